What follows belongs to an exercise in optimizing a design on an open flow for small area; a production flow would make more cautious choices.
Where RTL was checked, it was by simulation tests only, not by an equivalence proof against the original.
Order is by start time. A run may have started before the one above it ended, and the first run may already hold edits.
The series may have gaps, and a smaller design here may also do less where the tests do not look.
No functional check of the RTL was part of runs 2, 3 and 5 to 10. The clock port is modelled as an ideal driver; clocking choices that lean on that would not hold on a real chip.

**config.mk**
```make
export PLATFORM = sky130hd
export DESIGN_NAME = build
export DESIGN_NICKNAME = build
export VERILOG_FILES = /design/flow/design.v
export SDC_FILE = /design/flow/constraint.sdc
export NUM_CORES = 4
export LEC_CHECK = 0
export CAP_MARGIN = 20
export CORE_MARGIN = 2
export CORE_UTILIZATION = 45
export PLACE_DENSITY = 0.6
export SLEW_MARGIN = 20
```
**constraint.sdc**
```tcl
create_clock -name core_clock -period 12.0 [get_ports {clk}]
set_input_delay 2.4000 -clock core_clock [delete_from_list [all_inputs] [get_ports {clk}]]
set_output_delay 2.4000 -clock core_clock [all_outputs]
set_load 0.01 [all_outputs]
```
**design.v**
```verilog
module line_buff(rst,clk,sin,sout,x1,x2,x3);
  parameter bitsize = 8,length=480;
  input rst, clk;
  input [bitsize-1:0] sin;
  output [bitsize-1:0] sout;
  output [bitsize-1:0] x1,x2,x3;
  genvar k,i;
  generate
    for(k=0;k<length;k=k+1)
    begin : buff
      reg [bitsize-1:0] b;
    end
  endgenerate
  generate
    for(i=0;i<length-1;i=i+1)
    begin
    always @(posedge clk)
      begin
        buff[i+1].b <= rst?'b0:buff[i].b;
      end
    end
  endgenerate
  always @(posedge clk)
      begin
        buff[0].b <= rst?'b0:sin;
      end
  assign sout = buff[length-1].b;
  assign x1 = buff[0].b;
  assign x2 = buff[1].b;
  assign x3 = buff[2].b;
endmodule
module kernel(x1,y1,z1,x2,y2,z2,x3,y3,z3,sum);
  parameter bitsize = 8;
  input [bitsize-1:0] x1,y1,z1,x2,y2,z2,x3,y3,z3;
  output wire [bitsize:0] sum;
  wire signed [bitsize:0] Sum;
  assign Sum = x1+x2+x2+x3-z1-z2-z2-z3;
  assign sum = Sum[bitsize] ? -Sum : Sum;
endmodule
module CORDIC_VEC(clk,x_in,y_in,r);
  parameter bitsize = 16;
  input [bitsize-1:0] x_in,y_in;
  input clk;
  reg [bitsize-1:0] theta_out;
  output [bitsize-1:0] r;
  wire [2*bitsize-1:0] rbuff;
  genvar k;
  generate
    for(k = 0; k < bitsize; k = k + 1)
    begin : w
      wire [bitsize-1:0] m,n,p,deltheta;
    end
  endgenerate
  genvar i;
  generate
    for(i = 0; i<bitsize;i=i+1)
    begin : PIPES 
      if(i==0)
        PIP_BLOC #(.bitsize(bitsize),.i(i))BLOC(.clk(clk),.theta_in(16'h0000),.x_in(x_in),.y_in(y_in),.theta_out(w[i].p),.x_out(w[i].m),.y_out(w[i].n),.deltheta(w[i].deltheta));
      else if(i==15)
        PIP_BLOC #(.bitsize(bitsize),.i(i))BLOC(.clk(clk),.theta_in(w[i-1].p),.x_in(w[i-1].m),.y_in(w[i-1].n),.theta_out(w[i].p),.x_out(w[i].m),.y_out(w[i].n),.deltheta(w[i].deltheta));
      else  
      PIP_BLOC #(.bitsize(bitsize),.i(i))BLOC(.clk(clk),.theta_in(w[i-1].p),.x_in(w[i-1].m),.y_in(w[i-1].n),.theta_out(w[i].p),.x_out(w[i].m),.y_out(w[i].n),.deltheta(w[i].deltheta));
    end
  endgenerate
    always @ (posedge clk)
    begin
      theta_out <= w[15].p;
    end
    assign w[0].deltheta = 16'b0011001001000100;
    assign w[1].deltheta = 16'b0001110110101100;
    assign w[2].deltheta = 16'b0000111110101110;
    assign w[3].deltheta = 16'b0000011111110101;
    assign w[4].deltheta = 16'b0000001111111111;
    assign w[5].deltheta = 16'b0000001000000000;
    assign w[6].deltheta = 16'b0000000100000000;
    assign w[7].deltheta = 16'b0000000010000000;
    assign w[8].deltheta = 16'b0000000001000000;
    assign w[9].deltheta = 16'b0000000000100000;
    assign w[10].deltheta = 16'b0000000000010000;
    assign w[11].deltheta = 16'b0000000000001000;
    assign w[12].deltheta = 16'b0000000000000100;
    assign w[13].deltheta = 16'b0000000000000010;
    assign w[14].deltheta = 16'b0000000000000001;
    assign w[15].deltheta = 16'b0000000000000000;
    assign r = rbuff[2*bitsize-3:2*bitsize-18];
    assign rbuff = (w[15].m*16'h26dd);
endmodule
module PIP_BLOC(clk,theta_in,x_in,y_in,theta_out,x_out,y_out,deltheta);
  parameter i = 0;
  parameter bitsize = 16;
  input clk;
  input [bitsize-1:0] theta_in,x_in,y_in,deltheta;
  output reg [bitsize-1:0] theta_out,x_out,y_out;
  reg [bitsize-1:0] theta,x,y;
  wire [bitsize-1:0] x_shift,y_shift;
  assign y_sign = y[bitsize-1];
  shifter #(.i(i),.bitsize(bitsize)) s1(x,x_shift);
  shifter #(.i(i),.bitsize(bitsize)) s2(y,y_shift);
  always @ (posedge clk)
  begin
    x <= x_in;
    y <= y_in;
    theta <= theta_in;
  end
  always @ (*)
  begin
    if(~y_sign)
      x_out <= x + y_shift;
    else
      x_out <= x - y_shift;
  end
  always @ (*)
  begin
    if(~y_sign)
      y_out <= y - x_shift;
    else
      y_out <= y + x_shift;
  end
  always @ (*)
  begin
    if(~y_sign)
      theta_out <= theta + deltheta;
    else
      theta_out <= theta - deltheta;
  end
endmodule
module shifter(In,Out);
  parameter i=0;
  parameter bitsize=8;
  input [bitsize-1:0] In;
  output reg [bitsize-1:0] Out;
  integer k;
  always@(*)
  begin
    for(k=0;k<bitsize;k=k+1)
    begin
      if(k+i>bitsize-1)
        Out[k] = In[bitsize-1];
      else
        Out[k] = In[k+i];
    end
  end
endmodule
module build(rst,clk,sin,sout);
  parameter bitsize = 8, length=256;
  input rst,clk;
  input [bitsize-1:0] sin;
  output [bitsize-1:0] sout;
  wire [bitsize-1:0] w1,w2,w3,x1,x2,x3,y1,y2,y3,z1,z2,z3;
  wire [bitsize:0] sumx,sumy;
  wire [15:0] Sumx,Sumy,Sout;
  line_buff #(.bitsize(bitsize),.length(length)) l1(.rst(rst),.clk(clk),.sin(sin),.sout(w1),.x1(x1),.x2(x2),.x3(x3));
  line_buff #(.bitsize(bitsize),.length(length)) l2(.rst(rst),.clk(clk),.sin(w1),.sout(w2),.x1(y1),.x2(y2),.x3(y3));
  line_buff #(.bitsize(bitsize),.length(length)) l3(.rst(rst),.clk(clk),.sin(w2),.sout(w3),.x1(z1),.x2(z2),.x3(z3));
  kernel #(.bitsize(bitsize)) kx(x1,y1,z1,x2,y2,z2,x3,y3,z3,sumx);
  kernel #(.bitsize(bitsize)) ky(x1,x2,x3,y1,y2,y3,z1,z2,z3,sumy);
  assign Sumx={sumx[bitsize],1'b0,sumx[bitsize-1:0],6'd0};
  assign Sumy={sumy[bitsize],1'b0,sumy[bitsize-1:0],6'd0};
  CORDIC_VEC #(.bitsize(16)) grad(clk,Sumx,Sumy,Sout);
  assign sout = Sout[13:6];
  endmodule
```
**run.sh**
```bash
#!/bin/bash
# synth_recipe.tcl (not shown) runs the flow's synth.tcl, then flattens the netlist and writes it again
# the make line also repeats each setting of config.mk as NAME=value (left out here)
make -C /OpenROAD-flow-scripts/flow DESIGN_CONFIG=/design/flow/config.mk WORK_HOME=/design/flow/orfs CLKGATE_MAP_FILE= SYNTH_SCRIPT=/design/flow/synth_recipe.tcl finish
```
==> notes.md, run 1 <==
Setup violations remaining at the end of the flow were counted as 0. From synthesis to final layout, the design area changed by 12.9%. The count of pins over their slew limit is 0, and the buffer depth of the longest clock path is 4.

The run gives 138 mm as the HPWL after detailed placement. The critical path contains buffers and inverters numbering 7 combined. The run gives 0.149 mm² as the netlist area before placement.

The kind of start point of the critical path was a flip-flop. For the clock buffer count from CTS, the log shows 438. The path type of the worst min-delay path is reg2reg. The wire length of the first global-routing pass was 393 mm. In the final timing run, aggregate negative setup slack is 0 ns. The net count of the finished layout is 14000. The sort of element at the end of the critical path is a primary output.

The worst pin sits at a relative slew slack of 20.9%. Final critical-path share of the clock period: 95.2%. In this run the standard cell core region covers 0.330 mm².

The synthesized design spends more area on one cell type than any other, namely sky130_fd_sc_hd__dfxtp_1. Entering global routing, the biggest net connects 275 pins. For this run, the leading register cell type out of synthesis is sky130_fd_sc_hd__dfxtp_1. The logs give 9.60 ns for the data required time at the worst endpoint and 79400 for the total vias in the final route. The startpoint identified for the worst hold timing path is l1.buff[24].b[0]. The maximum level of the CTS H-tree is 5, and the post-synthesis share of cell area spent on xor and xnor gates is 3.11%. Summing the areas of all compound-gate instances in the mapped netlist gives 4.09% of the synthesized area.

The tools report the total detailed-routing wirelength as 230 mm. Across every metal layer, demand over resource in global routing totals 13.7%. TritonCTS built the clock tree.

The via count normalized by instance count came out at 4.44. Among cell families on the critical path, the largest total delay comes from adder cells. Tracing the worst setup path back leads to its startpoint at grad.PIPES[15].genblk1.genblk1.BLOC.y[15]. The clock reaches the later pin of the worst-skew pair after 0.93 ns. The synthesized netlist devotes 20.8% of its cell area to simple gates. For this configuration, the core starts out at a cell density of 45.1%.

I/O pin count: 18. The cell with the most instances on the worst path was sky130_fd_sc_hd__inv_1. In this run the worst path has a maximum fanout of 5. The x dimension of the die was 579 µm. Of the post-synthesis cell area, the dominant cell type holds 61.5%.

The most common cell after layout, fill and taps aside is sky130_fd_sc_hd__dfxtp_1. Yosys printed 50 warnings. The number of port buffers was 17; the share of cells above drive strength 1 was 6.22%.

The tools report the launch point of the worst reg-to-reg path as l1.buff[0].b[1]. Hold violation total from the final report: 0. Dividing the synthesized area by the synthesized cell count gives 11.3 µm². The combinational family with the most area after synthesis is simple AND/OR/NAND/NOR gates.

After clock tree synthesis, the clock-pin slew on the worst setup and hold paths is 0.06 ns. Total routed wire length on the met1 layer: 116 mm. Highest routing layer actually used: met4. The number of nets in the synthesized netlist is 14000. The overall overflow remaining after global route was 0. The largest individual stage delay along the critical path comes from the cell sky130_fd_sc_hd__o311ai_0. In this run, synthesis produced a sequential element count of 4571. The slew at the pin closest to its max-slew limit came out at 1.18 ns. Setup repair after global routing left no endpoint under its margin.

Summing the areas of all fa, ha and maj instances in the mapped netlist gives 7.66% of the synthesized area. The number of placement rows came out at 211. Measured along the y axis, the die boundary spans 579 µm. The die covers 0.335 mm². Counting every sink on the clock net gives 4571. In this run, the number of DRC markers left after iteration 0 of detailed routing was 3446.

For the instance count of the mapped netlist, the log shows 13200. In the post-synthesis netlist, the biggest area contributors are sky130_fd_sc_hd__dfxtp_1, sky130_fd_sc_hd__nor2b_1, sky130_fd_sc_hd__ha_1. For the number of global-route vias before repair, the log shows 79800. The wire length per cell is 12.8 µm, and the highest cell delay on the worst timing path is 0.60 ns.

The share of synthesized flip-flops with an asynchronous set or reset works out to 0%. After filler insertion, the fill cell instance count of the layout stands at 28900. In the synthesized netlist, mux cells make up 0.306% of the area. The clock arrives with 0.0696 ns of skew. The run gives 7.93 mm as the met3 wire length. Worst setup path category: reg2out.

The tools report the clock root buffer as sky130_fd_sc_hd__clkbuf_16. The number of optimization iterations in the first detailed-route pass was 5. The run finished with no timing, DRC or antenna violations. Detailed routing placed a total of 99.9 mm of wire on met2.

The number of different library cells used by synthesis comes to 70. The reported max-cap violation count came out at 0. The remaining routing DRC violations was 0; the post-route minimum period was 11.43 ns.

In the layout the commonest cells are sky130_fd_sc_hd__dfxtp_1, sky130_fd_sc_hd__nor2b_1, sky130_fd_sc_hd__ha_1. Routability-driven placement finished with a final weighted congestion of 0.825. The number of flops mapped to enable cells by yosys was 0.

Fmax: 87.5 MHz. The post-synthesis sequential area ratio is 61.5%, and the residual antenna-violating net count after detailed routing is 0. For the number of antenna violations at the first check in global routing, the log shows 1. The arrival time at the worst endpoint is 9.03 ns.
stage by stage:
| stage | instances | area [µm²] | util, % | setup slack (ns) | hold slack [ns] |
|---|---|---|---|---|---|
| finish | 17900 | 168000 | 51.0 | 0.574 | 0.401 |
| global route | 17900 | 168000 | 51.0 | 0.0494 | 0.417 |
| CTS | 17900 | 168000 | 50.9 | 0.102 | 0.397 |
| detailed placement | 17100 | 153000 | 46.4 | 0.825 | 0.420 |
| global placement | 17100 | 153000 | 46.4 | 0.598 | 0.415 |
| floorplan | 13200 | 149000 | - | 2.52 | 0.414 |
path summary, 6_finish.rpt:
kind                            slack (ns)                               to  cells past startpoint
worst max register to register        7.13  grad.PIPES[0].genblk1.BLOC.y[7]                     14
worst max-delay path                  0.57                          sout[7]                     28
worst min-delay path                  0.40                 l1.buff[25].b[0]                      1
worst min register to register        0.40                 l1.buff[25].b[0]                      1
flip-flops by register name, indices dropped and copies added, names as in the netlist:
register                           flops
l1.buff.b                           2048
l2.buff.b                           2048
grad.PIPES.genblk1.genblk1.BLOC.x    224
grad.PIPES.genblk1.genblk1.BLOC.y    209
l3.buff.b                             24
grad.PIPES.genblk1.BLOC.x              9
grad.PIPES.genblk1.BLOC.y              9
cell usage after synthesis, drive strengths merged (8+ instances only):
cell type,count
nor4,25
inv,514
and3,23
or2,40
xor2,122
xnor2,406
o22a,9
dfxtp,4571
nor4b,13
a31o,22
o41ai,14
and2,31
o21ai,241
a21boi,10
nor2,457
a2bb2oi,8
a21oi,288
a31oi,31
nor3,191
or4,10
o31a,15
buf,11
mux2i,23
a211oi,16
mux2,20
clkbuf,486
o211ai,26
fa,176
nor2b,4121
o21bai,64
a21o,56
o22ai,11
o31ai,25
nand3,27
nor3b,10
or3,41
ha,630
o21a,76
a211o,9
nand2b,24
nand2,206
metal layers:
metal	track usage [%]	up-vias
met2	21.5	807
met3	2.50	454
met5	0	-
met1	19.0	36700
met4	4.12	0
li1	-	41500
worst register-to-register path, delay by kind of cell (launching register included):
| family | cells | cell delay, ns |
|---|---|---|
| fa+ha+maj | 5 | 2.31 |
| buf+inv | 2 | 0.16 |
| flops | 1 | 0.37 |
| compound gates | 5 | 0.86 |
| xor+xnor | 1 | 0.65 |
| mux | 1 | 0.42 |
cell families (layout without fill, tap and decap cells):
logic type / after synthesis / in the layout
flip-flops: 4571 / 4571
adder cells (fa/ha/maj): 806 / 806
buffers and inverters: 1011 / 1368
multiplexers: 43 / 43
other: 0 / 2
AO/OA/AOI/OAI: 969 / 969
XOR/XNOR: 528 / 528
AND/OR/NAND/NOR: 5243 / 5243
layout make-up:
type	instances	area [µm²]	area share (%)
diodes	2	5.00	0.00298
repair buffers	58	716	0.426
inverters	514	1930	1.15
clock buffers	655	13000	7.73
clock inverters	140	1760	1.05
flip-flops and latches	4571	91500	54.5
multi-input cells	7589	53700	31.9
well taps	4366	5460	3.25
repair inverters	1	7.51	0.00447
repair_timing:
action / in CTS / in global routing
gates resized for setup: 7 / 9
buffers inserted: 1 / 4
pin swaps: 0 / 3
hold buffers: 0 / 0
endpoints found under the setup margin: 4 / 6
cloned: 0 / 1
Power of run 1 is not shown: default switching activity piles up to over one toggle a cycle in this logic, so the estimate is an artifact.
==> run 2, diff against run 1 <==
==> design.v (replaced) <==
module line_buff(clk, rst, sin, x1, x2, x3, y1, y3, z1, z2, z3);
  input clk, rst;
  input [7:0] sin;
  output [7:0] x1, x2, x3, y1, y3, z1, z2, z3;
  localparam N = 515;
  reg [8*N-1:0] sr;
  reg [9:0] age;
  always @(posedge clk) begin
    sr <= {sr[8*(N-1)-1:0], sin};
    if (rst)
      age <= 10'd0;
    else if (age != 10'd515)
      age <= age + 10'd1;
  end
  wire v0   = (age != 10'd0);
  wire v1   = (age >  10'd1);
  wire v2   = (age >  10'd2);
  wire v256 = (age >  10'd256);
  wire v258 = (age >  10'd258);
  wire v512 = (age >  10'd512);
  wire v513 = (age >  10'd513);
  wire v514 = (age >  10'd514);
  assign x1 = sr[8*0   +: 8] & {8{v0}};
  assign x2 = sr[8*1   +: 8] & {8{v1}};
  assign x3 = sr[8*2   +: 8] & {8{v2}};
  assign y1 = sr[8*256 +: 8] & {8{v256}};
  assign y3 = sr[8*258 +: 8] & {8{v258}};
  assign z1 = sr[8*512 +: 8] & {8{v512}};
  assign z2 = sr[8*513 +: 8] & {8{v513}};
  assign z3 = sr[8*514 +: 8] & {8{v514}};
endmodule
module kernel(x1, x2, x3, y1, y3, z1, z2, z3, ax, ay);
  input [7:0] x1, x2, x3, y1, y3, z1, z2, z3;
  output [8:0] ax, ay;
  wire [8:0] gx = x1 + {x2, 1'b0} + x3 - z1 - {z2, 1'b0} - z3;
  wire [8:0] gy = x1 + {y1, 1'b0} + z1 - x3 - {y3, 1'b0} - z3;
  assign ax = gx[8] ? -gx : gx;
  assign ay = gy[8] ? -gy : gy;
endmodule
module rca(a, b, ci, s);
  parameter W = 16;
  input [W-1:0] a, b;
  input ci;
  output [W-1:0] s;
  wire [W:0] c;
  assign c[0] = ci;
  genvar j;
  generate
    for (j = 0; j < W; j = j + 1) begin : b_
      assign s[j] = a[j] ^ b[j] ^ c[j];
      assign c[j+1] = (a[j] & b[j]) | (a[j] & c[j]) | (b[j] & c[j]);
    end
  endgenerate
endmodule
module cstage(x, y, xo, yo);
  parameter I = 0;
  input [15:0] x, y;
  output [15:0] xo, yo;
  wire [15:0] xsh = $signed(x) >>> I;
  wire [15:0] ysh = $signed(y) >>> I;
  wire n = y[15];
  rca #(16) ax_(.a(x), .b(ysh ^ {16{n}}), .ci(n), .s(xo));
  rca #(16) ay_(.a(y), .b(xsh ^ {16{~n}}), .ci(~n), .s(yo));
endmodule
module cordic_mag(clk, ax, ay, mag);
  input clk;
  input [8:0] ax, ay;
  output reg [7:0] mag;
  wire [15:0] x0 = {ax[8], 1'b0, ax[7:0], 6'b0};
  wire [15:0] y0 = {ay[8], 1'b0, ay[7:0], 6'b0};
  wire [15:0] x1, y1, x2, y2;
  cstage #(0) s0(.x(x0), .y(y0), .xo(x1), .yo(y1));
  cstage #(1) s1(.x(x1), .y(y1), .xo(x2), .yo(y2));
  genvar k;
  generate
    for (k = 0; k <= 12; k = k + 1) begin : it
      reg [15:0] xr, yr;
      if (k == 0) begin : f
        always @(posedge clk) begin
          xr <= x2;
          yr <= y2;
        end
      end else begin : s
        wire [15:0] xn, yn;
        cstage #(k + 1) s(.x(it[k-1].xr), .y(it[k-1].yr), .xo(xn), .yo(yn));
        always @(posedge clk) begin
          xr <= xn;
          yr <= yn;
        end
      end
    end
  endgenerate
  wire [15:0] x15, y15;
  cstage #(14) s14(.x(it[12].xr), .y(it[12].yr), .xo(x15), .yo(y15));
  reg [15:0] x15r;
  reg n15r;
  always @(posedge clk) begin
    x15r <= x15;
    n15r <= y15[15];
  end
  wire [15:0] x16 = x15r + {15'b0, n15r};
  wire [27:0] p = x16 * 28'h26DD;
  always @(posedge clk)
    mag <= p[27:20];
endmodule
module build(rst, clk, sin, sout);
  parameter bitsize = 8, length = 256;
  input rst, clk;
  input [bitsize-1:0] sin;
  output [bitsize-1:0] sout;
  wire [7:0] x1, x2, x3, y1, y3, z1, z2, z3;
  wire [8:0] ax, ay;
  reg [8:0] axr, ayr;
  line_buff lb(.clk(clk), .rst(rst), .sin(sin), .x1(x1), .x2(x2), .x3(x3),
               .y1(y1), .y3(y3), .z1(z1), .z2(z2), .z3(z3));
  kernel k(.x1(x1), .x2(x2), .x3(x3), .y1(y1), .y3(y3), .z1(z1), .z2(z2),
           .z3(z3), .ax(ax), .ay(ay));
  always @(posedge clk) begin
    axr <= ax;
    ayr <= ay;
  end
  cordic_mag c(.clk(clk), .ax(axr), .ay(ayr), .mag(sout));
endmodule
==> run 2 against run 1 <==
Via count decreased by 49%. Register-to-register slack lost 3.6 ns. Synthesized cell count down 50%.
==> notes.md, run 2 <==
The flow ran to the end and the layout has no timing, DRC or antenna violations. The post-CTS setup-driven buffer insertion count came out at 0 (-1). The tools report the pin count of the biggest net entering global routing as 28 (-90%). The wire length per cell was 11.8 µm (-8.4%).

STA classifies the critical path startpoint as a flip-flop. TritonCTS built the clock tree. The via count normalized by instance count is 3.85 (-13%), and the post-synthesis sequential area ratio is 83.1% (+22 points). The number of antenna violations at the first check in global routing was 1 (unchanged). The number of flip-flops in the largest register is 4120, and the number of flops mapped to enable cells by yosys is 0 (unchanged). The setup violation total in the final timing report came out at 0 (unchanged). The largest area contributor in the synthesized netlist was sky130_fd_sc_hd__dfxtp_1. The wire length of the first global-routing pass was 215 mm (-45%). The remaining routing DRC violations is 0 (unchanged), and the number of distinct library cells after synthesis is 46 (-34%). The post-route minimum period works out to 8.44 ns (-2.99 ns).

By area the synthesized netlist is led by sky130_fd_sc_hd__dfxtp_1, sky130_fd_sc_hd__fa_1, sky130_fd_sc_hd__ha_1. Number of fill cells in the layout: 19300 (-33%). The clock transition at the register clock pins on the worst setup and hold paths after CTS is 0.06 ns (about the same). The most instantiated flip-flop cell in the synthesis netlist is sky130_fd_sc_hd__dfxtp_1. The share of synthesized flip-flops with an asynchronous set or reset works out to 0% (unchanged). The tools report the fmax as 118 MHz (+35%). The layout overhead on the synthesized area came out at 16.7%. The cell at the slowest stage of the critical path is sky130_fd_sc_hd__dfxtp_1. The maximum fanout along the worst path came out at 18 (+13). In the layout the commonest cells are sky130_fd_sc_hd__dfxtp_1, sky130_fd_sc_hd__inv_1, sky130_fd_sc_hd__clkbuf_16.

The I/O pin count was 18 (unchanged); the number of optimization iterations in the first detailed-route pass was 4 (-1). The cell with the most instances on the worst path was sky130_fd_sc_hd__fa_1. The TritonCTS sink count came out at 4573 (+0.044%). The path class of the tightest hold or removal check is reg2reg. The tools report the overall overflow remaining after global route as 0 (unchanged). The run gives 417 (-4.8%) as the clock buffer count from CTS. The source-to-sink clock delay at the later pin of the worst-skew pair was 0.92 ns (about the same).

The worst-case register-to-register setup slack is 3.56 ns (-3.57 ns), and the share of cells above drive strength 1 is 9.64% (+3.4 points). The number of global-route vias before repair was 43400 (-46%); the starting density of the core was 45.3% (+0.11 points). In the final layout, the registers with the most flip-flops are lb.sr (4120), c.it.xr (200), c.it.yr (200). X dimension of the die: 499 µm (-14%).

Post-cts repair resize count: 0 (-7). The hold violation total from the final report is 0 (unchanged), and the count of pins over their slew limit is 0 (unchanged). The capturing instance or port of the critical path is c.it[0].yr[15]. Residual antenna-violating net count after detailed routing: 0 (unchanged).

The category of cells accounting for the largest share of critical-path delay was adder cells. The logs give 5 (unchanged) for the maximum level of the CTS H-tree and 1428 (-59%) for the iteration-0 DRC count of the detailed router. The logs give 181 (-14%) for the number of placement rows and 10500 (-41%) for the non-filler instance count after layout.

The capture instance of the worst register-to-register path is c.it[0].yr[15]. The core area came out at 0.243 mm² (-26%). The data required time at the worst endpoint is 12.78 ns (+3.18 ns). The post-synthesis average cell area is 16.7 µm² (+48%). The y dimension of the die was 499 µm (-14%).

Yosys instantiated no cell more often than sky130_fd_sc_hd__dfxtp_1. The highest cell delay on the worst timing path came out at 0.89 ns (+0.29 ns). Worst setup path category: reg2reg. The number of port buffers works out to 17 (unchanged).

The post-synthesis register bit count was 4573 (+0.044%). Setup repair after global routing left no endpoint under its margin. The worst reg2reg path depth was 23 (+9). The final critical-path share of the clock period is 70.3% (-25 points).

Ranked by flip-flop count, first place goes to lb.sr. The total negative slack came out at 0 ns (unchanged). The run gives 3 (-94%) as the count of synthesis-stage warnings from yosys. Total vias in the final route: 40500 (-49%). Buffer depth of the longest clock path: 4 (unchanged). The tools report the number of nets produced by synthesis as 7265 (-48%). The worst setup path is captured at a flip-flop. The launch point of the critical path is ayr[8]. The number of cells in the design after placement came out at 9795 (-43%).

The most common cell after layout, fill and taps aside was sky130_fd_sc_hd__dfxtp_1. The worst hold path stage count works out to 0 (-1). The tools report the clock root buffer as sky130_fd_sc_hd__clkbuf_16.

Ranked by instance count, the synthesized netlist is headed by sky130_fd_sc_hd__dfxtp_1, sky130_fd_sc_hd__inv_1, sky130_fd_sc_hd__fa_1. The signal on the critical path passes through xor2_1, fa_1, inv_1, fa_1, fa_1, fa_1, fa_1, fa_1, fa_1, ha_1, xnor2_2, buf_4, xnor2_1, fa_1, fa_1, fa_1, fa_1, fa_1, fa_1, fa_1, fa_1, fa_1, xor2_1. The worst slew slack as a fraction of its limit was 33.3% (+12 points). The slew at the pin closest to its max-slew limit came out at 0.997 ns (-0.181 ns). The logs give 69.8 mm (-50%) for the HPWL after detailed placement and 0.249 mm² (-26%) for the area enclosed by the die boundary. The net count reported at finish is 7688 (-45%), and the total detailed-routing wirelength is 124 mm (-46%). The netlist area before placement came out at 0.110 mm² (-26%).

Fraction of post-synthesis cell area in the top cell type by area: 83.1% (+22 points). The arrival time at the worst endpoint came out at 9.22 ns (+0.19 ns). In this run the critical register-to-register path is launched from ayr[8]. The instance count of the mapped netlist was 6589 (-50%).

The logs give 0.0508 ns (-0.0188 ns) for the clock tree skew after final layout and 0 (unchanged) for the reported max-cap violation count. The logic depth of the worst setup path including buffers works out to 23 (-18%). The last weighted congestion value of the routability-driven placer is 0.788 (-4.5%). The tools report the count of hold buffers inserted by post-cts repair as 0 (unchanged). The aggregate global-route resource usage was 10.3% (-3.3 points); the combined buffer and inverter count along the critical path was 2 (-5).
run 2: per-layer routing:
metal,global-route usage [%],wire (µm),vias to the layer above
li1,-,-,20800
met1,14.9,64400,18800
met2,14.8,50300,528
met3,2.41,4960,363
met4,4.62,4330,0
met5,0,0,-
run 2: how the worst min path moves through the flow:
stage                 from     endpoint  slack (ns)
3_5_place_dp   lb.sr[1124]  lb.sr[1132]        0.31
3_3_place_gp   lb.sr[2110]  lb.sr[2118]        0.31
6_report       lb.sr[2901]  lb.sr[2909]        0.29
4_1_cts        lb.sr[2901]  lb.sr[2909]        0.29
5_1_grt        lb.sr[3411]  lb.sr[3419]        0.29
2_1_floorplan   lb.sr[992]  lb.sr[1000]        0.31
run 2: kinds of logic after synthesis:
group / count (synthesis) / synth area share (%)
simple gates: 197 / 0.846
flops: 4573 / 83.1
compound gates: 93 / 0.521
fa+ha+maj: 666 / 10.4
mux: 13 / 0.136
xor+xnor: 317 / 2.56
buf+inv: 730 / 2.49
run 2: layout make-up:
cell class                 count  area, µm²  area share [%]
sequential                  4573      91500            71.2
multi-input combinational   1286      15900            12.4
clock buffer                 578      12000            9.32
tap                         3202       4010            3.12
inverter                     702       2640            2.05
clock inverter               161       2210            1.72
timing repair buffer          32        283           0.220
antenna                        1       2.50         0.00195
run 2: stage by stage:
step | hold slack [ns] | instance area, µm² | util [%] | worst slack, ns
final | 0.289 | 129000 | 52.8 | 3.56
after global routing | 0.294 | 129000 | 52.8 | 3.18
after CTS | 0.291 | 129000 | 52.8 | 3.51
after detailed placement | 0.312 | 114000 | 47.0 | 3.55
after global placement | 0.310 | 114000 | 47.0 | 3.47
after floorplan | 0.310 | 110000 | - | 3.08
Power of run 2 is left out for the same reason.
==> run 3, diff against run 2 <==
--- a/config.mk
+++ b/config.mk
@@ -9,4 +9,6 @@
 export CORE_MARGIN = 2
 export CORE_UTILIZATION = 45
+export CTS_CLUSTER_DIAMETER = 150
+export CTS_CLUSTER_SIZE = 30
 export PLACE_DENSITY = 0.6
 export SLEW_MARGIN = 20
==> run 3 against run 2 <==
Critical endpoint unchanged. Highest routed layer unchanged. Maximum frequency down 0.11%. Area after synthesis unchanged. Flip-flop and latch count unchanged. Largest cell class unchanged. Non-clock buffer count unchanged.
==> notes.md, run 3 <==
Fmax: 118 MHz (-0.11%). The combined buffer and inverter count along the critical path works out to 2 (unchanged). TritonCTS built the clock tree.

Cell with the most instances on the worst path: sky130_fd_sc_hd__fa_1. The number of optimization iterations in the first detailed-route pass is 4 (unchanged), and the data required time at the worst endpoint is 12.71 ns (-0.07 ns). The tools report the aggregate global-route resource usage as 9.77% (-0.54 points). The clock tree skew after final layout is 0.0421 ns (-0.00866 ns). The arrival time at the worst endpoint was 9.16 ns (-0.06 ns); the final critical-path share of the clock period was 70.4% (+0.080 points). In this run the clock root is driven by a sky130_fd_sc_hd__clkbuf_16.

The setup violation total in the final timing report is 0 (unchanged), and the clock transition at the register clock pins on the worst setup and hold paths after CTS is 0.11 ns (+0.05 ns). Path type of the worst min-delay path: reg2reg. The register cell area after layout is 0.0915 mm² (unchanged), and the number of global-route vias before repair is 40400 (-6.8%). The hold violation total from the final report came out at 0 (unchanged).

For this design, the slowest cell found on the critical path is sky130_fd_sc_hd__dfxtp_1. The run gives 0 (unchanged) as the post-cts repair resize count. The tools report the last weighted congestion value of the routability-driven placer as 0.788 (unchanged). The overall overflow remaining after global route is 0 (unchanged), and the number of nets produced by synthesis is 7265 (unchanged). I/O pin count: 18 (unchanged). Count of synthesis-stage warnings from yosys: 3 (unchanged). The number of fill cells in the layout came out at 20200 (+4.5%).

Setup repair after global routing left no endpoint under its margin. Among all cell types in the netlist, the one instantiated most often is sky130_fd_sc_hd__dfxtp_1. Iteration-0 DRC count of the detailed router: 1571 (+10%). The net count reported at finish was 7442 (-3.2%). The library cell used most frequently in the layout, excluding fill and tap cells, is sky130_fd_sc_hd__dfxtp_1. STA classifies the critical path startpoint as a flip-flop. The cell family contributing the most delay on the critical path is adder cells. The share of synthesized flip-flops with an asynchronous set or reset is 0% (unchanged). The number of placement rows is 181 (unchanged). For the netlist area before placement, the log shows 0.110 mm² (unchanged). The reported max-cap violation count is 0 (unchanged), and the post-synthesis average cell area is 16.7 µm² (unchanged). The worst setup path is captured at a flip-flop.

The number of distinct library cells after synthesis is 46 (unchanged). The run finished with no timing, DRC or antenna violations. Number of flops mapped to enable cells by yosys: 0 (unchanged). The post-route minimum period was 8.45 ns (+0.00961 ns); the total detailed-routing wirelength was 117 mm (-5.6%). The tools report the worst slew slack as a fraction of its limit as 32.5% (-0.80 points).

The worst reg2reg path depth was 23 (unchanged); the core area was 0.243 mm² (unchanged). The maximum fanout along the worst path is 18 (unchanged). The number of flip-flops in the largest register works out to 4120 (unchanged). The logic depth of the worst setup path including buffers came out at 23 (unchanged).

The via count normalized by instance count works out to 3.86 (+0.40%). Highest cell delay on the worst timing path: 0.91 ns (+0.02 ns). Ranked by instance count, the synthesized netlist is headed by sky130_fd_sc_hd__dfxtp_1, sky130_fd_sc_hd__inv_1, sky130_fd_sc_hd__fa_1. Y dimension of the die: 499 µm (unchanged).

The area enclosed by the die boundary was 0.249 mm² (unchanged). The source-to-sink clock delay at the later pin of the worst-skew pair was 0.86 ns (-0.06 ns). The remaining routing DRC violations is 0 (unchanged), and the pin count of the biggest net entering global routing is 31 (+11%). The x dimension of the die works out to 499 µm (unchanged). The logs give 0 (unchanged) for the post-CTS setup-driven buffer insertion count and 0.0159 mm² (unchanged) for the multi-input combinational cell area. The run gives 0 (unchanged) as the residual antenna-violating net count after detailed routing. The post-synthesis sequential area ratio is 83.1% (unchanged). The register with the most flip-flops in the final layout is lb.sr. The clock buffer count from CTS is 171 (-59%). The share of cells above drive strength 1 is 3.35% (-6.3 points), and the slew at the pin closest to its max-slew limit is 1.01 ns (+0.0153 ns). The largest total area in the synthesized netlist belongs to sky130_fd_sc_hd__dfxtp_1. The run gives 4573 (unchanged) as the TritonCTS sink count. The fraction of post-synthesis cell area in the top cell type by area came out at 83.1% (unchanged).

The signal on the critical path passes through xor2_1, fa_1, inv_1, fa_1, fa_1, fa_1, fa_1, fa_1, fa_1, ha_1, xnor2_2, buf_4, xnor2_1, fa_1, fa_1, fa_1, fa_1, fa_1, fa_1, fa_1, fa_1, fa_1, xor2_1. In the final layout, the registers with the most flip-flops are lb.sr (4120), c.it.xr (200), c.it.yr (200). The tools report the count of hold buffers inserted by post-cts repair as 0 (unchanged).

For the count of pins over their slew limit, the log shows 0 (unchanged). The critical path in this run is classified as reg2reg. In the layout the commonest cells are sky130_fd_sc_hd__dfxtp_1, sky130_fd_sc_hd__inv_1, sky130_fd_sc_hd__fa_1. Post-synthesis register bit count: 4573 (unchanged). Total negative slack: 0 ns (unchanged).

The wire length per cell works out to 11.7 µm (-0.40%). The logs give 203 mm (-5.7%) for the wire length of the first global-routing pass and 6589 (unchanged) for the instance count of the mapped netlist. The number of port buffers is 17 (unchanged).

HPWL after detailed placement: 69.8 mm (unchanged). The most instantiated flip-flop cell in the synthesis netlist is sky130_fd_sc_hd__dfxtp_1. Compared with the post-synthesis result, the final layout area differs by 8.04%. For the buffer depth of the longest clock path, the log shows 3 (-1). Worst hold path stage count: 0 (unchanged). The run gives 4 (-1) as the maximum level of the CTS H-tree. Number of antenna violations at the first check in global routing: 1 (unchanged). Total vias in the final route: 38600 (-4.8%).

Starting density of the core: 45.3% (unchanged). After synthesis, the cell types taking the most area are sky130_fd_sc_hd__dfxtp_1, sky130_fd_sc_hd__fa_1, sky130_fd_sc_hd__ha_1.
==> run 3: cell counts after synthesis <==
No cell type changed its count.
==> run 3: layout make-up <==
| cell class | instances | share of cell area (%) |
|---|---|---|
| sequential | 4573 | 76.9 |
| clock inverter | 16 | 0.275 |
| multi-input combinational | 1286 | 13.4 |
| tap | 3202 | 3.37 |
| timing repair buffer | 32 | 0.238 |
| clock buffer | 172 | 3.62 |
| antenna | 3 | 0.00631 |
| inverter | 702 | 2.21 |
==> run 3: layer usage <==
| layer | vias to the layer above | part of all wire (%) | routed length [µm] | GRT usage, % |
|---|---|---|---|---|
| li1 | 20000 | - | - | - |
| met1 | 18100 | 54 | 63400 | 14.7 |
| met2 | 263 | 40 | 47100 | 14.1 |
| met3 | 204 | 2.9 | 3450 | 1.82 |
| met4 | 0 | 2.7 | 3200 | 3.46 |
| met5 | - | 0 | 0 | 0 |
==> run 3: worst paths after layout <==
path / start / to / slack (ns)
min: lb.sr[3115] / lb.sr[3123] / 0.30
max: ayr[8] / c.it[0].yr[15] / 3.55
max reg2reg: ayr[8] / c.it[0].yr[15] / 3.55
min reg2reg: lb.sr[3115] / lb.sr[3123] / 0.30
==> run 3: kinds of logic (layout without fill, tap and decap cells) <==
| family | count (synthesis) | count (layout) | share of synthesized area, % |
|---|---|---|---|
| flip-flops | 4573 | 4573 | 83.1 |
| multiplexers | 13 | 13 | 0.136 |
| XOR/XNOR | 317 | 317 | 2.56 |
| AO/OA/AOI/OAI | 93 | 93 | 0.521 |
| adder cells (fa/ha/maj) | 666 | 666 | 10.4 |
| other | 0 | 3 | 0 |
| buffers and inverters | 730 | 922 | 2.49 |
| AND/OR/NAND/NOR | 197 | 197 | 0.846 |
==> run 3: per-stage QoR <==
stage | worst slack [ns] | instances | utilization, % | area [µm²] | hold WS (ns)
after global routing | 3.18 | 9984 | 48.9 | 119000 | 0.312
after global placement | 3.47 | 9795 | 47.0 | 114000 | 0.310
after CTS | 3.51 | 9983 | 48.9 | 119000 | 0.307
after detailed placement | 3.55 | 9795 | 47.0 | 114000 | 0.312
final | 3.55 | 9986 | 48.9 | 119000 | 0.305
after floorplan | 3.08 | 6589 | - | 110000 | 0.310
Power of run 3 is left out for the same reason.
==> run 4, diff against run 3 <==
--- a/design.v
+++ b/design.v
@@ -57,6 +57,12 @@
   input [15:0] x, y;
   output [15:0] xo, yo;
-  wire [15:0] xsh = $signed(x) >>> I;
-  wire [15:0] ysh = $signed(y) >>> I;
+  wire [15:0] xsh, ysh;
+  genvar j;
+  generate
+    for (j = 0; j < 16; j = j + 1) begin : sh
+      assign xsh[j] = x[(j + I > 15) ? 15 : j + I];
+      assign ysh[j] = y[(j + I > 15) ? 15 : j + I];
+    end
+  endgenerate
   wire n = y[15];
   rca #(16) ax_(.a(x), .b(ysh ^ {16{n}}), .ci(n), .s(xo));
==> run 4 against run 3 <==
Hold slack got worse by 0.00066 ns. Final area rose by 0.23%. Register-to-register slack improved by 0.03 ns. First-iteration DRC count fell by 4.3%. Utilization rose by 0.11 points. Worst setup slack improved by 0.034 ns. Area after synthesis rose by 0.15%. Die area rose by 0.15%. Largest cell class unchanged. Non-clock buffer count rose by 1. Synthesized cell count rose by 0.41%. Final cell count rose by 0.25%.
==> notes.md, run 4 <==
The tools report the wire length of the first global-routing pass as 205 mm (+0.85%). For the area enclosed by the die boundary, the log shows 0.249 mm² (+0.15%). The logs give 3 (unchanged) for the buffer depth of the longest clock path and 4573 (unchanged) for the TritonCTS sink count. The tools report the number of global-route vias before repair as 40700 (+0.78%).

TritonCTS built the clock tree. The run gives 0 (unchanged) as the post-CTS setup-driven buffer insertion count. The x dimension of the die was 499 µm (about the same).

The root buffer cell chosen for the clock tree is sky130_fd_sc_hd__clkbuf_16. The count of hold buffers inserted by post-cts repair was 0 (unchanged). Ranked by flip-flop count, first place goes to lb.sr. For the number of placement rows, the log shows 181 (unchanged). The top cell types in the final layout, fill and taps aside, are sky130_fd_sc_hd__dfxtp_1, sky130_fd_sc_hd__inv_1, sky130_fd_sc_hd__fa_1. The post-synthesis register bit count came out at 4573 (unchanged).

The count of pins over their slew limit is 0 (unchanged). The run finished with no timing, DRC or antenna violations. For the data required time at the worst endpoint, the log shows 12.74 ns (+0.03 ns). The post-cts repair resize count came out at 0 (unchanged).

The tools report the remaining routing DRC violations as 0 (unchanged). The largest registers in the layout are lb.sr (4120), c.it.xr (200), c.it.yr (200). The most common cell after layout, fill and taps aside is sky130_fd_sc_hd__dfxtp_1. The post-synthesis average cell area works out to 16.7 µm² (-0.26%). STA classifies the critical path endpoint as a flip-flop. The logs give 9.16 ns (about the same) for the arrival time at the worst endpoint and 0.768 (-2.5%) for the last weighted congestion value of the routability-driven placer. The layout overhead on the synthesized area is 8.12% (about the same), and the post-route minimum period is 8.42 ns (-0.0342 ns). The number of cells in the design after placement came out at 9817 (+0.22%). The worst setup path category was reg2reg. The wire length per cell came out at 11.8 µm (+0.50%). The slew at the pin closest to its max-slew limit is 1.00 ns (-0.00950 ns). The fraction of post-synthesis cell area in the top cell type by area is 83.0% (-0.12 points). The count of synthesis-stage warnings from yosys is 3 (unchanged). Setup repair after global routing left no endpoint under its margin. Clock transition at the register clock pins on the worst setup and hold paths after CTS: 0.11 ns (about the same). Y dimension of the die: 499 µm (about the same).

The maximum fanout along the worst path came out at 18 (unchanged). The logs give 83.0% (-0.12 points) for the post-synthesis sequential area ratio and 172 (+0.58%) for the clock buffer count from CTS. Area of all placed cells without fillers: 0.119 mm² (+0.23%).

The overall overflow remaining after global route was 0 (unchanged). The clock tree skew after final layout is 0.0411 ns (-0.000996 ns), and the setup violation total in the final timing report is 0 (unchanged). The tools report the number of antenna violations at the first check in global routing as 1 (unchanged). The number of nets produced by synthesis was 7292 (+0.37%); the number of port buffers was 17 (unchanged). Maximum level of the CTS H-tree: 4 (unchanged). The via count normalized by instance count works out to 3.88 (+0.41%). Core area: 0.243 mm² (unchanged). The tools report the number of distinct library cells after synthesis as 54 (+17%).

The pin count of the biggest net entering global routing came out at 31 (unchanged). The most instantiated flip-flop cell in the synthesis netlist was sky130_fd_sc_hd__dfxtp_1. The source-to-sink clock delay at the later pin of the worst-skew pair was 0.87 ns (about the same); the number of optimization iterations in the first detailed-route pass was 4 (unchanged). The run gives 32.9% (+0.41 points) as the worst slew slack as a fraction of its limit. The non-filler instance count after layout was 10000 (+0.25%); the instance count of the mapped netlist was 6616 (+0.41%). The number of flops mapped to enable cells by yosys is 0 (unchanged). The share of cells above drive strength 1 came out at 3.39% (+0.046 points).

The reported max-cap violation count came out at 0 (unchanged). STA classifies the critical path startpoint as a flip-flop. The residual antenna-violating net count after detailed routing was 0 (unchanged). The largest area contributor in the synthesized netlist is sky130_fd_sc_hd__dfxtp_1. The netlist area before placement is 0.110 mm² (+0.15%), and the iteration-0 DRC count of the detailed router is 1503 (-4.3%). Final critical-path share of the clock period: 70.1% (-0.28 points). The commonest cells after synthesis are sky130_fd_sc_hd__dfxtp_1, sky130_fd_sc_hd__inv_1, sky130_fd_sc_hd__fa_1. The run gives 0.115 mm² (+0.12%) as the instance area after placement. The starting density of the core is 45.3% (+0.066 points). sky130_fd_sc_hd__dfxtp_1 is the most common cell in the netlist. The share of synthesized flip-flops with an asynchronous set or reset was 0% (unchanged). The total detailed-routing wirelength was 118 mm (+0.75%); the net count reported at finish was 7465 (+0.31%). The hold violation total from the final report came out at 0 (unchanged).

The path type of the worst min-delay path is reg2reg. Sorting the synthesized cells by area gives the leading types as sky130_fd_sc_hd__dfxtp_1, sky130_fd_sc_hd__fa_1, sky130_fd_sc_hd__ha_1. The total negative slack was 0 ns (unchanged). The total vias in the final route came out at 38800 (+0.66%).

The logs give 119 MHz (+0.41%) for the fmax and 9.83% (+0.060 points) for the aggregate global-route resource usage. I/O pin count: 18 (unchanged). Final core area utilization: 49.0% (+0.11 points). The HPWL after detailed placement is 69.5 mm (-0.34%), and the number of flip-flops in the largest register is 4120 (unchanged).
[run 4: cell types whose count changed after synthesis, sizes merged, moves of 4 or more]
cell    change
xor2        +4
a211oi      +6
clkbuf      +9
o21ai       +5
and3        +7
o21bai      +6
xnor2       -6
[run 4: worst max-delay path, stage by stage, from the launching register on]
cell and delay, ns:
sky130_fd_sc_hd__dfxtp_1 0.89, sky130_fd_sc_hd__xor2_1 0.25, sky130_fd_sc_hd__fa_1 0.20, sky130_fd_sc_hd__inv_1 0.05, sky130_fd_sc_hd__fa_1 0.37, sky130_fd_sc_hd__fa_1 0.39
sky130_fd_sc_hd__fa_1 0.39, sky130_fd_sc_hd__fa_1 0.40, sky130_fd_sc_hd__fa_1 0.40, sky130_fd_sc_hd__fa_1 0.39, sky130_fd_sc_hd__ha_1 0.26, sky130_fd_sc_hd__xnor2_2 0.12
sky130_fd_sc_hd__buf_4 0.28, sky130_fd_sc_hd__xnor2_1 0.13, sky130_fd_sc_hd__fa_1 0.43, sky130_fd_sc_hd__fa_1 0.40, sky130_fd_sc_hd__fa_1 0.39, sky130_fd_sc_hd__fa_1 0.39
sky130_fd_sc_hd__fa_1 0.40, sky130_fd_sc_hd__fa_1 0.40, sky130_fd_sc_hd__fa_1 0.39, sky130_fd_sc_hd__fa_1 0.41, sky130_fd_sc_hd__fa_1 0.39, sky130_fd_sc_hd__xor2_1 0.17
[run 4: cell type report]
class	instances	area, µm²
clock buffer	173	4330
clock inverter	18	418
inverter	701	2630
sequential	4573	91500
antenna	3	7.51
timing repair buffer	33	290
fill	20200	124000
multi-input combinational	1308	16100
tap	3202	4010
[run 4: cells by family after synthesis]
group                    count (synthesis)  share of synthesized area [%]
XOR/XNOR                               314                           2.51
multiplexers                            16                          0.163
flip-flops                            4573                           83.0
buffers and inverters                  735                           2.51
AO/OA/AOI/OAI                          108                          0.615
AND/OR/NAND/NOR                        204                          0.893
adder cells (fa/ha/maj)                666                           10.3
[run 4: final timing paths]
kind	start	end	cells after the start	slack, ns
hold / removal	lb.sr[2193]	lb.sr[2201]	0	0.30
setup reg to reg	ayr[8]	c.it[0].yr[15]	23	3.58
hold reg to reg	lb.sr[2193]	lb.sr[2201]	0	0.30
setup / recovery	ayr[8]	c.it[0].yr[15]	23	3.58
[run 4: metal layers]
layer  vias up  wire length (µm)  share of wire, %  track usage, %
met5         -                 0                 0               0
met4         0              3300               2.8            3.39
met3       218              3810               3.2            2.04
met2       288             47300                40            14.1
met1     18300             63600                54            14.7
li1      20000                 -                 -               -
[run 4: metrics by stage]
| step | setup WS, ns | hold slack (ns) |
|---|---|---|
| 2_1_floorplan | 3.05 | 0.310 |
| 3_3_place_gp | 3.48 | 0.310 |
| 3_5_place_dp | 3.57 | 0.312 |
| 4_1_cts | 3.54 | 0.303 |
| 5_1_grt | 3.14 | 0.313 |
| 6_report | 3.58 | 0.304 |
Power of run 4 is left out for the same reason.
==> run 5, diff against run 4 <==
--- a/design.v
+++ b/design.v
@@ -53,19 +53,28 @@
   endgenerate
 endmodule
-module cstage(x, y, xo, yo);
+module cstage(x, t, n, xo, to, no);
   parameter I = 0;
-  input [15:0] x, y;
-  output [15:0] xo, yo;
-  wire [15:0] xsh, ysh;
+  input [15:0] x;
+  input [14:0] t;
+  input n;
+  output [15:0] xo;
+  output [14:0] to;
+  output no;
+  wire [15:0] tsh, xsh, d;
   genvar j;
   generate
     for (j = 0; j < 16; j = j + 1) begin : sh
       assign xsh[j] = x[(j + I > 15) ? 15 : j + I];
-      assign ysh[j] = y[(j + I > 15) ? 15 : j + I];
+      if (j + I > 14) begin : z
+        assign tsh[j] = 1'b0;
+      end else begin : v
+        assign tsh[j] = t[j + I];
+      end
     end
   endgenerate
-  wire n = y[15];
-  rca #(16) ax_(.a(x), .b(ysh ^ {16{n}}), .ci(n), .s(xo));
-  rca #(16) ay_(.a(y), .b(xsh ^ {16{~n}}), .ci(~n), .s(yo));
+  rca #(16) ax_(.a(x), .b(tsh), .ci(n), .s(xo));
+  rca #(16) ay_(.a({1'b0, t}), .b(~xsh), .ci(1'b1), .s(d));
+  assign to = d[14:0] ^ {15{d[15]}};
+  assign no = n ^ d[15];
 endmodule
 module cordic_mag(clk, ax, ay, mag);
@@ -74,39 +83,94 @@
   output reg [7:0] mag;
   wire [15:0] x0 = {ax[8], 1'b0, ax[7:0], 6'b0};
-  wire [15:0] y0 = {ay[8], 1'b0, ay[7:0], 6'b0};
-  wire [15:0] x1, y1, x2, y2;
-  cstage #(0) s0(.x(x0), .y(y0), .xo(x1), .yo(y1));
-  cstage #(1) s1(.x(x1), .y(y1), .xo(x2), .yo(y2));
+  wire [14:0] t0 = ay[8] ? 15'h7FFF : {1'b0, ay[7:0], 6'b0};
+  wire [15:0] x1, x2;
+  wire [14:0] t1, t2;
+  wire n1, n2;
+  cstage #(0) s0(.x(x0), .t(t0), .n(ay[8]), .xo(x1), .to(t1), .no(n1));
+  cstage #(1) s1(.x(x1), .t(t1), .n(n1), .xo(x2), .to(t2), .no(n2));
   genvar k;
   generate
     for (k = 0; k <= 12; k = k + 1) begin : it
-      reg [15:0] xr, yr;
+      reg [15:0] xr;
+      reg [14:0] tr;
+      reg nr;
       if (k == 0) begin : f
         always @(posedge clk) begin
           xr <= x2;
-          yr <= y2;
+          tr <= t2;
+          nr <= n2;
         end
       end else begin : s
-        wire [15:0] xn, yn;
-        cstage #(k + 1) s(.x(it[k-1].xr), .y(it[k-1].yr), .xo(xn), .yo(yn));
+        wire [15:0] xn;
+        wire [14:0] tn;
+        wire nn;
+        cstage #(k + 1) s(.x(it[k-1].xr), .t(it[k-1].tr), .n(it[k-1].nr),
+                          .xo(xn), .to(tn), .no(nn));
         always @(posedge clk) begin
           xr <= xn;
-          yr <= yn;
+          tr <= tn;
+          nr <= nn;
         end
       end
     end
   endgenerate
-  wire [15:0] x15, y15;
-  cstage #(14) s14(.x(it[12].xr), .y(it[12].yr), .xo(x15), .yo(y15));
+  wire [15:0] x15;
+  wire [14:0] t15;
+  wire n15;
+  cstage #(14) s14(.x(it[12].xr), .t(it[12].tr), .n(it[12].nr),
+                   .xo(x15), .to(t15), .no(n15));
   reg [15:0] x15r;
   reg n15r;
   always @(posedge clk) begin
     x15r <= x15;
-    n15r <= y15[15];
+    n15r <= n15;
   end
-  wire [15:0] x16 = x15r + {15'b0, n15r};
-  wire [27:0] p = x16 * 28'h26DD;
+  wire [7:0] m;
+  gain_mul g(.x(x15r), .n(n15r), .mag(m));
   always @(posedge clk)
-    mag <= p[27:20];
+    mag <= m;
+endmodule
+module gain_mul(x, n, mag);
+  input [15:0] x;
+  input n;
+  output [7:0] mag;
+  wire [15:0] nx = ~x;
+  wire [27:0] r0 = {x[14:0], 13'b0};
+  wire [27:0] r1 = {1'b0, x, 11'b0};
+  wire [27:0] r2 = {4'b0, nx, 8'b0};
+  wire [27:0] r3 = {7'b0, nx, 5'b0};
+  wire [27:0] r4 = {11'b0, nx, 1'b0};
+  wire [27:0] r5 = {12'b0, nx};
+  wire [27:0] r6 = n ? 28'hEDD2800 : 28'hEDD0123;
+  wire [27:0] r7 = 28'd0;
+  wire [27:0] s1, c1, s2, c2, s3, c3, s4, c4, s5, c5, s6, c6;
+  csa28 a1(r0, r1, r2, s1, c1);
+  csa28 a2(r3, r4, r5, s2, c2);
+  csa28 a3(s1, c1, s2, s3, c3);
+  csa28 a4(c2, r6, r7, s4, c4);
+  csa28 a5(s3, c3, s4, s5, c5);
+  csa28 a6(s5, c5, c4, s6, c6);
+  wire [19:0] g = s6[19:0] & c6[19:0];
+  wire [19:0] p = s6[19:0] | c6[19:0];
+  wire [5:0] cb;
+  assign cb[0] = 1'b0;
+  genvar k;
+  generate
+    for (k = 0; k < 5; k = k + 1) begin : blk
+      wire [3:0] gg = g[4*k +: 4];
+      wire [3:0] pp = p[4*k +: 4];
+      wire bg = gg[3] | (pp[3] & gg[2]) | (pp[3] & pp[2] & gg[1]) |
+                (pp[3] & pp[2] & pp[1] & gg[0]);
+      wire bp = &pp;
+      assign cb[k+1] = bg | (bp & cb[k]);
+    end
+  endgenerate
+  rca #(8) hi(.a(s6[27:20]), .b(c6[27:20]), .ci(cb[5]), .s(mag));
+endmodule
+module csa28(a, b, c, s, cy);
+  input [27:0] a, b, c;
+  output [27:0] s, cy;
+  assign s = a ^ b ^ c;
+  assign cy = {(a[26:0] & b[26:0]) | (a[26:0] & c[26:0]) | (b[26:0] & c[26:0]), 1'b0};
 endmodule
 module build(rst, clk, sin, sout);
--- a/config.mk
+++ b/config.mk
@@ -6,4 +6,5 @@
 export NUM_CORES = 4
 export LEC_CHECK = 0
+export ABC_AREA = 1
 export CAP_MARGIN = 20
 export CORE_MARGIN = 2
==> run 5 against run 4 <==
Worst setup slack got worse by 0.43 ns. Wire length shrank 2.8%. Final cell count is 3.1% lower. Largest cell class unchanged. Clock skew grew 0.0065 ns.
==> notes.md, run 5 <==
Number of port buffers: 17 (unchanged). For the number of cells in the design after placement, the log shows 9514 (-3.1%). The worst-case register-to-register setup slack was 3.15 ns (-0.43 ns). The total detailed-routing wirelength is 115 mm (-2.8%).

The clock tree skew after final layout was 0.0476 ns (+0.00646 ns); the highest cell delay on the worst timing path was 0.57 ns (-0.32 ns). The share of cells above drive strength 1 is 3.61% (+0.21 points). Kind of start point of the critical path: a flip-flop. Sort of element at the end of the critical path: a flip-flop. The number of placement rows was 180 (-0.55%); the via count normalized by instance count was 3.84 (-0.88%).

The slew at the pin closest to its max-slew limit was 0.614 ns (-0.389 ns). For the core area, the log shows 0.240 mm² (-1.4%). The path class of the tightest hold or removal check is reg2reg.

The worst reg2reg path depth came out at 29 (+26%). X dimension of the die: 495 µm (-0.87%). The clock root buffer is sky130_fd_sc_hd__clkbuf_16. Remaining routing DRC violations: 0 (unchanged). The commonest cells after synthesis are sky130_fd_sc_hd__dfxtp_1, sky130_fd_sc_hd__inv_1, sky130_fd_sc_hd__fa_1. The number of optimization iterations in the first detailed-route pass came out at 5 (+1). The tools report the post-CTS setup-driven buffer insertion count as 0 (unchanged). The run gives 0 (unchanged) as the overall overflow remaining after global route. The count of synthesis-stage warnings from yosys was 3 (unchanged). The tools report the buffer depth of the longest clock path as 3 (unchanged). The most flop-heavy register is lb.sr. Cell with the most instances on the worst path: sky130_fd_sc_hd__fa_1. The TritonCTS sink count was 4577 (+0.087%). The worst hold path begins at lb.sr[3176].

The worst hold path stage count was 0 (unchanged). The tools report the instance area after placement as 0.113 mm² (-1.7%). Among all flip-flop cells after synthesis, the most frequent one is sky130_fd_sc_hd__dfxtp_1.

The number of flip-flops in the largest register came out at 4120 (unchanged). The flow ran to the end and the layout has no timing, DRC or antenna violations. The run gives 0 (unchanged) as the residual antenna-violating net count after detailed routing.

sky130_fd_sc_hd__dfxtp_1 takes more of the synthesized area than any other cell. Total negative slack: 0 ns (unchanged). The run gives 0 (unchanged) as the count of hold buffers inserted by post-cts repair. The tools report the hold violation total from the final report as 0 (unchanged).

The logs give 0 (unchanged) for the count of pins over their slew limit and 39700 (-2.4%) for the number of global-route vias before repair. TritonCTS built the clock tree. Netlist area before placement: 0.108 mm² (-1.7%). The most common cell in the synthesized netlist is sky130_fd_sc_hd__dfxtp_1. Maximum fanout along the worst path: 11 (-7). The clock transition at the register clock pins on the worst setup and hold paths after CTS was 0.12 ns (about the same). The source-to-sink clock delay at the later pin of the worst-skew pair came out at 0.84 ns (-0.03 ns). The maximum level of the CTS H-tree came out at 4 (unchanged). The post-cts repair resize count was 0 (unchanged).

The tools report the sink of the worst hold path as lb.sr[3184]. The setup violation total in the final timing report was 0 (unchanged); the post-route minimum period was 8.85 ns (+0.433 ns). The tools report the capture instance of the worst register-to-register path as c.it[0].tr[6]. The worst setup path category is reg2reg. The pin count of the biggest net entering global routing came out at 31 (unchanged). The layout overhead on the synthesized area was 8.04% (about the same); the last weighted congestion value of the routability-driven placer was 0.757 (-1.4%). The launch point of the worst reg-to-reg path was ayr[8].

The fraction of post-synthesis cell area in the top cell type by area came out at 84.5% (+1.5 points). In the layout the commonest cells are sky130_fd_sc_hd__dfxtp_1, sky130_fd_sc_hd__inv_1, sky130_fd_sc_hd__fa_1. The run gives 6949 (-4.7%) as the number of nets produced by synthesis.

The library cell used most frequently in the layout, excluding fill and tap cells, is sky130_fd_sc_hd__dfxtp_1. For the area enclosed by the die boundary, the log shows 0.245 mm² (-1.7%). The number of distinct library cells after synthesis is 42 (-22%), and the I/O pin count is 18 (unchanged). The share of synthesized flip-flops with an asynchronous set or reset came out at 0% (unchanged).

By area the synthesized netlist is led by sky130_fd_sc_hd__dfxtp_1, sky130_fd_sc_hd__fa_1, sky130_fd_sc_hd__ha_1. The tools report the reported max-cap violation count as 0 (unchanged). On the critical path, the stage with the largest delay is an instance of sky130_fd_sc_hd__dfxtp_1.

Number of flops mapped to enable cells by yosys: 0 (unchanged). The arrival time at the worst endpoint is 9.60 ns (+0.44 ns). The wire length per cell is 11.8 µm (+0.34%), and the worst slew slack as a fraction of its limit is 59.0% (+26 points). The clock buffer count from CTS was 170 (-1.2%); the iteration-0 DRC count of the detailed router was 1469 (-2.3%). Area of all placed cells without fillers: 0.117 mm² (-1.8%).

The post-synthesis register bit count works out to 4577 (+0.087%). The starting density of the core is 45.2% (-0.16 points). The logs give 7135 (-4.4%) for the net count reported at finish and 12.75 ns (about the same) for the data required time at the worst endpoint. For the number of antenna violations at the first check in global routing, the log shows 2 (+1). The post-synthesis average cell area is 17.2 µm² (+2.9%). Worst setup slack before clock tree synthesis: 3.09 ns (-0.475 ns).

Setup repair after global routing left no endpoint under its margin. The y dimension of the die works out to 495 µm (-0.87%). The final worst-path setup slack is 3.15 ns (-0.433 ns), and the aggregate global-route resource usage is 9.81% (-0.026 points). The fmax is 113 MHz (-4.9%), and the non-filler instance count after layout is 9702 (-3.1%). The final critical-path share of the clock period came out at 73.7% (+3.6 points).

The tools report the HPWL after detailed placement as 67.5 mm (-2.9%). The largest registers in the layout are lb.sr (4120), c.it.xr (202), c.it.tr (191). The run gives 84.5% (+1.5 points) as the post-synthesis sequential area ratio. Total vias in the final route: 37300 (-3.9%). The wire length of the first global-routing pass is 200 mm (-2.4%), and the instance count of the mapped netlist is 6315 (-4.5%).
==> run 5: logic make-up (layout without fill, tap and decap cells) <==
kind of cell | Yosys count | count (layout) | synth area share [%]
DFF | 4577 | 4577 | 84.5
adders and majority gates | 624 | 624 | 10.0
buffers and inverters | 497 | 698 | 1.74
and+or+nand+nor | 304 | 304 | 1.33
xor gates and xnor gates | 257 | 257 | 2.12
AOI/OAI and AO/OA | 54 | 54 | 0.292
other | 2 | 3 | 0.00693
==> run 5: how the worst max path moves through the flow <==
stage                 from            end  slack (ns)  cells past startpoint
finish              ayr[8]  c.it[0].tr[6]        3.15                     29
global route        ayr[8]  c.it[0].tr[6]        2.55                     29
CTS                 ayr[8]  c.it[0].tr[6]        3.04                     29
detailed placement  ayr[8]  c.it[0].tr[6]        3.09                     29
global placement    ayr[8]  c.it[0].tr[5]        3.14                     29
floorplan           ayr[8]  c.it[0].tr[5]        3.63                     30
==> run 5: final cells by class <==
class | count | area, µm²
clock inverters | 15 | 288
flip-flops and latches | 4577 | 91600
diodes | 1 | 2.50
multi-input cells | 1241 | 14900
well taps | 3185 | 3990
clock buffers | 172 | 4260
inverters | 481 | 1810
fillers | 20200 | 123000
repair buffers | 30 | 268
==> run 5: critical path, delay by kind of cell (launching register included) <==
kind | cells | cell delay, ns
adders and majority gates | 18 | 6.34
buffers and inverters | 4 | 0.28
and+or+nand+nor | 2 | 0.19
xor gates and xnor gates | 4 | 1.23
DFF | 1 | 0.57
AOI/OAI and AO/OA | 1 | 0.16
==> run 5: metrics by stage <==
stage	hold WS [ns]	util, %
floorplan	0.310	-
global placement	0.310	46.9
detailed placement	0.312	46.9
CTS	0.301	48.8
global route	0.307	48.8
finish	0.303	48.8
==> run 5: routing by layer <==
metal  GRT usage [%]  vias up  wire, µm
met4            3.43        0      2950
met2            14.1      298     45900
met1            14.7    17500     62300
li1                -    19300         -
met3            1.95      206      3530
met5               0        -         0
Power of run 5 is not shown: the default activity estimate is doubtful for this run.
==> run 6, diff against run 5 <==
--- a/config.mk
+++ b/config.mk
@@ -6,5 +6,4 @@
 export NUM_CORES = 4
 export LEC_CHECK = 0
-export ABC_AREA = 1
 export CAP_MARGIN = 20
 export CORE_MARGIN = 2
==> run 6 against run 5 <==
Worst setup slack got worse by 0.36 ns. Die area fell by 0.55%. Maximum frequency fell by 3.9%. Hold slack got worse by 0.00094 ns. Via count fell by 2.5%. Critical path depth rose by 1. Count of clock-buffer cells in the layout fell by 1. Utilization rose by 0.20 points. Sequential share of layout area rose by 0.33 points. Critical path type unchanged. Critical endpoint unchanged.
==> notes.md, run 6 <==
The flow ran to the end and the layout has no timing, DRC or antenna violations. The share of synthesized flip-flops with an asynchronous set or reset was 0% (unchanged); the post-route minimum period was 9.21 ns (+0.359 ns). In this run the critical register-to-register path is captured at c.it[0].tr[6]. The data required time at the worst endpoint was 12.73 ns (-0.02 ns); the overall overflow remaining after global route was 0 (unchanged). The via count normalized by instance count was 3.82 (-0.46%). By startpoint and endpoint, the worst setup path is classified as reg2reg.

The clock buffer count from CTS was 171 (+0.59%); the wire length per cell was 12.0 µm (+1.2%). The tools report the TritonCTS sink count as 4577 (unchanged). The instance count of the mapped netlist was 6135 (-2.9%); the layout overhead on the synthesized area was 8.19%. Pin count of the biggest net entering global routing: 31 (unchanged). Counting instances in the post-synthesis netlist gives the leading cell types as sky130_fd_sc_hd__dfxtp_1, sky130_fd_sc_hd__fa_1, sky130_fd_sc_hd__inv_1. The run gives 0 ns (unchanged) as the total negative slack. The number of global-route vias before repair is 38200 (-3.9%), and the count of synthesis-stage warnings from yosys is 3 (unchanged). The run gives 6952 (-2.6%) as the net count reported at finish. The post-cts repair resize count is 0 (unchanged).

The largest registers in the layout are lb.sr (4120), c.it.xr (202), c.it.tr (191). Clock tree skew after final layout: 0.0412 ns (-0.00636 ns). In this run the most critical hold path is launched from lb.sr[1258]. In this run the clock root is driven by a sky130_fd_sc_hd__clkbuf_16. The run gives 1 (-1) as the number of antenna violations at the first check in global routing. The tightest min-delay check is of the reg2reg type. The run gives 0 (unchanged) as the setup violation total in the final timing report.

The number of flip-flops in the largest register was 4120 (unchanged). Setup repair after global routing left no endpoint under its margin. Number of optimization iterations in the first detailed-route pass: 4 (-1). For the hold violation total from the final report, the log shows 0 (unchanged). The post-synthesis sequential area ratio was 85.0% (+0.48 points). The run gives 0 (unchanged) as the count of hold buffers inserted by post-cts repair. The worst hold path stage count is 0 (unchanged). The category of cells accounting for the largest share of critical-path delay is adder cells. The tools report the I/O pin count as 18 (unchanged).

The run gives 109 MHz (-3.9%) as the fmax. The clock transition at the register clock pins on the worst setup and hold paths after CTS came out at 0.10 ns (-0.02 ns). The area enclosed by the die boundary is 0.244 mm² (-0.55%). TritonCTS built the clock tree.

The tools report the final worst-path setup slack as 2.79 ns (-0.359 ns). The number of nets produced by synthesis is 6769 (-2.6%). The count of pins over their slew limit came out at 0 (unchanged). Highest cell delay on the worst timing path: 0.60 ns (+0.03 ns).

The final core area utilization came out at 49.0% (+0.20 points). The cell with the most instances on the worst path is sky130_fd_sc_hd__fa_1. The worst-case register-to-register setup slack is 2.79 ns (-0.36 ns). Maximum fanout along the worst path: 12 (+1). The leading cell type by number of instances after synthesis is sky130_fd_sc_hd__dfxtp_1. The sort of element at the end of the critical path was a flip-flop. The number of flops mapped to enable cells by yosys is 0 (unchanged), and the worst reg2reg path depth is 30 (+3.4%). The total detailed-routing wirelength is 114 mm (-0.89%), and the post-CTS setup-driven buffer insertion count is 0 (unchanged). The post-synthesis register bit count is 4577 (unchanged), and the netlist area before placement is 0.108 mm² (-0.56%). The top cell types in the final layout, fill and taps aside, are sky130_fd_sc_hd__dfxtp_1, sky130_fd_sc_hd__fa_1, sky130_fd_sc_hd__inv_1. In the synthesized netlist the dominant register cell turns out to be sky130_fd_sc_hd__dfxtp_1.

The slew at the pin closest to its max-slew limit was 0.983 ns (+0.369 ns); the remaining routing DRC violations was 0 (unchanged). The run gives 179 (-0.56%) as the number of placement rows. Share of cells above drive strength 1: 3.44% (-0.16 points). The number of port buffers works out to 17 (unchanged).

For the starting density of the core, the log shows 45.3% (+0.13 points). The most flop-heavy register is lb.sr. The post-synthesis average cell area works out to 17.6 µm² (+2.4%). For hold timing, the worst endpoint is lb.sr[1266]. The largest total area in the synthesized netlist belongs to sky130_fd_sc_hd__dfxtp_1. The combined buffer and inverter count along the critical path was 4 (unchanged). The arrival time at the worst endpoint is 9.94 ns (+0.34 ns).

STA classifies the critical path startpoint as a flip-flop. The fraction of post-synthesis cell area in the top cell type by area is 85.0% (+0.48 points). The reported max-cap violation count was 0 (unchanged); the y dimension of the die was 493 µm (-0.28%). The wire length of the first global-routing pass is 195 mm (-2.4%), and the core area is 0.238 mm² (-0.84%). The worst slew slack as a fraction of its limit came out at 34.0% (-25 points).

The run gives 9.63% (-0.18 points) as the aggregate global-route resource usage. For the maximum level of the CTS H-tree, the log shows 4 (unchanged). The x dimension of the die is 493 µm (-0.28%). The tools report the last weighted congestion value of the routability-driven placer as 0.737 (-2.7%).

Residual antenna-violating net count after detailed routing: 0 (unchanged). The tools report the buffer depth of the longest clock path as 3 (unchanged). The slowest stage of the critical path is the sky130_fd_sc_hd__xor2_2 cell. The total vias in the final route came out at 36300 (-2.5%). The logs give 66.1 mm (-2.0%) for the HPWL after detailed placement and 1443 (-1.8%) for the iteration-0 DRC count of the detailed router. The source-to-sink clock delay at the later pin of the worst-skew pair is 0.85 ns (about the same). The library cell used most frequently in the layout, excluding fill and tap cells, is sky130_fd_sc_hd__dfxtp_1. The worst setup slack before clock tree synthesis is 2.66 ns (-0.429 ns). The worst register-to-register path begins at ayr[8].

The tools report the number of distinct library cells after synthesis as 50 (+19%). The final critical-path share of the clock period was 76.7% (+3.0 points). In the post-synthesis netlist, the biggest area contributors are sky130_fd_sc_hd__dfxtp_1, sky130_fd_sc_hd__fa_1, sky130_fd_sc_hd__ha_1.
run 6: cells by family (layout without fill, tap and decap cells):
logic type,Yosys count,after routing,synth area share (%)
flops,4577,4577,85.0
fa+ha+maj,631,631,10.1
buf+inv,417,616,1.46
xor+xnor,273,273,2.24
simple gates,177,177,0.827
compound gates,54,54,0.323
mux,4,4,0.0395
other cells,2,3,0.00697
run 6: worst register-to-register path: cells and delay by family, from the launching register on:
family                     cells  cell delay, ns
DFF                            1            0.59
and+or+nand+nor                2            0.24
buffers and inverters          4            0.39
adders and majority gates     18            6.41
AOI/OAI and AO/OA              1            0.06
xor gates and xnor gates       5            1.41
run 6: worst max-delay path by stage:
stage,from,end,slack [ns],cells past startpoint
finish,ayr[8],c.it[0].tr[6],2.79,30
global route,ayr[8],c.it[0].tr[6],2.18,30
CTS,ayr[8],c.it[0].tr[6],2.66,30
detailed placement,ayr[8],c.it[0].tr[6],2.66,30
global placement,ayr[8],c.it[0].tr[6],2.68,30
floorplan,ayr[8],c.it[0].tr[6],3.03,30
run 6: layout make-up:
class / count / area, µm²
timing repair buffer: 30 / 268
inverter: 397 / 1490
clock inverter: 18 / 402
tap: 3167 / 3960
multi-input combinational: 1141 / 14600
fill: 19600 / 121000
clock buffer: 171 / 4280
sequential: 4577 / 91600
antenna: 1 / 2.50
run 6: metal layers:
layer  GRT usage, %  part of all wire (%)  up-vias
li1               -                     -    18800
met1           14.3                    54    17100
met2           13.9                    41      243
met3           2.06                   3.1      184
met4           3.22                   2.6        0
met5              0                     0        -
run 6: through the flow:
step	hold WS (ns)	area (µm²)	std cells
floorplan	0.310	108000	6135
global placement	0.310	112000	9312
detailed placement	0.312	112000	9312
CTS	0.292	117000	9501
global route	0.303	117000	9502
finish	0.302	117000	9502
Power of run 6 is not shown: the default activity estimate is doubtful for this run.
==> run 7, diff against run 6 <==
--- a/design.v
+++ b/design.v
@@ -33,8 +33,43 @@
   input [7:0] x1, x2, x3, y1, y3, z1, z2, z3;
   output [8:0] ax, ay;
-  wire [8:0] gx = x1 + {x2, 1'b0} + x3 - z1 - {z2, 1'b0} - z3;
-  wire [8:0] gy = x1 + {y1, 1'b0} + z1 - x3 - {y3, 1'b0} - z3;
-  assign ax = gx[8] ? -gx : gx;
-  assign ay = gy[8] ? -gy : gy;
+  wire [8:0] gx, gy;
+  sum6 sx(.a({1'b0, x1}), .b({x2, 1'b1}), .c({1'b0, x3}),
+          .d({1'b0, ~z1}), .e({~z2, 1'b1}), .f({1'b0, ~z3}), .s(gx));
+  sum6 sy(.a({1'b0, x1}), .b({y1, 1'b1}), .c({1'b0, z1}),
+          .d({1'b0, ~x3}), .e({~y3, 1'b1}), .f({1'b0, ~z3}), .s(gy));
+  absv abx(.g(gx), .a(ax));
+  absv aby(.g(gy), .a(ay));
+endmodule
+module sum6(a, b, c, d, e, f, s);
+  input [8:0] a, b, c, d, e, f;
+  output [8:0] s;
+  wire [8:0] s1, c1, s2, c2, s3, c3, s4, c4;
+  csa9 k1(a, b, c, s1, c1);
+  csa9 k2(d, e, f, s2, c2);
+  csa9 k3(s1, c1, s2, s3, c3);
+  csa9 k4(s3, c3, c2, s4, c4);
+  rca #(9) r(.a(s4), .b({c4[8:1], 1'b1}), .ci(1'b1), .s(s));
+endmodule
+module csa9(a, b, c, s, cy);
+  input [8:0] a, b, c;
+  output [8:0] s, cy;
+  assign s = a ^ b ^ c;
+  assign cy = {(a[7:0] & b[7:0]) | (a[7:0] & c[7:0]) | (b[7:0] & c[7:0]), 1'b0};
+endmodule
+module absv(g, a);
+  input [8:0] g;
+  output [8:0] a;
+  wire [8:0] c;
+  assign c[0] = g[8];
+  genvar j;
+  generate
+    for (j = 0; j < 9; j = j + 1) begin : b_
+      wire v = g[j] ^ g[8];
+      assign a[j] = v ^ c[j];
+      if (j < 8) begin : n
+        assign c[j+1] = v & c[j];
+      end
+    end
+  endgenerate
 endmodule
 module rca(a, b, ci, s);
==> run 7 against run 6 <==
Still clean on timing, DRC and antenna. Sequential share of layout area up 0.059 points. Register-to-register slack worse by 0.07 ns. Count of clock-buffer cells in the layout up 1. Maximum frequency down 0.80%.
==> notes.md, run 7 <==
The cell with the most instances on the worst path was sky130_fd_sc_hd__fa_1. The last weighted congestion value of the routability-driven placer is 0.736 (about the same). The leading cell type by number of instances after synthesis is sky130_fd_sc_hd__dfxtp_1.

The I/O pin count is 18 (unchanged), and the share of cells above drive strength 1 is 3.52% (+0.081 points). The wire length per cell works out to 11.9 µm (-0.76%). The most congested layer reported by global routing was met1. For the setup violation total in the final timing report, the log shows 0 (unchanged).

The fraction of post-synthesis cell area in the top cell type by area is 85.1% (about the same). The flow ran to the end and the layout has no timing, DRC or antenna violations. The via count normalized by instance count was 3.81 (-0.39%). The y dimension of the die is 493 µm (about the same), and the register cell area after layout is 0.0916 mm² (unchanged). The post-synthesis register bit count is 4577 (unchanged), and the number of optimization iterations in the first detailed-route pass is 4 (unchanged). The netlist area before placement was 0.108 mm² (about the same).

The non-filler instance count after layout was 9470 (-0.34%). The highest cell delay on the worst timing path works out to 0.60 ns (about the same). The number of port buffers is 17 (unchanged). The met2 track utilization from global routing was 14.0% (+0.076 points). The final critical-path share of the clock period came out at 77.4% (+0.62 points). The number of flops mapped to enable cells by yosys was 0 (unchanged); the post-CTS setup-driven buffer insertion count was 0 (unchanged).

The largest individual stage delay along the critical path comes from the cell sky130_fd_sc_hd__dfxtp_1. The run gives 9.66% (+0.027 points) as the aggregate global-route resource usage. The hold violation total from the final report came out at 0 (unchanged). The tools report the wire length of the first global-routing pass as 195 mm (-0.11%).

The number of nets produced by synthesis came out at 6743 (-0.38%). The number of flip-flops in the largest register was 4120 (unchanged). The count of synthesis-stage warnings from yosys is 3 (unchanged), and the number of antenna violations at the first check in global routing is 3 (+2).

For the iteration-0 DRC count of the detailed router, the log shows 1377 (-4.6%). For the instance area after placement, the log shows 0.112 mm² (about the same). The number of fill cells in the layout is 19700 (+0.76%). Sorting the synthesized cells by area gives the leading types as sky130_fd_sc_hd__dfxtp_1, sky130_fd_sc_hd__fa_1, sky130_fd_sc_hd__ha_1. The post-synthesis sequential area ratio came out at 85.1% (about the same). sky130_fd_sc_hd__dfxtp_1 takes more of the synthesized area than any other cell. The worst slew slack as a fraction of its limit was 54.3% (+20 points); the count of hold buffers inserted by post-cts repair was 0 (unchanged). The met1 track utilization from global routing is 14.3% (about the same). The total negative slack came out at 0 ns (unchanged).

The tools report the data required time at the worst endpoint as 12.71 ns (-0.02 ns). The met3 track demand over resource in global routing is 1.93% (-0.12 points). The logs give 0.238 mm² (unchanged) for the core area and 53 (+6.0%) for the number of distinct library cells after synthesis. Path type of the worst min-delay path: reg2reg. The number of cells in the design after placement was 9282 (-0.32%).

By count the netlist is led by sky130_fd_sc_hd__dfxtp_1, sky130_fd_sc_hd__inv_1, sky130_fd_sc_hd__fa_1. The run gives 170 (-0.58%) as the clock buffer count from CTS. The tools report the overall overflow remaining after global route as 0 (unchanged). The reported max-cap violation count was 0 (unchanged); the residual antenna-violating net count after detailed routing was 0 (unchanged).

Leaving out fill and tap cells, the most frequent cells in the layout are sky130_fd_sc_hd__dfxtp_1, sky130_fd_sc_hd__inv_1, sky130_fd_sc_hd__fa_1. The TritonCTS sink count came out at 4577 (unchanged). The number of global-route vias before repair is 38400 (+0.50%), and the instance count of the mapped netlist is 6101 (-0.55%). For the HPWL after detailed placement, the log shows 65.6 mm (-0.78%). The share of synthesized flip-flops with an asynchronous set or reset is 0% (unchanged), and the buffer depth of the longest clock path is 3 (unchanged). The clock transition at the register clock pins on the worst setup and hold paths after CTS works out to 0.11 ns (about the same).

The area of all placed cells without fillers was 0.117 mm² (about the same). Post-cts repair resize count: 0 (unchanged). The worst setup path is launched from a flip-flop. The logs give 6929 (-0.33%) for the net count reported at finish and 0.0144 mm² (-1.6%) for the multi-input combinational cell area. The post-route minimum period is 9.28 ns (+0.0739 ns), and the worst-case register-to-register setup slack is 2.72 ns (-0.07 ns). The clock root buffer is sky130_fd_sc_hd__clkbuf_16.

The slew at the pin closest to its max-slew limit works out to 0.685 ns (-0.298 ns). The total vias in the final route was 36100 (-0.72%); the number of placement rows was 179 (unchanged). The run gives 0 (unchanged) as the count of pins over their slew limit. STA classifies the critical path endpoint as a flip-flop.

The maximum fanout along the worst path came out at 12 (unchanged). More flip-flops sit in one register than any other, and that register is lb.sr. The starting density of the core was 45.3% (about the same). The x dimension of the die is 493 µm (about the same). The setup path with the least slack is of type reg2reg. For the remaining routing DRC violations, the log shows 0 (unchanged). The post-synthesis average cell area was 17.7 µm² (+0.47%). The largest registers in the layout are lb.sr (4120), c.it.xr (202), c.it.tr (191).

The area enclosed by the die boundary is 0.243 mm² (about the same). For the total detailed-routing wirelength, the log shows 112 mm (-1.1%). The tools report the fmax as 108 MHz (-0.80%).

The run gives 4 (unchanged) as the maximum level of the CTS H-tree. Setup repair after global routing left no endpoint under its margin. Among all flip-flop cells after synthesis, the most frequent one is sky130_fd_sc_hd__dfxtp_1.

The clock tree skew after final layout was 0.0633 ns (+0.0221 ns). Leaving out fill and tap cells, the most frequent cell in the layout is sky130_fd_sc_hd__dfxtp_1. The arrival time at the worst endpoint is 9.99 ns (+0.05 ns). TritonCTS built the clock tree.

The layout overhead on the synthesized area works out to 8.20% (about the same). The logs give 0.88 ns (+0.03 ns) for the source-to-sink clock delay at the later pin of the worst-skew pair and 31 (unchanged) for the pin count of the biggest net entering global routing.
-- run 7: cell count changes in the layout (fill, tap and decap cells not counted), sizes merged, moves of 9 or more --
cell and change:
and2 +9, fa +10, a21oi -13, nor2 -9, inv +35, nor2b -18
-- run 7: area by class of cell --
cell class                      count  area share [%]
Antenna cell                        1         0.00215
Sequential cell                  4577            78.6
Multi-Input combinational cell   1072            12.3
Clock inverter                     15           0.337
Tap cell                         3167            3.40
Timing Repair Buffer               31           0.236
Inverter                          435            1.40
Clock buffer                      172            3.67
-- run 7: kinds of logic (layout without fill, tap and decap cells) --
logic type / count (synthesis) / after routing / synth area share, %
AND/OR/NAND/NOR: 140 / 140 / 0.675
AO/OA/AOI/OAI: 26 / 26 / 0.170
XOR/XNOR: 269 / 269 / 2.24
buffers and inverters: 452 / 653 / 1.59
flip-flops: 4577 / 4577 / 85.1
adder cells (fa/ha/maj): 634 / 634 / 10.3
multiplexers: 1 / 1 / 0.00929
other: 2 / 3 / 0.00697
-- run 7: path summary, 6_finish.rpt --
check             start             to  depth (start not counted)
max              ayr[8]  c.it[0].tr[6]                         29
min reg2reg  lb.sr[219]     lb.sr[227]                          0
min          lb.sr[219]     lb.sr[227]                          0
max reg2reg      ayr[8]  c.it[0].tr[6]                         29
-- run 7: worst max-delay path: cells and delay by family (launching register included) --
kind,cells,cell delay [ns]
DFF,1,0.60
and+or+nand+nor,2,0.25
AOI/OAI and AO/OA,1,0.07
xor gates and xnor gates,5,1.72
buffers and inverters,3,0.18
adders and majority gates,18,6.32
-- run 7: per-layer routing --
layer | routed length [µm] | part of all wire [%] | up-vias
met5 | 0 | 0 | -
met4 | 3200 | 2.8 | 0
met3 | 3630 | 3.2 | 215
met2 | 45100 | 40 | 255
met1 | 60500 | 54 | 17000
li1 | - | - | 18600
-- run 7: through the flow --
| stage | util [%] | worst slack (ns) | hold slack (ns) |
|---|---|---|---|
| 2_1_floorplan | - | 3.30 | 0.310 |
| 3_3_place_gp | 47.0 | 2.65 | 0.310 |
| 3_5_place_dp | 47.0 | 2.69 | 0.312 |
| 4_1_cts | 49.0 | 2.64 | 0.296 |
| 5_1_grt | 49.0 | 2.23 | 0.310 |
| 6_report | 49.0 | 2.72 | 0.301 |
Power of run 7 is not shown: the default activity estimate is doubtful for this run.
==> run 8, diff against run 7 <==
--- a/config.mk
+++ b/config.mk
@@ -8,7 +8,7 @@
 export CAP_MARGIN = 20
 export CORE_MARGIN = 2
-export CORE_UTILIZATION = 45
+export CORE_UTILIZATION = 65
 export CTS_CLUSTER_DIAMETER = 150
 export CTS_CLUSTER_SIZE = 30
-export PLACE_DENSITY = 0.6
+export PLACE_DENSITY = 0.75
 export SLEW_MARGIN = 20
==> run 8 against run 7 <==
Still clean on timing, DRC and antenna. Register-to-register slack about the same. Via count rose by 0.60%. Wire length rose by 8.7%. Highest routed layer unchanged.
==> notes.md, run 8 <==
STA classifies the critical path startpoint as a flip-flop. The maximum fanout along the worst path was 12 (unchanged); the area enclosed by the die boundary was 0.169 mm² (-31%). The y dimension of the die came out at 411 µm (-17%). The HPWL after detailed placement was 67.3 mm (+2.6%). In the post-synthesis netlist, the cell with the most instances is sky130_fd_sc_hd__dfxtp_1.

The post-synthesis sequential area ratio is 85.1% (unchanged), and the total vias in the final route is 36300 (+0.60%). The layout overhead on the synthesized area is 6.97%, and the post-synthesis average cell area is 17.7 µm² (unchanged). The logs give 108 MHz (about the same) for the fmax and 53 (unchanged) for the number of distinct library cells after synthesis.

The run gives 0 (unchanged) as the count of hold buffers inserted by post-cts repair. The arrival time at the worst endpoint is 10.02 ns (+0.03 ns). The I/O pin count came out at 18 (unchanged). Worst slew slack as a fraction of its limit: 38.3% (-16 points). The logs give 6927 (-0.029%) for the net count reported at finish and 4577 (unchanged) for the TritonCTS sink count. For the number of nets produced by synthesis, the log shows 6743 (unchanged).

For the instance count of the mapped netlist, the log shows 6101 (unchanged). The tools report the residual antenna-violating net count after detailed routing as 0 (unchanged). The fraction of post-synthesis cell area in the top cell type by area was 85.1% (unchanged). The total negative slack is 0 ns (unchanged). For the pin count of the biggest net entering global routing, the log shows 31 (unchanged). The tools report the maximum level of the CTS H-tree as 4 (unchanged).

The number of port buffers works out to 17 (unchanged). The slew at the pin closest to its max-slew limit was 0.921 ns (+0.236 ns); the instance area after placement was 0.111 mm² (-1.1%). The wire length per cell was 14.4 µm (+21%); the number of flops mapped to enable cells by yosys was 0 (unchanged).

The post-synthesis register bit count is 4577 (unchanged), and the overall overflow remaining after global route is 0 (unchanged). Ranked by instance count, the synthesized netlist is headed by sky130_fd_sc_hd__dfxtp_1, sky130_fd_sc_hd__inv_1, sky130_fd_sc_hd__fa_1. The path type of the worst min-delay path was reg2reg. Starting density of the core: 65.4% (+20 points). The critical path is of the reg2reg type.

The tools report the number of placement rows as 149 (-17%). The synthesized design spends more area on one cell type than any other, namely sky130_fd_sc_hd__dfxtp_1. The tools report the core area as 0.165 mm² (-31%). The logs give 0.802 (+8.9%) for the last weighted congestion value of the routability-driven placer and 0.108 mm² (unchanged) for the netlist area before placement. The most flop-heavy register is lb.sr. For the aggregate global-route resource usage, the log shows 15.2% (+5.6 points).

The run gives 40100 (+4.3%) as the number of global-route vias before repair. The number of optimization iterations in the first detailed-route pass was 4 (unchanged). Count of pins over their slew limit: 0 (unchanged).

Setup repair after global routing left no endpoint under its margin. The post-route minimum period was 9.29 ns (+0.00618 ns). The number of flip-flops in the largest register came out at 4120 (unchanged). The run gives 0 (unchanged) as the remaining routing DRC violations.

The tools report the wire length of the first global-routing pass as 206 mm (+5.9%). The worst setup path is captured at a flip-flop. Most instantiated flip-flop cell in the synthesis netlist: sky130_fd_sc_hd__dfxtp_1. The via count normalized by instance count came out at 4.28 (+12%). The area of all placed cells without fillers was 0.115 mm² (-1.1%); the buffer depth of the longest clock path was 3 (unchanged).

The run gives 0.0210 ns (-0.0423 ns) as the clock tree skew after final layout. After synthesis, the cell types taking the most area are sky130_fd_sc_hd__dfxtp_1, sky130_fd_sc_hd__fa_1, sky130_fd_sc_hd__ha_1. The logs give 170 (unchanged) for the clock buffer count from CTS and 0 (unchanged) for the hold violation total from the final report.

The top cell types in the final layout, fill and taps aside, are sky130_fd_sc_hd__dfxtp_1, sky130_fd_sc_hd__inv_1, sky130_fd_sc_hd__fa_1. The run gives 0 (unchanged) as the post-CTS setup-driven buffer insertion count. The root buffer cell chosen for the clock tree is sky130_fd_sc_hd__clkbuf_16.

The share of cells above drive strength 1 was 3.49% (-0.030 points); the post-cts repair resize count was 0 (unchanged). Leaving out fill and tap cells, the most frequent cell in the layout is sky130_fd_sc_hd__dfxtp_1. The count of synthesis-stage warnings from yosys was 3 (unchanged); the x dimension of the die was 411 µm (-17%).

The highest cell delay on the worst timing path came out at 0.60 ns (about the same). The tools report the total detailed-routing wirelength as 122 mm (+8.7%). In the final layout, the registers with the most flip-flops are lb.sr (4120), c.it.xr (202), c.it.tr (191).

The share of synthesized flip-flops with an asynchronous set or reset is 0% (unchanged), and the iteration-0 DRC count of the detailed router is 1539 (+12%). For the number of antenna violations at the first check in global routing, the log shows 0 (-3). In this design, the critical path's most frequently occurring cell is sky130_fd_sc_hd__fa_1.

The reported max-cap violation count came out at 0 (unchanged). The source-to-sink clock delay at the later pin of the worst-skew pair is 0.84 ns (-0.04 ns). TritonCTS built the clock tree. The setup violation total in the final timing report was 0 (unchanged).

The clock transition at the register clock pins on the worst setup and hold paths after CTS works out to 0.12 ns (about the same). For this design, the slowest cell found on the critical path is sky130_fd_sc_hd__dfxtp_1. The flow ran to the end and the layout has no timing, DRC or antenna violations. Final critical-path share of the clock period: 77.4% (about the same).

The data required time at the worst endpoint is 12.73 ns (+0.02 ns).
run 8: worst max-delay path: cells and delay by family (launching register included):
kind	cells	cell delay, ns
flops	1	0.60
buf+inv	3	0.18
compound gates	1	0.06
fa+ha+maj	18	6.40
simple gates	2	0.22
xor+xnor	5	1.69
run 8: worst paths after layout:
check                                  from            end  slack [ns]  cells past startpoint
worst max-delay path                 ayr[8]  c.it[0].tr[6]        2.71                     29
worst min-delay path            lb.sr[3187]    lb.sr[3195]        0.32                      0
worst max register to register       ayr[8]  c.it[0].tr[6]        2.71                     29
worst min register to register  lb.sr[3187]    lb.sr[3195]        0.32                      0
run 8: through the flow:
step / hold slack [ns] / setup WS, ns / utilization [%] / std cells
5_1_grt: 0.317 / 2.07 / 69.9 / 8488
3_5_place_dp: 0.312 / 2.60 / 67.1 / 8302
4_1_cts: 0.313 / 2.60 / 69.9 / 8488
2_1_floorplan: 0.310 / 3.30 / - / 6101
6_report: 0.316 / 2.71 / 69.9 / 8489
3_3_place_gp: 0.310 / 2.66 / 67.1 / 8302
run 8: cell families after synthesis:
kind of cell,Yosys count,share of synthesized area [%]
flip-flops,4577,85.1
XOR/XNOR,269,2.24
adder cells (fa/ha/maj),634,10.3
buffers and inverters,452,1.59
multiplexers,1,0.00929
AO/OA/AOI/OAI,26,0.170
other,2,0.00697
AND/OR/NAND/NOR,140,0.675
run 8: area by class of cell:
cell class | instances | area, µm²
multi-input combinational | 1072 | 14400
inverter | 435 | 1630
fill | 10400 | 49600
clock buffer | 172 | 4300
sequential | 4577 | 91600
tap | 2189 | 2740
timing repair buffer | 29 | 260
clock inverter | 14 | 290
antenna | 1 | 2.50
run 8: per-layer routing:
layer | part of all wire [%] | up-vias | global-route usage [%]
li1 | - | 18600 | -
met1 | 49 | 17200 | 21.2
met2 | 46 | 264 | 24.8
met3 | 2.5 | 204 | 2.46
met4 | 2.3 | 0 | 4.77
met5 | 0 | - | 0
Power of run 8 is not shown: the default activity estimate is doubtful for this run.
==> run 9, diff against run 8 <==
--- a/config.mk
+++ b/config.mk
@@ -8,7 +8,7 @@
 export CAP_MARGIN = 20
 export CORE_MARGIN = 2
-export CORE_UTILIZATION = 65
-export CTS_CLUSTER_DIAMETER = 150
-export CTS_CLUSTER_SIZE = 30
-export PLACE_DENSITY = 0.75
+export CORE_UTILIZATION = 45
+export CTS_CLUSTER_DIAMETER = 100
+export CTS_CLUSTER_SIZE = 35
+export PLACE_DENSITY = 0.6
 export SLEW_MARGIN = 20
==> run 9 against run 8 <==
Final area is 1.2% higher. Global-route usage is 5.7 points lower. Non-clock buffer count is 2 higher. Critical path depth stayed put. Critical path type unchanged.
==> notes.md, run 9 <==
The largest registers in the layout are lb.sr (4120), c.it.xr (202), c.it.tr (191). The post-synthesis average cell area came out at 17.7 µm² (unchanged). The tools report the count of pins over their slew limit as 0 (unchanged).

The met3 wire length is 3.47 mm (+14%), and the via count normalized by instance count is 3.79 (-11%). The tools report the TritonCTS sink count as 4577 (unchanged). The tree is rooted in a sky130_fd_sc_hd__clkbuf_16.

The fmax is 108 MHz (+0.62%). Cell at the slowest stage of the critical path: sky130_fd_sc_hd__dfxtp_1. The run gives 157 (-7.6%) as the clock buffer count from CTS.

The starting density of the core was 45.3% (-20 points). The instance count of the mapped netlist was 6101 (unchanged). Slew at the pin closest to its max-slew limit: 0.685 ns (-0.236 ns). The number of global-route vias before repair is 38200 (-4.6%). The final critical-path share of the clock period came out at 76.9% (-0.48 points). The flow ran to the end and the layout has no timing, DRC or antenna violations. The number of antenna violations at the first check in global routing is 3 (+3). Residual antenna-violating net count after detailed routing: 0 (unchanged). The aggregate global-route resource usage is 9.55% (-5.7 points), and the arrival time at the worst endpoint is 9.93 ns (-0.09 ns). The maximum level of the CTS H-tree was 4 (unchanged).

Ranked by instance count, the synthesized netlist is headed by sky130_fd_sc_hd__dfxtp_1, sky130_fd_sc_hd__inv_1, sky130_fd_sc_hd__fa_1. The count of hold buffers inserted by post-cts repair came out at 0 (unchanged). The y dimension of the die is 493 µm (+20%), and the fraction of post-synthesis cell area in the top cell type by area is 85.1% (unchanged). The synthesized design spends more area on one cell type than any other, namely sky130_fd_sc_hd__dfxtp_1.

STA classifies the critical path endpoint as a flip-flop. The number of port buffers is 17 (unchanged). The post-synthesis register bit count is 4577 (unchanged), and the reported max-cap violation count is 0 (unchanged).

By instance count, the leading cell after synthesis is sky130_fd_sc_hd__dfxtp_1. The clock transition at the register clock pins on the worst setup and hold paths after CTS works out to 0.12 ns (about the same). Setup repair after global routing left no endpoint under its margin.

The remaining routing DRC violations was 0 (unchanged). The number of flip-flops in the largest register is 4120 (unchanged), and the HPWL after detailed placement is 65.6 mm (-2.5%). Cell with the most instances on the worst path: sky130_fd_sc_hd__fa_1. The most flop-heavy register was lb.sr.

For the number of optimization iterations in the first detailed-route pass, the log shows 4 (unchanged). The maximum fanout along the worst path is 12 (unchanged), and the final hold slack is 0.309 ns (-0.00686 ns). The overall overflow remaining after global route is 0 (unchanged), and the share of cells above drive strength 1 is 3.66% (+0.17 points). The netlist area before placement is 0.108 mm² (unchanged), and the I/O pin count is 18 (unchanged). For the post-synthesis sequential area ratio, the log shows 85.1% (unchanged). The worst hold path belongs to the class reg2reg.

The wire length of the first global-routing pass is 193 mm (-6.4%), and the length of routed met2 wiring is 44.9 mm (-21%). The tools report the post-cts repair resize count as 0 (unchanged). The source-to-sink clock delay at the later pin of the worst-skew pair is 0.86 ns (+0.02 ns).

The wire length per cell is 11.8 µm (-18%), and the worst slew slack as a fraction of its limit is 54.3% (+16 points). TritonCTS built the clock tree. The detailed router used layers up to and including met4. The worst setup slack before clock tree synthesis is 2.69 ns (+0.0902 ns), and the number of nets produced by synthesis is 6743 (unchanged).

Total detailed-routing wirelength: 112 mm (-8.3%). By startpoint and endpoint, the worst setup path is classified as reg2reg. Layout overhead on the synthesized area: 8.23%. Count of synthesis-stage warnings from yosys: 3 (unchanged). The logs give 0.0624 ns (+0.0414 ns) for the clock tree skew after final layout and 35900 (-0.96%) for the total vias in the final route. X dimension of the die: 493 µm (+20%). The number of placement rows was 179 (+20%); the post-CTS setup-driven buffer insertion count was 0 (unchanged). The area enclosed by the die boundary was 0.243 mm² (+44%); the number of distinct library cells after synthesis was 53 (unchanged). In the synthesized netlist the dominant register cell turns out to be sky130_fd_sc_hd__dfxtp_1. The last weighted congestion value of the routability-driven placer was 0.736 (-8.2%); the final worst-path setup slack was 2.77 ns (+0.0576 ns). The logs give 1469 (-4.5%) for the iteration-0 DRC count of the detailed router and 60.8 mm (+2.0%) for the total routed wire length on the met1 layer. The tools report the kind of start point of the critical path as a flip-flop.

The net count reported at finish was 6916 (-0.16%); the total negative slack was 0 ns (unchanged). The data required time at the worst endpoint came out at 12.70 ns (-0.03 ns). The core area was 0.238 mm² (+44%); the pin count of the biggest net entering global routing was 36 (+16%). Yosys attributes the largest share of cell area to sky130_fd_sc_hd__dfxtp_1, sky130_fd_sc_hd__fa_1, sky130_fd_sc_hd__ha_1. The hold violation total from the final report was 0 (unchanged); the setup violation total in the final timing report was 0 (unchanged).

The tools report the buffer depth of the longest clock path as 3 (unchanged). The most common cell after layout, fill and taps aside is sky130_fd_sc_hd__dfxtp_1. In the layout the commonest cells are sky130_fd_sc_hd__dfxtp_1, sky130_fd_sc_hd__inv_1, sky130_fd_sc_hd__fa_1. The post-route minimum period is 9.23 ns (-0.0576 ns). The highest cell delay on the worst timing path is 0.59 ns (about the same), and the number of flops mapped to enable cells by yosys is 0 (unchanged). Share of synthesized flip-flops with an asynchronous set or reset: 0% (unchanged).
==> run 9: cell counts after synthesis <==
Identical to the previous run, type by type.
==> run 9: layout make-up <==
cell class	count	area [µm²]
diodes	1	2.50
flip-flops and latches	4577	91600
well taps	3167	3960
repair buffers	31	275
fillers	19700	121000
multi-input cells	1072	14400
inverters	435	1630
clock inverters	37	766
clock buffers	158	3940
==> run 9: cells by family (layout without fill, tap and decap cells) <==
group           after synthesis  count (layout)  share of synthesized area [%]
flops                      4577            4577                           85.1
other cells                   2               3                        0.00697
xor+xnor                    269             269                           2.24
compound gates               26              26                          0.170
fa+ha+maj                   634             634                           10.3
mux                           1               1                        0.00929
buf+inv                     452             661                           1.59
simple gates                140             140                          0.675
==> run 9: critical path: cells and delay by family, from the launching register on <==
kind / cells / cell delay [ns]
AOI/OAI and AO/OA: 1 / 0.07
xor gates and xnor gates: 5 / 1.71
DFF: 1 / 0.59
adders and majority gates: 18 / 6.31
and+or+nand+nor: 2 / 0.24
buffers and inverters: 3 / 0.18
==> run 9: path summary, 6_finish.rpt <==
check        cells after the start         from  slack [ns]       endpoint
max reg2reg                     29       ayr[8]        2.77  c.it[0].tr[6]
max                             29       ayr[8]        2.77  c.it[0].tr[6]
min reg2reg                      0  lb.sr[1128]        0.31    lb.sr[1136]
min                              0  lb.sr[1128]        0.31    lb.sr[1136]
==> run 9: stage by stage <==
| step | instances | cell area (µm²) | util [%] |
|---|---|---|---|
| 2_1_floorplan | 6101 | 108000 | - |
| 3_3_place_gp | 9282 | 112000 | 47.0 |
| 3_5_place_dp | 9282 | 112000 | 47.0 |
| 4_1_cts | 9477 | 117000 | 49.0 |
| 5_1_grt | 9478 | 117000 | 49.0 |
| 6_report | 9478 | 117000 | 49.0 |
==> run 9: routing by layer <==
metal | vias up | global-route usage (%)
li1 | 18600 | -
met1 | 16900 | 14.2
met2 | 257 | 13.9
met3 | 194 | 1.88
met4 | 0 | 3.30
met5 | - | 0
Power of run 9 is not shown: the default activity estimate is doubtful for this run.
==> run 10, diff against run 9 <==
--- a/design.v
+++ b/design.v
@@ -170,20 +170,19 @@
   input n;
   output [7:0] mag;
-  wire [15:0] nx = ~x;
+  wire [27:0] q0 = {4'b0, x, 8'b0};
+  wire [27:0] q1 = {7'b0, x, 5'b0};
+  wire [27:0] q2 = {11'b0, x, 1'b0};
+  wire [27:0] q3 = {12'b0, x};
+  wire [27:0] ms1, mc1, ms, mc;
+  csa28 m1(q0, q1, q2, ms1, mc1);
+  csa28 m2(ms1, mc1, q3, ms, mc);
   wire [27:0] r0 = {x[14:0], 13'b0};
   wire [27:0] r1 = {1'b0, x, 11'b0};
-  wire [27:0] r2 = {4'b0, nx, 8'b0};
-  wire [27:0] r3 = {7'b0, nx, 5'b0};
-  wire [27:0] r4 = {11'b0, nx, 1'b0};
-  wire [27:0] r5 = {12'b0, nx};
-  wire [27:0] r6 = n ? 28'hEDD2800 : 28'hEDD0123;
-  wire [27:0] r7 = 28'd0;
-  wire [27:0] s1, c1, s2, c2, s3, c3, s4, c4, s5, c5, s6, c6;
+  wire [27:0] r2 = n ? 28'h00026DF : 28'h0000002;
+  wire [27:0] s1, c1, s2, c2, s3, c3;
   csa28 a1(r0, r1, r2, s1, c1);
-  csa28 a2(r3, r4, r5, s2, c2);
-  csa28 a3(s1, c1, s2, s3, c3);
-  csa28 a4(c2, r6, r7, s4, c4);
-  csa28 a5(s3, c3, s4, s5, c5);
-  csa28 a6(s5, c5, c4, s6, c6);
+  csa28 a2(s1, c1, ~ms, s2, c2);
+  csa28 a3(s2, c2, ~mc, s3, c3);
+  wire [27:0] s6 = s3, c6 = c3;
   wire [19:0] g = s6[19:0] & c6[19:0];
   wire [19:0] p = s6[19:0] | c6[19:0];
==> flow/run.sh (new file) <==
#!/bin/bash
# Standard layout, with clock tree synthesis run without dummy loads.
set -e
cp standard.sh standard_sh.txt
export CTS_ARGS="-sink_clustering_enable -repair_clock_nets -sink_clustering_size 30 -sink_clustering_max_diameter 150 -dont_use_dummy_load"
bash standard.sh > standard.log 2>&1
==> standard.sh (new file) <==
#!/bin/bash
# synth_recipe.tcl (not shown) runs the flow's synth.tcl, then flattens the netlist and writes it again
# the make line also repeats each setting of config.mk as NAME=value (left out here)
make -C /OpenROAD-flow-scripts/flow DESIGN_CONFIG=/design/flow/config.mk WORK_HOME=/design/flow/orfs CLKGATE_MAP_FILE= SYNTH_SCRIPT=/design/flow/synth_recipe.tcl "${@:-finish}"
--- a/config.mk
+++ b/config.mk
@@ -9,6 +9,6 @@
 export CORE_MARGIN = 2
 export CORE_UTILIZATION = 45
-export CTS_CLUSTER_DIAMETER = 100
-export CTS_CLUSTER_SIZE = 35
+export CTS_CLUSTER_DIAMETER = 150
+export CTS_CLUSTER_SIZE = 30
 export PLACE_DENSITY = 0.6
 export SLEW_MARGIN = 20
removed: run.sh
==> run 10 against run 9 <==
Area after synthesis is essentially flat. Die area is essentially flat. Wire length decreased by 1.7%. Critical path depth did not move. Synthesized cell count shrank 0.48%. First-iteration DRC count fell by 8.8%. Final area is 0.42% lower. Final cell count down 0.59%. Global-route usage is 0.18 points lower.
==> notes.md, run 10 <==
The run finished with no timing, DRC or antenna violations. The most flop-heavy register is lb.sr. The category of cells accounting for the largest share of critical-path delay is adder cells. By area the synthesized netlist is led by sky130_fd_sc_hd__dfxtp_1, sky130_fd_sc_hd__fa_1, sky130_fd_sc_hd__ha_1. The number of flops mapped to enable cells by yosys is 0 (unchanged), and the overall overflow remaining after global route is 0 (unchanged). The kind of start point of the critical path was a flip-flop.

The post-cts repair resize count came out at 0 (unchanged). The tools report the I/O pin count as 18 (unchanged). Layout overhead on the synthesized area: 7.80%. The library cell used most frequently in the layout, excluding fill and tap cells, is sky130_fd_sc_hd__dfxtp_1. The clock root buffer was sky130_fd_sc_hd__clkbuf_16. For the arrival time at the worst endpoint, the log shows 9.98 ns (+0.05 ns). Hold violation total from the final report: 0 (unchanged).

Setup repair after global routing left no endpoint under its margin. The fraction of post-synthesis cell area in the top cell type by area is 85.1% (about the same). The tools report the remaining routing DRC violations as 0 (unchanged).

Count of hold buffers inserted by post-cts repair: 0 (unchanged). The share of cells above drive strength 1 is 3.34% (-0.32 points). The clock buffer count from CTS came out at 170 (+8.3%). The path class of the tightest hold or removal check is reg2reg. STA classifies the critical path endpoint as a flip-flop. The maximum fanout along the worst path is 12 (unchanged). The clock transition at the register clock pins on the worst setup and hold paths after CTS is 0.11 ns (about the same), and the post-route minimum period is 9.26 ns (+0.0307 ns). The number of placement rows was 179 (unchanged); the net count reported at finish was 6894 (-0.32%).

The number of port buffers was 17 (unchanged); the share of synthesized flip-flops with an asynchronous set or reset was 0% (unchanged). The logs give 63.1 mm (-3.9%) for the HPWL after detailed placement and 1340 (-8.8%) for the iteration-0 DRC count of the detailed router. The TritonCTS sink count was 4577 (unchanged); the post-synthesis average cell area was 17.7 µm² (+0.45%). sky130_fd_sc_hd__dfxtp_1 takes more of the synthesized area than any other cell. For the total vias in the final route, the log shows 36000 (+0.14%). The source-to-sink clock delay at the later pin of the worst-skew pair was 0.83 ns (-0.03 ns). The number of flip-flops in the largest register was 4120 (unchanged); the via count normalized by instance count was 3.82 (+0.73%).

TritonCTS built the clock tree. For the core area, the log shows 0.238 mm² (about the same). The total negative slack is 0 ns (unchanged).

The reported max-cap violation count was 0 (unchanged); the number of distinct library cells after synthesis was 51 (-3.8%). The maximum level of the CTS H-tree came out at 4 (unchanged). The count of pins over their slew limit is 0 (unchanged).

In the layout the commonest cells are sky130_fd_sc_hd__dfxtp_1, sky130_fd_sc_hd__fa_1, sky130_fd_sc_hd__inv_1. The worst setup path category is reg2reg. For the netlist area before placement, the log shows 0.108 mm² (about the same). The starting density of the core is 45.3% (about the same), and the fmax is 108 MHz (-0.33%). The most used flip-flop cell after synthesis is sky130_fd_sc_hd__dfxtp_1. The tools report the last weighted congestion value of the routability-driven placer as 0.742 (+0.81%).

The slew at the pin closest to its max-slew limit came out at 0.891 ns (+0.206 ns). The post-CTS setup-driven buffer insertion count came out at 0 (unchanged). The tools report the aggregate global-route resource usage as 9.37% (-0.18 points). On the critical path, the stage with the largest delay is an instance of sky130_fd_sc_hd__xor2_2. The total detailed-routing wirelength is 110 mm (-1.7%), and the number of global-route vias before repair is 37900 (-0.86%). The wire length of the first global-routing pass was 191 mm (-1.2%).

The largest registers in the layout are lb.sr (4120), c.it.xr (202), c.it.tr (191). In the post-synthesis netlist, the cell with the most instances is sky130_fd_sc_hd__dfxtp_1. The instance count of the mapped netlist is 6072 (-0.48%).

For the data required time at the worst endpoint, the log shows 12.72 ns (+0.02 ns). The y dimension of the die came out at 493 µm (about the same). The pin count of the biggest net entering global routing was 31 (-14%). The combined buffer and inverter count along the critical path is 3 (unchanged). For the number of fill cells in the layout, the log shows 19800 (+0.30%).

The setup violation total in the final timing report is 0 (unchanged). For the count of synthesis-stage warnings from yosys, the log shows 3 (unchanged). The post-synthesis register bit count came out at 4577 (unchanged). The highest cell delay on the worst timing path came out at 0.62 ns (+0.03 ns). The worst slew slack as a fraction of its limit came out at 40.5% (-14 points). The commonest cells after synthesis are sky130_fd_sc_hd__dfxtp_1, sky130_fd_sc_hd__fa_1, sky130_fd_sc_hd__inv_1.

The clock tree skew after final layout is 0.0534 ns (-0.00898 ns), and the number of antenna violations at the first check in global routing is 2 (-1). The number of optimization iterations in the first detailed-route pass is 4 (unchanged), and the final critical-path share of the clock period is 77.2% (+0.26 points). The number of nets produced by synthesis was 6710 (-0.49%); the wire length per cell was 11.7 µm (-1.1%). Post-synthesis sequential area ratio: 85.1% (about the same).

The most numerous cell type found on the critical path is sky130_fd_sc_hd__fa_1. The buffer depth of the longest clock path came out at 3 (unchanged). The area enclosed by the die boundary was 0.243 mm² (about the same); the residual antenna-violating net count after detailed routing was 0 (unchanged). The x dimension of the die was 493 µm (about the same).
==> run 10: cell types whose count changed after synthesis, sizes merged, moves of 3 or more <==
cell    change
nor2b       -3
buf         -4
clkbuf      +4
nand3       +5
fa          +3
maj3        +5
ha          -7
nand2       +3
inv        -32
==> run 10: area by class of cell <==
| class | instances | area, µm² | share of cell area, % |
|---|---|---|---|
| flip-flops and latches | 4577 | 91600 | 78.9 |
| multi-input cells | 1075 | 14500 | 12.5 |
| clock buffers | 170 | 4250 | 3.66 |
| well taps | 3167 | 3960 | 3.41 |
| inverters | 403 | 1510 | 1.30 |
| repair buffers | 29 | 260 | 0.224 |
| diodes | 1 | 2.50 | 0.00216 |
==> run 10: through the flow <==
stage	instances	hold slack, ns	utilization (%)	area, µm²	setup WS, ns
2_1_floorplan	6072	0.310	-	108000	3.30
3_3_place_gp	9251	0.310	47.0	112000	2.61
3_5_place_dp	9251	0.312	47.0	112000	2.64
4_1_cts	9421	0.298	48.8	116000	2.66
5_1_grt	9422	0.295	48.8	116000	2.16
6_report	9422	0.292	48.8	116000	2.74
==> run 10: worst paths after layout <==
path | end | slack, ns | from | depth (start not counted)
worst max-delay path | c.it[0].tr[6] | 2.74 | ayr[8] | 29
worst min-delay path | lb.sr[143] | 0.29 | lb.sr[135] | 0
worst max register to register | c.it[0].tr[6] | 2.74 | ayr[8] | 29
worst min register to register | lb.sr[143] | 0.29 | lb.sr[135] | 0
==> run 10: worst reg2reg max path: cells and delay by family, from the launching register on <==
family          cells  cell delay, ns
fa+ha+maj          18            6.37
buf+inv             3            0.19
simple gates        2            0.23
flops               1            0.59
compound gates      1            0.06
xor+xnor            5            1.75
==> run 10: logic make-up (layout without fill, tap and decap cells) <==
kind of cell,after synthesis,after routing,synth area share [%]
AO/OA/AOI/OAI,28,28,0.188
other,2,3,0.00697
flip-flops,4577,4577,85.1
adder cells (fa/ha/maj),635,635,10.3
buffers and inverters,420,602,1.47
XOR/XNOR,269,269,2.30
AND/OR/NAND/NOR,141,141,0.681
==> run 10: metal layers <==
metal	routed length, µm	vias to the layer above	GRT usage (%)
met2	43800	244	13.3
met1	59900	17100	14.2
met4	2850	0	3.12
li1	-	18500	-
met3	3650	182	2.02
met5	0	-	0
Power of run 10 is not shown: the default activity estimate is doubtful for this run.
==> run 11, diff against run 10 <==
--- a/design.v
+++ b/design.v
@@ -90,4 +90,5 @@
 module cstage(x, t, n, xo, to, no);
   parameter I = 0;
+  parameter Z = 0;
   input [15:0] x;
   input [14:0] t;
@@ -96,20 +97,67 @@
   output [14:0] to;
   output no;
-  wire [15:0] tsh, xsh, d;
+  wire [15:0] xz, tsh, xsh, d;
+  wire [14:0] tz;
   genvar j;
   generate
     for (j = 0; j < 16; j = j + 1) begin : sh
-      assign xsh[j] = x[(j + I > 15) ? 15 : j + I];
+      if (j < Z) begin : k
+        assign xz[j] = 1'b0;
+      end else begin : v
+        assign xz[j] = x[j];
+      end
+      if (j < 15) begin : tb
+        if (j < Z) begin : k
+          assign tz[j] = n;
+        end else begin : v
+          assign tz[j] = t[j];
+        end
+      end
+    end
+    for (j = 0; j < 16; j = j + 1) begin : sr
+      assign xsh[j] = xz[(j + I > 15) ? 15 : j + I];
       if (j + I > 14) begin : z
         assign tsh[j] = 1'b0;
       end else begin : v
-        assign tsh[j] = t[j + I];
-      end
-    end
-  endgenerate
-  rca #(16) ax_(.a(x), .b(tsh), .ci(n), .s(xo));
-  rca #(16) ay_(.a({1'b0, t}), .b(~xsh), .ci(1'b1), .s(d));
+        assign tsh[j] = tz[j + I];
+      end
+    end
+  endgenerate
+  rca #(16) ax_(.a(xz), .b(tsh), .ci(n), .s(xo));
+  rca #(16) ay_(.a({1'b0, tz}), .b(~xsh), .ci(1'b1), .s(d));
   assign to = d[14:0] ^ {15{d[15]}};
   assign no = n ^ d[15];
+endmodule
+module cstate(clk, x, t, n, xq, tq, nq);
+  parameter I = 2;
+  localparam Z = (I < 2) ? 6 : (I == 2) ? 5 : (I == 3) ? 3 : 0;
+  input clk;
+  input [15:0] x;
+  input [14:0] t;
+  input n;
+  output [15:0] xq;
+  output [14:0] tq;
+  output reg nq;
+  reg [15:Z] xr;
+  reg [14:Z] tr;
+  always @(posedge clk) begin
+    xr <= x[15:Z];
+    tr <= t[14:Z];
+    nq <= n;
+  end
+  genvar j;
+  generate
+    for (j = 0; j < 16; j = j + 1) begin : b
+      if (j < Z) begin : k
+        assign xq[j] = 1'b0;
+        assign tq[j] = nq;
+      end else begin : v
+        assign xq[j] = xr[j];
+        if (j < 15) begin : t_
+          assign tq[j] = tr[j];
+        end
+      end
+    end
+  endgenerate
 endmodule
 module cordic_mag(clk, ax, ay, mag);
@@ -122,51 +170,48 @@
   wire [14:0] t1, t2;
   wire n1, n2;
-  cstage #(0) s0(.x(x0), .t(t0), .n(ay[8]), .xo(x1), .to(t1), .no(n1));
-  cstage #(1) s1(.x(x1), .t(t1), .n(n1), .xo(x2), .to(t2), .no(n2));
+  cstage #(.I(0), .Z(6)) s0(.x(x0), .t(t0), .n(ay[8]), .xo(x1), .to(t1), .no(n1));
+  cstage #(.I(1), .Z(6)) s1(.x(x1), .t(t1), .n(n1), .xo(x2), .to(t2), .no(n2));
   genvar k;
   generate
-    for (k = 0; k <= 12; k = k + 1) begin : it
-      reg [15:0] xr;
-      reg [14:0] tr;
-      reg nr;
+    for (k = 0; k <= 11; k = k + 1) begin : it
+      wire [15:0] xq;
+      wire [14:0] tq;
+      wire nq;
       if (k == 0) begin : f
-        always @(posedge clk) begin
-          xr <= x2;
-          tr <= t2;
-          nr <= n2;
-        end
+        cstate #(.I(2)) r(.clk(clk), .x(x2), .t(t2), .n(n2), .xq(xq), .tq(tq), .nq(nq));
       end else begin : s
         wire [15:0] xn;
         wire [14:0] tn;
         wire nn;
-        cstage #(k + 1) s(.x(it[k-1].xr), .t(it[k-1].tr), .n(it[k-1].nr),
-                          .xo(xn), .to(tn), .no(nn));
-        always @(posedge clk) begin
-          xr <= xn;
-          tr <= tn;
-          nr <= nn;
-        end
-      end
-    end
-  endgenerate
-  wire [15:0] x15;
-  wire [14:0] t15;
-  wire n15;
-  cstage #(14) s14(.x(it[12].xr), .t(it[12].tr), .n(it[12].nr),
-                   .xo(x15), .to(t15), .no(n15));
-  reg [15:0] x15r;
-  reg n15r;
-  always @(posedge clk) begin
-    x15r <= x15;
-    n15r <= n15;
+        cstage #(.I(k + 1), .Z((k == 1) ? 5 : (k == 2) ? 3 : 0))
+          s(.x(it[k-1].xq), .t(it[k-1].tq), .n(it[k-1].nq), .xo(xn), .to(tn), .no(nn));
+        cstate #(.I(k + 2)) r(.clk(clk), .x(xn), .t(tn), .n(nn), .xq(xq), .tq(tq), .nq(nq));
+      end
+    end
+  endgenerate
+  wire [15:0] x14;
+  wire [14:0] t14, t15;
+  wire n14, n15;
+  wire [15:0] x15_unused;
+  cstage #(.I(13)) s13(.x(it[11].xq), .t(it[11].tq), .n(it[11].nq),
+                       .xo(x14), .to(t14), .no(n14));
+  cstage #(.I(14)) s14(.x(x14), .t(t14), .n(n14), .xo(x15_unused), .to(t15), .no(n15));
+  reg [15:0] x14r;
+  reg [1:0] sr;
+  always @(posedge clk) begin
+    x14r <= x14;
+    sr <= {1'b0, t14[14]} + {1'b0, n14} + {1'b0, n15};
   end
   wire [7:0] m;
-  gain_mul g(.x(x15r), .n(n15r), .mag(m));
-  always @(posedge clk)
-    mag <= m;
-endmodule
-module gain_mul(x, n, mag);
+  reg [7:0] mr;
+  gain_mul g(.x(x14r), .s(sr), .mag(m));
+  always @(posedge clk) begin
+    mr <= m;
+    mag <= mr;
+  end
+endmodule
+module gain_mul(x, s, mag);
   input [15:0] x;
-  input n;
+  input [1:0] s;
   output [7:0] mag;
   wire [27:0] q0 = {4'b0, x, 8'b0};
@@ -179,5 +224,6 @@
   wire [27:0] r0 = {x[14:0], 13'b0};
   wire [27:0] r1 = {1'b0, x, 11'b0};
-  wire [27:0] r2 = n ? 28'h00026DF : 28'h0000002;
+  wire [27:0] r2 = (s == 2'd0) ? 28'd2 : (s == 2'd1) ? 28'd9951 :
+                   (s == 2'd2) ? 28'd19900 : 28'd29849;
   wire [27:0] s1, c1, s2, c2, s3, c3;
   csa28 a1(r0, r1, r2, s1, c1);
==> run 11 against run 10 <==
Non-clock buffer count is the same. Utilization increased by 0.10 points. Worst setup slack got worse by 0.12 ns. First-iteration DRC count up 2.6%. Via count is 0.32% lower. Die area is 0.74% lower. Highest routed layer unchanged. Final cell count fell by 0.47%. Clock skew rose by 0.0058 ns. Flip-flop and latch count decreased by 27.
==> notes.md, run 11 <==
The buffer depth of the longest clock path was 3 (unchanged); the number of nets produced by synthesis was 6670 (-0.60%). The fraction of post-synthesis cell area in the top cell type by area was 85.2% (+0.14 points); the data required time at the worst endpoint was 12.67 ns (-0.05 ns). The run gives 178 (-0.56%) as the number of placement rows. The number of antenna violations at the first check in global routing was 3 (+1); the x dimension of the die was 491 µm (-0.37%).

The wire length per cell was 11.9 µm (+1.3%). The run gives 10.06 ns (+0.08 ns) as the arrival time at the worst endpoint. The pin count of the biggest net entering global routing was 31 (unchanged). The run gives 0 (unchanged) as the count of pins over their slew limit.

The met3 wire length is 3.58 mm (-1.9%). The clock transition at the register clock pins on the worst setup and hold paths after CTS is 0.12 ns (about the same). The starting density of the core is 45.4% (+0.085 points), and the share of synthesized flip-flops with an asynchronous set or reset is 0% (unchanged). The hold violation total from the final report is 0 (unchanged).

The post-cts repair resize count was 0 (unchanged); the TritonCTS sink count was 4550 (-0.59%). The number of global-route vias before repair is 38200 (+0.75%). For the instance count of the mapped netlist, the log shows 6044 (-0.46%). The reported max-cap violation count was 0 (unchanged); the residual antenna-violating net count after detailed routing was 0 (unchanged). The run gives 0 ns (unchanged) as the total negative slack. The run gives 35900 (-0.32%) as the total vias in the final route. Clock tree synthesis selected as its root buffer the cell sky130_fd_sc_hd__clkbuf_16.

In the layout the commonest cells are sky130_fd_sc_hd__dfxtp_1, sky130_fd_sc_hd__inv_1, sky130_fd_sc_hd__fa_1. In the post-synthesis netlist, the cell with the most instances is sky130_fd_sc_hd__dfxtp_1. The aggregate global-route resource usage is 9.48% (+0.11 points), and the netlist area before placement is 0.107 mm² (-0.75%). In the final layout, the registers with the most flip-flops are lb.sr (4120), c.it.s.r.xr (173), c.it.s.r.tr (162). More flip-flops sit in one register than any other, and that register is lb.sr. The y dimension of the die was 491 µm (-0.37%). The tools report the worst slew slack as a fraction of its limit as 50.1% (+9.6 points). The core area is 0.236 mm² (-0.93%), and the net count reported at finish is 6855 (-0.57%).

The wire length of the first global-routing pass was 191 mm (+0.25%). TritonCTS built the clock tree. Ranked by total cell area, the synthesized netlist is headed by sky130_fd_sc_hd__dfxtp_1, sky130_fd_sc_hd__fa_1, sky130_fd_sc_hd__ha_1. The HPWL after detailed placement was 64.3 mm (+2.0%).

The logs give 44.3 mm (+1.2%) for the length of routed met2 wiring and 60.2 mm (+0.45%) for the total routed wire length on the met1 layer. The logs give 4 (unchanged) for the maximum level of the CTS H-tree and 0.0592 ns (+0.00579 ns) for the clock tree skew after final layout. The setup violation total in the final timing report is 0 (unchanged). The library cell used most frequently in the layout, excluding fill and tap cells, is sky130_fd_sc_hd__dfxtp_1.

The number of flops mapped to enable cells by yosys was 0 (unchanged). The logs give 169 (-0.59%) for the clock buffer count from CTS and 107 MHz (-1.3%) for the fmax. STA classifies the critical path startpoint as a flip-flop. Share of cells above drive strength 1: 3.24% (-0.098 points). The final critical-path share of the clock period is 78.2% (+1.0 points), and the last weighted congestion value of the routability-driven placer is 0.738 (-0.65%). The count of synthesis-stage warnings from yosys is 15 (+12). The post-synthesis average cell area was 17.7 µm² (-0.29%). STA classifies the critical path endpoint as a flip-flop. By startpoint and endpoint, the worst setup path is classified as reg2reg. The multi-input combinational cell area was 0.0142 mm² (-2.2%). Overall overflow remaining after global route: 0 (unchanged). The maximum fanout along the worst path came out at 11 (-1). The tools report the number of distinct library cells after synthesis as 44 (-14%). Layout overhead on the synthesized area: 7.83% (about the same).

The number of port buffers came out at 17 (unchanged). The run finished with no timing, DRC or antenna violations. The I/O pin count is 18 (unchanged), and the post-CTS setup-driven buffer insertion count is 0 (unchanged).

The slew at the pin closest to its max-slew limit works out to 0.747 ns (-0.144 ns). The area enclosed by the die boundary was 0.241 mm² (-0.74%). For the register cell area after layout, the log shows 0.0911 mm² (-0.59%).

The number of optimization iterations in the first detailed-route pass was 4 (unchanged); the number of flip-flops in the largest register was 4120 (unchanged). The post-route minimum period is 9.38 ns (+0.121 ns), and the count of hold buffers inserted by post-cts repair is 0 (unchanged). The via count normalized by instance count works out to 3.83 (+0.15%). The total detailed-routing wirelength is 111 mm (+0.84%).

By count the netlist is led by sky130_fd_sc_hd__dfxtp_1, sky130_fd_sc_hd__inv_1, sky130_fd_sc_hd__fa_1. Iteration-0 DRC count of the detailed router: 1375 (+2.6%). In the synthesized netlist the dominant register cell turns out to be sky130_fd_sc_hd__dfxtp_1. The remaining routing DRC violations was 0 (unchanged); the number of fill cells in the layout was 19700 (-0.36%). The post-synthesis register bit count works out to 4550 (-0.59%). The post-synthesis sequential area ratio is 85.2% (+0.14 points). The biggest area contributor in the post-synthesis netlist is sky130_fd_sc_hd__dfxtp_1.

The source-to-sink clock delay at the later pin of the worst-skew pair is 0.84 ns (about the same). Setup repair after global routing left no endpoint under its margin. Path type of the worst min-delay path: reg2reg.

The detailed router used layers up to and including met4.
-- run 11: cell count changes after synthesis, moves of 4 or more --
cell and change:
sky130_fd_sc_hd__dfxtp_1 -27, sky130_fd_sc_hd__maj3_1 -6, sky130_fd_sc_hd__buf_2 -9, sky130_fd_sc_hd__clkbuf_1 +6, sky130_fd_sc_hd__nor2_1 +5, sky130_fd_sc_hd__xnor2_1 -12
sky130_fd_sc_hd__inv_1 +19, sky130_fd_sc_hd__or2_2 +4, sky130_fd_sc_hd__ha_1 -15
-- run 11: critical path: stages (launching register included) --
cell                      delay [ns]
sky130_fd_sc_hd__dfxtp_1        0.54
sky130_fd_sc_hd__or2_2          0.19
sky130_fd_sc_hd__inv_1          0.06
sky130_fd_sc_hd__ha_1           0.19
sky130_fd_sc_hd__fa_1           0.39
sky130_fd_sc_hd__fa_1           0.39
sky130_fd_sc_hd__fa_1           0.39
sky130_fd_sc_hd__fa_1           0.40
sky130_fd_sc_hd__fa_1           0.39
sky130_fd_sc_hd__fa_1           0.41
sky130_fd_sc_hd__fa_1           0.40
sky130_fd_sc_hd__ha_1           0.22
sky130_fd_sc_hd__xor2_1         0.14
sky130_fd_sc_hd__buf_4          0.19
sky130_fd_sc_hd__xnor2_1        0.31
sky130_fd_sc_hd__ha_1           0.21
sky130_fd_sc_hd__inv_1          0.05
sky130_fd_sc_hd__fa_1           0.38
sky130_fd_sc_hd__fa_1           0.41
sky130_fd_sc_hd__fa_1           0.40
sky130_fd_sc_hd__fa_1           0.39
sky130_fd_sc_hd__fa_1           0.39
sky130_fd_sc_hd__fa_1           0.40
sky130_fd_sc_hd__fa_1           0.40
sky130_fd_sc_hd__fa_1           0.43
sky130_fd_sc_hd__fa_1           0.43
sky130_fd_sc_hd__xor2_2         0.56
sky130_fd_sc_hd__xnor2_1        0.15
-- run 11: layout make-up --
type	count	share of cell area (%)
antenna	1	0.00217
inverter	422	1.37
tap	3150	3.42
sequential	4550	79.0
timing repair buffer	29	0.226
clock buffer	169	3.67
multi-input combinational	1057	12.3
-- run 11: stage by stage --
stage | hold slack [ns] | utilization, % | worst slack [ns] | cells | cell area [µm²]
6_report | 0.281 | 48.9 | 2.62 | 9378 | 115000
5_1_grt | 0.293 | 48.9 | 2.09 | 9378 | 115000
4_1_cts | 0.282 | 48.9 | 2.52 | 9377 | 115000
3_5_place_dp | 0.312 | 47.1 | 2.59 | 9208 | 111000
3_3_place_gp | 0.310 | 47.1 | 2.64 | 9208 | 111000
2_1_floorplan | 0.310 | - | 2.82 | 6044 | 107000
-- run 11: path summary, 6_finish.rpt --
path,from,to,slack [ns],cells past startpoint
min reg2reg,lb.sr[2982],lb.sr[2990],0.28,0
min,lb.sr[2982],lb.sr[2990],0.28,0
max reg2reg,ayr[8],c.it[0].f.r.nq,2.62,27
max,ayr[8],c.it[0].f.r.nq,2.62,27
-- run 11: logic make-up (layout without fill, tap and decap cells) --
group	count (synthesis)	in the layout	share of synthesized area (%)
flip-flops	4550	4550	85.2
XOR/XNOR	250	250	2.12
other	0	1	0
AND/OR/NAND/NOR	146	146	0.678
buffers and inverters	437	620	1.54
AO/OA/AOI/OAI	41	41	0.250
multiplexers	3	3	0.0304
adder cells (fa/ha/maj)	617	617	10.2
-- run 11: metal layers --
| layer | global-route usage [%] | vias to the layer above |
|---|---|---|
| met3 | 2.04 | 205 |
| li1 | - | 18400 |
| met1 | 14.0 | 17000 |
| met4 | 3.16 | 0 |
| met2 | 13.8 | 235 |
| met5 | 0 | - |
Power of run 11 is not shown: the default activity estimate is doubtful for this run.
==> run 12, diff against run 11 <==
==> flow/run.sh (replaced) <==
#!/bin/bash
# Standard layout, with clock tree synthesis run without dummy loads.
set -e
cp standard.sh standard_sh.txt
export CTS_ARGS="-sink_clustering_enable -repair_clock_nets -sink_clustering_size 35 -sink_clustering_max_diameter 80 -dont_use_dummy_load"
bash standard.sh > standard.log 2>&1
--- a/config.mk
+++ b/config.mk
@@ -9,6 +9,6 @@
 export CORE_MARGIN = 2
 export CORE_UTILIZATION = 45
-export CTS_CLUSTER_DIAMETER = 150
-export CTS_CLUSTER_SIZE = 30
+export CTS_CLUSTER_DIAMETER = 80
+export CTS_CLUSTER_SIZE = 35
 export PLACE_DENSITY = 0.6
 export SLEW_MARGIN = 20
==> run 12 against run 11 <==
Still clean on timing, DRC and antenna. First-iteration DRC count grew 4.3%. Utilization is 0.053 points lower. Synthesized cell count unchanged. Sequential share of layout area up 0.086 points. Via count hardly changed. Critical path depth stayed put. Final area shrank 0.11%. Final cell count is essentially flat. Worst setup slack got worse by 0.0098 ns. Register-to-register slack about the same. Largest cell class unchanged.
==> notes.md, run 12 <==
STA classifies the critical path endpoint as a flip-flop. Number of cells in the design after placement: 9208 (unchanged). Among all flip-flop cells after synthesis, the most frequent one is sky130_fd_sc_hd__dfxtp_1.

Among all stages on the critical path, the largest delay is contributed by sky130_fd_sc_hd__xor2_2. The wire length of the first global-routing pass was 190 mm (-0.35%). The x dimension of the die was 491 µm (unchanged). The tools report the maximum level of the CTS H-tree as 4 (unchanged). The number of port buffers is 17 (unchanged). The category of cells accounting for the largest share of critical-path delay is adder cells. The most numerous cell type found on the critical path is sky130_fd_sc_hd__fa_1. The run gives 12.64 ns (-0.03 ns) as the data required time at the worst endpoint.

Worst slew slack as a fraction of its limit: 50.2% (+0.060 points). Number of optimization iterations in the first detailed-route pass: 4 (unchanged). The flow ran to the end and the layout has no timing, DRC or antenna violations. The non-filler instance count after layout is 9373 (-0.053%).

The path type of the worst min-delay path was reg2reg. Clock transition at the register clock pins on the worst setup and hold paths after CTS: 0.11 ns (about the same). The y dimension of the die was 491 µm (unchanged); the number of fill cells in the layout was 19700 (+0.061%).

TritonCTS built the clock tree. The largest registers in the layout are lb.sr (4120), c.it.s.r.xr (173), c.it.s.r.tr (162). The residual antenna-violating net count after detailed routing is 0 (unchanged).

Clock tree synthesis selected as its root buffer the cell sky130_fd_sc_hd__clkbuf_16. In the layout the commonest cells are sky130_fd_sc_hd__dfxtp_1, sky130_fd_sc_hd__inv_1, sky130_fd_sc_hd__fa_1. The last weighted congestion value of the routability-driven placer is 0.738 (unchanged), and the post-synthesis register bit count is 4550 (unchanged). The multi-input combinational cell area was 0.0142 mm² (unchanged).

The count of hold buffers inserted by post-cts repair came out at 0 (unchanged). The share of cells above drive strength 1 works out to 3.17% (-0.078 points). The wire length per cell was 11.8 µm (-0.21%); the buffer depth of the longest clock path was 3 (unchanged).

For the total vias in the final route, the log shows 35800 (-0.095%). After synthesis, the cell types taking the most area are sky130_fd_sc_hd__dfxtp_1, sky130_fd_sc_hd__fa_1, sky130_fd_sc_hd__ha_1. For the remaining routing DRC violations, the log shows 0 (unchanged).

The tools report the total detailed-routing wirelength as 111 mm (-0.26%). The most common cell after layout, fill and taps aside was sky130_fd_sc_hd__dfxtp_1. The met2 track utilization from global routing came out at 13.7% (-0.14 points). The logs give 3 (unchanged) for the number of antenna violations at the first check in global routing and 0 (unchanged) for the setup violation total in the final timing report. The met1 track utilization from global routing came out at 14.0% (about the same).

The clock buffer count from CTS is 164 (-3.0%), and the layout overhead on the synthesized area is 7.71%. The fraction of post-synthesis cell area in the top cell type by area is 85.2% (unchanged). The slew at the pin closest to its max-slew limit works out to 0.746 ns (-0.000906 ns). The instance count of the mapped netlist is 6044 (unchanged), and the final core area utilization is 48.9% (-0.053 points). The starting density of the core is 45.4% (unchanged), and the number of flip-flops in the largest register is 4120 (unchanged).

The post-synthesis average cell area works out to 17.7 µm² (unchanged). The number of nets produced by synthesis was 6670 (unchanged). The worst-case register-to-register setup slack came out at 2.61 ns (about the same).

Count of synthesis-stage warnings from yosys: 15 (unchanged). The reported max-cap violation count was 0 (unchanged). The number of flops mapped to enable cells by yosys is 0 (unchanged), and the number of global-route vias before repair is 37900 (-0.63%).

The tools report the area enclosed by the die boundary as 0.241 mm² (unchanged). The largest total area in the synthesized netlist belongs to sky130_fd_sc_hd__dfxtp_1. The count of pins over their slew limit came out at 0 (unchanged). The source-to-sink clock delay at the later pin of the worst-skew pair is 0.83 ns (about the same).

The run gives 106 MHz (-0.10%) as the fmax. The area of all placed cells without fillers is 0.115 mm² (-0.11%). The tools report the hold violation total from the final report as 0 (unchanged). The total negative slack is 0 ns (unchanged). Yosys instantiated no cell more often than sky130_fd_sc_hd__dfxtp_1. The instance area after placement came out at 0.111 mm² (unchanged). The worst setup path is of the reg2reg kind. The arrival time at the worst endpoint came out at 10.03 ns (-0.03 ns). The pin count of the biggest net entering global routing came out at 36 (+16%). The post-synthesis sequential area ratio is 85.2% (unchanged). The combined buffer and inverter count along the critical path was 3 (unchanged); the post-route minimum period was 9.39 ns (+0.00982 ns). For the overall overflow remaining after global route, the log shows 0 (unchanged). The highest cell delay on the worst timing path was 0.56 ns (about the same); the I/O pin count was 18 (unchanged). The most flop-heavy register was lb.sr. The logs give 1434 (+4.3%) for the iteration-0 DRC count of the detailed router and 1.94% (-0.098 points) for the met3 track demand over resource in global routing. Core area: 0.236 mm² (unchanged). Most congested layer reported by global routing: met1. For the netlist area before placement, the log shows 0.107 mm² (unchanged). The register cell area after layout is 0.0911 mm² (unchanged).

Counting instances in the post-synthesis netlist gives the leading cell types as sky130_fd_sc_hd__dfxtp_1, sky130_fd_sc_hd__inv_1, sky130_fd_sc_hd__fa_1. The final critical-path share of the clock period came out at 78.3% (+0.082 points). The HPWL after detailed placement was 64.3 mm (unchanged). The tools report the kind of start point of the critical path as a flip-flop. The net count reported at finish is 6850 (-0.073%). The tools report the aggregate global-route resource usage as 9.46% (-0.027 points). Setup repair after global routing left no endpoint under its margin. The number of placement rows was 178 (unchanged). The number of distinct library cells after synthesis was 44 (unchanged). The clock tree skew after final layout was 0.0791 ns (+0.0200 ns). The via count normalized by instance count was 3.82 (about the same); the post-CTS setup-driven buffer insertion count was 0 (unchanged). The share of synthesized flip-flops with an asynchronous set or reset was 0% (unchanged); the post-cts repair resize count was 0 (unchanged). The maximum fanout along the worst path was 11 (unchanged); the TritonCTS sink count was 4550 (unchanged).
-- run 12: worst paths after layout --
path	startpoint	to	cells past startpoint
min	lb.sr[3841]	lb.sr[3849]	0
min reg2reg	lb.sr[3841]	lb.sr[3849]	0
max	ayr[8]	c.it[0].f.r.nq	27
max reg2reg	ayr[8]	c.it[0].f.r.nq	27
-- run 12: layer usage --
layer	vias up	wire, µm
li1	18400	-
met1	17000	60000
met2	227	44100
met3	193	3680
met4	0	3130
met5	-	0
-- run 12: kinds of logic (layout without fill, tap and decap cells) --
group,count (synthesis),after routing,share of synthesized area (%)
other cells,0,1,0
mux,3,3,0.0304
compound gates,41,41,0.250
flops,4550,4550,85.2
fa+ha+maj,617,617,10.2
xor+xnor,250,250,2.12
buf+inv,437,615,1.54
simple gates,146,146,0.678
-- run 12: final cells by class --
type                       count  share of cell area, %
sequential                  4550                   79.1
multi-input combinational   1057                   12.3
clock buffer                 164                   3.56
tap                         3150                   3.42
inverter                     422                   1.38
timing repair buffer          29                  0.226
antenna                        1                0.00217
-- run 12: worst register-to-register path, delay by kind of cell, from the launching register on --
family | cells | cell delay, ns
adders and majority gates | 19 | 7.04
DFF | 1 | 0.52
xor gates and xnor gates | 4 | 1.16
and+or+nand+nor | 1 | 0.20
buffers and inverters | 3 | 0.30
-- run 12: metrics by stage --
stage	setup WS [ns]	hold WS, ns
finish	2.61	0.283
global route	2.09	0.287
CTS	2.51	0.280
detailed placement	2.59	0.312
global placement	2.64	0.310
floorplan	2.82	0.310
Power of run 12 is not shown: the default activity estimate is doubtful for this run.
==> run 13, diff against run 12 <==
==> flow/run.sh (replaced) <==
#!/bin/bash
# Standard layout, with clock tree synthesis run without dummy loads.
set -e
export CTS_ARGS="-sink_clustering_enable -repair_clock_nets -sink_clustering_size 35 -sink_clustering_max_diameter 80 -dont_use_dummy_load"
bash standard.sh > standard.log 2>&1
==> run 13 against run 12 <==
Die area is the same. Final cell count is the same. Final area is the same. Worst setup slack is the same. Flip-flop and latch count is the same. Global-route usage is the same. Hold slack is the same. Critical path depth is the same. Synthesized cell count is the same. First-iteration DRC count is the same. Area after synthesis is the same. Utilization is the same.
==> notes.md, run 13 <==
The post-synthesis average cell area is 17.7 µm² (unchanged). The tools report the number of distinct library cells after synthesis as 44 (unchanged). The met2 track utilization from global routing is 13.7% (unchanged). The critical path starts at ayr[8]. The logs give 0 (unchanged) for the overall overflow remaining after global route and 6044 (unchanged) for the instance count of the mapped netlist. Layout overhead on the synthesized area: 7.71% (unchanged). The source-to-sink clock delay at the later pin of the worst-skew pair is 0.83 ns (about the same). In the synthesized netlist, the cells that appear most often are sky130_fd_sc_hd__dfxtp_1, sky130_fd_sc_hd__inv_1, sky130_fd_sc_hd__fa_1. The x dimension of the die works out to 491 µm (unchanged). The logs give 0 (unchanged) for the remaining routing DRC violations and 12.64 ns (about the same) for the data required time at the worst endpoint.

The library cells used most frequently in the layout, excluding fill and tap cells, are sky130_fd_sc_hd__dfxtp_1, sky130_fd_sc_hd__inv_1, sky130_fd_sc_hd__fa_1. TritonCTS built the clock tree. The worst reg2reg path depth came out at 27 (unchanged). The maximum level of the CTS H-tree was 4 (unchanged). The share of cells above drive strength 1 is 3.17% (unchanged), and the reported max-cap violation count is 0 (unchanged). Final critical-path share of the clock period: 78.3% (unchanged). The post-CTS setup-driven buffer insertion count was 0 (unchanged); the count of hold buffers inserted by post-cts repair was 0 (unchanged). The number of port buffers works out to 17 (unchanged). For the count of pins over their slew limit, the log shows 0 (unchanged).

The logs give 36 (unchanged) for the pin count of the biggest net entering global routing and 6850 (unchanged) for the net count reported at finish. Path type of the worst min-delay path: reg2reg. sky130_fd_sc_hd__dfxtp_1 takes more of the synthesized area than any other cell. The fmax is 106 MHz (unchanged). The register with the most flip-flops in the final layout is lb.sr. The tools report the area of all placed cells without fillers as 0.115 mm² (unchanged). The tools report the launch point of the worst reg-to-reg path as ayr[8]. The aggregate global-route resource usage was 9.46% (unchanged).

The clock transition at the register clock pins on the worst setup and hold paths after CTS was 0.11 ns (about the same). The y dimension of the die is 491 µm (unchanged), and the worst-case register-to-register setup slack is 2.61 ns (about the same). The clock root buffer was sky130_fd_sc_hd__clkbuf_16.

Via count normalized by instance count: 3.82 (unchanged). met1 is the most crowded layer. The run gives 4550 (unchanged) as the TritonCTS sink count. The worst setup path is launched from a flip-flop.

The number of flip-flops in the largest register was 4120 (unchanged). The number of flops mapped to enable cells by yosys was 0 (unchanged). The final core area utilization is 48.9% (unchanged). For the met1 track utilization from global routing, the log shows 14.0% (unchanged).

The logs give 0.111 mm² (unchanged) for the instance area after placement and 4 (unchanged) for the number of optimization iterations in the first detailed-route pass. The last weighted congestion value of the routability-driven placer came out at 0.738 (unchanged). Among all flip-flop cells after synthesis, the most frequent one is sky130_fd_sc_hd__dfxtp_1. The critical path is of the reg2reg type. The run gives 0.283 ns (unchanged) as the final hold slack. The starting density of the core was 45.4% (unchanged). The sort of element at the end of the critical path is a flip-flop. Clock buffer count from CTS: 164 (unchanged).

The flow ran to the end and the layout has no timing, DRC or antenna violations. The HPWL after detailed placement was 64.3 mm (unchanged). The buffer depth of the longest clock path is 3 (unchanged), and the slew at the pin closest to its max-slew limit is 0.746 ns (unchanged). The number of global-route vias before repair was 37900 (unchanged); the post-route minimum period was 9.39 ns (unchanged). The setup violation total in the final timing report was 0 (unchanged); the area enclosed by the die boundary was 0.241 mm² (unchanged). The maximum fanout along the worst path is 11 (unchanged), and the number of nets produced by synthesis is 6670 (unchanged). The residual antenna-violating net count after detailed routing is 0 (unchanged). The clock tree skew after final layout is 0.0791 ns (unchanged). The total detailed-routing wirelength was 111 mm (unchanged); the I/O pin count was 18 (unchanged). The fraction of post-synthesis cell area in the top cell type by area works out to 85.2% (unchanged). Arrival time at the worst endpoint: 10.03 ns (about the same). The core area is 0.236 mm² (unchanged), and the iteration-0 DRC count of the detailed router is 1434 (unchanged).

The share of synthesized flip-flops with an asynchronous set or reset was 0% (unchanged); the hold violation total from the final report was 0 (unchanged). Wire length per cell: 11.8 µm (unchanged). Leading cell type by number of instances after synthesis: sky130_fd_sc_hd__dfxtp_1. The total vias in the final route is 35800 (unchanged), and the post-synthesis sequential area ratio is 85.2% (unchanged).

The worst slew slack as a fraction of its limit was 50.2% (unchanged); the post-synthesis register bit count was 4550 (unchanged). Setup repair after global routing left no endpoint under its margin. The logs give 0.107 mm² (unchanged) for the netlist area before placement and 0 ns (unchanged) for the total negative slack. Leaving out fill and tap cells, the most frequent cell in the layout is sky130_fd_sc_hd__dfxtp_1. Sorting the synthesized cells by area gives the leading types as sky130_fd_sc_hd__dfxtp_1, sky130_fd_sc_hd__fa_1, sky130_fd_sc_hd__ha_1. The tools report the number of antenna violations at the first check in global routing as 3 (unchanged). Capture instance of the worst register-to-register path: c.it[0].f.r.nq. For the met3 track demand over resource in global routing, the log shows 1.94% (unchanged).

Capturing instance or port of the critical path: c.it[0].f.r.nq. The largest registers in the layout are lb.sr (4120), c.it.s.r.xr (173), c.it.s.r.tr (162). The logs give 190 mm (unchanged) for the wire length of the first global-routing pass and 0 (unchanged) for the post-cts repair resize count. The number of placement rows is 178 (unchanged), and the count of synthesis-stage warnings from yosys is 15 (unchanged).
## run 13: worst min path at each step
stage,from,end,slack (ns),cells past startpoint
floorplan,c.mr[0],c.mag[0],0.31,0
global placement,lb.sr[708],lb.sr[716],0.31,0
detailed placement,lb.sr[1145],lb.sr[1153],0.31,0
CTS,lb.sr[267],lb.sr[275],0.28,0
global route,lb.sr[3841],lb.sr[3849],0.29,0
finish,lb.sr[3841],lb.sr[3849],0.28,0
## run 13: worst max-delay path, stage by stage, from the launching register on
cell	delay, ns
sky130_fd_sc_hd__dfxtp_1	0.52
sky130_fd_sc_hd__or2_2	0.19
sky130_fd_sc_hd__inv_1	0.06
sky130_fd_sc_hd__ha_1	0.19
sky130_fd_sc_hd__fa_1	0.39
sky130_fd_sc_hd__fa_1	0.39
sky130_fd_sc_hd__fa_1	0.39
sky130_fd_sc_hd__fa_1	0.40
sky130_fd_sc_hd__fa_1	0.39
sky130_fd_sc_hd__fa_1	0.41
sky130_fd_sc_hd__fa_1	0.40
sky130_fd_sc_hd__ha_1	0.22
sky130_fd_sc_hd__xor2_1	0.14
sky130_fd_sc_hd__buf_4	0.19
sky130_fd_sc_hd__xnor2_1	0.31
sky130_fd_sc_hd__ha_1	0.22
sky130_fd_sc_hd__inv_1	0.05
sky130_fd_sc_hd__fa_1	0.39
sky130_fd_sc_hd__fa_1	0.41
sky130_fd_sc_hd__fa_1	0.40
sky130_fd_sc_hd__fa_1	0.39
sky130_fd_sc_hd__fa_1	0.39
sky130_fd_sc_hd__fa_1	0.40
sky130_fd_sc_hd__fa_1	0.40
sky130_fd_sc_hd__fa_1	0.43
sky130_fd_sc_hd__fa_1	0.43
sky130_fd_sc_hd__xor2_2	0.56
sky130_fd_sc_hd__xnor2_1	0.15
## run 13: kinds of logic (layout without fill, tap and decap cells)
family / Yosys count / after routing / share of synthesized area (%)
compound gates: 41 / 41 / 0.250
xor+xnor: 250 / 250 / 2.12
other cells: 0 / 1 / 0
mux: 3 / 3 / 0.0304
fa+ha+maj: 617 / 617 / 10.2
flops: 4550 / 4550 / 85.2
simple gates: 146 / 146 / 0.678
buf+inv: 437 / 615 / 1.54
## run 13: per-layer routing
layer / wire [µm] / share of wire (%) / up-vias
met5: 0 / 0 / -
met4: 3130 / 2.8 / 0
met3: 3680 / 3.3 / 193
met2: 44100 / 40 / 227
met1: 60000 / 54 / 17000
li1: - / - / 18400
## run 13: layout make-up
type	instances	area [µm²]
diodes	1	2.50
well taps	3150	3940
clock buffers	164	4100
flip-flops and latches	4550	91100
multi-input cells	1057	14200
fillers	19700	120000
inverters	422	1580
repair buffers	29	260
## run 13: per-stage QoR
stage	setup slack, ns	std cells
2_1_floorplan	2.82	6044
3_3_place_gp	2.64	9208
3_5_place_dp	2.59	9208
4_1_cts	2.51	9372
5_1_grt	2.09	9373
6_report	2.61	9373
Power of run 13 is not shown: the default activity estimate is doubtful for this run.
==> run 14, diff against run 13 <==
==> flow/run.sh (replaced) <==
#!/bin/bash
# Standard layout, with clock tree synthesis run without dummy loads and the
# ports buffered with the smallest buffer.
set -e
export CTS_ARGS="-sink_clustering_enable -repair_clock_nets -sink_clustering_size 35 -sink_clustering_max_diameter 80 -dont_use_dummy_load"
export BUFFER_PORTS_ARGS="-buffer_cell sky130_fd_sc_hd__buf_1"
bash standard.sh > standard.log 2>&1
==> run 14 against run 13 <==
Critical path type unchanged. Via count down 0.20%. Worst setup slack better by 0.049 ns. Area after synthesis unchanged.
==> notes.md, run 14 <==
The pin count of the biggest net entering global routing was 36 (unchanged). Fmax: 107 MHz (+0.52%). The tools report the worst setup slack before clock tree synthesis as 2.60 ns (+0.0179 ns). The cell with the most instances on the worst path was sky130_fd_sc_hd__fa_1. The y dimension of the die is 491 µm (unchanged). The reported max-cap violation count came out at 0 (unchanged).

Ranked by instance count, the synthesized netlist is headed by sky130_fd_sc_hd__dfxtp_1, sky130_fd_sc_hd__inv_1, sky130_fd_sc_hd__fa_1. The overall overflow remaining after global route was 0 (unchanged). The run gives 0.107 mm² (unchanged) as the netlist area before placement. The final critical-path share of the clock period was 77.9% (-0.40 points); the clock transition at the register clock pins on the worst setup and hold paths after CTS was 0.11 ns (about the same). By area the synthesized netlist is led by sky130_fd_sc_hd__dfxtp_1, sky130_fd_sc_hd__fa_1, sky130_fd_sc_hd__ha_1. Setup repair after global routing left no endpoint under its margin. The starting density of the core is 45.4% (unchanged), and the total detailed-routing wirelength is 110 mm (-1.1%). The last weighted congestion value of the routability-driven placer was 0.742 (+0.53%).

The count of hold buffers inserted by post-cts repair is 0 (unchanged), and the net count reported at finish is 6851 (+0.015%). Sort of element at the end of the critical path: a flip-flop. The remaining routing DRC violations was 0 (unchanged); the layout overhead on the synthesized area was 7.64% (about the same). The number of flip-flops in the largest register is 4120 (unchanged), and the instance count of the mapped netlist is 6044 (unchanged). The run gives 63.0 mm (-2.0%) as the HPWL after detailed placement. The worst setup path category is reg2reg. Final core area utilization: 48.8% (about the same). Register cell area after layout: 0.0911 mm² (unchanged). The iteration-0 DRC count of the detailed router was 1352 (-5.7%); the residual antenna-violating net count after detailed routing was 0 (unchanged). The tools report the maximum level of the CTS H-tree as 4 (unchanged).

The final worst-path setup slack was 2.66 ns (+0.0486 ns). The number of flops mapped to enable cells by yosys is 0 (unchanged), and the clock tree skew after final layout is 0.0803 ns (+0.00112 ns). The fraction of post-synthesis cell area in the top cell type by area works out to 85.2% (unchanged). The cell at the slowest stage of the critical path is sky130_fd_sc_hd__xor2_2. The via count normalized by instance count was 3.82 (-0.22%).

The largest registers in the layout are lb.sr (4120), c.it.s.r.xr (173), c.it.s.r.tr (162). The source-to-sink clock delay at the later pin of the worst-skew pair is 0.83 ns (about the same). The run gives 0 (unchanged) as the post-cts repair resize count. The flow ran to the end and the layout has no timing, DRC or antenna violations. The tree is rooted in a sky130_fd_sc_hd__clkbuf_16. The run gives 4550 (unchanged) as the TritonCTS sink count. The x dimension of the die was 491 µm (unchanged); the I/O pin count was 18 (unchanged).

The tools report the data required time at the worst endpoint as 12.66 ns (+0.02 ns). The arrival time at the worst endpoint is 10.01 ns (-0.02 ns). The most common cell after layout, fill and taps aside is sky130_fd_sc_hd__dfxtp_1. TritonCTS built the clock tree.

The number of global-route vias before repair is 37500 (-1.1%). Number of antenna violations at the first check in global routing: 1 (-2). The run gives 47.5% (-2.6 points) as the worst slew slack as a fraction of its limit. The share of synthesized flip-flops with an asynchronous set or reset is 0% (unchanged), and the number of placement rows is 178 (unchanged).

The run gives 85.2% (unchanged) as the post-synthesis sequential area ratio. The leading cell type by number of instances after synthesis is sky130_fd_sc_hd__dfxtp_1. The post-synthesis average cell area is 17.7 µm² (unchanged), and the area enclosed by the die boundary is 0.241 mm² (unchanged).

The most instantiated flip-flop cell in the synthesis netlist was sky130_fd_sc_hd__dfxtp_1. For the setup violation total in the final timing report, the log shows 0 (unchanged). The share of cells above drive strength 1 is 3.18% (+0.016 points). The tools report the buffer depth of the longest clock path as 3 (unchanged). The synthesized design spends more area on one cell type than any other, namely sky130_fd_sc_hd__dfxtp_1.

The tools report the wire length of the first global-routing pass as 188 mm (-1.2%). The total negative slack came out at 0 ns (unchanged). The wire length per cell is 11.7 µm (-1.1%), and the slew at the pin closest to its max-slew limit is 0.786 ns (+0.0396 ns). The post-route minimum period came out at 9.34 ns (-0.0486 ns).

The core area is 0.236 mm² (unchanged). The logs give 0 (unchanged) for the count of pins over their slew limit and 6670 (unchanged) for the number of nets produced by synthesis. The aggregate global-route resource usage came out at 9.30% (-0.16 points). The number of port buffers was 17 (unchanged); the multi-input combinational cell area was 0.0142 mm² (unchanged). Post-CTS setup-driven buffer insertion count: 0 (unchanged). The logs give 4 (unchanged) for the number of optimization iterations in the first detailed-route pass and 35800 (-0.20%) for the total vias in the final route. The run gives 15 (unchanged) as the count of synthesis-stage warnings from yosys. In the layout the commonest cells are sky130_fd_sc_hd__dfxtp_1, sky130_fd_sc_hd__inv_1, sky130_fd_sc_hd__fa_1.

The clock buffer count from CTS is 165 (+0.61%), and the highest cell delay on the worst timing path is 0.56 ns (about the same). The maximum fanout along the worst path is 11 (unchanged). The tightest min-delay check is of the reg2reg type. The number of distinct library cells after synthesis was 44 (unchanged).

The logs give 19700 (-0.32%) for the number of fill cells in the layout and 0 (unchanged) for the hold violation total from the final report. The post-synthesis register bit count came out at 4550 (unchanged). The kind of start point of the critical path is a flip-flop. The most flop-heavy register was lb.sr.
run 14: cell counts after synthesis:
No cell type changed its count.
run 14: cell families after synthesis:
kind of cell	share of synthesized area, %
multiplexers	0.0304
XOR/XNOR	2.12
adder cells (fa/ha/maj)	10.2
flip-flops	85.2
AO/OA/AOI/OAI	0.250
buffers and inverters	1.54
AND/OR/NAND/NOR	0.678
run 14: layer usage:
metal | global-route usage, % | vias to the layer above | part of all wire (%)
li1 | - | 18400 | -
met2 | 13.4 | 245 | 40
met3 | 1.96 | 211 | 3.2
met5 | 0 | - | 0
met4 | 3.20 | 0 | 2.8
met1 | 13.9 | 16900 | 54
run 14: final cells by class:
cell class              instances  share of cell area [%]
inverters                     422                    1.38
diodes                          2                 0.00435
well taps                    3150                    3.43
repair buffers                 29                   0.134
flip-flops and latches       4550                    79.2
multi-input cells            1057                    12.3
clock buffers                 165                    3.59
run 14: final timing paths:
path,from,endpoint,slack (ns),cells past startpoint
worst min register to register,lb.sr[492],lb.sr[500],0.25,0
worst max register to register,ayr[8],c.it[0].f.r.nq,2.66,27
worst min-delay path,lb.sr[492],lb.sr[500],0.25,0
worst max-delay path,ayr[8],c.it[0].f.r.nq,2.66,27
run 14: critical path, delay by kind of cell (launching register included):
family / cells / cell delay [ns]
XOR/XNOR: 4 / 1.17
adder cells (fa/ha/maj): 19 / 6.98
AND/OR/NAND/NOR: 1 / 0.19
buffers and inverters: 3 / 0.30
flip-flops: 1 / 0.54
run 14: per-stage QoR:
stage / instances / area [µm²] / hold WS (ns)
CTS: 9373 / 115000 / 0.246
detailed placement: 9208 / 111000 / 0.312
global route: 9374 / 115000 / 0.243
global placement: 9208 / 111000 / 0.310
finish: 9375 / 115000 / 0.247
floorplan: 6044 / 107000 / 0.310
Power of run 14 is not shown: the default activity estimate is doubtful for this run.
==> run 15, diff against run 14 <==
--- a/design.v
+++ b/design.v
@@ -97,35 +97,66 @@
   output [14:0] to;
   output no;
-  wire [15:0] xz, tsh, xsh, d;
-  wire [14:0] tz;
+  wire [15:0] d;
+  wire cx, cy;
+  cslice #(.I(I), .L(0), .H(16), .Z(Z)) s(.x(x), .t(t), .n(n), .cxi(n), .cyi(1'b1),
+                                          .xo(xo), .d(d), .cxo(cx), .cyo(cy));
+  assign to = d[14:0] ^ {15{d[15]}};
+  assign no = n ^ d[15];
+endmodule
+module cslice(x, t, n, cxi, cyi, xo, d, cxo, cyo);
+  parameter I = 0;
+  parameter L = 0;
+  parameter H = 16;
+  parameter Z = 0;
+  input [15:0] x;
+  input [14:0] t;
+  input n;
+  input cxi, cyi;
+  output [15:0] xo, d;
+  output cxo, cyo;
+  wire [15:0] xz, tz;
+  wire [16:0] cx, cy;
   genvar j;
   generate
-    for (j = 0; j < 16; j = j + 1) begin : sh
+    for (j = 0; j < 16; j = j + 1) begin : b
       if (j < Z) begin : k
         assign xz[j] = 1'b0;
+        assign tz[j] = n;
       end else begin : v
         assign xz[j] = x[j];
-      end
-      if (j < 15) begin : tb
-        if (j < Z) begin : k
-          assign tz[j] = n;
-        end else begin : v
+        if (j < 15) begin : t_
           assign tz[j] = t[j];
+        end else begin : t15
+          assign tz[j] = 1'b0;
         end
       end
     end
-    for (j = 0; j < 16; j = j + 1) begin : sr
-      assign xsh[j] = xz[(j + I > 15) ? 15 : j + I];
-      if (j + I > 14) begin : z
-        assign tsh[j] = 1'b0;
+    for (j = 0; j <= 16; j = j + 1) begin : c
+      if (j < L || j > H) begin : u
+        assign cx[j] = 1'b0;
+        assign cy[j] = 1'b0;
+      end else if (j == L) begin : i
+        assign cx[j] = cxi;
+        assign cy[j] = cyi;
+      end
+    end
+    for (j = 0; j < 16; j = j + 1) begin : a
+      if (j < L || j >= H) begin : u
+        assign xo[j] = 1'b0;
+        assign d[j] = 1'b0;
       end else begin : v
-        assign tsh[j] = tz[j + I];
+        wire xa = xz[j];
+        wire xb = (j + I > 14) ? 1'b0 : tz[(j + I > 14) ? 14 : j + I];
+        wire ya = tz[j];
+        wire yb = ~xz[(j + I > 15) ? 15 : j + I];
+        assign xo[j] = xa ^ xb ^ cx[j];
+        assign cx[j+1] = (xa & xb) | (xa & cx[j]) | (xb & cx[j]);
+        assign d[j] = ya ^ yb ^ cy[j];
+        assign cy[j+1] = (ya & yb) | (ya & cy[j]) | (yb & cy[j]);
       end
     end
   endgenerate
-  rca #(16) ax_(.a(xz), .b(tsh), .ci(n), .s(xo));
-  rca #(16) ay_(.a({1'b0, tz}), .b(~xsh), .ci(1'b1), .s(d));
-  assign to = d[14:0] ^ {15{d[15]}};
-  assign no = n ^ d[15];
+  assign cxo = cx[H];
+  assign cyo = cy[H];
 endmodule
 module cstate(clk, x, t, n, xq, tq, nq);
@@ -164,5 +195,5 @@
   input clk;
   input [8:0] ax, ay;
-  output reg [7:0] mag;
+  output [7:0] mag;
   wire [15:0] x0 = {ax[8], 1'b0, ax[7:0], 6'b0};
   wire [14:0] t0 = ay[8] ? 15'h7FFF : {1'b0, ay[7:0], 6'b0};
@@ -172,42 +203,206 @@
   cstage #(.I(0), .Z(6)) s0(.x(x0), .t(t0), .n(ay[8]), .xo(x1), .to(t1), .no(n1));
   cstage #(.I(1), .Z(6)) s1(.x(x1), .t(t1), .n(n1), .xo(x2), .to(t2), .no(n2));
-  genvar k;
-  generate
-    for (k = 0; k <= 11; k = k + 1) begin : it
-      wire [15:0] xq;
-      wire [14:0] tq;
-      wire nq;
-      if (k == 0) begin : f
-        cstate #(.I(2)) r(.clk(clk), .x(x2), .t(t2), .n(n2), .xq(xq), .tq(tq), .nq(nq));
-      end else begin : s
-        wire [15:0] xn;
-        wire [14:0] tn;
-        wire nn;
-        cstage #(.I(k + 1), .Z((k == 1) ? 5 : (k == 2) ? 3 : 0))
-          s(.x(it[k-1].xq), .t(it[k-1].tq), .n(it[k-1].nq), .xo(xn), .to(tn), .no(nn));
-        cstate #(.I(k + 2)) r(.clk(clk), .x(xn), .t(tn), .n(nn), .xq(xq), .tq(tq), .nq(nq));
-      end
-    end
-  endgenerate
-  wire [15:0] x14;
-  wire [14:0] t14, t15;
-  wire n14, n15;
-  wire [15:0] x15_unused;
-  cstage #(.I(13)) s13(.x(it[11].xq), .t(it[11].tq), .n(it[11].nq),
-                       .xo(x14), .to(t14), .no(n14));
-  cstage #(.I(14)) s14(.x(x14), .t(t14), .n(n14), .xo(x15_unused), .to(t15), .no(n15));
-  reg [15:0] x14r;
-  reg [1:0] sr;
+  wire [15:0] x_2;
+  wire [14:0] t_2;
+  wire n_2;
+  cstate #(.I(2)) r2(.clk(clk), .x(x2), .t(t2), .n(n2), .xq(x_2), .tq(t_2), .nq(n_2));
+  wire [15:0] x_3;
+  wire [14:0] t_3;
+  wire n_3;
+  cstage #(.I(2), .Z(5)) s2(.x(x_2), .t(t_2), .n(n_2), .xo(x_3), .to(t_3), .no(n_3));
+  wire [15:0] xl_3, dl_3;
+  wire cxl_3, cyl_3;
+  cslice #(.I(3), .L(0), .H(6), .Z(3)) lo3(.x(x_3), .t(t_3), .n(n_3), .cxi(n_3), .cyi(1'b1),
+    .xo(xl_3), .d(dl_3), .cxo(cxl_3), .cyo(cyl_3));
+  reg [5:0] rxl_3, rdl_3;
+  reg rcx_3, rcy_3, rn_3;
+  reg [15:6] rx_3;
+  reg [14:6] rt_3;
   always @(posedge clk) begin
-    x14r <= x14;
-    sr <= {1'b0, t14[14]} + {1'b0, n14} + {1'b0, n15};
+    rxl_3 <= xl_3[5:0];
+    rdl_3 <= dl_3[5:0];
+    rcx_3 <= cxl_3;
+    rcy_3 <= cyl_3;
+    rn_3 <= n_3;
+    rx_3 <= x_3[15:6];
+    rt_3 <= t_3[14:6];
   end
-  wire [7:0] m;
-  reg [7:0] mr;
-  gain_mul g(.x(x14r), .s(sr), .mag(m));
+  wire [15:0] xh_3, dh_3;
+  wire cxh_3, cyh_3;
+  cslice #(.I(3), .L(6), .H(16), .Z(0)) hi3(.x({rx_3, 6'b0}), .t({rt_3, 6'b0}), .n(rn_3), .cxi(rcx_3), .cyi(rcy_3),
+    .xo(xh_3), .d(dh_3), .cxo(cxh_3), .cyo(cyh_3));
+  wire [15:0] d_3 = {dh_3[15:6], rdl_3};
+  wire [15:0] x_4 = {xh_3[15:6], rxl_3};
+  wire [14:0] t_4 = d_3[14:0] ^ {15{d_3[15]}};
+  wire n_4 = rn_3 ^ d_3[15];
+  wire [15:0] xl_4, dl_4;
+  wire cxl_4, cyl_4;
+  cslice #(.I(4), .L(0), .H(12), .Z(0)) lo4(.x(x_4), .t(t_4), .n(n_4), .cxi(n_4), .cyi(1'b1),
+    .xo(xl_4), .d(dl_4), .cxo(cxl_4), .cyo(cyl_4));
+  reg [11:0] rxl_4, rdl_4;
+  reg rcx_4, rcy_4, rn_4;
+  reg [15:12] rx_4;
+  reg [14:12] rt_4;
+  always @(posedge clk) begin
+    rxl_4 <= xl_4[11:0];
+    rdl_4 <= dl_4[11:0];
+    rcx_4 <= cxl_4;
+    rcy_4 <= cyl_4;
+    rn_4 <= n_4;
+    rx_4 <= x_4[15:12];
+    rt_4 <= t_4[14:12];
+  end
+  wire [15:0] xh_4, dh_4;
+  wire cxh_4, cyh_4;
+  cslice #(.I(4), .L(12), .H(16), .Z(0)) hi4(.x({rx_4, 12'b0}), .t({rt_4, 12'b0}), .n(rn_4), .cxi(rcx_4), .cyi(rcy_4),
+    .xo(xh_4), .d(dh_4), .cxo(cxh_4), .cyo(cyh_4));
+  wire [15:0] d_4 = {dh_4[15:12], rdl_4};
+  wire [15:0] x_5 = {xh_4[15:12], rxl_4};
+  wire [14:0] t_5 = d_4[14:0] ^ {15{d_4[15]}};
+  wire n_5 = rn_4 ^ d_4[15];
+  wire [15:0] x_6;
+  wire [14:0] t_6;
+  wire n_6;
+  cstage #(.I(5), .Z(0)) s5(.x(x_5), .t(t_5), .n(n_5), .xo(x_6), .to(t_6), .no(n_6));
+  wire [15:0] xq_6;
+  wire [14:0] tq_6;
+  wire nq_6;
+  cstate #(.I(6)) r6(.clk(clk), .x(x_6), .t(t_6), .n(n_6), .xq(xq_6), .tq(tq_6), .nq(nq_6));
+  wire [15:0] x_7;
+  wire [14:0] t_7;
+  wire n_7;
+  cstage #(.I(6), .Z(0)) s6(.x(xq_6), .t(tq_6), .n(nq_6), .xo(x_7), .to(t_7), .no(n_7));
+  wire [15:0] xl_7, dl_7;
+  wire cxl_7, cyl_7;
+  cslice #(.I(7), .L(0), .H(6), .Z(0)) lo7(.x(x_7), .t(t_7), .n(n_7), .cxi(n_7), .cyi(1'b1),
+    .xo(xl_7), .d(dl_7), .cxo(cxl_7), .cyo(cyl_7));
+  reg [5:0] rxl_7, rdl_7;
+  reg rcx_7, rcy_7, rn_7;
+  reg [15:6] rx_7;
+  reg [14:6] rt_7;
+  always @(posedge clk) begin
+    rxl_7 <= xl_7[5:0];
+    rdl_7 <= dl_7[5:0];
+    rcx_7 <= cxl_7;
+    rcy_7 <= cyl_7;
+    rn_7 <= n_7;
+    rx_7 <= x_7[15:6];
+    rt_7 <= t_7[14:6];
+  end
+  wire [15:0] xh_7, dh_7;
+  wire cxh_7, cyh_7;
+  cslice #(.I(7), .L(6), .H(16), .Z(0)) hi7(.x({rx_7, 6'b0}), .t({rt_7, 6'b0}), .n(rn_7), .cxi(rcx_7), .cyi(rcy_7),
+    .xo(xh_7), .d(dh_7), .cxo(cxh_7), .cyo(cyh_7));
+  wire [15:0] d_7 = {dh_7[15:6], rdl_7};
+  wire [15:0] x_8 = {xh_7[15:6], rxl_7};
+  wire [14:0] t_8 = d_7[14:0] ^ {15{d_7[15]}};
+  wire n_8 = rn_7 ^ d_7[15];
+  wire [15:0] xl_8, dl_8;
+  wire cxl_8, cyl_8;
+  cslice #(.I(8), .L(0), .H(12), .Z(0)) lo8(.x(x_8), .t(t_8), .n(n_8), .cxi(n_8), .cyi(1'b1),
+    .xo(xl_8), .d(dl_8), .cxo(cxl_8), .cyo(cyl_8));
+  reg [11:0] rxl_8, rdl_8;
+  reg rcx_8, rcy_8, rn_8;
+  reg [15:12] rx_8;
+  reg [14:12] rt_8;
   always @(posedge clk) begin
-    mr <= m;
-    mag <= mr;
+    rxl_8 <= xl_8[11:0];
+    rdl_8 <= dl_8[11:0];
+    rcx_8 <= cxl_8;
+    rcy_8 <= cyl_8;
+    rn_8 <= n_8;
+    rx_8 <= x_8[15:12];
+    rt_8 <= t_8[14:12];
   end
+  wire [15:0] xh_8, dh_8;
+  wire cxh_8, cyh_8;
+  cslice #(.I(8), .L(12), .H(16), .Z(0)) hi8(.x({rx_8, 12'b0}), .t({rt_8, 12'b0}), .n(rn_8), .cxi(rcx_8), .cyi(rcy_8),
+    .xo(xh_8), .d(dh_8), .cxo(cxh_8), .cyo(cyh_8));
+  wire [15:0] d_8 = {dh_8[15:12], rdl_8};
+  wire [15:0] x_9 = {xh_8[15:12], rxl_8};
+  wire [14:0] t_9 = d_8[14:0] ^ {15{d_8[15]}};
+  wire n_9 = rn_8 ^ d_8[15];
+  wire [15:0] x_10;
+  wire [14:0] t_10;
+  wire n_10;
+  cstage #(.I(9), .Z(0)) s9(.x(x_9), .t(t_9), .n(n_9), .xo(x_10), .to(t_10), .no(n_10));
+  wire [15:0] xq_10;
+  wire [14:0] tq_10;
+  wire nq_10;
+  cstate #(.I(10)) r10(.clk(clk), .x(x_10), .t(t_10), .n(n_10), .xq(xq_10), .tq(tq_10), .nq(nq_10));
+  wire [15:0] x_11;
+  wire [14:0] t_11;
+  wire n_11;
+  cstage #(.I(10), .Z(0)) s10(.x(xq_10), .t(tq_10), .n(nq_10), .xo(x_11), .to(t_11), .no(n_11));
+  wire [15:0] xl_11, dl_11;
+  wire cxl_11, cyl_11;
+  cslice #(.I(11), .L(0), .H(7), .Z(0)) lo11(.x(x_11), .t(t_11), .n(n_11), .cxi(n_11), .cyi(1'b1),
+    .xo(xl_11), .d(dl_11), .cxo(cxl_11), .cyo(cyl_11));
+  reg [6:0] rxl_11, rdl_11;
+  reg rcx_11, rcy_11, rn_11;
+  reg [15:7] rx_11;
+  reg [14:7] rt_11;
+  always @(posedge clk) begin
+    rxl_11 <= xl_11[6:0];
+    rdl_11 <= dl_11[6:0];
+    rcx_11 <= cxl_11;
+    rcy_11 <= cyl_11;
+    rn_11 <= n_11;
+    rx_11 <= x_11[15:7];
+    rt_11 <= t_11[14:7];
+  end
+  wire [15:0] xh_11, dh_11;
+  wire cxh_11, cyh_11;
+  cslice #(.I(11), .L(7), .H(16), .Z(0)) hi11(.x({rx_11, 7'b0}), .t({rt_11, 7'b0}), .n(rn_11), .cxi(rcx_11), .cyi(rcy_11),
+    .xo(xh_11), .d(dh_11), .cxo(cxh_11), .cyo(cyh_11));
+  wire [15:0] d_11 = {dh_11[15:7], rdl_11};
+  wire [15:0] x_12 = {xh_11[15:7], rxl_11};
+  wire [14:0] t_12 = d_11[14:0] ^ {15{d_11[15]}};
+  wire n_12 = rn_11 ^ d_11[15];
+  wire [15:0] xl_12, dl_12;
+  wire cxl_12, cyl_12;
+  cslice #(.I(12), .L(0), .H(13), .Z(0)) lo12(.x(x_12), .t(t_12), .n(n_12), .cxi(n_12), .cyi(1'b1),
+    .xo(xl_12), .d(dl_12), .cxo(cxl_12), .cyo(cyl_12));
+  reg [12:0] rxl_12, rdl_12;
+  reg rcx_12, rcy_12, rn_12;
+  reg [15:13] rx_12;
+  reg [14:13] rt_12;
+  always @(posedge clk) begin
+    rxl_12 <= xl_12[12:0];
+    rdl_12 <= dl_12[12:0];
+    rcx_12 <= cxl_12;
+    rcy_12 <= cyl_12;
+    rn_12 <= n_12;
+    rx_12 <= x_12[15:13];
+    rt_12 <= t_12[14:13];
+  end
+  wire [15:0] xh_12, dh_12;
+  wire cxh_12, cyh_12;
+  cslice #(.I(12), .L(13), .H(16), .Z(0)) hi12(.x({rx_12, 13'b0}), .t({rt_12, 13'b0}), .n(rn_12), .cxi(rcx_12), .cyi(rcy_12),
+    .xo(xh_12), .d(dh_12), .cxo(cxh_12), .cyo(cyh_12));
+  wire [15:0] d_12 = {dh_12[15:13], rdl_12};
+  wire [15:0] x_13 = {xh_12[15:13], rxl_12};
+  wire [14:0] t_13 = d_12[14:0] ^ {15{d_12[15]}};
+  wire n_13 = rn_12 ^ d_12[15];
+  wire [15:0] x_14;
+  wire [14:0] t_14;
+  wire n_14;
+  cstage #(.I(13), .Z(0)) s13(.x(x_13), .t(t_13), .n(n_13), .xo(x_14), .to(t_14), .no(n_14));
+  reg [15:0] x14r;
+  reg t14r, n14r, z14r;
+  always @(posedge clk) begin
+    x14r <= x_14;
+    t14r <= t_14[14];
+    n14r <= n_14;
+    z14r <= (t_14 == 15'd0);
+  end
+  wire n15 = n14r ^ (z14r & (x14r[15:14] == 2'b01));
+  wire [1:0] s = {1'b0, t14r} + {1'b0, n14r} + {1'b0, n15};
+  wire [7:0] m;
+  gain_mul g(.x(x14r), .s(s), .mag(m));
+  reg [8*5-1:0] md;
+  always @(posedge clk)
+    md <= {md[8*4-1:0], m};
+  assign mag = md[8*5-1 -: 8];
 endmodule
 module gain_mul(x, s, mag);
==> run 15 against run 14 <==
Synthesized cell count grew 0.74%. Area after synthesis shrank 0.58%. Flip-flop and latch count shrank 53. Hold slack lost 0.026 ns. Final cell count grew 0.43%. Via count is essentially flat. Maximum frequency shrank 11%. Critical endpoint is now c.rdl_11[6]. Highest routed layer unchanged.
==> notes.md, run 15 <==
The number of placement rows is 178 (unchanged), and the final critical-path share of the clock period is 87.2% (+9.4 points). The total detailed-routing wirelength is 111 mm (+1.3%). The buffer depth of the longest clock path came out at 3 (unchanged). The fmax is 95.5 MHz (-11%).

The category of cells accounting for the largest share of critical-path delay is adder cells. For the total vias in the final route, the log shows 35800 (-0.034%). Leading cell type by number of instances after synthesis: sky130_fd_sc_hd__dfxtp_1. The tools report the setup violation total in the final timing report as 0 (unchanged). The layout overhead on the synthesized area is 7.61% (about the same). The tree is rooted in a sky130_fd_sc_hd__clkbuf_16. Final hold slack: 0.221 ns (-0.0256 ns).

Most flop-heavy register: lb.sr. The post-synthesis register bit count is 4497 (-1.2%), and the starting density of the core is 45.2% (-0.14 points). The worst setup path is of the reg2reg kind. Launch point of the critical path: c.r10.xr[10]. The share of cells above drive strength 1 works out to 3.32% (+0.14 points). The post-route minimum period is 10.47 ns (+1.13 ns). For the last weighted congestion value of the routability-driven placer, the log shows 0.750 (+1.1%). The number of fill cells in the layout was 19500 (-0.86%); the clock tree skew after final layout was 0.106 ns (+0.0256 ns).

STA classifies the critical path endpoint as a flip-flop. For the clock buffer count from CTS, the log shows 163 (-1.2%). Following the worst setup path forward leads to its endpoint at c.rdl_11[6]. The highest cell delay on the worst timing path works out to 0.51 ns (-0.05 ns).

The tools report the number of optimization iterations in the first detailed-route pass as 4 (unchanged). The arrival time at the worst endpoint is 11.16 ns (+1.15 ns). The post-CTS setup-driven buffer insertion count was 0 (unchanged).

TritonCTS built the clock tree. Pin count of the biggest net entering global routing: 36 (unchanged). The logs give 0.235 mm² (-0.28%) for the core area and 38.7% (-8.8 points) for the worst slew slack as a fraction of its limit. The most common cell after layout, fill and taps aside was sky130_fd_sc_hd__dfxtp_1. The logic depth of the worst setup path including buffers is 26 (-3.7%). The tools report the number of global-route vias before repair as 37400 (-0.16%). The path type of the worst min-delay path was reg2reg. The run gives 0.240 mm² (-0.58%) as the area enclosed by the die boundary. The count of pins over their slew limit is 0 (unchanged). The worst-case register-to-register setup slack was 1.53 ns (-1.13 ns); the via count normalized by instance count was 3.80 (-0.46%). The number of port buffers came out at 17 (unchanged). The wire length per cell works out to 11.8 µm (+0.87%). The capture instance of the worst register-to-register path was c.rdl_11[6]. The logs give 0.106 mm² (-0.58%) for the netlist area before placement and 64.3 mm (+2.0%) for the HPWL after detailed placement.

For the source-to-sink clock delay at the later pin of the worst-skew pair, the log shows 0.86 ns (+0.03 ns). The combined buffer and inverter count along the critical path came out at 3 (unchanged). The count of hold buffers inserted by post-cts repair is 0 (unchanged), and the post-synthesis average cell area is 17.5 µm² (-1.3%). The number of antenna violations at the first check in global routing was 2 (+1). The number of flip-flops in the largest register came out at 4120 (unchanged). Maximum level of the CTS H-tree: 4 (unchanged). Setup repair after global routing left no endpoint under its margin. The largest registers in the layout are lb.sr (4120), c.md (40). The worst setup path is launched from a flip-flop.

The run gives 54 (+23%) as the number of distinct library cells after synthesis. Total negative slack: 0 ns (unchanged). In this design, the critical path's most frequently occurring cell is sky130_fd_sc_hd__fa_1. The net count reported at finish was 6889 (+0.55%).

By count the netlist is led by sky130_fd_sc_hd__dfxtp_1, sky130_fd_sc_hd__inv_1, sky130_fd_sc_hd__fa_1. The logs give 18 (unchanged) for the I/O pin count and 0 (unchanged) for the post-cts repair resize count. The tools report the iteration-0 DRC count of the detailed router as 1371 (+1.4%).

The reported max-cap violation count is 0 (unchanged). The worst reg2reg path depth was 26 (-3.7%). The largest area contributor in the synthesized netlist is sky130_fd_sc_hd__dfxtp_1. Yosys attributes the largest share of cell area to sky130_fd_sc_hd__dfxtp_1, sky130_fd_sc_hd__fa_1, sky130_fd_sc_hd__ha_1.

The clock transition at the register clock pins on the worst setup and hold paths after CTS was 0.11 ns (about the same); the number of nets produced by synthesis was 6713 (+0.64%). The slew at the pin closest to its max-slew limit was 0.919 ns (+0.133 ns). Cell at the slowest stage of the critical path: sky130_fd_sc_hd__fa_1. The residual antenna-violating net count after detailed routing is 0 (unchanged). The x dimension of the die was 490 µm (-0.29%); the count of synthesis-stage warnings from yosys was 6 (-9). Post-synthesis sequential area ratio: 84.7% (-0.50 points).

The run finished with no timing, DRC or antenna violations. The startpoint identified for the worst register-to-register timing path is c.r10.xr[10]. The logs give 0 (unchanged) for the overall overflow remaining after global route and 9.47% (+0.18 points) for the aggregate global-route resource usage. The data required time at the worst endpoint is 12.69 ns (+0.03 ns).

In the layout the commonest cells are sky130_fd_sc_hd__dfxtp_1, sky130_fd_sc_hd__inv_1, sky130_fd_sc_hd__fa_1. The TritonCTS sink count was 4497 (-1.2%). The remaining routing DRC violations was 0 (unchanged); the hold violation total from the final report was 0 (unchanged). The number of flops mapped to enable cells by yosys works out to 0 (unchanged). For this run, the leading register cell type out of synthesis is sky130_fd_sc_hd__dfxtp_1.

The fraction of post-synthesis cell area in the top cell type by area was 84.7% (-0.50 points); the share of synthesized flip-flops with an asynchronous set or reset was 0% (unchanged). The instance count of the mapped netlist was 6089 (+0.74%); the maximum fanout along the worst path was 10 (-1). The y dimension of the die was 490 µm (-0.29%); the wire length of the first global-routing pass was 190 mm (+1.1%).
## run 15: cell types whose count changed after synthesis, sizes merged, moves of 9 or more
cell    before   now
buf          2    18
clkbuf      13     4
dfxtp     4550  4497
inv        422   529
nor2        30    20
xnor2      194   154
xor2        56    96
## run 15: metal layers
layer | wire, µm | global-route usage, % | up-vias | share of wire [%]
met5 | 0 | 0 | - | 0
met1 | 60800 | 14.3 | 16900 | 55
met3 | 3770 | 1.98 | 213 | 3.4
met4 | 3190 | 3.49 | 0 | 2.9
li1 | - | - | 18400 | -
met2 | 43300 | 13.4 | 245 | 39
## run 15: worst register-to-register path, delay by kind of cell, from the launching register on
family	cells	cell delay, ns
fa+ha+maj	21	9.00
xor+xnor	2	0.61
flops	1	0.35
buf+inv	3	0.43
## run 15: how the worst min path moves through the flow
stage,startpoint,endpoint,cells after the start
6_report,lb.sr[3074],lb.sr[3082],0
5_1_grt,lb.sr[3074],lb.sr[3082],0
4_1_cts,lb.sr[3074],lb.sr[3082],0
3_5_place_dp,lb.sr[1047],lb.sr[1055],0
3_3_place_gp,lb.sr[3060],lb.sr[3068],0
2_1_floorplan,c.md[2],c.md[10],0
## run 15: area by class of cell
type                    instances  area [µm²]  area share, %
flip-flops and latches       4497       90000           78.7
clock buffers                 163        4080           3.57
multi-input cells            1041       14100           12.4
repair buffers                 33         180          0.158
inverters                     529        1990           1.74
well taps                    3150        3940           3.45
diodes                          2        5.00        0.00438
## run 15: cell families (layout without fill, tap and decap cells)
kind of cell	count (synthesis)	after routing	synth area share [%]
flip-flops	4497	4497	84.7
adder cells (fa/ha/maj)	616	616	10.2
buffers and inverters	551	725	1.99
XOR/XNOR	251	251	2.17
AND/OR/NAND/NOR	139	139	0.679
AO/OA/AOI/OAI	33	33	0.221
multiplexers	2	2	0.0188
other	0	2	0
## run 15: through the flow
stage | instance area (µm²) | cells | setup WS (ns) | utilization, %
3_3_place_gp | 110000 | 9249 | 1.39 | 46.9
5_1_grt | 114000 | 9414 | 1.10 | 48.7
3_5_place_dp | 110000 | 9249 | 1.36 | 46.9
6_report | 114000 | 9415 | 1.53 | 48.7
2_1_floorplan | 106000 | 6089 | 1.62 | -
4_1_cts | 114000 | 9412 | 1.40 | 48.7
Power of run 15 is not shown: default switching activity piles up to over one toggle a cycle in this logic, so the estimate is an artifact.
==> run 16, diff against run 15 <==
--- a/design.v
+++ b/design.v
@@ -213,174 +213,136 @@
   wire [15:0] xl_3, dl_3;
   wire cxl_3, cyl_3;
-  cslice #(.I(3), .L(0), .H(6), .Z(3)) lo3(.x(x_3), .t(t_3), .n(n_3), .cxi(n_3), .cyi(1'b1),
+  cslice #(.I(3), .L(0), .H(9), .Z(3)) lo3(.x(x_3), .t(t_3), .n(n_3), .cxi(n_3), .cyi(1'b1),
     .xo(xl_3), .d(dl_3), .cxo(cxl_3), .cyo(cyl_3));
-  reg [5:0] rxl_3, rdl_3;
+  reg [8:0] rxl_3, rdl_3;
   reg rcx_3, rcy_3, rn_3;
-  reg [15:6] rx_3;
-  reg [14:6] rt_3;
+  reg [15:9] rx_3;
+  reg [14:9] rt_3;
   always @(posedge clk) begin
-    rxl_3 <= xl_3[5:0];
-    rdl_3 <= dl_3[5:0];
+    rxl_3 <= xl_3[8:0];
+    rdl_3 <= dl_3[8:0];
     rcx_3 <= cxl_3;
     rcy_3 <= cyl_3;
     rn_3 <= n_3;
-    rx_3 <= x_3[15:6];
-    rt_3 <= t_3[14:6];
+    rx_3 <= x_3[15:9];
+    rt_3 <= t_3[14:9];
   end
   wire [15:0] xh_3, dh_3;
   wire cxh_3, cyh_3;
-  cslice #(.I(3), .L(6), .H(16), .Z(0)) hi3(.x({rx_3, 6'b0}), .t({rt_3, 6'b0}), .n(rn_3), .cxi(rcx_3), .cyi(rcy_3),
+  cslice #(.I(3), .L(9), .H(16), .Z(0)) hi3(.x({rx_3, 9'b0}), .t({rt_3, 9'b0}), .n(rn_3), .cxi(rcx_3), .cyi(rcy_3),
     .xo(xh_3), .d(dh_3), .cxo(cxh_3), .cyo(cyh_3));
-  wire [15:0] d_3 = {dh_3[15:6], rdl_3};
-  wire [15:0] x_4 = {xh_3[15:6], rxl_3};
+  wire [15:0] d_3 = {dh_3[15:9], rdl_3};
+  wire [15:0] x_4 = {xh_3[15:9], rxl_3};
   wire [14:0] t_4 = d_3[14:0] ^ {15{d_3[15]}};
   wire n_4 = rn_3 ^ d_3[15];
-  wire [15:0] xl_4, dl_4;
-  wire cxl_4, cyl_4;
-  cslice #(.I(4), .L(0), .H(12), .Z(0)) lo4(.x(x_4), .t(t_4), .n(n_4), .cxi(n_4), .cyi(1'b1),
-    .xo(xl_4), .d(dl_4), .cxo(cxl_4), .cyo(cyl_4));
-  reg [11:0] rxl_4, rdl_4;
-  reg rcx_4, rcy_4, rn_4;
-  reg [15:12] rx_4;
-  reg [14:12] rt_4;
-  always @(posedge clk) begin
-    rxl_4 <= xl_4[11:0];
-    rdl_4 <= dl_4[11:0];
-    rcx_4 <= cxl_4;
-    rcy_4 <= cyl_4;
-    rn_4 <= n_4;
-    rx_4 <= x_4[15:12];
-    rt_4 <= t_4[14:12];
-  end
-  wire [15:0] xh_4, dh_4;
-  wire cxh_4, cyh_4;
-  cslice #(.I(4), .L(12), .H(16), .Z(0)) hi4(.x({rx_4, 12'b0}), .t({rt_4, 12'b0}), .n(rn_4), .cxi(rcx_4), .cyi(rcy_4),
-    .xo(xh_4), .d(dh_4), .cxo(cxh_4), .cyo(cyh_4));
-  wire [15:0] d_4 = {dh_4[15:12], rdl_4};
-  wire [15:0] x_5 = {xh_4[15:12], rxl_4};
-  wire [14:0] t_5 = d_4[14:0] ^ {15{d_4[15]}};
-  wire n_5 = rn_4 ^ d_4[15];
+  wire [15:0] x_5;
+  wire [14:0] t_5;
+  wire n_5;
+  cstage #(.I(4), .Z(0)) s4(.x(x_4), .t(t_4), .n(n_4), .xo(x_5), .to(t_5), .no(n_5));
+  wire [15:0] xq_5;
+  wire [14:0] tq_5;
+  wire nq_5;
+  cstate #(.I(5)) r5(.clk(clk), .x(x_5), .t(t_5), .n(n_5), .xq(xq_5), .tq(tq_5), .nq(nq_5));
   wire [15:0] x_6;
   wire [14:0] t_6;
   wire n_6;
-  cstage #(.I(5), .Z(0)) s5(.x(x_5), .t(t_5), .n(n_5), .xo(x_6), .to(t_6), .no(n_6));
-  wire [15:0] xq_6;
-  wire [14:0] tq_6;
-  wire nq_6;
-  cstate #(.I(6)) r6(.clk(clk), .x(x_6), .t(t_6), .n(n_6), .xq(xq_6), .tq(tq_6), .nq(nq_6));
-  wire [15:0] x_7;
-  wire [14:0] t_7;
-  wire n_7;
-  cstage #(.I(6), .Z(0)) s6(.x(xq_6), .t(tq_6), .n(nq_6), .xo(x_7), .to(t_7), .no(n_7));
-  wire [15:0] xl_7, dl_7;
-  wire cxl_7, cyl_7;
-  cslice #(.I(7), .L(0), .H(6), .Z(0)) lo7(.x(x_7), .t(t_7), .n(n_7), .cxi(n_7), .cyi(1'b1),
-    .xo(xl_7), .d(dl_7), .cxo(cxl_7), .cyo(cyl_7));
-  reg [5:0] rxl_7, rdl_7;
-  reg rcx_7, rcy_7, rn_7;
-  reg [15:6] rx_7;
-  reg [14:6] rt_7;
-  always @(posedge clk) begin
-    rxl_7 <= xl_7[5:0];
-    rdl_7 <= dl_7[5:0];
-    rcx_7 <= cxl_7;
-    rcy_7 <= cyl_7;
-    rn_7 <= n_7;
-    rx_7 <= x_7[15:6];
-    rt_7 <= t_7[14:6];
-  end
-  wire [15:0] xh_7, dh_7;
-  wire cxh_7, cyh_7;
-  cslice #(.I(7), .L(6), .H(16), .Z(0)) hi7(.x({rx_7, 6'b0}), .t({rt_7, 6'b0}), .n(rn_7), .cxi(rcx_7), .cyi(rcy_7),
-    .xo(xh_7), .d(dh_7), .cxo(cxh_7), .cyo(cyh_7));
-  wire [15:0] d_7 = {dh_7[15:6], rdl_7};
-  wire [15:0] x_8 = {xh_7[15:6], rxl_7};
-  wire [14:0] t_8 = d_7[14:0] ^ {15{d_7[15]}};
-  wire n_8 = rn_7 ^ d_7[15];
-  wire [15:0] xl_8, dl_8;
-  wire cxl_8, cyl_8;
-  cslice #(.I(8), .L(0), .H(12), .Z(0)) lo8(.x(x_8), .t(t_8), .n(n_8), .cxi(n_8), .cyi(1'b1),
-    .xo(xl_8), .d(dl_8), .cxo(cxl_8), .cyo(cyl_8));
-  reg [11:0] rxl_8, rdl_8;
-  reg rcx_8, rcy_8, rn_8;
-  reg [15:12] rx_8;
-  reg [14:12] rt_8;
-  always @(posedge clk) begin
-    rxl_8 <= xl_8[11:0];
-    rdl_8 <= dl_8[11:0];
-    rcx_8 <= cxl_8;
-    rcy_8 <= cyl_8;
-    rn_8 <= n_8;
-    rx_8 <= x_8[15:12];
-    rt_8 <= t_8[14:12];
-  end
-  wire [15:0] xh_8, dh_8;
-  wire cxh_8, cyh_8;
-  cslice #(.I(8), .L(12), .H(16), .Z(0)) hi8(.x({rx_8, 12'b0}), .t({rt_8, 12'b0}), .n(rn_8), .cxi(rcx_8), .cyi(rcy_8),
-    .xo(xh_8), .d(dh_8), .cxo(cxh_8), .cyo(cyh_8));
-  wire [15:0] d_8 = {dh_8[15:12], rdl_8};
-  wire [15:0] x_9 = {xh_8[15:12], rxl_8};
-  wire [14:0] t_9 = d_8[14:0] ^ {15{d_8[15]}};
-  wire n_9 = rn_8 ^ d_8[15];
-  wire [15:0] x_10;
-  wire [14:0] t_10;
-  wire n_10;
-  cstage #(.I(9), .Z(0)) s9(.x(x_9), .t(t_9), .n(n_9), .xo(x_10), .to(t_10), .no(n_10));
-  wire [15:0] xq_10;
-  wire [14:0] tq_10;
-  wire nq_10;
-  cstate #(.I(10)) r10(.clk(clk), .x(x_10), .t(t_10), .n(n_10), .xq(xq_10), .tq(tq_10), .nq(nq_10));
+  cstage #(.I(5), .Z(0)) s5(.x(xq_5), .t(tq_5), .n(nq_5), .xo(x_6), .to(t_6), .no(n_6));
+  wire [15:0] xl_6, dl_6;
+  wire cxl_6, cyl_6;
+  cslice #(.I(6), .L(0), .H(9), .Z(0)) lo6(.x(x_6), .t(t_6), .n(n_6), .cxi(n_6), .cyi(1'b1),
+    .xo(xl_6), .d(dl_6), .cxo(cxl_6), .cyo(cyl_6));
+  reg [8:0] rxl_6, rdl_6;
+  reg rcx_6, rcy_6, rn_6;
+  reg [15:9] rx_6;
+  reg [14:9] rt_6;
+  always @(posedge clk) begin
+    rxl_6 <= xl_6[8:0];
+    rdl_6 <= dl_6[8:0];
+    rcx_6 <= cxl_6;
+    rcy_6 <= cyl_6;
+    rn_6 <= n_6;
+    rx_6 <= x_6[15:9];
+    rt_6 <= t_6[14:9];
+  end
+  wire [15:0] xh_6, dh_6;
+  wire cxh_6, cyh_6;
+  cslice #(.I(6), .L(9), .H(16), .Z(0)) hi6(.x({rx_6, 9'b0}), .t({rt_6, 9'b0}), .n(rn_6), .cxi(rcx_6), .cyi(rcy_6),
+    .xo(xh_6), .d(dh_6), .cxo(cxh_6), .cyo(cyh_6));
+  wire [15:0] d_6 = {dh_6[15:9], rdl_6};
+  wire [15:0] x_7 = {xh_6[15:9], rxl_6};
+  wire [14:0] t_7 = d_6[14:0] ^ {15{d_6[15]}};
+  wire n_7 = rn_6 ^ d_6[15];
+  wire [15:0] x_8;
+  wire [14:0] t_8;
+  wire n_8;
+  cstage #(.I(7), .Z(0)) s7(.x(x_7), .t(t_7), .n(n_7), .xo(x_8), .to(t_8), .no(n_8));
+  wire [15:0] xq_8;
+  wire [14:0] tq_8;
+  wire nq_8;
+  cstate #(.I(8)) r8(.clk(clk), .x(x_8), .t(t_8), .n(n_8), .xq(xq_8), .tq(tq_8), .nq(nq_8));
+  wire [15:0] x_9;
+  wire [14:0] t_9;
+  wire n_9;
+  cstage #(.I(8), .Z(0)) s8(.x(xq_8), .t(tq_8), .n(nq_8), .xo(x_9), .to(t_9), .no(n_9));
+  wire [15:0] xl_9, dl_9;
+  wire cxl_9, cyl_9;
+  cslice #(.I(9), .L(0), .H(9), .Z(0)) lo9(.x(x_9), .t(t_9), .n(n_9), .cxi(n_9), .cyi(1'b1),
+    .xo(xl_9), .d(dl_9), .cxo(cxl_9), .cyo(cyl_9));
+  reg [8:0] rxl_9, rdl_9;
+  reg rcx_9, rcy_9, rn_9;
+  reg [15:9] rx_9;
+  reg [14:9] rt_9;
+  always @(posedge clk) begin
+    rxl_9 <= xl_9[8:0];
+    rdl_9 <= dl_9[8:0];
+    rcx_9 <= cxl_9;
+    rcy_9 <= cyl_9;
+    rn_9 <= n_9;
+    rx_9 <= x_9[15:9];
+    rt_9 <= t_9[14:9];
+  end
+  wire [15:0] xh_9, dh_9;
+  wire cxh_9, cyh_9;
+  cslice #(.I(9), .L(9), .H(16), .Z(0)) hi9(.x({rx_9, 9'b0}), .t({rt_9, 9'b0}), .n(rn_9), .cxi(rcx_9), .cyi(rcy_9),
+    .xo(xh_9), .d(dh_9), .cxo(cxh_9), .cyo(cyh_9));
+  wire [15:0] d_9 = {dh_9[15:9], rdl_9};
+  wire [15:0] x_10 = {xh_9[15:9], rxl_9};
+  wire [14:0] t_10 = d_9[14:0] ^ {15{d_9[15]}};
+  wire n_10 = rn_9 ^ d_9[15];
   wire [15:0] x_11;
   wire [14:0] t_11;
   wire n_11;
-  cstage #(.I(10), .Z(0)) s10(.x(xq_10), .t(tq_10), .n(nq_10), .xo(x_11), .to(t_11), .no(n_11));
-  wire [15:0] xl_11, dl_11;
-  wire cxl_11, cyl_11;
-  cslice #(.I(11), .L(0), .H(7), .Z(0)) lo11(.x(x_11), .t(t_11), .n(n_11), .cxi(n_11), .cyi(1'b1),
-    .xo(xl_11), .d(dl_11), .cxo(cxl_11), .cyo(cyl_11));
-  reg [6:0] rxl_11, rdl_11;
-  reg rcx_11, rcy_11, rn_11;
-  reg [15:7] rx_11;
-  reg [14:7] rt_11;
-  always @(posedge clk) begin
-    rxl_11 <= xl_11[6:0];
-    rdl_11 <= dl_11[6:0];
-    rcx_11 <= cxl_11;
-    rcy_11 <= cyl_11;
-    rn_11 <= n_11;
-    rx_11 <= x_11[15:7];
-    rt_11 <= t_11[14:7];
-  end
-  wire [15:0] xh_11, dh_11;
-  wire cxh_11, cyh_11;
-  cslice #(.I(11), .L(7), .H(16), .Z(0)) hi11(.x({rx_11, 7'b0}), .t({rt_11, 7'b0}), .n(rn_11), .cxi(rcx_11), .cyi(rcy_11),
-    .xo(xh_11), .d(dh_11), .cxo(cxh_11), .cyo(cyh_11));
-  wire [15:0] d_11 = {dh_11[15:7], rdl_11};
-  wire [15:0] x_12 = {xh_11[15:7], rxl_11};
-  wire [14:0] t_12 = d_11[14:0] ^ {15{d_11[15]}};
-  wire n_12 = rn_11 ^ d_11[15];
+  cstage #(.I(10), .Z(0)) s10(.x(x_10), .t(t_10), .n(n_10), .xo(x_11), .to(t_11), .no(n_11));
+  wire [15:0] xq_11;
+  wire [14:0] tq_11;
+  wire nq_11;
+  cstate #(.I(11)) r11(.clk(clk), .x(x_11), .t(t_11), .n(n_11), .xq(xq_11), .tq(tq_11), .nq(nq_11));
+  wire [15:0] x_12;
+  wire [14:0] t_12;
+  wire n_12;
+  cstage #(.I(11), .Z(0)) s11(.x(xq_11), .t(tq_11), .n(nq_11), .xo(x_12), .to(t_12), .no(n_12));
   wire [15:0] xl_12, dl_12;
   wire cxl_12, cyl_12;
-  cslice #(.I(12), .L(0), .H(13), .Z(0)) lo12(.x(x_12), .t(t_12), .n(n_12), .cxi(n_12), .cyi(1'b1),
+  cslice #(.I(12), .L(0), .H(9), .Z(0)) lo12(.x(x_12), .t(t_12), .n(n_12), .cxi(n_12), .cyi(1'b1),
     .xo(xl_12), .d(dl_12), .cxo(cxl_12), .cyo(cyl_12));
-  reg [12:0] rxl_12, rdl_12;
+  reg [8:0] rxl_12, rdl_12;
   reg rcx_12, rcy_12, rn_12;
-  reg [15:13] rx_12;
-  reg [14:13] rt_12;
+  reg [15:9] rx_12;
+  reg [14:9] rt_12;
   always @(posedge clk) begin
-    rxl_12 <= xl_12[12:0];
-    rdl_12 <= dl_12[12:0];
+    rxl_12 <= xl_12[8:0];
+    rdl_12 <= dl_12[8:0];
     rcx_12 <= cxl_12;
     rcy_12 <= cyl_12;
     rn_12 <= n_12;
-    rx_12 <= x_12[15:13];
-    rt_12 <= t_12[14:13];
+    rx_12 <= x_12[15:9];
+    rt_12 <= t_12[14:9];
   end
   wire [15:0] xh_12, dh_12;
   wire cxh_12, cyh_12;
-  cslice #(.I(12), .L(13), .H(16), .Z(0)) hi12(.x({rx_12, 13'b0}), .t({rt_12, 13'b0}), .n(rn_12), .cxi(rcx_12), .cyi(rcy_12),
+  cslice #(.I(12), .L(9), .H(16), .Z(0)) hi12(.x({rx_12, 9'b0}), .t({rt_12, 9'b0}), .n(rn_12), .cxi(rcx_12), .cyi(rcy_12),
     .xo(xh_12), .d(dh_12), .cxo(cxh_12), .cyo(cyh_12));
-  wire [15:0] d_12 = {dh_12[15:13], rdl_12};
-  wire [15:0] x_13 = {xh_12[15:13], rxl_12};
+  wire [15:0] d_12 = {dh_12[15:9], rdl_12};
+  wire [15:0] x_13 = {xh_12[15:9], rxl_12};
   wire [14:0] t_13 = d_12[14:0] ^ {15{d_12[15]}};
   wire n_13 = rn_12 ^ d_12[15];
@@ -401,8 +363,8 @@
   wire [7:0] m;
   gain_mul g(.x(x14r), .s(s), .mag(m));
-  reg [8*5-1:0] md;
+  reg [8*6-1:0] md;
   always @(posedge clk)
-    md <= {md[8*4-1:0], m};
-  assign mag = md[8*5-1 -: 8];
+    md <= {md[8*5-1:0], m};
+  assign mag = md[8*6-1 -: 8];
 endmodule
 module gain_mul(x, s, mag);
==> run 16 against run 15 <==
Via count down 0.24%. Global-route usage up 0.072 points. Utilization up 0.14 points. Still clean. Count of clock-buffer cells in the layout unchanged. Flip-flop and latch count down 28. Critical path depth up 4. Worst setup slack worse by 0.93 ns. Register-to-register slack worse by 0.93 ns. Hold slack better by 0.037 ns. Final area down 0.55%. Synthesized cell count down 0.56%. Wire length down 0.57%.
==> notes.md, run 16 <==
For hold timing, the worst endpoint is lb.sr[1113]. The largest registers in the layout are lb.sr (4120), c.md (48). In this run the most critical hold path is launched from lb.sr[1105]. The tools report the data required time at the worst endpoint as 12.63 ns (-0.06 ns).

In this run the critical register-to-register path is captured at c.rxl_6[8]. The fraction of post-synthesis cell area in the top cell type by area was 84.7% (about the same). The path type of the worst min-delay path was reg2reg. The area enclosed by the die boundary is 0.239 mm² (-0.58%). The post-synthesis sequential area ratio is 84.7% (about the same), and the arrival time at the worst endpoint is 12.03 ns (+0.87 ns). The most instantiated flip-flop cell in the synthesis netlist was sky130_fd_sc_hd__dfxtp_1.

The tools report the starting density of the core as 45.3% (+0.12 points). The HPWL after detailed placement is 64.2 mm (about the same). TritonCTS built the clock tree. The count of hold buffers inserted by post-cts repair came out at 0 (unchanged).

The x dimension of the die is 489 µm (-0.29%). The post-cts repair resize count is 0 (unchanged). The number of flip-flops in the largest register works out to 4120 (unchanged). For the netlist area before placement, the log shows 0.106 mm² (-0.59%).

The post-synthesis average cell area was 17.4 µm² (about the same). The y dimension of the die is 489 µm (-0.29%), and the source-to-sink clock delay at the later pin of the worst-skew pair is 0.80 ns (-0.06 ns). The number of placement rows is 177 (-0.56%), and the total vias in the final route is 35700 (-0.24%). The number of global-route vias before repair was 37000 (-1.2%). The reported max-cap violation count was 0 (unchanged); the number of distinct library cells after synthesis was 48 (-11%). The TritonCTS sink count was 4469 (-0.62%). CTS placed an instance of sky130_fd_sc_hd__clkbuf_16 at the clock tree root.

The worst slew slack as a fraction of its limit is 28.6% (-10 points), and the area of all placed cells without fillers is 0.114 mm² (-0.55%). The setup path with the least slack is of type reg2reg. For the clock tree skew after final layout, the log shows 0.0987 ns (-0.00722 ns). Wire length per cell: 11.8 µm (about the same). The remaining routing DRC violations was 0 (unchanged); the clock buffer count from CTS was 163 (unchanged). The worst hold path stage count is 0 (unchanged).

The highest cell delay on the worst timing path was 0.48 ns (-0.03 ns). The library cells used most frequently in the layout, excluding fill and tap cells, are sky130_fd_sc_hd__dfxtp_1, sky130_fd_sc_hd__inv_1, sky130_fd_sc_hd__fa_1. The run finished with no timing, DRC or antenna violations.

The pin count of the biggest net entering global routing came out at 36 (unchanged). The total negative slack was 0 ns (unchanged). The tools report the iteration-0 DRC count of the detailed router as 1427 (+4.1%). The number of antenna violations at the first check in global routing was 2 (unchanged); the overall overflow remaining after global route was 0 (unchanged). The tools report the launch point of the critical path as c.r5.tr[0].

The logs give 6679 (-0.51%) for the number of nets produced by synthesis and 0 (unchanged) for the residual antenna-violating net count after detailed routing. Number of port buffers: 17 (unchanged). The kind of start point of the critical path was a flip-flop.

The maximum fanout along the worst path was 15 (+5). For the setup violation total in the final timing report, the log shows 0 (unchanged). The net count reported at finish came out at 6849 (-0.58%). The via count normalized by instance count works out to 3.81 (+0.38%).

The largest individual stage delay along the critical path comes from the cell sky130_fd_sc_hd__fa_1. After synthesis, the most frequently instantiated cells are sky130_fd_sc_hd__dfxtp_1, sky130_fd_sc_hd__inv_1, sky130_fd_sc_hd__fa_1. The instance count of the mapped netlist is 6055 (-0.56%). Setup repair after global routing left no endpoint under its margin.

The share of cells above drive strength 1 was 3.23% (-0.091 points); the maximum level of the CTS H-tree was 4 (unchanged). The cell with the most instances on the worst path was sky130_fd_sc_hd__fa_1. The number of optimization iterations in the first detailed-route pass was 4 (unchanged); the worst reg2reg path depth was 30 (+15%). The I/O pin count was 18 (unchanged); the post-route minimum period was 11.40 ns (+0.931 ns).

STA classifies the critical path endpoint as a flip-flop. The post-synthesis register bit count was 4469 (-0.62%); the total detailed-routing wirelength was 110 mm (-0.57%). The last weighted congestion value of the routability-driven placer is 0.763 (+1.8%), and the layout overhead on the synthesized area is 7.64% (about the same). The tools report the instance area after placement as 0.110 mm² (-0.58%).

In this run the critical register-to-register path is launched from c.r5.tr[0]. The largest total area in the synthesized netlist belongs to sky130_fd_sc_hd__dfxtp_1. Most common cell after layout, fill and taps aside: sky130_fd_sc_hd__dfxtp_1. Count of pins over their slew limit: 0 (unchanged). The run gives 3 (unchanged) as the buffer depth of the longest clock path.

The core area was 0.233 mm² (-0.84%). The final critical-path share of the clock period was 95.0% (+7.8 points); the aggregate global-route resource usage was 9.55% (+0.072 points). The post-CTS setup-driven buffer insertion count was 0 (unchanged); the slew at the pin closest to its max-slew limit was 1.07 ns (+0.148 ns). The logs give 87.7 MHz (-8.2%) for the fmax and 0 (unchanged) for the hold violation total from the final report. The number of flops mapped to enable cells by yosys came out at 0 (unchanged). Leading cell type by number of instances after synthesis: sky130_fd_sc_hd__dfxtp_1.

The tools report the wire length of the first global-routing pass as 188 mm (-1.2%). lb.sr holds more flip-flops than any other register. The count of synthesis-stage warnings from yosys is 7 (+1), and the clock transition at the register clock pins on the worst setup and hold paths after CTS is 0.11 ns (about the same). Yosys attributes the largest share of cell area to sky130_fd_sc_hd__dfxtp_1, sky130_fd_sc_hd__fa_1, sky130_fd_sc_hd__ha_1. The worst-case register-to-register setup slack is 0.60 ns (-0.93 ns), and the share of synthesized flip-flops with an asynchronous set or reset is 0% (unchanged).
==> run 16: cell count changes after synthesis, moves of 4 or more <==
cell | before | now
sky130_fd_sc_hd__clkbuf_1 | 4 | 12
sky130_fd_sc_hd__dfxtp_1 | 4497 | 4469
sky130_fd_sc_hd__buf_2 | 7 | 3
sky130_fd_sc_hd__and3_1 | 0 | 4
sky130_fd_sc_hd__inv_1 | 529 | 516
sky130_fd_sc_hd__xnor2_1 | 148 | 144
sky130_fd_sc_hd__xor2_1 | 91 | 99
==> run 16: cell type report <==
cell class | instances | area [µm²]
timing repair buffer | 30 | 174
fill | 19500 | 119000
tap | 3132 | 3920
clock buffer | 163 | 4080
antenna | 2 | 5.00
multi-input combinational | 1045 | 14100
sequential | 4469 | 89500
inverter | 516 | 1940
==> run 16: per-layer routing <==
| layer | track usage [%] | share of wire (%) |
|---|---|---|
| met2 | 13.2 | 39 |
| met5 | 0 | 0 |
| met4 | 3.19 | 2.5 |
| met1 | 14.7 | 55 |
| met3 | 2.07 | 3.5 |
==> run 16: worst max-delay path, delay by kind of cell (launching register included) <==
kind / cells / cell delay, ns
xor gates and xnor gates: 2 / 0.53
adders and majority gates: 24 / 10.02
buffers and inverters: 4 / 0.36
DFF: 1 / 0.31
==> run 16: worst max path at each step <==
stage	endpoint	slack, ns	depth (start not counted)
floorplan	c.rxl_6[8]	0.46	29
CTS	c.rxl_6[8]	0.46	30
global placement	c.rxl_6[8]	0.57	30
finish	c.rxl_6[8]	0.60	30
detailed placement	c.rxl_6[8]	0.53	30
global route	c.rxl_6[8]	0.1	29
==> run 16: through the flow <==
step / cells / utilization (%) / worst slack (ns) / hold WS (ns)
2_1_floorplan: 6055 / - / 0.458 / 0.310
3_3_place_gp: 9192 / 47.1 / 0.573 / 0.310
3_5_place_dp: 9192 / 47.1 / 0.527 / 0.312
4_1_cts: 9355 / 48.8 / 0.462 / 0.261
5_1_grt: 9357 / 48.8 / 0.0984 / 0.254
6_report: 9357 / 48.8 / 0.600 / 0.258
==> run 16: cells by family after synthesis <==
| kind of cell | share of synthesized area, % |
|---|---|
| and+or+nand+nor | 0.664 |
| AOI/OAI and AO/OA | 0.217 |
| xor gates and xnor gates | 2.17 |
| DFF | 84.7 |
| buffers and inverters | 1.96 |
| muxes | 0.0284 |
| adders and majority gates | 10.3 |
Power of run 16 is left out for the same reason.
==> run 17, diff against run 16 <==
==> flow/run.sh (replaced) <==
#!/bin/bash
# Standard layout, with clock tree synthesis run without dummy loads and the
# ports buffered with the smallest buffer.
set -e
export CTS_ARGS="-sink_clustering_enable -repair_clock_nets -sink_clustering_size 37 -sink_clustering_max_diameter 90 -dont_use_dummy_load"
export BUFFER_PORTS_ARGS="-buffer_cell sky130_fd_sc_hd__buf_1"
bash standard.sh > standard.log 2>&1
--- a/config.mk
+++ b/config.mk
@@ -9,6 +9,6 @@
 export CORE_MARGIN = 2
 export CORE_UTILIZATION = 45
-export CTS_CLUSTER_DIAMETER = 80
-export CTS_CLUSTER_SIZE = 35
+export CTS_CLUSTER_DIAMETER = 90
+export CTS_CLUSTER_SIZE = 37
 export PLACE_DENSITY = 0.6
 export SLEW_MARGIN = 20
==> run 17 against run 16 <==
Final cell count decreased by 0.13%. Utilization decreased by 0.12 points. Wire length down 0.67%. Worst setup slack worse by 0.0073 ns. Maximum frequency barely moved. Hold slack lost 0.014 ns.
==> notes.md, run 17 <==
The tools report the fmax as 87.7 MHz (about the same). For the maximum level of the CTS H-tree, the log shows 4 (unchanged). The share of synthesized flip-flops with an asynchronous set or reset is 0% (unchanged).

The category of cells accounting for the largest share of critical-path delay is adder cells. The number of antenna violations at the first check in global routing came out at 2 (unchanged). The buffer depth of the longest clock path came out at 3 (unchanged). The worst setup path is captured at a flip-flop. Final critical-path share of the clock period: 95.1% (about the same).

Fraction of post-synthesis cell area in the top cell type by area: 84.7% (unchanged). The clock root buffer is sky130_fd_sc_hd__clkbuf_16. The number of fill cells in the layout is 19600 (+0.20%), and the core area is 0.233 mm² (unchanged). The share of cells above drive strength 1 was 3.06% (-0.17 points); the total detailed-routing wirelength was 110 mm (-0.67%).

The setup violation total in the final timing report is 0 (unchanged). The run gives 177 (unchanged) as the number of placement rows. The post-cts repair resize count is 0 (unchanged), and the pin count of the biggest net entering global routing is 38 (+5.6%).

The highest cell delay on the worst timing path is 0.48 ns (about the same), and the source-to-sink clock delay at the later pin of the worst-skew pair is 0.81 ns (about the same). The tools report the hold violation total from the final report as 0 (unchanged). The most flop-heavy register is lb.sr.

The TritonCTS sink count came out at 4469 (unchanged). The logs give 9.47% (-0.079 points) for the aggregate global-route resource usage and 0 (unchanged) for the count of pins over their slew limit. The critical path in this run is classified as reg2reg. STA classifies the critical path startpoint as a flip-flop. The run gives 187 mm (-0.44%) as the wire length of the first global-routing pass. For the netlist area before placement, the log shows 0.106 mm² (unchanged). The starting density of the core was 45.3% (unchanged). Among all cell types in the netlist, the one instantiated most often is sky130_fd_sc_hd__dfxtp_1. The number of flip-flops in the largest register was 4120 (unchanged); the count of hold buffers inserted by post-cts repair was 0 (unchanged). In the synthesized netlist the dominant register cell turns out to be sky130_fd_sc_hd__dfxtp_1.

The tools report the number of global-route vias before repair as 36900 (-0.19%). The number of nets produced by synthesis came out at 6679 (unchanged). The via count normalized by instance count is 3.81 (about the same), and the residual antenna-violating net count after detailed routing is 0 (unchanged).

The count of synthesis-stage warnings from yosys was 7 (unchanged); the remaining routing DRC violations was 0 (unchanged). The slew at the pin closest to its max-slew limit came out at 1.07 ns (+0.000159 ns). The largest registers in the layout are lb.sr (4120), c.md (48). The commonest cells after synthesis are sky130_fd_sc_hd__dfxtp_1, sky130_fd_sc_hd__inv_1, sky130_fd_sc_hd__fa_1.

The run gives 18 (unchanged) as the I/O pin count. The slowest stage of the critical path belongs to the cell sky130_fd_sc_hd__fa_1. The maximum fanout along the worst path was 15 (unchanged). Setup repair after global routing left no endpoint under its margin.

The number of distinct library cells after synthesis is 48 (unchanged). The post-route minimum period was 11.41 ns (+0.00734 ns). In the layout the commonest cells are sky130_fd_sc_hd__dfxtp_1, sky130_fd_sc_hd__inv_1, sky130_fd_sc_hd__fa_1.

The total negative slack is 0 ns (unchanged), and the register cell area after layout is 0.0895 mm² (unchanged). The largest area contributor in the synthesized netlist was sky130_fd_sc_hd__dfxtp_1. The most common cell after layout, fill and taps aside is sky130_fd_sc_hd__dfxtp_1. The area enclosed by the die boundary was 0.239 mm² (unchanged); the net count reported at finish was 6838 (-0.16%).

The instance count of the mapped netlist was 6055 (unchanged); the post-synthesis sequential area ratio was 84.7% (unchanged). The clock transition at the register clock pins on the worst setup and hold paths after CTS works out to 0.12 ns (about the same). The combined buffer and inverter count along the critical path is 4 (unchanged). The clock buffer count from CTS was 152 (-6.7%). Total vias in the final route: 35600 (-0.12%). The number of port buffers is 17 (unchanged). For the worst slew slack as a fraction of its limit, the log shows 28.6% (about the same). The clock tree skew after final layout was 0.0862 ns (-0.0124 ns). For the post-CTS setup-driven buffer insertion count, the log shows 0 (unchanged).

The run gives 0.763 (unchanged) as the last weighted congestion value of the routability-driven placer. The flow ran to the end and the layout has no timing, DRC or antenna violations. The tightest min-delay check is of the reg2reg type. The y dimension of the die was 489 µm (unchanged). The post-synthesis average cell area works out to 17.4 µm² (unchanged).

The tools report the iteration-0 DRC count of the detailed router as 1434 (+0.49%). The run gives 0.0141 mm² (unchanged) as the multi-input combinational cell area. Cell with the most instances on the worst path: sky130_fd_sc_hd__fa_1. After synthesis, the cell types taking the most area are sky130_fd_sc_hd__dfxtp_1, sky130_fd_sc_hd__fa_1, sky130_fd_sc_hd__ha_1. The tools report the HPWL after detailed placement as 64.2 mm (unchanged).

The wire length per cell came out at 11.7 µm (-0.54%). The number of flops mapped to enable cells by yosys is 0 (unchanged), and the reported max-cap violation count is 0 (unchanged). The data required time at the worst endpoint was 12.61 ns (-0.02 ns); the number of optimization iterations in the first detailed-route pass was 4 (unchanged). The overall overflow remaining after global route was 0 (unchanged).

X dimension of the die: 489 µm (unchanged). The post-synthesis register bit count was 4469 (unchanged). The tools report the arrival time at the worst endpoint as 12.02 ns (about the same). The layout overhead on the synthesized area is 7.38%.

TritonCTS built the clock tree.
==> run 17: worst reg2reg max path: cells and delay by family, from the launching register on <==
family	cells	cell delay, ns
xor+xnor	2	0.54
flops	1	0.32
buf+inv	4	0.36
fa+ha+maj	24	10.02
==> run 17: cell families (layout without fill, tap and decap cells) <==
logic type / count (synthesis) / count (layout) / synth area share, %
muxes: 3 / 3 / 0.0284
and+or+nand+nor: 140 / 140 / 0.664
other: 0 / 1 / 0
buffers and inverters: 541 / 698 / 1.96
xor gates and xnor gates: 253 / 253 / 2.17
AOI/OAI and AO/OA: 32 / 32 / 0.217
adders and majority gates: 617 / 617 / 10.3
DFF: 4469 / 4469 / 84.7
==> run 17: layout make-up <==
class,instances,area share (%)
Antenna cell,1,0.00221
Multi-Input combinational cell,1045,12.5
Tap cell,3132,3.45
Timing Repair Buffer,30,0.153
Inverter,516,1.71
Sequential cell,4469,78.9
Clock buffer,152,3.35
==> run 17: through the flow <==
stage          hold slack (ns)  worst slack, ns  std cells  area [µm²]  utilization [%]
2_1_floorplan            0.310            0.458       6055      106000                -
3_3_place_gp             0.310            0.573       9192      110000             47.1
3_5_place_dp             0.312            0.527       9192      110000             47.1
4_1_cts                  0.253            0.454       9344      113000             48.7
5_1_grt                  0.238           0.0928       9345      113000             48.7
6_report                 0.244            0.592       9345      113000             48.7
==> run 17: routing by layer <==
metal / part of all wire (%) / global-route usage [%] / vias up / routed length (µm)
met3: 3.2 / 2.01 / 188 / 3530
li1: - / - / 18300 / -
met4: 2.5 / 2.77 / 0 / 2710
met2: 39 / 13.2 / 222 / 42500
met1: 56 / 14.6 / 16900 / 61000
met5: 0 / 0 / - / 0
==> run 17: path summary, 6_finish.rpt <==
check                   start          end  slack [ns]  depth (start not counted)
hold reg to reg   lb.sr[1183]  lb.sr[1191]        0.24                          0
setup / recovery   c.r5.tr[0]   c.rxl_6[8]        0.59                         30
hold / removal    lb.sr[1183]  lb.sr[1191]        0.24                          0
setup reg to reg   c.r5.tr[0]   c.rxl_6[8]        0.59                         30
Power of run 17 is left out for the same reason.
==> run 18, diff against run 17 <==
==> flow/run.sh (replaced) <==
#!/bin/bash
# Standard layout, with clock tree synthesis run without dummy loads and the
# ports buffered with the smallest buffer.
set -e
export CTS_ARGS="-sink_clustering_enable -repair_clock_nets -sink_clustering_size 36 -sink_clustering_max_diameter 90 -dont_use_dummy_load"
export BUFFER_PORTS_ARGS="-buffer_cell sky130_fd_sc_hd__buf_1"
bash standard.sh > standard.log 2>&1
--- a/config.mk
+++ b/config.mk
@@ -10,5 +10,5 @@
 export CORE_UTILIZATION = 45
 export CTS_CLUSTER_DIAMETER = 90
-export CTS_CLUSTER_SIZE = 37
+export CTS_CLUSTER_SIZE = 36
 export PLACE_DENSITY = 0.6
 export SLEW_MARGIN = 20
==> run 18 against run 17 <==
Wire length rose by 0.40%. Area after synthesis did not move. Worst setup slack about the same. Largest cell class unchanged. Final area about the same. Synthesized cell count unchanged. Die area is the same. First-iteration DRC count grew 4.5%. Critical path depth did not move. Hold slack better by 0.0022 ns.
==> notes.md, run 18 <==
The run finished with no timing, DRC or antenna violations. Worst setup path category: reg2reg. TritonCTS built the clock tree.

The largest registers in the layout are lb.sr (4120), c.md (48). The starting density of the core is 45.3% (unchanged). Non-filler instance count after layout: 9347 (+0.021%).

The number of antenna violations at the first check in global routing was 2 (unchanged); the via count normalized by instance count was 3.81 (-0.13%). The tools report the wire length of the first global-routing pass as 188 mm (+0.38%). The min-delay analysis places its worst path in the category reg2reg. The iteration-0 DRC count of the detailed router was 1499 (+4.5%); the post-synthesis register bit count was 4469 (unchanged). The I/O pin count was 18 (unchanged); the TritonCTS sink count was 4469 (unchanged).

The count of synthesis-stage warnings from yosys came out at 7 (unchanged). Hold violation total from the final report: 0 (unchanged). The run gives 0 (unchanged) as the post-cts repair resize count. The y dimension of the die works out to 489 µm (unchanged). The tools report the data required time at the worst endpoint as 12.62 ns (about the same).

sky130_fd_sc_hd__dfxtp_1 takes more of the synthesized area than any other cell. The source-to-sink clock delay at the later pin of the worst-skew pair was 0.84 ns (+0.03 ns); the arrival time at the worst endpoint was 12.03 ns (about the same). The total detailed-routing wirelength is 110 mm (+0.40%). Area enclosed by the die boundary: 0.239 mm² (unchanged). The launch point of the critical path is c.r5.tr[0]. The fraction of post-synthesis cell area in the top cell type by area is 84.7% (unchanged), and the fmax is 87.7 MHz (about the same). The final critical-path share of the clock period was 95.1% (about the same).

Counting stages on the worst path, the most repeated cell is sky130_fd_sc_hd__fa_1. For the reported max-cap violation count, the log shows 0 (unchanged). The wire length per cell came out at 11.8 µm (+0.38%).

The run gives 9.53% (+0.059 points) as the aggregate global-route resource usage. The layout overhead on the synthesized area was 7.43% (about the same). The clock transition at the register clock pins on the worst setup and hold paths after CTS was 0.12 ns (about the same); the number of fill cells in the layout was 19600 (+0.026%). The startpoint identified for the worst register-to-register timing path is c.r5.tr[0]. The total vias in the final route was 35600 (-0.11%).

The logs give 48 (unchanged) for the number of distinct library cells after synthesis and 6055 (unchanged) for the instance count of the mapped netlist. The number of global-route vias before repair was 36900 (+0.11%). The sort of element at the end of the critical path was a flip-flop. The run gives 0 (unchanged) as the remaining routing DRC violations. The cell family contributing the most delay on the critical path is adder cells. The tools report the last weighted congestion value of the routability-driven placer as 0.763 (unchanged). lb.sr holds more flip-flops than any other register. The tools report the number of cells in the design after placement as 9192 (unchanged). The x dimension of the die works out to 489 µm (unchanged).

STA classifies the critical path startpoint as a flip-flop. The share of synthesized flip-flops with an asynchronous set or reset is 0% (unchanged). Setup violation total in the final timing report: 0 (unchanged). The clock buffer count from CTS was 154 (+1.3%); the net count reported at finish was 6840 (+0.029%).

The number of optimization iterations in the first detailed-route pass was 4 (unchanged); the combined buffer and inverter count along the critical path was 4 (unchanged). The buffer depth of the longest clock path came out at 3 (unchanged). Worst slew slack as a fraction of its limit: 28.6% (about the same). The clock root buffer is sky130_fd_sc_hd__clkbuf_16. Number of placement rows: 177 (unchanged). The tools report the total negative slack as 0 ns (unchanged). The HPWL after detailed placement is 64.2 mm (unchanged).

Setup repair after global routing left no endpoint under its margin. In the synthesized netlist, the cells that appear most often are sky130_fd_sc_hd__dfxtp_1, sky130_fd_sc_hd__inv_1, sky130_fd_sc_hd__fa_1. For this run, the leading register cell type out of synthesis is sky130_fd_sc_hd__dfxtp_1. The tools report the pin count of the biggest net entering global routing as 37 (-2.6%). The library cell used most frequently in the layout, excluding fill and tap cells, is sky130_fd_sc_hd__dfxtp_1. The share of cells above drive strength 1 was 3.09% (+0.031 points); the maximum fanout along the worst path was 15 (unchanged).

For the core area, the log shows 0.233 mm² (unchanged). The top cell types in the final layout, fill and taps aside, are sky130_fd_sc_hd__dfxtp_1, sky130_fd_sc_hd__inv_1, sky130_fd_sc_hd__fa_1. Number of flops mapped to enable cells by yosys: 0 (unchanged). The post-CTS setup-driven buffer insertion count is 0 (unchanged). The highest cell delay on the worst timing path works out to 0.48 ns (about the same). The post-synthesis average cell area is 17.4 µm² (unchanged).

The number of port buffers is 17 (unchanged). The count of hold buffers inserted by post-cts repair is 0 (unchanged), and the count of pins over their slew limit is 0 (unchanged). The overall overflow remaining after global route came out at 0 (unchanged). The post-route minimum period works out to 11.41 ns (-0.000411 ns).

The run gives 6679 (unchanged) as the number of nets produced by synthesis. The clock tree skew after final layout was 0.0849 ns (-0.00136 ns); the final hold slack was 0.246 ns (+0.00219 ns). Ranked by total cell area, the synthesized netlist is headed by sky130_fd_sc_hd__dfxtp_1, sky130_fd_sc_hd__fa_1, sky130_fd_sc_hd__ha_1.

On the critical path, the stage with the largest delay is an instance of sky130_fd_sc_hd__fa_1. Maximum level of the CTS H-tree: 4 (unchanged). The netlist area before placement is 0.106 mm² (unchanged), and the number of flip-flops in the largest register is 4120 (unchanged).

The leading cell type by number of instances after synthesis was sky130_fd_sc_hd__dfxtp_1. The slew at the pin closest to its max-slew limit was 1.07 ns (-0.00000212 ns); the residual antenna-violating net count after detailed routing was 0 (unchanged). The startpoint identified for the worst hold timing path is lb.sr[1183]. The post-synthesis sequential area ratio was 84.7% (unchanged).
run 18: cell types whose count changed in the layout (fill, tap and decap cells not counted), sizes merged:
cell,change
clkbuf,+2
run 18: stage by stage:
step                      cell area [µm²]  worst slack, ns  util [%]
after detailed placement           110000            0.527      47.1
after global routing               114000           0.0928      48.7
after global placement             110000            0.573      47.1
final                              114000            0.593      48.7
after floorplan                    106000            0.458         -
after CTS                          113000            0.454      48.7
run 18: layout make-up:
| class | count | area (µm²) | area share [%] |
|---|---|---|---|
| antenna | 1 | 2.50 | 0.00220 |
| clock buffer | 154 | 3850 | 3.40 |
| inverter | 516 | 1940 | 1.71 |
| multi-input combinational | 1045 | 14100 | 12.5 |
| sequential | 4469 | 89500 | 78.8 |
| tap | 3132 | 3920 | 3.45 |
| timing repair buffer | 30 | 174 | 0.153 |
run 18: final timing paths:
path	endpoint	slack [ns]	cells after the start
worst min-delay path	lb.sr[1191]	0.25	0
worst min register to register	lb.sr[1191]	0.25	0
worst max-delay path	c.rxl_6[8]	0.59	30
worst max register to register	c.rxl_6[8]	0.59	30
run 18: cells by family after synthesis:
kind of cell             share of synthesized area (%)
flip-flops                                        84.7
adder cells (fa/ha/maj)                           10.3
buffers and inverters                             1.96
XOR/XNOR                                          2.17
AND/OR/NAND/NOR                                  0.664
AO/OA/AOI/OAI                                    0.217
multiplexers                                    0.0284
run 18: routing by layer:
layer | vias up | global-route usage, % | part of all wire (%)
met4 | 0 | 3.06 | 2.6
li1 | 18300 | - | -
met2 | 225 | 13.2 | 38
met3 | 189 | 1.98 | 3.3
met1 | 16900 | 14.7 | 56
met5 | - | 0 | 0
Power of run 18 is left out for the same reason.

[static timing again, ports no longer ideal]
In the flow no input, the clock included, has a driving cell. The finished layouts below were timed again as built, in two steps. Step 1: set_driving_cell puts a clkbuf_16 on clk and a buf_2 on each other input, an assumption about the parent block. Step 2, shift: input delay + t, output delay - t, t = (earliest + latest rising clock arrival at the registers) / 2. This alone moves slack from input paths to output paths. Slacks: ideal ports / drivers / drivers and shift; pairs: ideal ports / drivers.
| run | shift t [ns] | setup slack, ns | hold WS [ns] | worst setup path at the end | pins driven straight from the clock port |
|---|---|---|---|---|---|
| run 1 | 0.996 | 0.574 / 0.483 / 1.479 | 0.401 / 0.401 / 0.401 | register to output | 1 |
| run 2 | 0.985 | 3.559 / 3.559 / 3.559 | 0.289 / 0.289 / 0.289 | register to register | 1 |
| run 3 | 0.902 | 3.550 / 3.550 / 3.550 | 0.305 / 0.305 / 0.305 | register to register | 1 |
| run 4 | 0.930 | 3.584 / 3.584 / 3.584 | 0.304 / 0.304 / 0.304 | register to register | 1 |
| run 5 | 0.904 | 3.151 / 3.151 / 3.151 | 0.303 / 0.303 / 0.303 | register to register | 1 |
| run 6 | 0.921 | 2.791 / 2.791 / 2.791 | 0.302 / 0.302 / 0.302 | register to register | 1 |
| run 7 | 0.922 | 2.717 / 2.717 / 2.717 | 0.301 / 0.301 / 0.301 | register to register | 1 |
| run 8 | 0.904 | 2.711 / 2.711 / 2.711 | 0.316 / 0.316 / 0.316 | register to register | 1 |
| run 9 | 0.905 | 2.769 / 2.769 / 2.769 | 0.309 / 0.309 / 0.309 | register to register | 1 |
| run 10 | 0.877 | 2.738 / 2.738 / 2.738 | 0.292 / 0.292 / 0.292 | register to register | 1 |
| run 11 | 0.883 | 2.617 / 2.617 / 2.617 | 0.281 / 0.281 / 0.281 | register to register | 1 |
| run 12 | 0.882 | 2.608 / 2.608 / 2.608 | 0.283 / 0.283 / 0.283 | register to register | 1 |
| run 13 | 0.882 | 2.608 / 2.608 / 2.608 | 0.283 / 0.283 / 0.283 | register to register | 1 |
| run 14 | 0.865 | 2.656 / 2.656 / 2.656 | 0.247 / 0.247 / 0.247 | register to register | 1 |
| run 15 | 0.886 | 1.531 / 1.531 / 1.531 | 0.221 / 0.221 / 0.221 | register to register | 1 |
| run 16 | 0.853 | 0.600 / 0.600 / 0.600 | 0.258 / 0.258 / 0.258 | register to register | 1 |
| run 17 | 0.846 | 0.592 / 0.592 / 0.592 | 0.244 / 0.244 / 0.244 | register to register | 1 |
| run 18 | 0.865 | 0.593 / 0.593 / 0.593 | 0.246 / 0.246 / 0.246 | register to register | 1 |
After both steps setup and hold are still met in every run listed.
